This design comes from an exercise in tuning for small area, a short achievable clock period and few clock cycles per item on the open sky130 flow, not from production work. At most, simulation tests tie the RTL to the original design; equivalence was not proved. Order is by start time. A run may have started before the one above it ended, and the first run may already hold edits. Not every run is shown, and edits may drop behaviour that the tests do not exercise. The RTL of runs 14 to 16, 18, 19, 27 and 28 was laid out without a check of its function. No activity file was given, so power comes from the tool's default toggle rates.

[flow/run.sh]
#!/bin/bash
# synth_recipe.tcl (not shown) runs the flow's synth.tcl, then flattens the netlist and writes it again
# the make line also repeats each setting of config.mk as NAME=value (left out here)
make -C /OpenROAD-flow-scripts/flow DESIGN_CONFIG=/design/flow/config.mk WORK_HOME=/design/flow/orfs CLKGATE_MAP_FILE= SYNTH_SCRIPT=/design/flow/synth_recipe.tcl finish
[flow/config.mk]
export PLATFORM = sky130hd
export DESIGN_NAME = divisor_secuencial
export DESIGN_NICKNAME = divisor_secuencial
export VERILOG_FILES = /design/flow/design.v
export SDC_FILE = /design/flow/constraint.sdc
export NUM_CORES = 4
export LEC_CHECK = 0
export CAP_MARGIN = 20
export CORE_MARGIN = 2
export CORE_UTILIZATION = 40
export PLACE_DENSITY = 0.6
export SLEW_MARGIN = 20
[flow/constraint.sdc]
create_clock -name core_clock -period 10.0 [get_ports {clk}]
set_input_delay 2.0000 -clock core_clock [delete_from_list [all_inputs] [get_ports {clk}]]
set_output_delay 2.0000 -clock core_clock [all_outputs]
set_load 0.01 [all_outputs]
[flow/design.v]
module divisor_secuencial #(
    parameter N = 32
) (
    input  logic             clk,
    input  logic             rst,
    input  logic             valid,
    input  logic [N-1:0]     A,
    input  logic [N-1:0]     B,
    output logic [N-1:0]     Q,
    output logic [N-1:0]     R,
    output logic             done,
    output logic             error
);
    logic [N-1:0]   divisor_reg;
    logic [2*N-1:0] acumulador;   
    logic [N:0]     contador;
    logic           div_by_zero;
    typedef enum logic [1:0] {IDLE, SHIFT, SUB, DONE_STATE} state_t;
    state_t state, next_state;
    assign div_by_zero = (B == '0);
    assign Q     = acumulador[N-1:0];
    assign R     = acumulador[2*N-1:N];
    assign done  = (state == DONE_STATE);
    assign error = div_by_zero && done;
    always_comb begin
        next_state = state;
        case (state)
            IDLE:       if (valid)               next_state = div_by_zero ? DONE_STATE : SHIFT;
            SHIFT:                                 next_state = SUB;
            SUB:        if (contador == N)       next_state = DONE_STATE;
                        else                     next_state = SHIFT;
            DONE_STATE:                            next_state = IDLE;
            default:                               next_state = IDLE;
        endcase
    end
    always_ff @(posedge clk or posedge rst) begin
        if (rst) begin
            state       <= IDLE;
            acumulador  <= '0;
            divisor_reg <= '0;
            contador    <= '0;
        end else begin
            state <= next_state;
            if (state == IDLE && valid && !div_by_zero) begin
                acumulador  <= { {N{1'b0}}, A };    
                divisor_reg <= B;
                contador    <= '0;
            end
            else if (state == SHIFT) begin
                acumulador <= acumulador << 1;
                contador   <= contador + 1;
            end
            else if (state == SUB) begin
                if (acumulador[2*N-1:N] >= divisor_reg) begin
                    acumulador[2*N-1:N] <= acumulador[2*N-1:N] - divisor_reg;
                    acumulador[0]       <= 1'b1;
                end else begin
                    acumulador[0] <= 1'b0;
                end
            end
        end
    end
endmodule
==> impl_metrics.ini, run 1 <==
[route]
firstDrtPassIters = 5
routed_via_density = 5.26
route.detailed.drc = 0
dr.first_iter.drc_count = 511
avgRoutedWirePerCell_um = 15.8
antenna_left = 0
totalWireLength_um = 20600
vias = 6823

[clocking]
cts.sinks = 131
cts-resized-gates = 0
clock_path_buffers = 2
clkLatencyLatePin_ns = 0.43
clkTransAtPathRegs_ns = 0.07
post_cts_buffers = 0
cts_root_buf = clkbuf_16
tritoncts = done
cts_buffers = 17
cts_max_level = 4
postCtsHoldBufs = 0

[setup_path]
required_ns = 8.00
crit_arrival_ns = 4.40
cp_common_cell = clkdlybuf4s50_1
cp_top_family = simple AND/OR/NAND/NOR gates
start_kind = primary input
critPathSlowestCell = clkdlybuf4s50_1
crit_path_max_incr_delay_ns = 0.53
end_kind = output pin
path_cells = clkdlybuf4s50_1 > nor4_1 > nand4_1 > nor2_1 > and2_1 > clkdlybuf4s50_1
crit_fanout = 4
worstSetupPathType = in2out
crit_buf_inv = 2

[global_routing]
grt_busiest_layer = met1
grt_pass1_vias = 6432
grt_overflow = 0
grt_use_met1 = 0.309
use_met3 = 0.0343
grt_start_max_net_pins = 70
grt_util_met2 = 0.301
grt_pass1_wl_um = 33400
gr-usage-all-layers = 0.205
antenna_found_initial = 0

[layout]
largest_reg_flops = 64
n_fill_cell = 1871
final_area_um2 = 9870
nNetsFinal = 1122
regArea_um2 = 3280
final_cells = 1298
syn_to_final_growth_pct = 26.9
antenna_cells = 0
drive_above_1_share = 0.0697
postLayoutCoreUtil = 0.512
multiInputGateArea_um2 = 4110

[placement]
place.gp.congestion = 0.862
port-buffer-count = 132
place_area_um2 = 9260
place_hpwl_um = 14000
dp_cells = 1266

[synth]
syn_nets = 1011
synthCells = 909
yosysTopAreaCellShare = 0.421
synth-seq-cells = 131
synth.area.top_cells = dfrtp_1 (42%), nand2_1 (7.2%), ha_1 (5.5%)
synth_area_um2 = 7780
async_flop_share = 1.00
yosysSeqAreaShare = 0.421
yosysMostFrequentCell = nand2_1
synth_fa_ha_area_frac = 0.0572
yosysTopAreaCell = dfrtp_1
ys_top_cells_by_count = nand2_1 (149), dfrtp_1 (131), nor2_1 (109)
avgSynthCellArea_um2 = 8.56
synth-xor-area-share = 0.0585
ys.flop_type = dfrtp_1
synth_top_family_by_area = simple AND/OR/NAND/NOR gates
yosys.cell_types.count = 76
synth_simple_gate_area_frac = 0.211
synth_edf_count = 0
yosysWarnings = 1
synth_mux_area_frac = 0.00514
synth-compound-area-share = 0.194

[timing]
holdWs_ns = 0.530
fin_crit_sh = 0.640
tightest_slew_ns = 0.850
drv_slew = 0
fmax_mhz = 156
max-slew-margin-rel = 0.432
period_needed_ns = 6.40
skew_ns = 0.00855
setup_tns_ns = 0
final-setup-viol-count = 0
hold_viol = 0
rsz0062_at_grt = no

[job]
maxCapViolCount = 0

[floorplanning]
initial_utilization = 0.404
die_h_um = 143
dieArea_um2 = 20600
core_area_um2 = 19300
ioPinCount = 133
rows = 51
die_x_um = 143

[power_and_ir_drop]
powerDensity_nw_per_um2 = 374
p_leak_nw = 4.28
peakVddDrop_v = 0.000173

[outcome]
status = no timing/DRC/antenna violations

[hold_path]
hold_class = reg2reg
-- cells in the final DEF (no fill, tap or decap), types with 4 or more instances in the layout --
cell type	synthesis	layout
xnor2_1	23	23
a22oi_1	4	4
nor4_1	14	14
dfrtp_1	131	131
buf_4	3	5
a21o_1	8	8
and2_1	4	4
clkinv_4	0	4
o21ai_0	68	68
nand2_1	149	148
clkbuf_16	0	17
clkdlybuf4s50_1	0	132
inv_6	0	4
nor3_1	9	9
a211oi_1	9	9
and3_1	8	8
o211a_1	4	4
or3_1	6	6
a31oi_1	39	39
o211ai_1	5	5
nand3_1	14	14
a211oi_2	5	5
inv_1	47	46
o21bai_1	5	5
nand4_1	18	18
mux2i_1	4	4
ha_1	34	34
nor2_1	109	108
xor2_1	29	29
a21oi_1	54	54
-- path summary, 6_finish.rpt --
path                                      from              to  slack (ns)  cells past startpoint
worst max-delay path                     B[17]           error        3.60                      6
worst min-delay path            acumulador[14]  acumulador[14]        0.53                      2
worst max register to register  acumulador[32]  acumulador[63]        6.16                     13
worst min register to register  acumulador[14]  acumulador[14]        0.53                      2
max in group asynchronous                  rst  acumulador[55]        6.57                      3
min in group asynchronous                  rst   acumulador[9]        2.09                      2
-- metrics by stage --
step           power [mW]  worst slack, ns
4_1_cts              3.71             3.49
6_report             3.69             3.60
5_1_grt              4.01             3.39
3_3_place_gp         3.01             3.50
3_5_place_dp         3.02             3.51
2_1_floorplan        2.40             4.50
-- per-layer routing --
layer,share of wire,vias up,wire [um]
met5,0,-,0
met4,0.014,0,295
met3,0.042,20,857
met2,0.44,152,9030
met1,0.51,3242,10400
li1,-,3409,-
-- area by class of cell --
| type | instances | share of cell area |
|---|---|---|
| repair buffers | 137 | 0.138 |
| well taps | 265 | 0.0336 |
| flip-flops and latches | 131 | 0.332 |
| clock buffers | 17 | 0.0431 |
| inverters | 47 | 0.0181 |
| clock inverters | 15 | 0.0195 |
| multi-input cells | 686 | 0.416 |
-- logic make-up after synthesis --
group | after synthesis
AND/OR/NAND/NOR | 360
XOR/XNOR | 52
multiplexers | 4
adder cells (fa/ha/maj) | 35
flip-flops | 131
AO/OA/AOI/OAI | 235
buffers and inverters | 92
-- worst reg2reg max path, delay by kind of cell (launching register included) --
kind            cells  cell delay [ns]
buf+inv             2             0.14
simple gates        4             1.42
fa+ha+maj           2             0.60
compound gates      5             1.10
flops               1             0.45
-- power breakdown --
part / leakage (nW) / internal, mW / switching, mW
clock network: 0.306 / 0.399 / 0.267
logic: 2.32 / 0.948 / 1.18
registers: 1.65 / 0.736 / 0.165
Testbench counts, summed over its fixed seeds: cycles 237,600, items 3,600.
==> run 2, diff against run 1 <==
==> flow/design.v (replaced) <==
module divisor_secuencial #(
    parameter N = 32
) (
    input  logic             clk,
    input  logic             rst,
    input  logic             valid,
    input  logic [N-1:0]     A,
    input  logic [N-1:0]     B,
    output logic [N-1:0]     Q,
    output logic [N-1:0]     R,
    output logic             done,
    output logic             error
);
    localparam int W = 5;   
    logic [N-1:0] x_reg;     
    logic [N-1:0] d_reg;     
    logic [N-1:0] q_reg;     
    logic [W-1:0] cnt;       
    logic         err_reg;
    logic s_align, s_step, s_done;
    logic idle;
    assign idle = !(s_align || s_step || s_done);
    function automatic logic [W:0] clz(input logic [N-1:0] v);
        clz = N;
        for (int i = 0; i < N; i++)
            if (v[i]) clz = N - 1 - i;
    endfunction
    logic [W:0] clz_x, clz_d;
    logic [W:0] shamt;
    logic       b_zero, no_bits;
    assign clz_x   = clz(x_reg);
    assign clz_d   = clz(d_reg);
    assign b_zero  = clz_d[W];               
    assign no_bits = clz_x > clz_d;          
    assign shamt   = clz_d - clz_x;
    logic [N:0]   diff;
    logic         ge;
    assign diff = {1'b0, x_reg} - {1'b0, d_reg};
    assign ge   = !diff[N];
    assign Q     = q_reg;
    assign R     = x_reg;
    assign done  = s_done;
    assign error = err_reg;
    always_ff @(posedge clk or posedge rst) begin
        if (rst) begin
            s_align <= 1'b0;
            s_step  <= 1'b0;
            s_done  <= 1'b0;
        end else begin
            s_align <= idle && valid;
            s_step  <= (s_align && !b_zero && !no_bits) || (s_step && cnt != '0);
            s_done  <= (s_align && (b_zero || no_bits)) || (s_step && cnt == '0);
        end
    end
    always_ff @(posedge clk) begin
        if (idle)
            x_reg <= A;
        else if (s_step && ge)
            x_reg <= diff[N-1:0];
        if (idle)
            d_reg <= B;
        else if (s_align)
            d_reg <= d_reg << shamt[W-1:0];
        else
            d_reg <= d_reg >> 1;
        if (s_step)
            q_reg <= {q_reg[N-2:0], ge};
        else
            q_reg <= '0;
        if (s_align)
            cnt <= shamt[W-1:0];
        else
            cnt <= cnt - 1'b1;
        if (s_align)
            err_reg <= b_zero;
    end
endmodule
==> run 2 against run 1 <==
Compared with the run above:
- final cell count fell by 1.4%
- non-clock buffer count rose by 5
- largest cell class unchanged
- fmax rose by 27%
- register-to-register slack got worse by 1.2 ns
- synthesized area barely moved
- worst hold slack got worse by 0.071 ns
- design area fell by 1.8%
- wire length rose by 9.9%
- sequential cell count fell by 26
- critical path type is now reg2reg
- utilization fell by 0.92 points
==> impl_metrics.ini, run 2 <==
[outcome]
status = no timing/DRC/antenna violations

[clocking]
cts_root_buf = clkbuf_16
postCtsHoldBufs = 0
clkTransAtPathRegs_ns = 0.08
clkLatencyLatePin_ns = 0.36
post_cts_buffers = 0
cts-resized-gates = 0
tritoncts = done
cts_buffers = 9
cts_max_level = 3
cts.sinks = 105
clock_path_buffers = 2

[floorplanning]
dieArea_um2 = 20600
die_x_um = 143
ioPinCount = 133
initial_utilization = 0.404
die_h_um = 143
rows = 51
core_area_um2 = 19300

[timing]
fin_crit_sh = 0.505
final-setup-viol-count = 0
setup_tns_ns = 0
period_needed_ns = 5.05
tightest_slew_ns = 0.813
fmax_mhz = 198
rsz0062_at_grt = no
drv_slew = 0
hold_viol = 0
skew_ns = 0.00997
max-slew-margin-rel = 0.458

[layout]
n_fill_cell = 1881
syn_to_final_growth_pct = 24.7
drive_above_1_share = 0.0739
layout_commonest_cell = clkdlybuf4s50_1
antenna_cells = 0
nNetsFinal = 1123
regArea_um2 = 2470
mostFrequentLayoutCells = clkdlybuf4s50_1 (132), nor2_1 (85), a21oi_1 (72)
multiInputGateArea_um2 = 4990

[route]
avgRoutedWirePerCell_um = 17.7
antenna_left = 0
vias = 7062
firstDrtPassIters = 6
route.detailed.drc = 0
dr.first_iter.drc_count = 616
totalWireLength_um = 22600
routed_via_density = 5.52

[synth]
yosysWarnings = 1
avgSynthCellArea_um2 = 8.64
synth_edf_count = 35
synth_area_um2 = 7780
synthCells = 900
synth.area.top_cells = dfxtp_1 (17%), edfxtp_1 (14%), ha_1 (7.1%)
yosysTopAreaCellShare = 0.172
syn_nets = 1013
yosys.cell_types.count = 62
ys_top_cells_by_count = nor2_1 (85), a21oi_1 (72), nand2_1 (71), o21ai_0 (71), dfxtp_1 (67)
yosysTopAreaCell = dfxtp_1
synth-seq-cells = 105
yosysMostFrequentCell = nor2_1
yosysSeqAreaShare = 0.317
async_flop_share = 0.0286
ys.flop_type = dfxtp_1

[placement]
place.gp.congestion = 0.867
port-buffer-count = 132
place_hpwl_um = 16700

[global_routing]
grt_start_max_net_pins = 69
grt_pass1_vias = 6777
grt_pass1_wl_um = 36200
antenna_found_initial = 0
gr-usage-all-layers = 0.223
grt_overflow = 0

[setup_path]
setup.worst_path.start = d_reg[1]
start_kind = flop
required_ns = 10.23
end_kind = flop
worstSetupPathType = reg2reg
crit_arrival_ns = 5.29
crit_fanout = 41
r2r_start = d_reg[1]

[hold_path]
min_from = q_reg[28]
hold_class = reg2reg

[job]
maxCapViolCount = 0
run 2: kinds of logic (layout without fill, tap and decap cells):
logic type | count (synthesis) | count (layout) | share of synthesized area
xor+xnor | 36 | 36 | 0.0405
fa+ha+maj | 46 | 46 | 0.0759
compound gates | 269 | 269 | 0.223
flops | 105 | 105 | 0.317
mux | 79 | 79 | 0.132
simple gates | 270 | 270 | 0.165
buf+inv | 95 | 210 | 0.0463
run 2: final cells by class:
type	instances	area share
timing repair buffer	142	0.144
tap	265	0.0342
inverter	52	0.0201
clock inverter	7	0.00916
multi-input combinational	700	0.515
clock buffer	9	0.0232
sequential	105	0.254
run 2: worst paths after layout:
| check | cells after the start | slack (ns) | to |
|---|---|---|---|
| worst min register to register | 1 | 0.46 | q_reg[29] |
| worst min-delay path | 1 | 0.46 | q_reg[29] |
| max in group asynchronous | 2 | 8.09 | s_align |
| worst max-delay path | 18 | 4.95 | d_reg[28] |
| min in group asynchronous | 2 | 1.79 | s_done |
| worst max register to register | 18 | 4.95 | d_reg[28] |
run 2: layer usage:
layer  GRT usage  vias up  part of all wire
met2       0.357      258              0.45
met4      0.0650        0             0.020
met1       0.306     3265              0.47
met3      0.0407       36             0.063
li1            -     3503                 -
met5           0        -                 0
run 2: critical path, stage by stage (launching register included):
cell	delay [ns]
dfxtp_1	0.46
nor2_1	0.08
o311ai_0	0.28
a311oi_1	0.15
o31ai_1	0.21
a211oi_1	0.14
o311ai_0	0.31
a311oi_1	0.14
o311ai_0	0.40
nand2_1	0.17
fa_2	0.54
buf_4	0.47
mux4_2	0.59
mux2_2	0.30
mux2_2	0.26
mux2i_1	0.12
nor2_1	0.05
a21oi_1	0.14
o21ai_0	0.08
run 2: per-stage QoR:
step                      instance area [um^2]  setup WS [ns]   util  instances  hold slack, ns
after global placement                    9380           5.10  0.487       1264           0.441
final                                     9700           4.95  0.503       1280           0.460
after floorplan                           7780           5.40      -        900           0.435
after CTS                                 9700           4.92  0.503       1280           0.464
after detailed placement                  9380           4.95  0.487       1264           0.446
after global routing                      9700           4.45  0.503       1280           0.482
Testbench counts for the RTL of run 2, summed over its fixed seeds: cycles 32,178, items 3,600.
Power of run 2 is left out: the tool's default activity adds up to more than one toggle a clock period on the data nets, which glitch-free logic cannot reach.
==> run 3, diff against run 2 <==
==> flow/design.v (replaced) <==
module divisor_secuencial #(
    parameter N = 32
) (
    input  logic             clk,
    input  logic             rst,
    input  logic             valid,
    input  logic [N-1:0]     A,
    input  logic [N-1:0]     B,
    output logic [N-1:0]     Q,
    output logic [N-1:0]     R,
    output logic             done,
    output logic             error
);
    logic [N-1:0] x_reg;     
    logic [N-1:0] d_reg;     
    logic [N-1:0] q_reg;     
    logic [4:0]   cnt;       
    logic         err_reg;
    logic s_align1, s_align2, s_step, s_done;
    logic idle;
    assign idle = !(s_align1 || s_align2 || s_step || s_done);
    function automatic logic [5:0] lzc32(input logic [31:0] v);
        logic [15:0] z1;  logic [15:0] c1;         
        logic [7:0]  z2;  logic [15:0] c2;         
        logic [3:0]  z3;  logic [11:0] c3;         
        logic [1:0]  z4;  logic [7:0]  c4;         
        for (int i = 0; i < 16; i++) begin
            z1[i] = !(v[2*i+1] || v[2*i]);
            c1[i] = !v[2*i+1];
        end
        for (int i = 0; i < 8; i++) begin
            z2[i] = z1[2*i+1] && z1[2*i];
            c2[2*i+:2] = z1[2*i+1] ? {1'b1, c1[2*i]} : {1'b0, c1[2*i+1]};
        end
        for (int i = 0; i < 4; i++) begin
            z3[i] = z2[2*i+1] && z2[2*i];
            c3[3*i+:3] = z2[2*i+1] ? {1'b1, c2[4*i+:2]} : {1'b0, c2[4*i+2+:2]};
        end
        for (int i = 0; i < 2; i++) begin
            z4[i] = z3[2*i+1] && z3[2*i];
            c4[4*i+:4] = z3[2*i+1] ? {1'b1, c3[6*i+:3]} : {1'b0, c3[6*i+3+:3]};
        end
        lzc32 = {z4[1] && z4[0], z4[1] ? {1'b1, c4[3:0]} : {1'b0, c4[7:4]}};
    endfunction
    logic [5:0] lz_x, lz_d;
    assign lz_x = lzc32(x_reg);
    assign lz_d = lzc32(d_reg);
    logic [N:0]   diff;
    logic         ge;
    assign diff = {1'b0, x_reg} - {1'b0, d_reg};
    assign ge   = !diff[N];
    assign Q     = q_reg;
    assign R     = x_reg;
    assign done  = s_done;
    assign error = err_reg;
    always_ff @(posedge clk or posedge rst) begin
        if (rst) begin
            s_align1 <= 1'b0;
            s_align2 <= 1'b0;
            s_step   <= 1'b0;
            s_done   <= 1'b0;
        end else begin
            s_align1 <= idle && valid;
            s_align2 <= s_align1 && ge && !lz_d[5];
            s_step   <= s_align2 || (s_step && cnt != '0);
            s_done   <= (s_align1 && (!ge || lz_d[5])) || (s_step && cnt == '0);
        end
    end
    always_ff @(posedge clk) begin
        if (idle)
            x_reg <= A;
        else if (s_step && ge)
            x_reg <= diff[N-1:0];
        if (idle)
            d_reg <= B;
        else if (s_align2)
            d_reg <= d_reg << cnt;
        else if (!s_align1)
            d_reg <= d_reg >> 1;
        if (s_step)
            q_reg <= {q_reg[N-2:0], ge};
        else
            q_reg <= '0;
        if (s_align1)
            cnt <= lz_d[4:0] - lz_x[4:0];
        else if (s_step)
            cnt <= cnt - 1'b1;
        if (s_align1)
            err_reg <= lz_d[5];
    end
endmodule
==> run 3 against run 2 <==
Compared with the run above:
- still clean
- fmax up 39%
- final cell count grew 2.4%
- clock skew grew 0.00094 ns
- sequential cell count increased by 1
- non-clock buffer count increased by 2
==> impl_metrics.ini, run 3 <==
[layout]
syn_to_final_growth_pct = 22.4
drive_above_1_share = 0.0615
nNetsFinal = 1142
mostFrequentLayoutCells = clkdlybuf4s50_1 (132), nor2_1 (118), nand2_1 (95)
n_fill_cell = 1985
postLayoutCoreUtil = 0.496
regArea_um2 = 2840
multiInputGateArea_um2 = 4830
antenna_cells = 0
layout_commonest_cell = clkdlybuf4s50_1

[global_routing]
gr-usage-all-layers = 0.226
antenna_found_initial = 0
grt_util_met2 = 0.368
use_met3 = 0.0388
grt_pass1_vias = 7080
grt_busiest_layer = met2
grt_pass1_wl_um = 38700
grt_overflow = 0
grt_use_met1 = 0.312
grt_start_max_net_pins = 68

[synth]
yosysSeqAreaShare = 0.350
yosysTopAreaCell = edfxtp_1
yosys.cell_types.count = 65
yosysTopAreaCellShare = 0.259
syn_nets = 1047
ys.flop_type = edfxtp_1
synthCells = 941
synth_edf_count = 70
synth.area.top_cells = edfxtp_1 (26%), dfxtp_1 (7.9%), mux4_2 (5.8%)
synth_area_um2 = 8120
synth-seq-cells = 106
yosysWarnings = 1
async_flop_share = 0.0377
ys_top_cells_by_count = nor2_1 (118), nand2_1 (95), a21oi_1 (87)
avgSynthCellArea_um2 = 8.62
yosysMostFrequentCell = nor2_1

[clocking]
cts_max_level = 3
postCtsHoldBufs = 0
clkLatencyLatePin_ns = 0.37
cts.sinks = 106
tritoncts = done
cts_buffers = 9
clkTransAtPathRegs_ns = 0.08
cts-resized-gates = 0
cts_root_buf = clkbuf_16
clock_path_buffers = 2
post_cts_buffers = 0

[timing]
fmax_mhz = 275
drv_slew = 0
final-setup-viol-count = 0
skew_ns = 0.0109
setup_tns_ns = 0
max-slew-margin-rel = 0.471
period_needed_ns = 3.63
hold_viol = 0
tightest_slew_ns = 0.793
rsz0062_at_grt = no
fin_crit_sh = 0.363

[floorplanning]
dieArea_um2 = 21400
core_area_um2 = 20000
die_x_um = 146
ioPinCount = 133
die_h_um = 146
initial_utilization = 0.405
rows = 52

[setup_path]
required_ns = 10.10
r2r_start = x_reg[10]
crit_arrival_ns = 3.73
ff2ff_path_depth = 13
path_cells = or4_1 > nor3_1 > o21ai_0 > a311o_1 > a211oi_1 > ha_1 > inv_1 > fa_1 > a21o_1 > a21oi_1 > xor2_1 > xnor2_1 > a21oi_1
cp_common_cell = a21oi_1
end_kind = flop
crit_path_max_incr_delay_ns = 0.63
critPathSlowestCell = or4_1
start_kind = flop
crit_fanout = 5
r2r_end = cnt[4]
worstSetupPathType = reg2reg
reg2reg_slack_ns = 6.37

[placement]
place.gp.congestion = 0.906
place_hpwl_um = 18100
port-buffer-count = 132

[route]
antenna_left = 0
avgRoutedWirePerCell_um = 18.5
route.detailed.drc = 0
vias = 7397
dr.first_iter.drc_count = 714
totalWireLength_um = 24300
routed_via_density = 5.64
firstDrtPassIters = 5

[hold_path]
hold_class = reg2reg
min_from = q_reg[8]
holdPathStages = 1
min_to = q_reg[9]

[outcome]
status = no timing/DRC/antenna violations

[job]
maxCapViolCount = 0
-- run 3: layout make-up --
class	instances	share of cell area
Clock inverter	7	0.00920
Clock buffer	9	0.0227
Timing Repair Buffer	144	0.142
Tap cell	270	0.0340
Sequential cell	106	0.286
Inverter	50	0.0189
Multi-Input combinational cell	725	0.487
-- run 3: worst max-delay path, delay by kind of cell, from the launching register on --
| kind | cells | cell delay [ns] |
|---|---|---|
| buffers and inverters | 1 | 0.06 |
| AOI/OAI and AO/OA | 6 | 1.15 |
| xor gates and xnor gates | 2 | 0.32 |
| and+or+nand+nor | 2 | 0.80 |
| adders and majority gates | 2 | 0.57 |
| DFF | 1 | 0.45 |
-- run 3: routing by layer --
metal  vias to the layer above  part of all wire
met5                         -                 0
met4                         0             0.018
met3                        39             0.064
met2                       295              0.47
met1                      3455              0.45
li1                       3608                 -
-- run 3: worst max-delay path by stage --
stage	startpoint	end	cells past startpoint
after global routing	x_reg[11]	cnt[4]	13
after floorplan	x_reg[0]	x_reg[0]	12
final	x_reg[10]	cnt[4]	13
after CTS	x_reg[11]	cnt[4]	13
after global placement	x_reg[10]	cnt[4]	13
after detailed placement	x_reg[11]	cnt[4]	13
-- run 3: kinds of logic after synthesis --
family / count (synthesis) / synth area share
xor gates and xnor gates: 34 / 0.0367
and+or+nand+nor: 327 / 0.184
buffers and inverters: 110 / 0.0547
muxes: 55 / 0.101
DFF: 106 / 0.350
AOI/OAI and AO/OA: 270 / 0.211
adders and majority gates: 39 / 0.0620
-- run 3: through the flow --
step / hold WS [ns] / cells / setup WS, ns / cell area (um^2)
CTS: 0.465 / 1311 / 6.35 / 9930
global route: 0.484 / 1311 / 6.10 / 9930
global placement: 0.445 / 1295 / 6.46 / 9610
floorplan: 0.504 / 941 / 6.58 / 8120
detailed placement: 0.444 / 1295 / 6.37 / 9610
finish: 0.460 / 1311 / 6.37 / 9930
Testbench counts for the RTL of run 3, summed over its fixed seeds: cycles 33,940, items 3,600.
Power of run 3 is not shown: the default activity estimate is doubtful for this run.
==> run 4, diff against run 3 <==
--- a/flow/design.v
+++ b/flow/design.v
@@ -16,9 +16,9 @@
     logic [N-1:0] q_reg;     
     logic [4:0]   cnt;       
     logic         err_reg;
-    logic s_align1, s_align2, s_step, s_done;
+    logic s_align, s_step, s_done;
     logic idle;
-    assign idle = !(s_align1 || s_align2 || s_step || s_done);
+    assign idle = !(s_align || s_step || s_done);
     function automatic logic [5:0] lzc32(input logic [31:0] v);
         logic [15:0] z1;  logic [15:0] c1;         
         logic [7:0]  z2;  logic [15:0] c2;         
@@ -42,9 +42,13 @@
         end
         lzc32 = {z4[1] && z4[0], z4[1] ? {1'b1, c4[3:0]} : {1'b0, c4[7:4]}};
     endfunction
-    logic [5:0] lz_x, lz_d;
-    assign lz_x = lzc32(x_reg);
-    assign lz_d = lzc32(d_reg);
+    logic [5:0] lz_a, lz_b;
+    logic [4:0] shamt;
+    always_ff @(posedge clk) begin
+        lz_a <= lzc32(A);
+        lz_b <= lzc32(B);
+    end
+    assign shamt = lz_b[4:0] - lz_a[4:0];
     logic [N:0]   diff;
     logic         ge;
     assign diff = {1'b0, x_reg} - {1'b0, d_reg};
@@ -55,15 +59,13 @@
     assign error = err_reg;
     always_ff @(posedge clk or posedge rst) begin
         if (rst) begin
-            s_align1 <= 1'b0;
-            s_align2 <= 1'b0;
-            s_step   <= 1'b0;
-            s_done   <= 1'b0;
+            s_align <= 1'b0;
+            s_step  <= 1'b0;
+            s_done  <= 1'b0;
         end else begin
-            s_align1 <= idle && valid;
-            s_align2 <= s_align1 && ge && !lz_d[5];
-            s_step   <= s_align2 || (s_step && cnt != '0);
-            s_done   <= (s_align1 && (!ge || lz_d[5])) || (s_step && cnt == '0);
+            s_align <= idle && valid;
+            s_step  <= (s_align && ge && !lz_b[5]) || (s_step && cnt != '0);
+            s_done  <= (s_align && (!ge || lz_b[5])) || (s_step && cnt == '0);
         end
     end
     always_ff @(posedge clk) begin
@@ -73,19 +75,19 @@
             x_reg <= diff[N-1:0];
         if (idle)
             d_reg <= B;
-        else if (s_align2)
-            d_reg <= d_reg << cnt;
-        else if (!s_align1)
+        else if (s_align)
+            d_reg <= d_reg << shamt;
+        else
             d_reg <= d_reg >> 1;
         if (s_step)
             q_reg <= {q_reg[N-2:0], ge};
         else
             q_reg <= '0;
-        if (s_align1)
-            cnt <= lz_d[4:0] - lz_x[4:0];
-        else if (s_step)
+        if (s_align)
+            cnt <= shamt;
+        else
             cnt <= cnt - 1'b1;
-        if (s_align1)
-            err_reg <= lz_d[5];
+        if (s_align)
+            err_reg <= lz_b[5];
     end
 endmodule
==> run 4 against run 3 <==
Compared with the run above:
- still clean
- global-route usage increased by 2.1 points
- sequential cell count increased by 10
- design area increased by 4.3%
==> impl_metrics.ini, run 4 <==
[floorplanning]
die_x_um = 147
dieArea_um2 = 21700
die_h_um = 147
ioPinCount = 133
initial_utilization = 0.407
rows = 52
core_area_um2 = 20200

[synth]
synth_edf_count = 35
yosys.cell_types.count = 79
synthCells = 968
yosysTopAreaCell = dfxtp_1
async_flop_share = 0.0259
synth.area.top_cells = dfxtp_1 (19%), edfxtp_1 (13%), mux2i_1 (6.2%)
syn_nets = 1075
avgSynthCellArea_um2 = 8.51
ys_top_cells_by_count = nand2_1 (87), nor2_1 (86), a21oi_1 (82)
yosysSeqAreaShare = 0.326
synth_area_um2 = 8230
yosysMostFrequentCell = nand2_1
yosysWarnings = 1
synth-seq-cells = 116
yosysTopAreaCellShare = 0.190
ys.flop_type = dfxtp_1

[layout]
mostFrequentLayoutCells = clkdlybuf4s50_1 (132), nand2_1 (87), nor2_1 (85)
nNetsFinal = 1191
syn_to_final_growth_pct = 25.7
layout_commonest_cell = clkdlybuf4s50_1
drive_above_1_share = 0.0811
regArea_um2 = 2690
antenna_cells = 0
n_fill_cell = 1929
multiInputGateArea_um2 = 5100

[setup_path]
path_cells = clkdlybuf4s50_1 > nor4_1 > nand3_1 > nor2_1 > nand3_1 > o21ai_0
crit_arrival_ns = 4.21
cp_common_cell = nand3_1
critPathSlowestCell = nor4_1
crit_buf_inv = 1
end_kind = flop
start_kind = primary input
crit_fanout = 6
worstSetupPathType = in2reg
required_ns = 10.34
crit_path_max_incr_delay_ns = 0.58
cp_top_family = simple AND/OR/NAND/NOR gates

[route]
vias = 7728
route.detailed.drc = 0
routed_via_density = 5.65
dr.first_iter.drc_count = 775
avgRoutedWirePerCell_um = 19.5
firstDrtPassIters = 5
totalWireLength_um = 26600
antenna_left = 0

[clocking]
cts_max_level = 4
clock_path_buffers = 2
post_cts_buffers = 0
postCtsHoldBufs = 0
cts_buffers = 17
cts-resized-gates = 0
cts_root_buf = clkbuf_16
cts.sinks = 116
clkTransAtPathRegs_ns = 0.06
clkLatencyLatePin_ns = 0.42
tritoncts = done

[global_routing]
grt_pass1_wl_um = 41600
gr-usage-all-layers = 0.247
grt_overflow = 0
grt_pass1_vias = 7453
antenna_found_initial = 0
grt_start_max_net_pins = 45

[timing]
drv_slew = 0
period_needed_ns = 3.87
fin_crit_sh = 0.387
hold_viol = 0
rsz0062_at_grt = no
holdWs_ns = 0.456
max-slew-margin-rel = 0.298
setup_tns_ns = 0
final-setup-viol-count = 0
tightest_slew_ns = 1.05
skew_ns = 0.0110
fmax_mhz = 259

[outcome]
status = no timing/DRC/antenna violations

[placement]
port-buffer-count = 132
place.gp.congestion = 0.934
place_hpwl_um = 20100

[job]
maxCapViolCount = 0

[hold_path]
hold_class = reg2reg
-- run 4: cell count changes after synthesis, moves of 9 or more --
cell | before | now
a221oi_1 | 15 | 2
o21ai_1 | 32 | 2
nand3_1 | 7 | 24
a211oi_1 | 9 | 18
mux2i_1 | 28 | 51
edfxtp_1 | 70 | 35
dfxtp_1 | 32 | 78
o21ai_0 | 37 | 80
nor2_1 | 118 | 86
-- run 4: worst paths after layout --
path / start / to / slack (ns) / cells after the start
setup reg to reg: x_reg[0] / x_reg[2] / 6.34 / 12
max in group asynchronous: rst / s_step / 8.13 / 2
hold / removal: q_reg[22] / q_reg[23] / 0.46 / 1
hold reg to reg: q_reg[22] / q_reg[23] / 0.46 / 1
setup / recovery: A[23] / lz_a[2] / 6.13 / 6
min in group asynchronous: rst / s_align / 1.74 / 2
-- run 4: logic make-up (layout without fill, tap and decap cells) --
logic type	after synthesis	in the layout	share of synthesized area
multiplexers	69	69	0.104
AND/OR/NAND/NOR	320	320	0.189
flip-flops	116	116	0.326
buffers and inverters	104	233	0.0576
XOR/XNOR	34	34	0.0362
adder cells (fa/ha/maj)	40	40	0.0626
AO/OA/AOI/OAI	285	285	0.223
-- run 4: final cells by class --
cell class,instances,area share
clock buffers,18,0.0435
repair buffers,145,0.137
inverters,56,0.0203
well taps,270,0.0326
clock inverters,14,0.0146
flip-flops and latches,116,0.260
multi-input cells,748,0.492
-- run 4: stage by stage --
stage,cells,cell area [um^2],setup WS [ns],util
CTS,1367,10400,6.22,0.512
finish,1367,10400,6.13,0.512
global placement,1335,9750,5.78,0.482
detailed placement,1335,9750,5.79,0.482
global route,1367,10400,6.04,0.512
floorplan,968,8230,6.40,-
-- run 4: metal layers --
layer,part of all wire,global-route usage,vias up
li1,-,-,3749
met1,0.45,0.343,3648
met2,0.47,0.396,282
met3,0.059,0.0386,49
met4,0.022,0.0774,0
met5,0,0,-
Testbench counts for the RTL of run 4, summed over its fixed seeds: cycles 32,125, items 3,600.
Power of run 4 is not shown: the default activity estimate is doubtful for this run.
==> run 5, diff against run 4 <==
==> flow/flow/run.sh (new file) <==
#!/bin/bash
# The standard layout (standard.sh), with two changes to how it is made:
#  - the ports are buffered with sky130_fd_sc_hd__buf_1 instead of the resizer's default pick;
#  - repair_timing aims for 6.8 ns of setup slack at the design's 10 ns clock.
# The SDC, the clock period and everything else are the standard flow's own.
bash standard.sh "BUFFER_PORTS_ARGS=-buffer_cell sky130_fd_sc_hd__buf_1" SETUP_SLACK_MARGIN=6.8 finish > standard.log 2>&1
==> flow/standard.sh (new file) <==
#!/bin/bash
# synth_recipe.tcl (not shown) runs the flow's synth.tcl, then flattens the netlist and writes it again
# the make line also repeats each setting of config.mk as NAME=value (left out here)
make -C /OpenROAD-flow-scripts/flow DESIGN_CONFIG=/design/flow/config.mk WORK_HOME=/design/flow/orfs CLKGATE_MAP_FILE= SYNTH_SCRIPT=/design/flow/synth_recipe.tcl "${@:-finish}"
removed: flow/run.sh
==> run 5 against run 4 <==
Compared with the run above:
- critical path depth up 6
- utilization down 2.3 points
- via count up 1.3%
- sequential share of layout area up 1.3 points
- final cell count up 1.5%
- synthesized area unchanged
- count of clock-buffer cells in the layout unchanged
- fmax up 20%
- global-route usage down 0.45 points
- sequential cell count unchanged
- register-to-register slack better by 0.43 ns
- largest cell class unchanged
- die area unchanged
==> impl_metrics.ini, run 5 <==
[route]
routed_via_density = 5.64
route.detailed.drc = 0
totalWireLength_um = 26800
firstDrtPassIters = 6
avgRoutedWirePerCell_um = 19.3
antenna_left = 0
dr.first_iter.drc_count = 728
vias = 7828

[layout]
final_area_um2 = 9890
nNetsFinal = 1211
antenna_cells = 0
drive_above_1_share = 0.122
mostFrequentLayoutCells = buf_1 (132), nand2_1 (87), nor2_1 (83)
final_cells = 1387
syn_to_final_growth_pct = 20.1
layout_commonest_cell = buf_1

[timing]
final-setup-viol-count = 0
drv_slew = 0
rsz0062_at_grt = yes
skew_ns = 0.0106
hold_viol = 0
period_needed_ns = 3.23
setup_tns_ns = 0
tightest_slew_ns = 0.870
max-slew-margin-rel = 0.420
holdWs_ns = 0.454
fin_crit_sh = 0.323
fmax_mhz = 310

[setup_path]
crit_fanout = 8
end_kind = flop
crit_arrival_ns = 3.42
crit_path_max_incr_delay_ns = 0.46
worstSetupPathType = reg2reg
start_kind = flop
critPathSlowestCell = dfxtp_1
cp.depth = 12
cp_top_family = compound AO/OA/AOI/OAI gates
ff2ff_path_depth = 12
path_cells = inv_1 > ha_2 > a2111oi_1 > o21ai_1 > o211ai_1 > o31ai_4 > nor4b_2 > nor3_2 > buf_4 > buf_6 > or2_4 > clkbuf_16
required_ns = 10.19
crit_buf_inv = 4

[synth]
synth-seq-cells = 116
synthCells = 968
avgSynthCellArea_um2 = 8.51
yosysMostFrequentCell = nand2_1
synth_edf_count = 35
yosysTopAreaCell = dfxtp_1
yosysWarnings = 1
yosys.cell_types.count = 79
syn_nets = 1075
ys_top_cells_by_count = nand2_1 (87), nor2_1 (86), a21oi_1 (82)
yosysTopAreaCellShare = 0.190
yosysSeqAreaShare = 0.326
ys.flop_type = dfxtp_1
async_flop_share = 0.0259
synth_area_um2 = 8230
synth.area.top_cells = dfxtp_1 (19%), edfxtp_1 (13%), mux2i_1 (6.2%)

[hold_path]
holdPathStages = 1
hold_class = reg2reg

[placement]
dp_cells = 1334
port-buffer-count = 132
place.gp.congestion = 0.956
place_area_um2 = 8930
place_hpwl_um = 19400

[floorplanning]
rows = 52
core_area_um2 = 20200
initial_utilization = 0.407
die_x_um = 147
die_h_um = 147
ioPinCount = 133
dieArea_um2 = 21700

[clocking]
cts_buffers = 17
clock_path_buffers = 2
cts_max_level = 4
cts_root_buf = clkbuf_16
clkTransAtPathRegs_ns = 0.06
postCtsHoldBufs = 0
cts.sinks = 116
tritoncts = done
clkLatencyLatePin_ns = 0.42

[global_routing]
grt_pass1_vias = 7406
antenna_found_initial = 0
grt_overflow = 0
grt_pass1_wl_um = 40900
gr-usage-all-layers = 0.242
grt_start_max_net_pins = 45

[job]
maxCapViolCount = 0

[outcome]
status = no timing/DRC/antenna violations
run 5: cell counts after synthesis:
No cell type changed its count.
run 5: cell type report:
class	count	area [um^2]
Clock buffer	18	450
Clock inverter	14	113
Fill cell	1964	10300
Inverter	56	210
Multi-Input combinational cell	749	5220
Sequential cell	116	2700
Tap cell	270	338
Timing Repair Buffer	164	861
run 5: metal layers:
| metal | GRT usage | wire, um | share of wire | vias to the layer above |
|---|---|---|---|---|
| met5 | 0 | 0 | 0 | - |
| met4 | 0.0779 | 626 | 0.023 | 0 |
| met3 | 0.0432 | 1620 | 0.060 | 48 |
| met2 | 0.397 | 12800 | 0.48 | 301 |
| met1 | 0.325 | 11800 | 0.44 | 3703 |
| li1 | - | - | - | 3776 |
run 5: cells by family after synthesis:
group	synth area share
AOI/OAI and AO/OA	0.223
xor gates and xnor gates	0.0362
DFF	0.326
adders and majority gates	0.0626
buffers and inverters	0.0576
and+or+nand+nor	0.189
muxes	0.104
run 5: timing repair:
action / in CTS / in global routing
buffers inserted: 11 / 6
gates cloned: 2 / 2
pin swaps: 4 / 5
gates resized for setup: 19 / 21
endpoints found under the setup margin: 40 / 38
run 5: through the flow:
step | utilization | setup slack, ns
floorplan | - | 6.82
global placement | 0.441 | 6.28
finish | 0.489 | 6.77
detailed placement | 0.441 | 6.30
CTS | 0.481 | 6.75
global route | 0.489 | 6.71
run 5: worst paths after layout:
check	from	endpoint	slack, ns
worst max-delay path	d_reg[21]	x_reg[31]	6.77
worst min-delay path	q_reg[26]	q_reg[27]	0.45
worst max register to register	d_reg[21]	x_reg[31]	6.77
worst min register to register	q_reg[26]	q_reg[27]	0.45
max in group asynchronous	rst	s_done	8.45
min in group asynchronous	rst	s_align	1.42
run 5: worst reg2reg max path: stages, from the launching register on:
cell	delay, ns
dfxtp_1	0.46
inv_1	0.18
ha_2	0.36
a2111oi_1	0.36
o21ai_1	0.17
o211ai_1	0.18
o31ai_4	0.14
nor4b_2	0.37
nor3_2	0.08
buf_4	0.15
buf_6	0.12
or2_4	0.27
clkbuf_16	0.17
Power of run 5 is not shown: the default activity estimate is doubtful for this run.
==> run 6, diff against run 5 <==
==> flow/flow/run.sh (replaced) <==
#!/bin/bash
# The standard layout (standard.sh), with two changes to how it is made:
#  - the ports are buffered with sky130_fd_sc_hd__buf_2 instead of the resizer's default pick;
#  - repair_timing aims for 6.8 ns of setup slack at the design's 10 ns clock.
# The SDC, the clock period and everything else are the standard flow's own.
bash standard.sh "BUFFER_PORTS_ARGS=-buffer_cell sky130_fd_sc_hd__buf_2" SETUP_SLACK_MARGIN=6.8 finish > standard.log 2>&1
==> run 6 against run 5 <==
Compared with the run above:
- still clean on timing, DRC and antenna
- first-iteration DRC count increased by 24%
- worst setup slack improved by 0.035 ns
- sequential share of layout area decreased by 0.25 points
- global-route usage increased by 0.32 points
- critical endpoint is now x_reg[8]
==> impl_metrics.ini, run 6 <==
[route]
wl_met1_um = 11800
firstDrtPassIters = 7
wl_met3_um = 1660
route.detailed.drc = 0
avgRoutedWirePerCell_um = 19.4
dr.first_iter.drc_count = 901
antenna_left = 0
routed_via_density = 5.69
vias = 7855
routed-wl-met2_um = 12800
highest_layer = met4
totalWireLength_um = 26900

[global_routing]
grt_pass1_vias = 7568
antenna_found_initial = 0
grt_start_max_net_pins = 45
grt_overflow = 0
gr-usage-all-layers = 0.245
grt_pass1_wl_um = 41500

[layout]
nNetsFinal = 1205
layout_commonest_cell = buf_2
antenna_cells = 0
postLayoutCoreUtil = 0.492
mostFrequentLayoutCells = buf_2 (132), nand2_1 (87), nor2_1 (83)
drive_above_1_share = 0.225
syn_to_final_growth_pct = 20.8

[clocking]
postCtsHoldBufs = 0
cts.sinks = 116
clock_path_buffers = 2
cts_root_buf = clkbuf_16
cts_max_level = 4
cts_buffers = 17
clkLatencyLatePin_ns = 0.43
clkTransAtPathRegs_ns = 0.06
tritoncts = done

[synth]
async_flop_share = 0.0259
ys.flop_type = dfxtp_1
synth-seq-cells = 116
ys_top_cells_by_count = nand2_1 (87), nor2_1 (86), a21oi_1 (82)
synth_edf_count = 35
yosysSeqAreaShare = 0.326
yosysTopAreaCellShare = 0.190
avgSynthCellArea_um2 = 8.51
synthCells = 968
synth.area.top_cells = dfxtp_1 (19%), edfxtp_1 (13%), mux2i_1 (6.2%)
yosysMostFrequentCell = nand2_1
synth_area_um2 = 8230
syn_nets = 1075
yosysWarnings = 1
yosys.cell_types.count = 79
yosysTopAreaCell = dfxtp_1

[job]
maxCapViolCount = 0

[timing]
tightest_slew_ns = 0.852
rsz0062_at_grt = yes
fmax_mhz = 313
skew_ns = 0.00843
period_needed_ns = 3.20
hold_viol = 0
max-slew-margin-rel = 0.429
final-setup-viol-count = 0
fin_crit_sh = 0.320
setup_tns_ns = 0
drv_slew = 0

[outcome]
status = no timing/DRC/antenna violations

[floorplanning]
die_h_um = 147
ioPinCount = 133
die_x_um = 147
dieArea_um2 = 21700
core_area_um2 = 20200
rows = 52
initial_utilization = 0.407

[setup_path]
worstSetupPathType = reg2reg
required_ns = 10.14
crit_arrival_ns = 3.34
end_kind = flop
crit_fanout = 12
start_kind = flop

[placement]
port-buffer-count = 132
place.gp.congestion = 0.935
place_hpwl_um = 19700

[hold_path]
hold_class = reg2reg
[run 6: cell type report]
cell class              count  area (um^2)
fillers                  1949        10300
multi-input cells         750         5190
clock buffers              19          464
clock inverters            13          136
inverters                  56          210
repair buffers            157          920
flip-flops and latches    116         2690
well taps                 270          338
[run 6: stage by stage]
stage | instance area [um^2] | setup slack, ns | hold slack [ns] | std cells
final | 9950 | 6.80 | 0.452 | 1381
after global routing | 9950 | 6.73 | 0.475 | 1381
after CTS | 9860 | 6.80 | 0.454 | 1376
after detailed placement | 9100 | 6.23 | 0.440 | 1334
after global placement | 9100 | 6.19 | 0.435 | 1334
after floorplan | 8250 | 6.82 | 0.402 | 968
[run 6: kinds of logic (layout without fill, tap and decap cells)]
group	count (synthesis)	after routing	share of synthesized area
AOI/OAI and AO/OA	285	285	0.223
DFF	116	116	0.326
xor gates and xnor gates	34	34	0.0362
adders and majority gates	40	40	0.0626
buffers and inverters	104	245	0.0576
and+or+nand+nor	320	322	0.189
muxes	69	69	0.104
[run 6: worst max-delay path: stages, from the launching register on]
cell and delay [ns]:
edfxtp_1 0.35, inv_1 0.05, ha_2 0.19, fa_2 0.34
and2b_4 0.27, o2111ai_4 0.13, a211oi_4 0.33, o2111ai_4 0.16
o31ai_4 0.31, nor4b_4 0.09, nor3_2 0.22, buf_4 0.18
or2_4 0.14, buf_12 0.14
[run 6: final timing paths]
check | start | end | slack, ns | cells past startpoint
hold reg to reg | q_reg[26] | q_reg[27] | 0.45 | 1
setup / recovery | x_reg[0] | x_reg[8] | 6.80 | 13
setup reg to reg | x_reg[0] | x_reg[8] | 6.80 | 13
hold / removal | q_reg[26] | q_reg[27] | 0.45 | 1
max in group asynchronous | rst | s_step | 8.44 | 2
min in group asynchronous | rst | s_align | 1.43 | 2
[run 6: metal layers]
metal | global-route usage | vias to the layer above
met1 | 0.333 | 3731
met5 | 0 | -
li1 | - | 3778
met2 | 0.406 | 295
met4 | 0.0697 | 0
met3 | 0.0395 | 51
[run 6: timing repair]
item	in CTS	in global routing
buffers inserted	7	4
endpoints found under the setup margin	40	39
resized for setup	13	10
pin swaps	4	2
gates cloned	3	1
Power of run 6 is not shown: the default activity estimate is doubtful for this run.
==> run 7, diff against run 6 <==
==> flow/flow/run.sh (replaced) <==
#!/bin/bash
# The standard layout (standard.sh), with changes to how it is made only:
#  - the ports are buffered with sky130_fd_sc_hd__buf_2 instead of the resizer's default pick;
#  - repair_timing aims for extra setup slack at the design's 10 ns clock;
#  - denser placement.
# The SDC, the clock period and everything else are the standard flow's own.
bash standard.sh "BUFFER_PORTS_ARGS=-buffer_cell sky130_fd_sc_hd__buf_2" SETUP_SLACK_MARGIN=7.5 CORE_UTILIZATION=55 PLACE_DENSITY=0.75 finish > standard.log 2>&1
==> run 7 against run 6 <==
Compared with the run above:
- global-route usage rose by 11 points
- largest cell class unchanged
- design area up 21%
- synthesized cell count did not move
- non-clock buffer count rose by 85
- die area decreased by 27%
- wire length grew 25%
- via count rose by 17%
- register-to-register slack worse by 0.03 ns
- critical path depth unchanged
- utilization grew 33 points
- critical path type unchanged
- clock skew is 0.0035 ns higher
- sequential cell count did not move
==> impl_metrics.ini, run 7 <==
[clocking]
cts_root_buf = clkbuf_16
cts.sinks = 116
clkLatencyLatePin_ns = 0.44
clock_path_buffers = 2
cts_max_level = 4
clkTransAtPathRegs_ns = 0.06
cts_buffers = 17
tritoncts = done

[floorplanning]
core_area_um2 = 14600
initial_utilization = 0.564
rows = 44
die_x_um = 126
dieArea_um2 = 16000
ioPinCount = 133
die_h_um = 126

[setup_path]
crit_arrival_ns = 3.37
end_kind = flop
crit_buf_inv = 3
worstSetupPathType = reg2reg
path_cells = inv_1 > ha_2 > fa_2 > and2b_4 > o2111ai_4 > a211oi_4 > o2111ai_4 > o31ai_4 > nor4b_4 > nor3_2 > buf_4 > or2_4 > buf_4
cp_top_family = compound AO/OA/AOI/OAI gates
required_ns = 10.14
crit_path_max_incr_delay_ns = 0.37
start_kind = flop
crit_fanout = 4
critPathSlowestCell = fa_2

[layout]
mostFrequentLayoutCells = buf_2 (93), nor2_1 (76), buf_4 (76)
n_fill_cell = 821
drive_above_1_share = 0.444
layout_commonest_cell = buf_2
syn_to_final_growth_pct = 46.2
nNetsFinal = 1290

[timing]
setup_tns_ns = 0
max-slew-margin-rel = 0.477
rsz0062_at_grt = yes
skew_ns = 0.0119
hold_viol = 0
period_needed_ns = 3.23
tightest_slew_ns = 0.764
fin_crit_sh = 0.323
fmax_mhz = 310
drv_slew = 0
final-setup-viol-count = 0

[synth]
synth-compound-area-share = 0.223
ys.flop_type = dfxtp_1
synth.area.top_cells = dfxtp_1 (19%), edfxtp_1 (13%), mux2i_1 (6.2%)
yosysTopAreaCellShare = 0.190
synth_fa_ha_area_frac = 0.0626
yosysTopAreaCell = dfxtp_1
syn_nets = 1075
synth_top_family_by_area = compound AO/OA/AOI/OAI gates
yosys.cell_types.count = 79
synth_simple_gate_area_frac = 0.189
async_flop_share = 0.0259
yosysSeqAreaShare = 0.326
synth-xor-area-share = 0.0362
synthCells = 968
yosysMostFrequentCell = nand2_1
avgSynthCellArea_um2 = 8.51
ys_top_cells_by_count = nand2_1 (87), nor2_1 (86), a21oi_1 (82)
synth_area_um2 = 8230
synth_mux_area_frac = 0.104
synth-seq-cells = 116
synth_edf_count = 35
yosysWarnings = 1

[placement]
port-buffer-count = 132
place.gp.congestion = 1.01
place_hpwl_um = 18800

[route]
avgRoutedWirePerCell_um = 24.3
vias = 9204
routed_via_density = 6.66
dr.first_iter.drc_count = 1491
firstDrtPassIters = 8
totalWireLength_um = 33600
route.detailed.drc = 0
antenna_left = 0

[hold_path]
hold_class = reg2reg

[job]
maxCapViolCount = 0

[global_routing]
grt_pass1_wl_um = 44900
grt_pass1_vias = 8439
gr-usage-all-layers = 0.360
antenna_found_initial = 2
grt_overflow = 0
grt_start_max_net_pins = 45

[outcome]
status = no timing/DRC/antenna violations
[run 7: through the flow]
step	setup slack (ns)	utilization	std cells	area (um^2)	hold WS (ns)
CTS	6.89	0.755	1348	11000	0.456
global route	6.69	0.825	1382	12000	0.475
global placement	6.34	0.621	1247	9050	0.431
finish	6.77	0.825	1382	12000	0.473
detailed placement	6.37	0.621	1247	9050	0.442
floorplan	6.92	-	968	8360	0.402
[run 7: repair_timing]
| item | CTS | global route |
|---|---|---|
| cloned | 6 | 1 |
| resized for setup | 191 | 170 |
| pin swaps | 45 | 62 |
| buffers inserted | 63 | 31 |
| hold buffers | 0 | 0 |
| hold endpoints to repair | 0 | 0 |
| setup endpoints to repair | 170 | 166 |
[run 7: worst paths after layout]
check / from / endpoint / cells past startpoint / slack, ns
worst max-delay path: x_reg[0] / x_reg[30] / 13 / 6.77
worst min-delay path: q_reg[24] / q_reg[25] / 1 / 0.47
worst max register to register: x_reg[0] / x_reg[30] / 13 / 6.77
worst min register to register: q_reg[24] / q_reg[25] / 1 / 0.47
max in group asynchronous: rst / s_step / 2 / 8.42
min in group asynchronous: rst / s_align / 2 / 1.43
[run 7: logic make-up after synthesis]
group           Yosys count
fa+ha+maj                40
xor+xnor                 34
buf+inv                 104
flops                   116
simple gates            320
compound gates          285
mux                      69
[run 7: layout make-up]
| cell class | instances | area (um^2) | area share |
|---|---|---|---|
| tap | 184 | 230 | 0.0191 |
| multi-input combinational | 750 | 6220 | 0.516 |
| clock buffer | 17 | 425 | 0.0353 |
| clock inverter | 15 | 185 | 0.0154 |
| antenna | 2 | 5.00 | 0.000416 |
| sequential | 116 | 2770 | 0.230 |
| inverter | 56 | 221 | 0.0184 |
| timing repair buffer | 242 | 1990 | 0.165 |
[run 7: layer usage]
| layer | vias to the layer above | GRT usage | part of all wire |
|---|---|---|---|
| met5 | - | 0 | 0 |
| met4 | 0 | 0.168 | 0.074 |
| met3 | 224 | 0.0755 | 0.11 |
| met2 | 732 | 0.578 | 0.46 |
| met1 | 4297 | 0.465 | 0.36 |
| li1 | 3951 | - | - |
Power of run 7 is not shown: the default activity estimate is doubtful for this run.
==> run 8, diff against run 7 <==
==> flow/flow/run.sh (replaced) <==
#!/bin/bash
# The standard layout (standard.sh), with changes to how it is made only:
#  - the ports are buffered with sky130_fd_sc_hd__buf_2 instead of the resizer's default pick;
#  - repair_timing aims for extra setup slack at the design's 10 ns clock.
# The SDC, the clock period and everything else are the standard flow's own.
bash standard.sh "BUFFER_PORTS_ARGS=-buffer_cell sky130_fd_sc_hd__buf_2" SETUP_SLACK_MARGIN=7.0 finish > standard.log 2>&1
==> run 8 against run 7 <==
Compared with the run above:
- still clean on timing, DRC and antenna
- non-clock buffer count down 32
- synthesized cell count unchanged
- sequential cell count unchanged
- die area up 36%
- global-route usage down 9.8 points
- critical path depth down 1
- fmax down 0.56%
- sequential share of layout area up 2.0 points
- synthesized area unchanged
- final cell count up 3.8%
- worst setup slack worse by 0.018 ns
- utilization down 29 points
- largest cell class unchanged
- highest routed layer unchanged
==> impl_metrics.ini, run 8 <==
[global_routing]
antenna_found_initial = 0
grt_pass1_vias = 7986
grt_overflow = 0
grt_start_max_net_pins = 45
gr-usage-all-layers = 0.261
grt_pass1_wl_um = 43900

[synth]
yosys.cell_types.count = 79
yosysSeqAreaShare = 0.326
synth-compound-area-share = 0.223
syn_nets = 1075
synth_simple_gate_area_frac = 0.189
synth_edf_count = 35
synth-seq-cells = 116
ys.flop_type = dfxtp_1
synth_top_family_by_area = compound AO/OA/AOI/OAI gates
yosysTopAreaCellShare = 0.190
yosysWarnings = 1
synth.area.top_cells = dfxtp_1 (19%), edfxtp_1 (13%), mux2i_1 (6.2%)
synth_area_um2 = 8230
avgSynthCellArea_um2 = 8.51
synthCells = 968
synth_mux_area_frac = 0.104
ys_top_cells_by_count = nand2_1 (87), nor2_1 (86), a21oi_1 (82)
yosysTopAreaCell = dfxtp_1
yosysMostFrequentCell = nand2_1
synth_fa_ha_area_frac = 0.0626
async_flop_share = 0.0259
synth-xor-area-share = 0.0362

[timing]
max-slew-margin-rel = 0.436
period_needed_ns = 3.24
fin_crit_sh = 0.324
fmax_mhz = 308
skew_ns = 0.0139
setup_tns_ns = 0
drv_slew = 0
tightest_slew_ns = 0.846
rsz0062_at_grt = yes
final-setup-viol-count = 0
hold_viol = 0

[route]
antenna_left = 0
vias = 8331
route.detailed.drc = 0
firstDrtPassIters = 7
dr.first_iter.drc_count = 876
routed_via_density = 5.81
totalWireLength_um = 29100
avgRoutedWirePerCell_um = 20.3

[setup_path]
crit_fanout = 9
reg2reg_slack_ns = 6.76
crit_arrival_ns = 3.40
r2r_start = x_reg[0]
worstSetupPathType = reg2reg
required_ns = 10.15
start_kind = flop
ff2ff_path_depth = 12
end_kind = flop
r2r_end = x_reg[30]

[layout]
final_cells = 1434
syn_to_final_growth_pct = 31.0
nNetsFinal = 1258
layout_commonest_cell = buf_2
antenna_cells = 0
mostFrequentLayoutCells = buf_2 (129), nand2_1 (82), nor2_1 (79)
drive_above_1_share = 0.314

[hold_path]
hold_class = reg2reg
min_from = lz_b[5]
holdPathStages = 0
min_to = err_reg

[clocking]
cts_buffers = 17
clkLatencyLatePin_ns = 0.44
cts.sinks = 116
clkTransAtPathRegs_ns = 0.06
tritoncts = done
clock_path_buffers = 2
cts_max_level = 4
cts_root_buf = clkbuf_16

[floorplanning]
rows = 52
ioPinCount = 133
die_x_um = 147
initial_utilization = 0.407
dieArea_um2 = 21700
die_h_um = 147
core_area_um2 = 20200

[job]
maxCapViolCount = 0

[placement]
place.gp.congestion = 0.992
port-buffer-count = 132
dp_cells = 1333
place_hpwl_um = 19800

[outcome]
status = no timing/DRC/antenna violations
run 8: cell counts after synthesis:
Identical to the previous run, type by type.
run 8: cell type report:
cell class | instances | area (um^2)
repair buffers | 210 | 1440
well taps | 270 | 338
flip-flops and latches | 116 | 2700
clock inverters | 15 | 159
fillers | 1842 | 9450
clock buffers | 17 | 425
inverters | 56 | 210
multi-input cells | 750 | 5520
run 8: kinds of logic (layout without fill, tap and decap cells):
logic type,Yosys count,count (layout)
adders and majority gates,40,40
muxes,69,69
and+or+nand+nor,320,322
AOI/OAI and AO/OA,285,285
xor gates and xnor gates,34,34
buffers and inverters,104,298
DFF,116,116
run 8: metrics by stage:
stage	util	hold WS, ns	area [um^2]	setup slack, ns
final	0.533	0.451	10800	6.76
after CTS	0.508	0.449	10300	6.75
after floorplan	-	0.402	8290	6.92
after detailed placement	0.451	0.440	9130	6.27
after global placement	0.451	0.433	9130	6.27
after global routing	0.533	0.459	10800	6.63
run 8: layer usage:
layer	global-route usage	vias up	share of wire
li1	-	3877	-
met1	0.340	3947	0.41
met2	0.436	417	0.48
met3	0.0463	90	0.076
met4	0.0986	0	0.035
met5	0	-	0
run 8: worst max-delay path, cell delays in order (launching register included):
cell       delay [ns]
edfxtp_1         0.35
inv_1            0.05
ha_2             0.19
fa_2             0.34
and2b_4          0.27
o2111ai_4        0.13
a211oi_4         0.32
o2111ai_4        0.19
o31ai_4          0.32
nor4b_4          0.09
nor3_4           0.34
or2_4            0.23
buf_12           0.13
run 8: repair_timing:
action / in CTS / in global routing
setup endpoints to repair: 99 / 104
pin swaps: 12 / 24
gates cloned: 4 / 0
hold buffers: 0 / 0
buffers inserted: 39 / 26
endpoints found under the hold margin: 0 / 0
resized for setup: 40 / 79
run 8: worst max-delay path by stage:
stage	startpoint	to	slack, ns	depth (start not counted)
4_1_cts	x_reg[0]	x_reg[30]	6.75	12
3_5_place_dp	B[23]	lz_b[5]	6.27	6
5_1_grt	x_reg[0]	x_reg[29]	6.63	12
2_1_floorplan	B[27]	lz_b[2]	6.92	4
3_3_place_gp	B[23]	lz_b[5]	6.27	6
6_report	x_reg[0]	x_reg[30]	6.76	12
Power of run 8 is not shown: the default activity estimate is doubtful for this run.
==> run 9, diff against run 8 <==
==> flow/flow/run.sh (replaced) <==
#!/bin/bash
# The standard layout (standard.sh), with changes to how it is made only:
#  - the ports are buffered with sky130_fd_sc_hd__buf_2 instead of the resizer's default pick;
#  - repair_timing aims for extra setup slack at the design's 10 ns clock.
# The SDC, the clock period and everything else are the standard flow's own.
bash standard.sh "BUFFER_PORTS_ARGS=-buffer_cell sky130_fd_sc_hd__buf_2" SETUP_SLACK_MARGIN=6.5 finish > standard.log 2>&1
==> run 9 against run 8 <==
Compared with the run above:
- critical path depth decreased by 6
- still clean on timing, DRC and antenna
- register-to-register slack got worse by 0.07 ns
- synthesized cell count unchanged
- final cell count decreased by 4.5%
==> impl_metrics.ini, run 9 <==
[setup_path]
worstSetupPathType = in2reg
required_ns = 10.33
crit_buf_inv = 1
critPathSlowestCell = nor4_1
end_kind = flop
crit_fanout = 4
crit_arrival_ns = 3.71
cp_top_family = simple AND/OR/NAND/NOR gates
path_cells = buf_2 > nor4_1 > nand3_1 > nor3_1 > o21ai_0 > o31ai_1
crit_path_max_incr_delay_ns = 0.72
start_kind = primary input

[clocking]
clkLatencyLatePin_ns = 0.43
tritoncts = done
clkTransAtPathRegs_ns = 0.06
postCtsHoldBufs = 0
clock_path_buffers = 2
cts_buffers = 17
cts.sinks = 116
cts_root_buf = clkbuf_16
cts_max_level = 4

[floorplanning]
dieArea_um2 = 21700
initial_utilization = 0.407
core_area_um2 = 20200
ioPinCount = 133
die_h_um = 147
rows = 52
die_x_um = 147

[synth]
yosysTopAreaCell = dfxtp_1
yosysWarnings = 1
yosysMostFrequentCell = nand2_1
avgSynthCellArea_um2 = 8.51
yosysSeqAreaShare = 0.326
ys_top_cells_by_count = nand2_1 (87), nor2_1 (86), a21oi_1 (82)
synth_edf_count = 35
syn_nets = 1075
yosys.cell_types.count = 79
synth_area_um2 = 8230
synthCells = 968
yosysTopAreaCellShare = 0.190
synth-seq-cells = 116
ys.flop_type = dfxtp_1
synth.area.top_cells = dfxtp_1 (19%), edfxtp_1 (13%), mux2i_1 (6.2%)
async_flop_share = 0.0259

[timing]
final-setup-viol-count = 0
fmax_mhz = 295
hold_viol = 0
period_needed_ns = 3.38
setup_tns_ns = 0
max-slew-margin-rel = 0.324
fin_ws_ns = 6.62
tightest_slew_ns = 0.989
rsz0062_at_grt = no
drv_slew = 0
fin_crit_sh = 0.338
skew_ns = 0.00835

[global_routing]
grt_start_max_net_pins = 45
antenna_found_initial = 1
grt_pass1_wl_um = 40800
gr-usage-all-layers = 0.242
grt_overflow = 0
grt_pass1_vias = 7327

[route]
antenna_left = 0
dr.first_iter.drc_count = 807
firstDrtPassIters = 6
vias = 7773
avgRoutedWirePerCell_um = 19.3
totalWireLength_um = 26400
routed_via_density = 5.67
route.detailed.drc = 0

[layout]
mostFrequentLayoutCells = buf_2 (132), nand2_1 (87), nor2_1 (84)
postLayoutCoreUtil = 0.481
drive_above_1_share = 0.207
syn_to_final_growth_pct = 18.2
layout_commonest_cell = buf_2
nNetsFinal = 1194
final_cells = 1370
antenna_cells = 0
n_fill_cell = 2002

[placement]
place_hpwl_um = 19800
place.gp.congestion = 0.922
dp_cells = 1334
dp_slack_ns = 6.06
port-buffer-count = 132

[outcome]
status = no timing/DRC/antenna violations

[job]
maxCapViolCount = 0

[hold_path]
hold_class = reg2reg
==> run 9: cell count changes in the layout (fill, tap and decap cells not counted), sizes merged <==
cell,before,now
buf,209,145
bufbuf,1,0
clkinvlp,1,2
inv,66,65
or2,4,5
==> run 9: worst paths after layout <==
check                               start         to  slack, ns  depth (start not counted)
worst max-delay path                B[23]    lz_b[0]       6.62                          6
worst min-delay path            q_reg[23]  q_reg[24]       0.45                          1
worst max register to register   x_reg[0]  x_reg[31]       6.69                         11
worst min register to register  q_reg[23]  q_reg[24]       0.45                          1
max in group asynchronous             rst    s_align       8.43                          2
min in group asynchronous             rst     s_step       1.44                          2
==> run 9: final cells by class <==
| class | count | area, um^2 | area share |
|---|---|---|---|
| Sequential cell | 116 | 2690 | 0.276 |
| Clock buffer | 17 | 425 | 0.0437 |
| Inverter | 56 | 210 | 0.0216 |
| Timing Repair Buffer | 145 | 766 | 0.0787 |
| Tap cell | 270 | 338 | 0.0347 |
| Clock inverter | 15 | 160 | 0.0165 |
| Multi-Input combinational cell | 751 | 5140 | 0.529 |
==> run 9: per-layer routing <==
layer | vias to the layer above | global-route usage | part of all wire
met4 | 0 | 0.0837 | 0.029
met5 | - | 0 | 0
met2 | 300 | 0.387 | 0.47
li1 | 3765 | - | -
met1 | 3653 | 0.333 | 0.44
met3 | 55 | 0.0398 | 0.061
==> run 9: kinds of logic after synthesis <==
kind of cell	after synthesis	synth area share
AND/OR/NAND/NOR	320	0.189
AO/OA/AOI/OAI	285	0.223
flip-flops	116	0.326
buffers and inverters	104	0.0576
multiplexers	69	0.104
adder cells (fa/ha/maj)	40	0.0626
XOR/XNOR	34	0.0362
==> run 9: metrics by stage <==
step                      hold WS, ns  area (um^2)
after detailed placement        0.438         9080
after global routing            0.473         9730
after floorplan                 0.402         8230
after CTS                       0.450         9690
after global placement          0.434         9080
final                           0.452         9730
==> run 9: what timing repair did <==
action / CTS / global route
setup endpoints to repair: 34 / 33
buffers inserted: 0 / 1
resized for setup: 5 / 7
cloned: 1 / 2
pin swaps: 0 / 5
Power of run 9 is not shown: the default activity estimate is doubtful for this run.
==> run 10, diff against run 9 <==
==> flow/flow/run.sh (replaced) <==
#!/bin/bash
set -e
here=$PWD
cat > my_synth.tcl <<EOT
proc abc {args} {
  set i [lsearch -exact \$args -script]
  if {\$i >= 0} { lset args [expr {\$i + 1}] $here/flow/area.abc }
  set j [lsearch -exact \$args -D]
  if {\$j >= 0} { lset args [expr {\$j + 1}] 2800 }
  yosys abc {*}\$args
}
source $here/synth_recipe.tcl
EOT
bash standard.sh SYNTH_SCRIPT=$here/my_synth.tcl "BUFFER_PORTS_ARGS=-buffer_cell sky130_fd_sc_hd__buf_2" SETUP_SLACK_MARGIN=6.8 finish > standard.log 2>&1
==> flow/flow/area.abc (new file) <==
&get -n
&st
&syn2
&dch
&nf -R 1000
&put
topo
dnsize -c
==> run 10 against run 9 <==
Compared with the run above:
- still clean on timing, DRC and antenna
- clock skew rose by 0.0021 ns
- synthesized area shrank 9.7%
- first-iteration DRC count shrank 22%
- sequential share of layout area is 0.26 points lower
- critical path type is now reg2reg
- largest cell class unchanged
- highest routed layer unchanged
==> impl_metrics.ini, run 10 <==
[outcome]
status = no timing/DRC/antenna violations

[route]
routed_via_density = 5.65
highest_layer = met4
totalWireLength_um = 26000
avgRoutedWirePerCell_um = 18.9
wl_met3_um = 1470
vias = 7790
antenna_left = 0
route.detailed.drc = 0
wl_met1_um = 11800
dr.first_iter.drc_count = 629
firstDrtPassIters = 6
routed-wl-met2_um = 11900

[synth]
yosysSeqAreaShare = 0.362
yosysTopAreaCellShare = 0.210
yosysTopAreaCell = dfxtp_1
synthCells = 941
yosys.cell_types.count = 48
async_flop_share = 0.0259
synth_simple_gate_area_frac = 0.222
synth_mux_area_frac = 0.0465
synth-compound-area-share = 0.230
yosysWarnings = 1
synth_area_um2 = 7430
synth-xor-area-share = 0.0460
yosysMostFrequentCell = nor2_1
synth.area.top_cells = dfxtp_1 (21%), edfxtp_1 (14%), nor2_1 (8.3%)
synth-seq-cells = 116
avgSynthCellArea_um2 = 7.90
synth_edf_count = 35
synth_top_family_by_area = compound AO/OA/AOI/OAI gates
synth_fa_ha_area_frac = 0.0693
syn_nets = 1048
ys.flop_type = dfxtp_1
ys_top_cells_by_count = nor2_1 (164), a21oi_1 (111), nand2_1 (110)

[layout]
nNetsFinal = 1243
mostFrequentLayoutCells = nor2_1 (163), buf_2 (130), nand2_1 (108)
layout_commonest_cell = nor2_1
n_fill_cell = 1770
antenna_cells = 0
multiInputGateArea_um2 = 4840
regArea_um2 = 2690
drive_above_1_share = 0.217
syn_to_final_growth_pct = 32.1

[timing]
hold_viol = 0
period_needed_ns = 3.41
drv_slew = 0
max-slew-margin-rel = 0.376
tightest_slew_ns = 0.937
skew_ns = 0.0104
fmax_mhz = 293
final-setup-viol-count = 0
fin_crit_sh = 0.341
setup_tns_ns = 0
rsz0062_at_grt = yes

[clocking]
postCtsHoldBufs = 0
tritoncts = done
cts_buffers = 17
clkTransAtPathRegs_ns = 0.06
cts_max_level = 4
cts.sinks = 116
clkLatencyLatePin_ns = 0.43
cts_root_buf = clkbuf_16
clock_path_buffers = 2

[setup_path]
reg2reg_slack_ns = 6.59
cp_common_cell = buf_12
crit_fanout = 5
path_cells = clkinv_2 > ha_4 > fa_2 > nand3b_1 > nand2_2 > a41oi_2 > or3_1 > o211ai_1 > nor3b_4 > or2_1 > and3_4 > a31oi_4 > o21ai_4 > buf_12 > buf_12 > buf_16
required_ns = 10.15
crit_path_max_incr_delay_ns = 0.36
start_kind = flop
worstSetupPathType = reg2reg
end_kind = flop
crit_arrival_ns = 3.57
critPathSlowestCell = edfxtp_1

[floorplanning]
rows = 49
ioPinCount = 133
dieArea_um2 = 19700
initial_utilization = 0.411
die_x_um = 140
core_area_um2 = 18100
die_h_um = 140

[placement]
place.gp.congestion = 0.993
port-buffer-count = 132
place_hpwl_um = 19200

[global_routing]
antenna_found_initial = 0
grt_pass1_wl_um = 40600
grt_overflow = 0
grt_pass1_vias = 7499
gr-usage-all-layers = 0.264
grt_start_max_net_pins = 92

[hold_path]
hold_class = reg2reg

[job]
maxCapViolCount = 0
-- run 10: per-layer routing --
layer | track usage | vias to the layer above
li1 | - | 3823
met1 | 0.352 | 3640
met2 | 0.422 | 271
met3 | 0.0410 | 56
met4 | 0.123 | 0
met5 | 0 | -
-- run 10: cells by family (layout without fill, tap and decap cells) --
| family | Yosys count | in the layout |
|---|---|---|
| muxes | 33 | 33 |
| and+or+nand+nor | 377 | 377 |
| DFF | 116 | 116 |
| AOI/OAI and AO/OA | 287 | 287 |
| xor gates and xnor gates | 39 | 39 |
| adders and majority gates | 40 | 40 |
| buffers and inverters | 49 | 257 |
-- run 10: worst paths after layout --
check,start,to,cells past startpoint
min in group asynchronous,rst,s_align,2
max in group asynchronous,rst,s_step,2
hold reg to reg,q_reg[20],q_reg[21],1
setup reg to reg,x_reg[0],x_reg[6],16
hold / removal,q_reg[20],q_reg[21],1
setup / recovery,x_reg[0],x_reg[6],16
-- run 10: repair_timing --
item,4_1_cts,5_1_grt
buffers inserted,17,11
cloned,3,2
pin swaps,6,14
resized for setup,19,34
setup endpoints to repair,51,58
-- run 10: layout make-up --
cell class	count	area share
repair buffers	176	0.121
multi-input cells	776	0.492
clock buffers	21	0.0512
flip-flops and latches	116	0.274
inverters	49	0.0189
clock inverters	11	0.0138
well taps	229	0.0292
-- run 10: through the flow --
stage               hold WS [ns]  area (um^2)   util  setup slack, ns  std cells
finish                     0.452         9820  0.543             6.59       1378
floorplan                  0.409         7500      -             4.78        941
global route               0.473         9820  0.543             6.48       1378
global placement           0.439         8550  0.473             5.87       1312
CTS                        0.457         9580  0.530             6.61       1365
detailed placement         0.444         8580  0.475             5.87       1313
-- run 10: critical path: cells and delay by family, from the launching register on --
family,cells,cell delay (ns)
buffers and inverters,4,0.45
adder cells (fa/ha/maj),2,0.49
AO/OA/AOI/OAI,4,0.59
flip-flops,1,0.36
AND/OR/NAND/NOR,6,1.22
Power of run 10 is not shown: the default activity estimate is doubtful for this run.
==> run 11, diff against run 10 <==
--- a/flow/flow/run.sh
+++ b/flow/flow/run.sh
@@ -11,4 +11,4 @@
 }
 source $here/synth_recipe.tcl
 EOT
-bash standard.sh SYNTH_SCRIPT=$here/my_synth.tcl "BUFFER_PORTS_ARGS=-buffer_cell sky130_fd_sc_hd__buf_2" SETUP_SLACK_MARGIN=6.8 finish > standard.log 2>&1
+bash standard.sh SYNTH_SCRIPT=$here/my_synth.tcl "BUFFER_PORTS_ARGS=-buffer_cell sky130_fd_sc_hd__buf_2" SETUP_SLACK_MARGIN=6.8 CTS_BUF_LIST=sky130_fd_sc_hd__clkbuf_8 finish > standard.log 2>&1
==> run 11 against run 10 <==
Compared with the run above:
- first-iteration DRC count fell by 9.1%
- non-clock buffer count shrank 1
- wire length fell by 0.84%
- utilization decreased by 1.0 points
- design area is 1.9% lower
- synthesized cell count did not move
- clock skew grew 0.0033 ns
- largest cell class unchanged
- still clean
- die area unchanged
==> impl_metrics.ini, run 11 <==
[hold_path]
min_to = q_reg[9]
hold_class = reg2reg
holdPathStages = 1
min_from = q_reg[8]

[route]
route.detailed.drc = 0
totalWireLength_um = 25800
vias = 7744
firstDrtPassIters = 5
avgRoutedWirePerCell_um = 18.7
routed_via_density = 5.62
antenna_left = 0
dr.first_iter.drc_count = 572

[synth]
synth_edf_count = 35
yosys.cell_types.count = 48
ys.flop_type = dfxtp_1
yosysWarnings = 1
syn_nets = 1048
ys_top_cells_by_count = nor2_1 (164), a21oi_1 (111), nand2_1 (110)
synth_fa_ha_area_frac = 0.0693
yosysTopAreaCellShare = 0.210
synth-compound-area-share = 0.230
synth_top_family_by_area = compound AO/OA/AOI/OAI gates
yosysTopAreaCell = dfxtp_1
avgSynthCellArea_um2 = 7.90
synth-xor-area-share = 0.0460
synth-seq-cells = 116
synthCells = 941
yosysSeqAreaShare = 0.362
yosysMostFrequentCell = nor2_1
synth_mux_area_frac = 0.0465
async_flop_share = 0.0259
synth_simple_gate_area_frac = 0.222
synth_area_um2 = 7430
synth.area.top_cells = dfxtp_1 (21%), edfxtp_1 (14%), nor2_1 (8.3%)

[outcome]
status = no timing/DRC/antenna violations

[timing]
fin_crit_sh = 0.340
drv_slew = 0
period_needed_ns = 3.40
max-slew-margin-rel = 0.374
hold_viol = 0
skew_ns = 0.0138
fmax_mhz = 294
tightest_slew_ns = 0.939
fin_ws_ns = 6.60
final-setup-viol-count = 0
setup_tns_ns = 0
rsz0062_at_grt = yes

[layout]
postLayoutCoreUtil = 0.533
layout_commonest_cell = nor2_1
n_fill_cell = 1802
syn_to_final_growth_pct = 29.6
drive_above_1_share = 0.217
antenna_cells = 0
nNetsFinal = 1242
mostFrequentLayoutCells = nor2_1 (163), buf_2 (130), nand2_1 (109)
final_cells = 1377

[floorplanning]
ioPinCount = 133
core_area_um2 = 18100
dieArea_um2 = 19700
initial_utilization = 0.411
rows = 49
die_h_um = 140
die_x_um = 140

[setup_path]
r2r_end = x_reg[4]
worstSetupPathType = reg2reg
crit_arrival_ns = 3.59
end_kind = flop
start_kind = flop
required_ns = 10.19
reg2reg_slack_ns = 6.60
ff2ff_path_depth = 16
crit_fanout = 5
r2r_start = x_reg[0]

[global_routing]
grt_overflow = 0
antenna_found_initial = 0
grt_pass1_vias = 7439
grt_start_max_net_pins = 92
grt_pass1_wl_um = 40300
gr-usage-all-layers = 0.263

[clocking]
cts_max_level = 4
cts_buffers = 17
cts_root_buf = clkbuf_8
clkLatencyLatePin_ns = 0.46
clkTransAtPathRegs_ns = 0.08
cts.sinks = 116
clock_path_buffers = 2
tritoncts = done
postCtsHoldBufs = 0

[placement]
dp_cells = 1313
place_hpwl_um = 19200
port-buffer-count = 132
place.gp.congestion = 0.993
dp_slack_ns = 5.87

[job]
maxCapViolCount = 0
==> run 11: cell counts after synthesis <==
Identical to the previous run, type by type.
==> run 11: cells by family (layout without fill, tap and decap cells) <==
family	Yosys count	after routing
flops	116	116
fa+ha+maj	40	40
mux	33	33
xor+xnor	39	39
buf+inv	49	256
compound gates	287	287
simple gates	377	377
==> run 11: per-layer routing <==
layer  track usage  vias to the layer above  share of wire
li1              -                     3817              -
met2         0.420                      305           0.45
met4         0.116                        0          0.037
met5             0                        -              0
met1         0.353                     3562           0.45
met3        0.0421                       60          0.066
==> run 11: stage by stage <==
step	area (um^2)	hold WS (ns)
6_report	9630	0.457
5_1_grt	9630	0.479
4_1_cts	9400	0.462
3_5_place_dp	8580	0.444
3_3_place_gp	8550	0.439
2_1_floorplan	7500	0.409
==> run 11: final cells by class <==
class | instances | area, um^2 | share of cell area
sequential | 116 | 2690 | 0.279
clock inverter | 13 | 195 | 0.0203
tap | 229 | 287 | 0.0297
multi-input combinational | 776 | 4840 | 0.502
inverter | 49 | 185 | 0.0192
clock buffer | 19 | 262 | 0.0271
timing repair buffer | 175 | 1180 | 0.123
==> run 11: repair_timing <==
action / in CTS / in global routing
setup buffers: 17 / 10
endpoints found under the hold margin: 0 / 0
endpoints found under the setup margin: 52 / 57
gates resized for setup: 19 / 33
gates cloned: 3 / 2
pin swaps: 6 / 14
==> run 11: worst max-delay path by stage <==
stage          slack, ns      from  cells past startpoint         to
2_1_floorplan       4.78  x_reg[0]                     13   x_reg[0]
3_3_place_gp        5.87     A[30]                      7    lz_a[0]
3_5_place_dp        5.87     A[30]                      7    lz_a[0]
4_1_cts             6.61  x_reg[0]                     19  x_reg[28]
5_1_grt             6.47  x_reg[0]                     16  x_reg[17]
6_report            6.60  x_reg[0]                     16   x_reg[4]
==> run 11: critical path, cell delays in order (launching register included) <==
cell and delay [ns]:
edfxtp_1 0.37, clkinv_2 0.08, ha_4 0.17, fa_2 0.33
nand3b_1 0.17, nand2_2 0.10, a41oi_2 0.11, or3_1 0.33
o211ai_1 0.14, nor3b_2 0.26, or2_1 0.16, and3_4 0.20
a31oi_4 0.10, o21ai_4 0.25, buf_12 0.16, buf_12 0.10
buf_16 0.11
Power of run 11 is not shown: the default activity estimate is doubtful for this run.
==> run 12, diff against run 11 <==
==> flow/flow/run.sh (replaced) <==
#!/bin/bash
# The standard layout (standard.sh), with changes to how it is made only:
#  - the ports are buffered with sky130_fd_sc_hd__buf_2 instead of the resizer's default pick;
#  - repair_timing aims for extra setup slack at the design's 10 ns clock.
# The SDC, the clock period and everything else are the standard flow's own.
bash standard.sh "BUFFER_PORTS_ARGS=-buffer_cell sky130_fd_sc_hd__buf_2" SETUP_SLACK_MARGIN=6.8 CTS_BUF_LIST=sky130_fd_sc_hd__clkbuf_8 finish > standard.log 2>&1
removed: flow/flow/area.abc
==> run 12 against run 11 <==
Compared with the run above:
- global-route usage is 2.1 points lower
- critical path depth shrank 3
- clock skew down 0.0044 ns
- utilization down 5.2 points
- fmax increased by 5.5%
- worst hold slack worse by 0.0021 ns
- first-iteration DRC count is 44% higher
- design area up 1.0%
- worst setup slack improved by 0.18 ns
- die area increased by 10%
- sequential share of layout area shrank 0.27 points
- critical path type unchanged
- synthesized cell count rose by 2.9%
==> impl_metrics.ini, run 12 <==
[outcome]
status = no timing/DRC/antenna violations

[route]
avgRoutedWirePerCell_um = 19.4
routed_via_density = 5.68
dr.first_iter.drc_count = 822
route.detailed.drc = 0
totalWireLength_um = 26800
firstDrtPassIters = 5
vias = 7826
antenna_left = 0

[placement]
place.gp.congestion = 0.935
port-buffer-count = 132
place_hpwl_um = 19700
dp_slack_ns = 6.23

[setup_path]
setup.worst_path.start = x_reg[0]
crit_arrival_ns = 3.39
cp_common_cell = o2111ai_4
required_ns = 10.16
crit_buf_inv = 3
start_kind = flop
end_kind = flop
crit_fanout = 12
cp_top_family = compound AO/OA/AOI/OAI gates
r2r_start = x_reg[0]
crit_path_max_incr_delay_ns = 0.36
critPathSlowestCell = edfxtp_1
path_cells = inv_1 > ha_2 > fa_2 > and2b_4 > o2111ai_4 > a211oi_4 > o2111ai_4 > o31ai_4 > nor4b_4 > nor3_2 > buf_4 > or2_4 > buf_12
worstSetupPathType = reg2reg

[synth]
yosysMostFrequentCell = nand2_1
yosysWarnings = 1
synth_edf_count = 35
ys.flop_type = dfxtp_1
avgSynthCellArea_um2 = 8.51
async_flop_share = 0.0259
synth_area_um2 = 8230
synth.area.top_cells = dfxtp_1 (19%), edfxtp_1 (13%), mux2i_1 (6.2%)
syn_nets = 1075
yosysSeqAreaShare = 0.326
yosysTopAreaCell = dfxtp_1
yosysTopAreaCellShare = 0.190
ys_top_cells_by_count = nand2_1 (87), nor2_1 (86), a21oi_1 (82)
yosys.cell_types.count = 79
synthCells = 968
synth-seq-cells = 116

[clocking]
postCtsHoldBufs = 0
cts.sinks = 116
cts_max_level = 4
clkLatencyLatePin_ns = 0.45
clkTransAtPathRegs_ns = 0.08
cts_buffers = 17
cts_root_buf = clkbuf_8
tritoncts = done
clock_path_buffers = 2

[global_routing]
grt_overflow = 0
grt_pass1_wl_um = 41200
antenna_found_initial = 0
grt_start_max_net_pins = 45
grt_pass1_vias = 7511
gr-usage-all-layers = 0.242

[timing]
tightest_slew_ns = 0.833
fin_crit_sh = 0.322
period_needed_ns = 3.22
final-setup-viol-count = 0
hold_viol = 0
skew_ns = 0.00938
drv_slew = 0
rsz0062_at_grt = yes
holdWs_ns = 0.455
max-slew-margin-rel = 0.441
setup_tns_ns = 0
fmax_mhz = 310
fin_ws_ns = 6.78

[layout]
antenna_cells = 0
multiInputGateArea_um2 = 5190
drive_above_1_share = 0.223
mostFrequentLayoutCells = buf_2 (132), nand2_1 (87), nor2_1 (83)
layout_commonest_cell = buf_2
postLayoutCoreUtil = 0.481
regArea_um2 = 2690
nNetsFinal = 1203
syn_to_final_growth_pct = 18.2
n_fill_cell = 1966

[floorplanning]
die_x_um = 147
rows = 52
core_area_um2 = 20200
ioPinCount = 133
dieArea_um2 = 21700
initial_utilization = 0.407
die_h_um = 147

[hold_path]
min_from = q_reg[4]
hold_class = reg2reg

[job]
maxCapViolCount = 0
==> run 12: final timing paths <==
path	end	slack (ns)	cells past startpoint
min in group asynchronous	s_align	1.40	2
min	q_reg[5]	0.46	1
max reg2reg	x_reg[27]	6.78	13
min reg2reg	q_reg[5]	0.46	1
max	x_reg[27]	6.78	13
max in group asynchronous	s_step	8.47	2
==> run 12: cells by family after synthesis <==
group / share of synthesized area
adder cells (fa/ha/maj): 0.0626
buffers and inverters: 0.0576
AO/OA/AOI/OAI: 0.223
AND/OR/NAND/NOR: 0.189
flip-flops: 0.326
XOR/XNOR: 0.0362
multiplexers: 0.104
==> run 12: cell type report <==
type | instances | share of cell area
repair buffers | 155 | 0.0922
multi-input cells | 750 | 0.533
inverters | 56 | 0.0216
clock inverters | 14 | 0.0171
well taps | 270 | 0.0347
clock buffers | 18 | 0.0254
flip-flops and latches | 116 | 0.276
==> run 12: stage by stage <==
step                      area [um^2]  cells
after detailed placement         9100   1334
after global placement           9100   1334
after global routing             9730   1379
after floorplan                  8250    968
after CTS                        9640   1375
final                            9730   1379
==> run 12: per-layer routing <==
metal	wire (um)	global-route usage	part of all wire
met2	12700	0.400	0.47
met4	538	0.0688	0.020
met3	1630	0.0377	0.061
met5	0	0	0
met1	11900	0.331	0.44
==> run 12: repair_timing <==
item	4_1_cts	5_1_grt
gates cloned	2	2
pin swaps	4	2
endpoints found under the setup margin	37	39
gates resized for setup	13	9
setup buffers	7	2
==> run 12: worst register-to-register path, delay by kind of cell (launching register included) <==
family	cells	cell delay, ns
and+or+nand+nor	4	0.72
adders and majority gates	2	0.53
AOI/OAI and AO/OA	4	0.95
DFF	1	0.36
buffers and inverters	3	0.38
Power of run 12 is not shown: the default activity estimate is doubtful for this run.
==> run 13, diff against run 12 <==
==> flow/flow/run.sh (replaced) <==
#!/bin/bash
bash standard.sh "BUFFER_PORTS_ARGS=-buffer_cell sky130_fd_sc_hd__buf_2" SETUP_SLACK_MARGIN=6.8 CTS_BUF_LIST=sky130_fd_sc_hd__clkbuf_8 TNS_END_PERCENT=0 finish > standard.log 2>&1
==> run 13 against run 12 <==
Compared with the run above:
- design area is 0.98% lower
- still clean on timing, DRC and antenna
- critical path type unchanged
- wire length is 2.2% lower
- first-iteration DRC count is 23% lower
==> impl_metrics.ini, run 13 <==
[clocking]
cts_root_buf = clkbuf_8
cts.sinks = 116
cts_max_level = 4
cts_buffers = 17
clock_path_buffers = 2
tritoncts = done
clkLatencyLatePin_ns = 0.46
clkTransAtPathRegs_ns = 0.09

[timing]
tightest_slew_ns = 0.913
holdWs_ns = 0.455
setup_tns_ns = 0
fin_crit_sh = 0.332
hold_viol = 0
final-setup-viol-count = 0
max-slew-margin-rel = 0.375
fmax_mhz = 301
drv_slew = 0
rsz0062_at_grt = yes
period_needed_ns = 3.32
skew_ns = 0.0163

[layout]
final_area_um2 = 9640
final_cells = 1375
layout_commonest_cell = buf_2
nNetsFinal = 1199
syn_to_final_growth_pct = 17.1
mostFrequentLayoutCells = buf_2 (132), nand2_1 (87), nor2_1 (84)
antenna_cells = 0
drive_above_1_share = 0.212

[job]
maxCapViolCount = 0

[route]
totalWireLength_um = 26200
antenna_left = 0
vias = 7794
routed_via_density = 5.67
dr.first_iter.drc_count = 631
firstDrtPassIters = 5
route.detailed.drc = 0
avgRoutedWirePerCell_um = 19.1

[hold_path]
hold_class = reg2reg

[synth]
yosysWarnings = 1
async_flop_share = 0.0259
yosysTopAreaCell = dfxtp_1
synth-seq-cells = 116
avgSynthCellArea_um2 = 8.51
syn_nets = 1075
synthCells = 968
synth_edf_count = 35
yosysMostFrequentCell = nand2_1
synth.area.top_cells = dfxtp_1 (19%), edfxtp_1 (13%), mux2i_1 (6.2%)
ys.flop_type = dfxtp_1
ys_top_cells_by_count = nand2_1 (87), nor2_1 (86), a21oi_1 (82)
synth_area_um2 = 8230
yosysTopAreaCellShare = 0.190
yosys.cell_types.count = 79
yosysSeqAreaShare = 0.326

[floorplanning]
ioPinCount = 133
core_area_um2 = 20200
die_x_um = 147
initial_utilization = 0.407
dieArea_um2 = 21700
die_h_um = 147
rows = 52

[outcome]
status = no timing/DRC/antenna violations

[placement]
place_area_um2 = 9090
dp_cells = 1334
place.gp.congestion = 0.908
place_hpwl_um = 19300
port-buffer-count = 132

[global_routing]
grt_pass1_wl_um = 41000
antenna_found_initial = 0
gr-usage-all-layers = 0.243
grt_start_max_net_pins = 45
grt_overflow = 0
grt_pass1_vias = 7456

[setup_path]
cp_common_cell = o2111ai_4
required_ns = 10.17
crit_fanout = 11
worstSetupPathType = reg2reg
crit_arrival_ns = 3.49
start_kind = flop
crit_path_max_incr_delay_ns = 0.36
end_kind = flop
critPathSlowestCell = edfxtp_1
path_cells = inv_1 > ha_1 > fa_2 > and2b_4 > o2111ai_4 > a211oi_4 > o2111ai_4 > o31ai_4 > nor4b_4 > nor3_4 > buf_6 > or2_4 > buf_12
[run 13: final cells by class]
type / count / area [um^2]
well taps: 270 / 338
repair buffers: 151 / 840
clock buffers: 17 / 234
clock inverters: 15 / 180
inverters: 56 / 210
multi-input cells: 750 / 5150
flip-flops and latches: 116 / 2690
fillers: 2003 / 10600
[run 13: per-stage QoR]
step	utilization	setup slack, ns
floorplan	-	6.71
global placement	0.449	6.22
detailed placement	0.449	6.28
CTS	0.476	6.75
global route	0.476	6.58
finish	0.476	6.68
[run 13: final timing paths]
| kind | from | to | slack, ns | cells after the start |
|---|---|---|---|---|
| setup / recovery | x_reg[0] | x_reg[7] | 6.68 | 13 |
| setup reg to reg | x_reg[0] | x_reg[7] | 6.68 | 13 |
| hold reg to reg | q_reg[24] | q_reg[25] | 0.45 | 1 |
| max in group asynchronous | rst | s_align | 8.48 | 2 |
| min in group asynchronous | rst | s_step | 1.40 | 2 |
| hold / removal | q_reg[24] | q_reg[25] | 0.45 | 1 |
[run 13: kinds of logic (layout without fill, tap and decap cells)]
family,count (synthesis),count (layout),synth area share
muxes,69,69,0.104
xor gates and xnor gates,34,34,0.0362
buffers and inverters,104,239,0.0576
and+or+nand+nor,320,322,0.189
DFF,116,116,0.326
adders and majority gates,40,40,0.0626
AOI/OAI and AO/OA,285,285,0.223
[run 13: critical path, delay by kind of cell, from the launching register on]
family                     cells  cell delay (ns)
AOI/OAI and AO/OA              4             1.01
adders and majority gates      2             0.58
buffers and inverters          3             0.34
DFF                            1             0.36
and+or+nand+nor                4             0.73
[run 13: routing by layer]
metal,vias up,wire (um),GRT usage
li1,3768,-,-
met2,303,12300,0.394
met4,0,689,0.0702
met1,3677,11700,0.334
met5,-,0,0
met3,46,1620,0.0420
[run 13: timing repair]
item                                    in CTS  in global routing
hold buffers                                 0                  0
pin swaps                                    4                  0
gates cloned                                 2                  0
gates resized for setup                     11                  2
endpoints found under the setup margin      43                 46
hold endpoints to repair                     0                  0
setup buffers                                7                  0
Power of run 13 is not shown: the default activity estimate is doubtful for this run.
==> run 14, diff against run 13 <==
--- a/flow/design.v
+++ b/flow/design.v
@@ -49,6 +49,31 @@
         lz_b <= lzc32(B);
     end
     assign shamt = lz_b[4:0] - lz_a[4:0];
+    logic [N-1:0] d_shift;
+    always_comb begin
+        logic [N-1:0] t;
+        logic [4:0]   s;
+        s = s_align ? shamt : 5'd0;
+        if (!s_align)
+            t = d_reg >> 1;
+        else if (s[0])
+            t = d_reg << 1;
+        else
+            t = d_reg;
+        if (s[1]) t = t << 2;
+        if (s[2]) t = t << 4;
+        if (s[3]) t = t << 8;
+        if (s[4]) t = t << 16;
+        d_shift = t;
+    end
+    logic [N-1:0] b_above;       
+    logic         a_short;
+    always_comb begin
+        b_above[N-1] = 1'b0;
+        for (int i = N - 2; i >= 0; i--)
+            b_above[i] = b_above[i+1] || B[i+1];
+    end
+    assign a_short = !(|(A & ~b_above)) && (b_above[0] || B[0]);
     logic [N:0]   diff;
     logic         ge;
     assign diff = {1'b0, x_reg} - {1'b0, d_reg};
@@ -63,9 +88,10 @@
             s_step  <= 1'b0;
             s_done  <= 1'b0;
         end else begin
-            s_align <= idle && valid;
+            s_align <= idle && valid && !a_short;
             s_step  <= (s_align && ge && !lz_b[5]) || (s_step && cnt != '0);
-            s_done  <= (s_align && (!ge || lz_b[5])) || (s_step && cnt == '0);
+            s_done  <= (idle && valid && a_short) || (s_align && (!ge || lz_b[5])) ||
+                       (s_step && cnt == '0);
         end
     end
     always_ff @(posedge clk) begin
@@ -75,10 +101,8 @@
             x_reg <= diff[N-1:0];
         if (idle)
             d_reg <= B;
-        else if (s_align)
-            d_reg <= d_reg << shamt;
         else
-            d_reg <= d_reg >> 1;
+            d_reg <= d_shift;
         if (s_step)
             q_reg <= {q_reg[N-2:0], ge};
         else
@@ -87,7 +111,6 @@
             cnt <= shamt;
         else
             cnt <= cnt - 1'b1;
-        if (s_align)
-            err_reg <= lz_b[5];
+        err_reg <= !idle && lz_b[5];
     end
 endmodule
==> flow/flow/run.sh (replaced) <==
#!/bin/bash
# The standard layout (standard.sh), with changes to how it is made only:
#  - the ports are buffered with sky130_fd_sc_hd__buf_2 instead of the resizer's default pick;
#  - The clock tree is built from sky130_fd_sc_hd__clkbuf_8.
#  - repair_timing aims for extra setup slack at the design's 10 ns clock.
# The SDC, the clock period and everything else are the standard flow's own.
bash standard.sh "BUFFER_PORTS_ARGS=-buffer_cell sky130_fd_sc_hd__buf_2" SETUP_SLACK_MARGIN=6.8 CTS_BUF_LIST=sky130_fd_sc_hd__clkbuf_8 finish > standard.log 2>&1
==> run 14 against run 13 <==
Compared with the run above:
- critical path type is now in2reg
- largest cell class unchanged
- critical path depth fell by 4
- sequential cell count did not move
- worst hold slack improved by 0.0034 ns
- clock skew rose by 0.0051 ns
- via count rose by 6.3%
- die area barely moved
- still clean
==> impl_metrics.ini, run 14 <==
[timing]
drv_slew = 0
max-slew-margin-rel = 0.409
setup_tns_ns = 0
tightest_slew_ns = 0.886
skew_ns = 0.0214
hold_viol = 0
fin_crit_sh = 0.336
rsz0062_at_grt = yes
fmax_mhz = 297
final-setup-viol-count = 0
period_needed_ns = 3.36

[hold_path]
hold_class = reg2reg
holdPathStages = 1
min_from = q_reg[14]

[layout]
drive_above_1_share = 0.236
nNetsFinal = 1253
mostFrequentLayoutCells = buf_2 (131), a21oi_1 (105), nor2_1 (101)
layout_commonest_cell = buf_2
syn_to_final_growth_pct = 20.8

[setup_path]
r2r_end = x_reg[0]
start_kind = primary input
worstSetupPathType = in2reg
crit_arrival_ns = 3.70
setup.worst_path.start = B[29]
crit_end = s_done
crit_fanout = 6
reg2reg_slack_ns = 6.80
r2r_start = x_reg[0]
ff2ff_path_depth = 13
required_ns = 10.34
end_kind = flop

[global_routing]
antenna_found_initial = 0
grt_pass1_wl_um = 45600
grt_pass1_vias = 7631
gr-usage-all-layers = 0.277
grt_overflow = 0
grt_start_max_net_pins = 64

[clocking]
clock_path_buffers = 2
tritoncts = done
clkTransAtPathRegs_ns = 0.08
clkLatencyLatePin_ns = 0.47
cts.sinks = 116
cts_max_level = 4
postCtsHoldBufs = 0
cts_root_buf = clkbuf_8
cts_buffers = 17

[synth]
syn_nets = 1124
avgSynthCellArea_um2 = 8.09
synth-seq-cells = 116
yosys.cell_types.count = 73
yosysTopAreaCellShare = 0.192
synthCells = 1017
yosysSeqAreaShare = 0.325
async_flop_share = 0.0259
synth_edf_count = 34
yosysWarnings = 1
synth.area.top_cells = dfxtp_1 (19%), edfxtp_1 (12%), a21oi_1 (6.7%)
ys_top_cells_by_count = a21oi_1 (110), nor2_1 (102), dfxtp_1 (79)
yosysMostFrequentCell = a21oi_1
synth_area_um2 = 8230
yosysTopAreaCell = dfxtp_1
ys.flop_type = dfxtp_1

[floorplanning]
ioPinCount = 133
initial_utilization = 0.407
dieArea_um2 = 21700
rows = 52
die_x_um = 147
core_area_um2 = 20200
die_h_um = 147

[route]
dr.first_iter.drc_count = 688
antenna_left = 0
routed_via_density = 5.79
totalWireLength_um = 30800
vias = 8284
avgRoutedWirePerCell_um = 21.5
route.detailed.drc = 0
firstDrtPassIters = 6

[placement]
place.gp.congestion = 0.955
place_hpwl_um = 22900
port-buffer-count = 132

[job]
maxCapViolCount = 0

[outcome]
status = no timing/DRC/antenna violations
## run 14: what timing repair did
item / CTS / global route
resized for setup: 32 / 31
cloned: 2 / 1
pin swaps: 6 / 8
endpoints found under the setup margin: 51 / 42
setup buffers: 9 / 6
## run 14: cell families after synthesis
| kind of cell | Yosys count | share of synthesized area |
|---|---|---|
| buffers and inverters | 129 | 0.0667 |
| XOR/XNOR | 25 | 0.0266 |
| flip-flops | 116 | 0.325 |
| multiplexers | 69 | 0.0872 |
| AO/OA/AOI/OAI | 317 | 0.243 |
| adder cells (fa/ha/maj) | 40 | 0.0626 |
| AND/OR/NAND/NOR | 321 | 0.188 |
## run 14: worst min path at each step
stage | to | slack, ns
final | q_reg[15] | 0.46
after global routing | q_reg[10] | 0.48
after CTS | q_reg[15] | 0.46
after detailed placement | q_reg[15] | 0.44
after global placement | q_reg[3] | 0.44
after floorplan | cnt[0] | 0.44
## run 14: routing by layer
| layer | track usage | wire, um | vias to the layer above |
|---|---|---|---|
| li1 | - | - | 3939 |
| met1 | 0.377 | 13600 | 3890 |
| met2 | 0.432 | 13600 | 391 |
| met3 | 0.0525 | 2340 | 64 |
| met4 | 0.121 | 1280 | 0 |
| met5 | 0 | 0 | - |
## run 14: worst max-delay path, cell delays in order
cell,delay [ns]
buf_6,0.11
nor4_4,0.29
and3_4,0.22
and3_4,0.19
o211ai_1,0.10
a21oi_2,0.21
a211oi_4,0.08
a21o_1,0.19
o41a_1,0.30
## run 14: final cells by class
class | count | area (um^2)
Tap cell | 270 | 338
Clock inverter | 15 | 181
Sequential cell | 116 | 2680
Inverter | 78 | 297
Fill cell | 2072 | 10300
Clock buffer | 17 | 234
Multi-Input combinational cell | 772 | 5250
Antenna cell | 2 | 5.00
Timing Repair Buffer | 161 | 956
## run 14: stage by stage
step	worst slack (ns)	instance area [um^2]	util	hold slack [ns]	std cells
5_1_grt	6.60	9940	0.491	0.484	1429
6_report	6.64	9950	0.492	0.458	1431
2_1_floorplan	5.87	8290	-	0.435	1017
3_5_place_dp	5.88	9120	0.451	0.441	1379
3_3_place_gp	5.91	9120	0.451	0.437	1379
4_1_cts	6.66	9760	0.482	0.458	1422
Power of run 14 is not shown: the default activity estimate is doubtful for this run.
==> run 15, diff against run 14 <==
==> flow/flow/run.sh (replaced) <==
#!/bin/bash
# The standard layout (standard.sh), with changes to how it is made only:
#  - the ports are buffered with sky130_fd_sc_hd__buf_2 instead of the resizer's default pick;
#  - The clock tree is built from sky130_fd_sc_hd__clkbuf_8.
#  - repair_timing aims for extra setup slack at the design's 10 ns clock.
#  - denser floorplan and placement.
# The SDC, the clock period and everything else are the standard flow's own.
bash standard.sh "BUFFER_PORTS_ARGS=-buffer_cell sky130_fd_sc_hd__buf_2" SETUP_SLACK_MARGIN=6.8 CTS_BUF_LIST=sky130_fd_sc_hd__clkbuf_8 CORE_UTILIZATION=55 PLACE_DENSITY=0.7 finish > standard.log 2>&1
==> run 15 against run 14 <==
Compared with the run above:
- still clean
- via count increased by 0.82%
- register-to-register slack improved by 0.07 ns
- wire length down 12%
- final cell count is 5.9% lower
- non-clock buffer count is 3 higher
- critical path depth fell by 2
- sequential cell count did not move
- global-route usage is 5.3 points higher
- fmax is 0.67% lower
- design area shrank 0.69%
- count of clock-buffer cells in the layout up 1
- highest routed layer is now met5
==> impl_metrics.ini, run 15 <==
[setup_path]
crit_buf_inv = 1
end_kind = flop
crit_arrival_ns = 3.72
worstSetupPathType = in2reg
critPathSlowestCell = nor4_1
required_ns = 10.34
ff2ff_path_depth = 12
start_kind = primary input
cp_top_family = compound AO/OA/AOI/OAI gates
r2r_start = d_reg[6]
reg2reg_slack_ns = 6.87
crit_fanout = 5
crit_path_max_incr_delay_ns = 0.57
path_cells = buf_2 > nor4_1 > o211ai_1 > a21oi_2 > a211oi_2 > a21o_1 > o41a_1
r2r_end = x_reg[22]

[route]
route.detailed.drc = 0
highest_layer = met5
firstDrtPassIters = 5
dr.first_iter.drc_count = 997
wl_met1_um = 10900
vias = 8352
antenna_left = 0
routed_via_density = 6.20
routed-wl-met2_um = 12500
avgRoutedWirePerCell_um = 20.1
wl_met3_um = 2450
totalWireLength_um = 27100

[synth]
syn_nets = 1124
yosysMostFrequentCell = a21oi_1
yosysTopAreaCellShare = 0.192
synth.area.top_cells = dfxtp_1 (19%), edfxtp_1 (12%), a21oi_1 (6.7%)
synth_edf_count = 34
yosys.cell_types.count = 73
synth_area_um2 = 8230
ys_top_cells_by_count = a21oi_1 (110), nor2_1 (102), dfxtp_1 (79)
synth-seq-cells = 116
yosysSeqAreaShare = 0.325
synthCells = 1017
avgSynthCellArea_um2 = 8.09
async_flop_share = 0.0259
yosysWarnings = 1
ys.flop_type = dfxtp_1
yosysTopAreaCell = dfxtp_1

[hold_path]
holdPathStages = 1
hold_class = reg2reg
min_from = q_reg[17]
min_to = q_reg[18]

[timing]
rsz0062_at_grt = yes
final-setup-viol-count = 0
fin_crit_sh = 0.338
drv_slew = 0
hold_viol = 0
fin_ws_ns = 6.62
period_needed_ns = 3.38
tightest_slew_ns = 0.870
max-slew-margin-rel = 0.420
skew_ns = 0.0157
setup_tns_ns = 0
fmax_mhz = 295

[placement]
place_area_um2 = 9000
place_hpwl_um = 19400
dp_cells = 1291
port-buffer-count = 132
place.gp.congestion = 1.00
dp_slack_ns = 5.78

[floorplanning]
die_h_um = 126
ioPinCount = 133
core_area_um2 = 14600
rows = 44
initial_utilization = 0.564
die_x_um = 126
dieArea_um2 = 16000

[layout]
layout_commonest_cell = buf_2
syn_to_final_growth_pct = 20.0
mostFrequentLayoutCells = buf_2 (131), a21oi_1 (104), nor2_1 (101)
drive_above_1_share = 0.233
nNetsFinal = 1256
final_area_um2 = 9880
final_cells = 1347

[job]
maxCapViolCount = 0

[global_routing]
gr-usage-all-layers = 0.330
grt_pass1_vias = 7593
grt_pass1_wl_um = 41000
grt_start_max_net_pins = 64
antenna_found_initial = 2
grt_overflow = 0

[outcome]
status = no timing/DRC/antenna violations

[clocking]
cts_root_buf = clkbuf_8
clkLatencyLatePin_ns = 0.47
postCtsHoldBufs = 0
cts_buffers = 17
cts.sinks = 116
clkTransAtPathRegs_ns = 0.07
tritoncts = done
clock_path_buffers = 2
cts_max_level = 4
-- run 15: cell counts after synthesis --
No cell type changed its count.
-- run 15: layer usage --
layer / track usage / up-vias
met4: 0.147 / 2
li1: - / 3939
met2: 0.546 / 471
met1: 0.416 / 3853
met5: 0 / -
met3: 0.0700 / 87
-- run 15: worst max-delay path by stage --
stage	to	cells past startpoint	from
final	s_done	7	B[15]
after global routing	s_done	9	B[29]
after CTS	s_done	9	B[31]
after detailed placement	s_done	8	B[23]
after global placement	s_done	8	B[23]
after floorplan	x_reg[0]	11	x_reg[0]
-- run 15: kinds of logic after synthesis --
group                    share of synthesized area
AO/OA/AOI/OAI                                0.243
XOR/XNOR                                    0.0266
adder cells (fa/ha/maj)                     0.0626
buffers and inverters                       0.0667
flip-flops                                   0.325
multiplexers                                0.0872
AND/OR/NAND/NOR                              0.188
-- run 15: area by class of cell --
cell class                      instances  area [um^2]
Antenna cell                            1         2.50
Clock buffer                           18          248
Clock inverter                         14          186
Fill cell                            1286         4710
Inverter                               78          297
Multi-Input combinational cell        772         5250
Sequential cell                       116         2680
Tap cell                              184          230
Timing Repair Buffer                  164          983
-- run 15: through the flow --
step / hold slack [ns] / utilization
after global routing: 0.472 / 0.677
after CTS: 0.459 / 0.660
after floorplan: 0.435 / -
after detailed placement: 0.438 / 0.617
after global placement: 0.439 / 0.617
final: 0.454 / 0.677
-- run 15: repair_timing --
action | in CTS | in global routing
setup endpoints to repair | 47 | 46
cloned | 2 | 1
buffers inserted | 6 | 14
gates resized for setup | 25 | 32
pin swaps | 6 | 12
Power of run 15 is not shown: the default activity estimate is doubtful for this run.
==> run 16, diff against run 15 <==
--- a/flow/design.v
+++ b/flow/design.v
@@ -16,9 +16,9 @@
     logic [N-1:0] q_reg;     
     logic [4:0]   cnt;       
     logic         err_reg;
-    logic s_align, s_step, s_done;
+    logic s_align, s_step, s_done, s_quick;
     logic idle;
-    assign idle = !(s_align || s_step || s_done);
+    assign idle = !(s_align || s_step || s_done || s_quick);
     function automatic logic [5:0] lzc32(input logic [31:0] v);
         logic [15:0] z1;  logic [15:0] c1;         
         logic [7:0]  z2;  logic [15:0] c2;         
@@ -80,18 +80,19 @@
     assign ge   = !diff[N];
     assign Q     = q_reg;
     assign R     = x_reg;
-    assign done  = s_done;
+    assign done  = s_done || s_quick;
     assign error = err_reg;
     always_ff @(posedge clk or posedge rst) begin
         if (rst) begin
             s_align <= 1'b0;
             s_step  <= 1'b0;
             s_done  <= 1'b0;
+            s_quick <= 1'b0;
         end else begin
             s_align <= idle && valid && !a_short;
+            s_quick <= idle && valid && a_short;
             s_step  <= (s_align && ge && !lz_b[5]) || (s_step && cnt != '0);
-            s_done  <= (idle && valid && a_short) || (s_align && (!ge || lz_b[5])) ||
-                       (s_step && cnt == '0);
+            s_done  <= (s_align && (!ge || lz_b[5])) || (s_step && cnt == '0);
         end
     end
     always_ff @(posedge clk) begin
==> flow/flow/run.sh (replaced) <==
#!/bin/bash
# The standard layout (standard.sh), with changes to how it is made only:
#  - the ports are buffered with sky130_fd_sc_hd__buf_2 instead of the resizer's default pick;
#  - The clock tree is built from sky130_fd_sc_hd__clkbuf_8.
#  - repair_timing aims for extra setup slack at the design's 10 ns clock.
# The SDC, the clock period and everything else are the standard flow's own.
bash standard.sh "BUFFER_PORTS_ARGS=-buffer_cell sky130_fd_sc_hd__buf_2" SETUP_SLACK_MARGIN=6.8 CTS_BUF_LIST=sky130_fd_sc_hd__clkbuf_8 finish > standard.log 2>&1
==> run 16 against run 15 <==
Compared with the run above:
- synthesized cell count increased by 1.1%
- register-to-register slack worse by 0.04 ns
- critical endpoint is now s_align
- utilization is 18 points lower
- fmax grew 3.5%
- largest cell class unchanged
- synthesized area down 1.7%
- critical path type unchanged
==> impl_metrics.ini, run 16 <==
[job]
maxCapViolCount = 0

[route]
firstDrtPassIters = 5
dr.first_iter.drc_count = 662
totalWireLength_um = 27600
routed_via_density = 5.63
avgRoutedWirePerCell_um = 19.0
route.detailed.drc = 0
vias = 8182
antenna_left = 0

[setup_path]
critPathSlowestCell = a221o_1
start_kind = primary input
worstSetupPathType = in2reg
r2r_end = x_reg[24]
reg2reg_slack_ns = 6.83
cp_common_cell = a21oi_2
crit_fanout = 2
required_ns = 10.34
path_cells = buf_6 > nand2b_4 > a21oi_2 > o21bai_1 > a21oi_2 > o221ai_2 > a221o_1 > a311oi_2 > o21ai_4 > nor2b_1
r2r_start = x_reg[0]
crit_path_max_incr_delay_ns = 0.36
crit_arrival_ns = 3.61
setup.worst_path.start = A[0]
end_kind = flop
crit_end = s_align
ff2ff_path_depth = 14

[synth]
yosysSeqAreaShare = 0.334
yosysWarnings = 1
ys_top_cells_by_count = a21oi_1 (122), nor2_1 (118), nand2_1 (83)
yosysTopAreaCellShare = 0.195
synth_edf_count = 34
ys.flop_type = dfxtp_1
synth_area_um2 = 8090
yosysTopAreaCell = dfxtp_1
syn_nets = 1135
yosys.cell_types.count = 68
avgSynthCellArea_um2 = 7.87
synth-seq-cells = 117
yosysMostFrequentCell = a21oi_1
synthCells = 1028
async_flop_share = 0.0342
synth.area.top_cells = dfxtp_1 (20%), edfxtp_1 (13%), a21oi_1 (7.5%)

[floorplanning]
rows = 52
initial_utilization = 0.404
die_x_um = 146
die_h_um = 146
ioPinCount = 133
core_area_um2 = 20000
dieArea_um2 = 21400

[clocking]
cts.sinks = 117
cts_buffers = 17
clock_path_buffers = 2
cts_max_level = 4
clkTransAtPathRegs_ns = 0.07
tritoncts = done
cts_root_buf = clkbuf_8
clkLatencyLatePin_ns = 0.46
postCtsHoldBufs = 0

[timing]
tightest_slew_ns = 0.762
fin_ws_ns = 6.73
setup_tns_ns = 0
skew_ns = 0.0164
final-setup-viol-count = 0
fmax_mhz = 306
period_needed_ns = 3.27
hold_viol = 0
drv_slew = 0
max-slew-margin-rel = 0.487
rsz0062_at_grt = yes
fin_crit_sh = 0.327

[layout]
drive_above_1_share = 0.225
postLayoutCoreUtil = 0.498
syn_to_final_growth_pct = 23.3
mostFrequentLayoutCells = buf_2 (130), a21oi_1 (119), nor2_1 (112)
layout_commonest_cell = buf_2
nNetsFinal = 1275
n_fill_cell = 2026

[outcome]
status = no timing/DRC/antenna violations

[global_routing]
antenna_found_initial = 2
grt_overflow = 0
grt_pass1_wl_um = 42900
gr-usage-all-layers = 0.256
grt_start_max_net_pins = 60
grt_pass1_vias = 7630

[hold_path]
holdPathStages = 1
hold_class = reg2reg

[placement]
place.gp.congestion = 0.964
dp_slack_ns = 5.87
port-buffer-count = 132
place_hpwl_um = 20000
## run 16: worst min-delay path by stage
stage | startpoint | endpoint | slack (ns)
global route | q_reg[14] | q_reg[15] | 0.47
finish | q_reg[5] | q_reg[6] | 0.45
detailed placement | q_reg[7] | q_reg[8] | 0.44
floorplan | cnt[0] | cnt[0] | 0.43
global placement | q_reg[7] | q_reg[8] | 0.44
CTS | q_reg[7] | q_reg[8] | 0.46
## run 16: per-layer routing
layer  GRT usage  wire, um  up-vias
li1            -         -     3990
met1       0.348     12200     3793
met2       0.414     12500      355
met3      0.0575      2320       44
met4      0.0665       595        0
met5           0         0        -
## run 16: cell families after synthesis
| family | after synthesis | synth area share |
|---|---|---|
| mux | 49 | 0.0618 |
| flops | 117 | 0.334 |
| buf+inv | 126 | 0.0590 |
| simple gates | 329 | 0.187 |
| xor+xnor | 32 | 0.0346 |
| fa+ha+maj | 40 | 0.0637 |
| compound gates | 335 | 0.260 |
## run 16: area by class of cell
cell class / count / area, um^2 / share of cell area
Multi-Input combinational cell: 788 / 5250 / 0.526
Inverter: 76 / 289 / 0.0290
Tap cell: 270 / 338 / 0.0339
Clock buffer: 19 / 262 / 0.0262
Timing Repair Buffer: 168 / 947 / 0.0949
Clock inverter: 12 / 184 / 0.0184
Sequential cell: 117 / 2710 / 0.271
Antenna cell: 3 / 7.51 / 0.000752
## run 16: critical path: cells and delay by family
kind / cells / cell delay, ns
AND/OR/NAND/NOR: 2 / 0.27
AO/OA/AOI/OAI: 7 / 1.25
buffers and inverters: 1 / 0.09
## run 16: what timing repair did
action / in CTS / in global routing
endpoints found under the setup margin: 62 / 69
gates resized for setup: 37 / 29
cloned: 3 / 0
pin swaps: 13 / 11
setup buffers: 11 / 17
## run 16: stage by stage
step | cell area (um^2) | std cells | hold slack (ns)
floorplan | 8120 | 1028 | 0.435
global placement | 8990 | 1388 | 0.435
detailed placement | 8990 | 1388 | 0.440
CTS | 9720 | 1433 | 0.456
global route | 9970 | 1450 | 0.475
finish | 9980 | 1453 | 0.453
Power of run 16 is not shown: the default activity estimate is doubtful for this run.
==> run 17, diff against run 16 <==
--- a/flow/design.v
+++ b/flow/design.v
@@ -16,9 +16,9 @@
     logic [N-1:0] q_reg;     
     logic [4:0]   cnt;       
     logic         err_reg;
-    logic s_align, s_step, s_done, s_quick;
+    logic s_align, s_step, s_done;
     logic idle;
-    assign idle = !(s_align || s_step || s_done || s_quick);
+    assign idle = !(s_align || s_step || s_done);
     function automatic logic [5:0] lzc32(input logic [31:0] v);
         logic [15:0] z1;  logic [15:0] c1;         
         logic [7:0]  z2;  logic [15:0] c2;         
@@ -66,31 +66,21 @@
         if (s[4]) t = t << 16;
         d_shift = t;
     end
-    logic [N-1:0] b_above;       
-    logic         a_short;
-    always_comb begin
-        b_above[N-1] = 1'b0;
-        for (int i = N - 2; i >= 0; i--)
-            b_above[i] = b_above[i+1] || B[i+1];
-    end
-    assign a_short = !(|(A & ~b_above)) && (b_above[0] || B[0]);
     logic [N:0]   diff;
     logic         ge;
     assign diff = {1'b0, x_reg} - {1'b0, d_reg};
     assign ge   = !diff[N];
     assign Q     = q_reg;
     assign R     = x_reg;
-    assign done  = s_done || s_quick;
+    assign done  = s_done;
     assign error = err_reg;
     always_ff @(posedge clk or posedge rst) begin
         if (rst) begin
             s_align <= 1'b0;
             s_step  <= 1'b0;
             s_done  <= 1'b0;
-            s_quick <= 1'b0;
         end else begin
-            s_align <= idle && valid && !a_short;
-            s_quick <= idle && valid && a_short;
+            s_align <= idle && valid;
             s_step  <= (s_align && ge && !lz_b[5]) || (s_step && cnt != '0);
             s_done  <= (s_align && (!ge || lz_b[5])) || (s_step && cnt == '0);
         end
@@ -112,6 +102,6 @@
             cnt <= shamt;
         else
             cnt <= cnt - 1'b1;
-        err_reg <= !idle && lz_b[5];
+        err_reg <= lz_b[5];
     end
 endmodule
==> run 17 against run 16 <==
Compared with the run above:
- final cell count fell by 4.3%
- sequential share of layout area is 1.5 points higher
- count of clock-buffer cells in the layout down 2
- clock skew fell by 0.0041 ns
- worst hold slack got worse by 0.022 ns
- global-route usage shrank 1.9 points
- wire length decreased by 12%
- design area shrank 6.0%
- synthesized cell count down 3.1%
- critical path type is now reg2reg
==> impl_metrics.ini, run 17 <==
[outcome]
status = no timing/DRC/antenna violations

[layout]
n_fill_cell = 2042
antenna_cells = 0
layout_commonest_cell = buf_2
mostFrequentLayoutCells = buf_2 (129), nand2_1 (114), nor2_1 (106)
nNetsFinal = 1220
final_cells = 1391
syn_to_final_growth_pct = 18.7
drive_above_1_share = 0.203
final_area_um2 = 9380
postLayoutCoreUtil = 0.483

[placement]
place_area_um2 = 8750
port-buffer-count = 132
place_hpwl_um = 18300
place.gp.congestion = 0.887
dp_cells = 1349

[clocking]
cts_root_buf = clkbuf_8
clkTransAtPathRegs_ns = 0.09
clkLatencyLatePin_ns = 0.46
postCtsHoldBufs = 0
clock_path_buffers = 2
cts_max_level = 4
cts.sinks = 116
cts_buffers = 17
tritoncts = done

[synth]
ys.flop_type = dfxtp_1
synth-seq-cells = 116
yosysTopAreaCell = dfxtp_1
synth.area.top_cells = dfxtp_1 (20%), edfxtp_1 (13%), a21oi_1 (6.3%)
yosys.cell_types.count = 72
async_flop_share = 0.0259
yosysWarnings = 1
synthCells = 996
ys_top_cells_by_count = nand2_1 (117), nor2_1 (106), a21oi_1 (100)
avgSynthCellArea_um2 = 7.93
synth_area_um2 = 7900
yosysTopAreaCellShare = 0.200
yosysSeqAreaShare = 0.339
syn_nets = 1103
yosysMostFrequentCell = nand2_1
synth_edf_count = 34

[setup_path]
crit_buf_inv = 1
critPathSlowestCell = or3_4
path_cells = inv_1 > ha_2 > fa_2 > and2b_1 > o2111ai_2 > a211oi_2 > o32ai_2 > or3_4 > a21oi_4 > a41oi_4 > o21ai_4 > a21o_4
r2r_start = x_reg[0]
required_ns = 10.16
crit_fanout = 8
start_kind = flop
end_kind = flop
cp_top_family = compound AO/OA/AOI/OAI gates
setup.worst_path.start = x_reg[0]
crit_path_max_incr_delay_ns = 0.36
worstSetupPathType = reg2reg
crit_arrival_ns = 3.49

[hold_path]
hold_class = reg2reg
min_from = lz_b[5]

[route]
route.detailed.drc = 0
vias = 7672
antenna_left = 0
avgRoutedWirePerCell_um = 17.5
firstDrtPassIters = 6
totalWireLength_um = 24400
dr.first_iter.drc_count = 626
routed_via_density = 5.52

[timing]
rsz0062_at_grt = yes
drv_slew = 0
period_needed_ns = 3.33
fin_crit_sh = 0.333
fmax_mhz = 300
max-slew-margin-rel = 0.443
skew_ns = 0.0123
hold_viol = 0
setup_tns_ns = 0
final-setup-viol-count = 0
tightest_slew_ns = 0.833

[floorplanning]
ioPinCount = 133
dieArea_um2 = 20900
die_x_um = 145
rows = 51
die_h_um = 145
initial_utilization = 0.407
core_area_um2 = 19400

[job]
maxCapViolCount = 0

[global_routing]
grt_pass1_vias = 7199
gr-usage-all-layers = 0.237
grt_overflow = 0
antenna_found_initial = 0
grt_pass1_wl_um = 37800
grt_start_max_net_pins = 61
[run 17: cell types whose count changed in the layout (fill, tap and decap cells not counted), moves of 9 or more]
cell	delta
nand2_1	+35
buf_4	-22
a21oi_1	-20
inv_1	-17
mux2i_1	-10
o21ai_0	+10
a211oi_1	-9
inv_6	+9
[run 17: final timing paths]
kind	to	cells past startpoint	slack [ns]
setup / recovery	x_reg[0]	12	6.67
hold / removal	err_reg	0	0.43
setup reg to reg	x_reg[0]	12	6.67
hold reg to reg	err_reg	0	0.43
max in group asynchronous	s_align	2	8.46
min in group asynchronous	s_step	2	1.39
[run 17: metrics by stage]
| step | hold WS (ns) | worst slack [ns] |
|---|---|---|
| 2_1_floorplan | 0.374 | 6.44 |
| 5_1_grt | 0.447 | 6.54 |
| 3_3_place_gp | 0.436 | 6.25 |
| 6_report | 0.431 | 6.67 |
| 4_1_cts | 0.431 | 6.67 |
| 3_5_place_dp | 0.430 | 6.22 |
[run 17: final cells by class]
| class | instances | area (um^2) | area share |
|---|---|---|---|
| well taps | 265 | 332 | 0.0354 |
| clock inverters | 15 | 180 | 0.0192 |
| clock buffers | 17 | 234 | 0.0250 |
| repair buffers | 146 | 788 | 0.0841 |
| inverters | 62 | 235 | 0.0251 |
| flip-flops and latches | 116 | 2680 | 0.286 |
| multi-input cells | 770 | 4930 | 0.525 |
[run 17: cell families (layout without fill, tap and decap cells)]
kind of cell               Yosys count  in the layout  share of synthesized area
buffers and inverters              113            240                     0.0597
AOI/OAI and AO/OA                  319            322                      0.260
DFF                                116            116                      0.339
and+or+nand+nor                    341            341                      0.196
muxes                               32             32                     0.0407
adders and majority gates           40             40                     0.0653
xor gates and xnor gates            35             35                     0.0388
[run 17: timing repair]
item                                    in CTS  in global routing
pin swaps                                    6                  5
resized for setup                           11                 19
buffers inserted                             6                  1
endpoints found under the hold margin        0                  0
gates cloned                                 3                  0
endpoints found under the setup margin      42                 50
[run 17: metal layers]
| layer | up-vias | GRT usage | part of all wire |
|---|---|---|---|
| met5 | - | 0 | 0 |
| met4 | 0 | 0.0843 | 0.029 |
| met1 | 3567 | 0.300 | 0.44 |
| met2 | 248 | 0.402 | 0.48 |
| met3 | 48 | 0.0467 | 0.056 |
| li1 | 3809 | - | - |
Testbench counts for the RTL of run 17, summed over its fixed seeds: cycles 32,125, items 3,600.
Power of run 17 is not shown: the default activity estimate is doubtful for this run.
==> run 18, diff against run 17 <==
--- a/flow/design.v
+++ b/flow/design.v
@@ -16,9 +16,9 @@
     logic [N-1:0] q_reg;     
     logic [4:0]   cnt;       
     logic         err_reg;
-    logic s_align, s_step, s_done;
+    logic s_align, s_step, s_done, s_quick;
     logic idle;
-    assign idle = !(s_align || s_step || s_done);
+    assign idle = !(s_align || s_step || s_done || s_quick);
     function automatic logic [5:0] lzc32(input logic [31:0] v);
         logic [15:0] z1;  logic [15:0] c1;         
         logic [7:0]  z2;  logic [15:0] c2;         
@@ -66,23 +66,33 @@
         if (s[4]) t = t << 16;
         d_shift = t;
     end
+    logic [N-1:0] b_above;       
+    logic         a_short;
+    always_comb begin
+        b_above[N-1] = 1'b0;
+        for (int i = N - 2; i >= 0; i--)
+            b_above[i] = b_above[i+1] || B[i+1];
+    end
+    assign a_short = !(|(A & ~b_above)) && (b_above[0] || B[0]);
     logic [N:0]   diff;
     logic         ge;
     assign diff = {1'b0, x_reg} - {1'b0, d_reg};
     assign ge   = !diff[N];
     assign Q     = q_reg;
     assign R     = x_reg;
-    assign done  = s_done;
+    assign done  = s_done || s_quick;
     assign error = err_reg;
     always_ff @(posedge clk or posedge rst) begin
         if (rst) begin
             s_align <= 1'b0;
             s_step  <= 1'b0;
             s_done  <= 1'b0;
+            s_quick <= 1'b0;
         end else begin
             s_align <= idle && valid;
-            s_step  <= (s_align && ge && !lz_b[5]) || (s_step && cnt != '0);
-            s_done  <= (s_align && (!ge || lz_b[5])) || (s_step && cnt == '0);
+            s_quick <= idle && valid && a_short;
+            s_step  <= (s_align && !s_quick && ge && !lz_b[5]) || (s_step && cnt != '0);
+            s_done  <= (s_align && !s_quick && (!ge || lz_b[5])) || (s_step && cnt == '0);
         end
     end
     always_ff @(posedge clk) begin
@@ -102,6 +112,6 @@
             cnt <= shamt;
         else
             cnt <= cnt - 1'b1;
-        err_reg <= lz_b[5];
+        err_reg <= !idle && lz_b[5];
     end
 endmodule
==> run 18 against run 17 <==
Compared with the run above:
- die area grew 5.0%
- critical path depth shrank 10
- final cell count grew 3.5%
- worst hold slack gained 0.028 ns
- sequential cell count grew 1
- wire length grew 22%
- clock skew grew 0.0034 ns
- fmax grew 1.8%
- sequential share of layout area shrank 1.4 points
- design area grew 6.0%
- largest cell class unchanged
==> impl_metrics.ini, run 18 <==
[global_routing]
antenna_found_initial = 0
grt_pass1_wl_um = 43900
grt_pass1_vias = 7733
grt_start_max_net_pins = 70
grt_overflow = 0
gr-usage-all-layers = 0.260

[floorplanning]
core_area_um2 = 20300
dieArea_um2 = 21900
die_x_um = 148
die_h_um = 148
ioPinCount = 133
rows = 52
initial_utilization = 0.409

[synth]
synthCells = 1030
yosysWarnings = 1
synth-seq-cells = 117
syn_nets = 1137
yosys.cell_types.count = 83
yosysSeqAreaShare = 0.326
synth.area.top_cells = dfxtp_1 (19%), edfxtp_1 (12%), ha_1 (5.7%)
synth_edf_count = 34
yosysMostFrequentCell = nor2_1
async_flop_share = 0.0342
yosysTopAreaCellShare = 0.191
ys_top_cells_by_count = nor2_1 (106), a21oi_1 (93), nand2_1 (89)
synth_area_um2 = 8300
ys.flop_type = dfxtp_1
avgSynthCellArea_um2 = 8.06
yosysTopAreaCell = dfxtp_1

[clocking]
clkLatencyLatePin_ns = 0.49
cts_max_level = 4
tritoncts = done
cts_buffers = 17
clock_path_buffers = 2
postCtsHoldBufs = 0
cts_root_buf = clkbuf_8
clkTransAtPathRegs_ns = 0.09
cts.sinks = 117

[route]
totalWireLength_um = 29600
avgRoutedWirePerCell_um = 20.6
antenna_left = 0
vias = 8410
route.detailed.drc = 0
firstDrtPassIters = 6
dr.first_iter.drc_count = 689
routed_via_density = 5.84

[setup_path]
start_kind = flop
crit_arrival_ns = 1.28
path_cells = or2_4 > buf_6
critPathSlowestCell = dfrtp_1
worstSetupPathType = reg2out
crit_fanout = 3
end_kind = output pin
required_ns = 8.00
crit_path_max_incr_delay_ns = 0.42

[timing]
period_needed_ns = 3.28
fmax_mhz = 305
final-setup-viol-count = 0
max-slew-margin-rel = 0.466
hold_viol = 0
rsz0062_at_grt = yes
fin_crit_sh = 0.328
setup_tns_ns = 0
tightest_slew_ns = 0.798
skew_ns = 0.0157
drv_slew = 0

[layout]
syn_to_final_growth_pct = 19.8
mostFrequentLayoutCells = buf_2 (131), nor2_1 (102), a21oi_1 (92)
drive_above_1_share = 0.219
layout_commonest_cell = buf_2
nNetsFinal = 1263
antenna_cells = 0
postLayoutCoreUtil = 0.490

[placement]
place.gp.congestion = 0.949
port-buffer-count = 132
place_hpwl_um = 21700

[outcome]
status = no timing/DRC/antenna violations

[job]
maxCapViolCount = 0

[hold_path]
hold_class = reg2reg
-- run 18: changes by cell type in the layout (fill, tap and decap cells not counted), sizes merged, moves of 8 or more --
cell	before	now
a21o	26	14
and3	5	13
buf	146	155
inv	74	83
mux2	1	10
mux2i	31	42
nand2	117	89
nor3	23	34
xnor2	24	12
-- run 18: path summary, 6_finish.rpt --
check | from | end | slack [ns] | depth (start not counted)
min in group asynchronous | rst | s_quick | 1.41 | 2
min reg2reg | q_reg[23] | q_reg[24] | 0.46 | 1
max reg2reg | x_reg[0] | x_reg[14] | 6.79 | 13
max in group asynchronous | rst | s_align | 8.38 | 2
min | q_reg[23] | q_reg[24] | 0.46 | 1
max | s_quick | done | 6.72 | 2
-- run 18: cells by family (layout without fill, tap and decap cells) --
| family | after synthesis | count (layout) | share of synthesized area |
|---|---|---|---|
| AO/OA/AOI/OAI | 326 | 326 | 0.262 |
| XOR/XNOR | 26 | 26 | 0.0274 |
| adder cells (fa/ha/maj) | 40 | 40 | 0.0621 |
| AND/OR/NAND/NOR | 347 | 347 | 0.201 |
| multiplexers | 52 | 52 | 0.0642 |
| flip-flops | 117 | 117 | 0.326 |
| buffers and inverters | 122 | 261 | 0.0577 |
-- run 18: final cells by class --
cell class	count	area, um^2
Fill cell	2055	10400
Inverter	72	274
Tap cell	270	338
Clock inverter	15	154
Multi-Input combinational cell	791	5310
Clock buffer	17	234
Timing Repair Buffer	157	927
Sequential cell	117	2710
-- run 18: critical path, delay by kind of cell, from the launching register on --
kind | cells | cell delay [ns]
simple gates | 1 | 0.26
flops | 1 | 0.42
buf+inv | 1 | 0.12
-- run 18: per-layer routing --
metal / vias to the layer above / global-route usage / part of all wire
li1: 3977 / - / -
met1: 3945 / 0.357 / 0.44
met2: 422 / 0.407 / 0.44
met3: 66 / 0.0463 / 0.083
met4: 0 / 0.101 / 0.033
met5: - / 0 / 0
-- run 18: what timing repair did --
item / 4_1_cts / 5_1_grt
pin swaps: 1 / 10
cloned: 0 / 3
resized for setup: 13 / 22
endpoints found under the setup margin: 58 / 53
setup buffers: 0 / 14
-- run 18: stage by stage --
step / worst slack (ns) / hold WS (ns) / instances / instance area, um^2
2_1_floorplan: 6.81 / 0.435 / 1030 / 8350
3_3_place_gp: 6.20 / 0.433 / 1390 / 9210
3_5_place_dp: 6.18 / 0.441 / 1390 / 9210
4_1_cts: 6.72 / 0.466 / 1422 / 9650
5_1_grt: 6.68 / 0.480 / 1439 / 9940
6_report: 6.72 / 0.458 / 1439 / 9940
Power of run 18 is not shown: the default activity estimate is doubtful for this run.
==> run 19, diff against run 18 <==
==> flow/flow/run.sh (replaced) <==
#!/bin/bash
# The standard layout (standard.sh), with changes to how it is made only:
#  - the ports are buffered with sky130_fd_sc_hd__buf_2 instead of the resizer's default pick;
#  - The clock tree is built from sky130_fd_sc_hd__clkbuf_8.
#  - repair_timing aims for extra setup slack at the design's 10 ns clock.
# The SDC, the clock period and everything else are the standard flow's own.
bash standard.sh "BUFFER_PORTS_ARGS=-buffer_cell sky130_fd_sc_hd__buf_2" SETUP_SLACK_MARGIN=7.0 CTS_BUF_LIST=sky130_fd_sc_hd__clkbuf_8 finish > standard.log 2>&1
==> run 19 against run 18 <==
Compared with the run above:
- still clean on timing, DRC and antenna
- first-iteration DRC count up 0.58%
- worst setup slack better by 0.054 ns
- register-to-register slack improved by 0.05 ns
- fmax grew 1.7%
- final cell count rose by 3.4%
- via count is 2.0% higher
- critical path type unchanged
- critical endpoint is now R[0]
==> impl_metrics.ini, run 19 <==
[outcome]
status = no timing/DRC/antenna violations

[global_routing]
gr-usage-all-layers = 0.263
grt_overflow = 0
grt_pass1_vias = 7923
antenna_found_initial = 0
grt_start_max_net_pins = 70
grt_pass1_wl_um = 44400

[layout]
regArea_um2 = 2720
n_fill_cell = 1970
mostFrequentLayoutCells = buf_2 (121), nor2_1 (99), a21oi_1 (86)
multiInputGateArea_um2 = 5620
drive_above_1_share = 0.292
nNetsFinal = 1312
syn_to_final_growth_pct = 29.9
antenna_cells = 0
layout_commonest_cell = buf_2

[timing]
period_needed_ns = 3.22
fin_crit_sh = 0.322
hold_viol = 0
fin_ws_ns = 6.78
final-setup-viol-count = 0
max-slew-margin-rel = 0.420
fmax_mhz = 310
skew_ns = 0.0136
rsz0062_at_grt = yes
tightest_slew_ns = 0.867
drv_slew = 0
setup_tns_ns = 0

[synth]
synth.area.top_cells = dfxtp_1 (19%), edfxtp_1 (12%), ha_1 (5.7%)
yosysTopAreaCell = dfxtp_1
async_flop_share = 0.0342
avgSynthCellArea_um2 = 8.06
synth_area_um2 = 8300
yosysTopAreaCellShare = 0.191
synthCells = 1030
yosysMostFrequentCell = nor2_1
yosys.cell_types.count = 83
yosysWarnings = 1
syn_nets = 1137
yosysSeqAreaShare = 0.326
synth-seq-cells = 117
synth_edf_count = 34
ys.flop_type = dfxtp_1
ys_top_cells_by_count = nor2_1 (106), a21oi_1 (93), nand2_1 (89)

[clocking]
clock_path_buffers = 2
cts_buffers = 17
clkLatencyLatePin_ns = 0.47
cts_root_buf = clkbuf_8
tritoncts = done
cts.sinks = 117
postCtsHoldBufs = 0
clkTransAtPathRegs_ns = 0.09
cts_max_level = 4

[setup_path]
crit_fanout = 2
setup.worst_path.start = x_reg[0]
required_ns = 8.00
start_kind = flop
crit_buf_inv = 3
r2r_start = x_reg[0]
cp_common_cell = buf_6
path_cells = buf_4 > buf_6 > buf_6
crit_path_max_incr_delay_ns = 0.40
crit_arrival_ns = 1.22
critPathSlowestCell = edfxtp_1
end_kind = output pin
cp_top_family = flip-flops
worstSetupPathType = reg2out

[placement]
dp_slack_ns = 6.30
port-buffer-count = 132
place_hpwl_um = 21700
place.gp.congestion = 0.974

[hold_path]
min_from = q_reg[0]
hold_class = reg2reg

[floorplanning]
dieArea_um2 = 21900
die_h_um = 148
core_area_um2 = 20300
rows = 52
die_x_um = 148
ioPinCount = 133
initial_utilization = 0.409

[route]
dr.first_iter.drc_count = 693
antenna_left = 0
routed_via_density = 5.77
avgRoutedWirePerCell_um = 20.0
vias = 8581
firstDrtPassIters = 7
route.detailed.drc = 0
totalWireLength_um = 29700

[job]
maxCapViolCount = 0
## run 19: cell counts after synthesis
No cell type changed its count.
## run 19: repair_timing
item	in CTS	in global routing
setup buffers	33	29
pin swaps	5	29
gates cloned	2	2
hold endpoints to repair	0	0
resized for setup	42	85
setup endpoints to repair	97	90
## run 19: kinds of logic after synthesis
family,count (synthesis),synth area share
AOI/OAI and AO/OA,326,0.262
adders and majority gates,40,0.0621
xor gates and xnor gates,26,0.0274
and+or+nand+nor,347,0.201
DFF,117,0.326
muxes,52,0.0642
buffers and inverters,122,0.0577
## run 19: cell type report
| type | count | area share |
|---|---|---|
| clock buffers | 17 | 0.0217 |
| flip-flops and latches | 117 | 0.252 |
| repair buffers | 205 | 0.134 |
| inverters | 72 | 0.0256 |
| clock inverters | 15 | 0.0142 |
| well taps | 270 | 0.0313 |
| multi-input cells | 792 | 0.521 |
## run 19: stage by stage
stage,hold slack [ns],instances,util,cell area (um^2)
2_1_floorplan,0.435,1030,-,8390
3_3_place_gp,0.439,1389,0.455,9240
3_5_place_dp,0.441,1390,0.457,9270
4_1_cts,0.464,1457,0.500,10200
5_1_grt,0.482,1488,0.531,10800
6_report,0.456,1488,0.531,10800
## run 19: metal layers
layer	vias up	global-route usage	part of all wire
met2	434	0.419	0.45
li1	4098	-	-
met3	43	0.0439	0.080
met4	0	0.0871	0.022
met1	4006	0.363	0.44
met5	-	0	0
## run 19: final timing paths
kind / endpoint / slack, ns / depth (start not counted)
setup / recovery: R[0] / 6.78 / 3
hold / removal: q_reg[1] / 0.46 / 1
setup reg to reg: x_reg[18] / 6.84 / 14
hold reg to reg: q_reg[1] / 0.46 / 1
max in group asynchronous: s_align / 8.40 / 2
min in group asynchronous: s_quick / 1.42 / 2
Power of run 19 is not shown: the default activity estimate is doubtful for this run.
==> run 20, diff against run 19 <==
--- a/flow/design.v
+++ b/flow/design.v
@@ -16,9 +16,10 @@
     logic [N-1:0] q_reg;     
     logic [4:0]   cnt;       
     logic         err_reg;
-    logic s_align, s_step, s_done, s_quick;
-    logic idle;
-    assign idle = !(s_align || s_step || s_done || s_quick);
+    logic s_align, s_step, s_done;
+    logic idle, quick;
+    assign idle  = !(s_align || s_step || s_done);
+    assign quick = s_align && s_done;
     function automatic logic [5:0] lzc32(input logic [31:0] v);
         logic [15:0] z1;  logic [15:0] c1;         
         logic [7:0]  z2;  logic [15:0] c2;         
@@ -80,19 +81,18 @@
     assign ge   = !diff[N];
     assign Q     = q_reg;
     assign R     = x_reg;
-    assign done  = s_done || s_quick;
+    assign done  = s_done;
     assign error = err_reg;
     always_ff @(posedge clk or posedge rst) begin
         if (rst) begin
             s_align <= 1'b0;
             s_step  <= 1'b0;
             s_done  <= 1'b0;
-            s_quick <= 1'b0;
         end else begin
             s_align <= idle && valid;
-            s_quick <= idle && valid && a_short;
-            s_step  <= (s_align && !s_quick && ge && !lz_b[5]) || (s_step && cnt != '0);
-            s_done  <= (s_align && !s_quick && (!ge || lz_b[5])) || (s_step && cnt == '0);
+            s_step  <= (s_align && !quick && ge && !lz_b[5]) || (s_step && cnt != '0);
+            s_done  <= (idle && valid && a_short) ||
+                       (s_align && !quick && (!ge || lz_b[5])) || (s_step && cnt == '0);
         end
     end
     always_ff @(posedge clk) begin
==> flow/flow/run.sh (replaced) <==
#!/bin/bash
# The standard layout (standard.sh), with changes to how it is made only:
#  - the ports are buffered with sky130_fd_sc_hd__buf_1 instead of the resizer's default pick;
#  - The clock tree is built from sky130_fd_sc_hd__clkbuf_8.
#  - repair_timing aims for extra setup slack at the design's 10 ns clock.
# The SDC, the clock period and everything else are the standard flow's own.
bash standard.sh "BUFFER_PORTS_ARGS=-buffer_cell sky130_fd_sc_hd__buf_1" SETUP_SLACK_MARGIN=6.8 CTS_BUF_LIST=sky130_fd_sc_hd__clkbuf_8 finish > standard.log 2>&1
==> run 20 against run 19 <==
Compared with the run above:
- still clean on timing, DRC and antenna
- wire length fell by 8.7%
- utilization shrank 2.8 points
- sequential cell count shrank 1
- synthesized area fell by 3.1%
- global-route usage decreased by 1.4 points
- worst setup slack got worse by 0.069 ns
- largest cell class unchanged
==> impl_metrics.ini, run 20 <==
[outcome]
status = no timing/DRC/antenna violations

[route]
totalWireLength_um = 27100
avgRoutedWirePerCell_um = 19.1
firstDrtPassIters = 6
route.detailed.drc = 0
antenna_left = 0
vias = 8101
dr.first_iter.drc_count = 865
routed_via_density = 5.69

[timing]
period_needed_ns = 3.29
final-setup-viol-count = 0
fmax_mhz = 304
max-slew-margin-rel = 0.442
fin_crit_sh = 0.329
skew_ns = 0.0102
fin_ws_ns = 6.71
rsz0062_at_grt = yes
tightest_slew_ns = 0.835
drv_slew = 0
setup_tns_ns = 0
hold_viol = 0

[setup_path]
crit_arrival_ns = 3.47
required_ns = 10.18
start_kind = flop
crit_path_max_incr_delay_ns = 0.36
r2r_start = x_reg[0]
critPathSlowestCell = edfxtp_1
cp_top_family = compound AO/OA/AOI/OAI gates
ff2ff_path_depth = 14
crit_fanout = 6
cp_common_cell = a21oi_4
crit_buf_inv = 3
r2r_end = x_reg[28]
path_cells = inv_1 > ha_2 > fa_2 > nand2b_4 > a21oi_4 > o31ai_4 > and4_4 > a211o_4 > a311oi_4 > a41oi_4 > a21oi_4 > buf_6 > or2_4 > buf_12
end_kind = flop
worstSetupPathType = reg2reg
reg2reg_slack_ns = 6.71
setup.worst_path.start = x_reg[0]

[clocking]
tritoncts = done
clkTransAtPathRegs_ns = 0.08
cts_buffers = 17
clock_path_buffers = 2
cts.sinks = 116
postCtsHoldBufs = 0
cts_root_buf = clkbuf_8
clkLatencyLatePin_ns = 0.46
cts_max_level = 4

[layout]
nNetsFinal = 1253
layout_commonest_cell = buf_1
regArea_um2 = 2680
syn_to_final_growth_pct = 22.6
mostFrequentLayoutCells = buf_1 (126), a21oi_1 (104), nor2_1 (100)
antenna_cells = 0
drive_above_1_share = 0.119
n_fill_cell = 1969
multiInputGateArea_um2 = 5180
postLayoutCoreUtil = 0.503

[synth]
synth.area.top_cells = dfxtp_1 (20%), edfxtp_1 (13%), a21oi_1 (6.5%)
synth-seq-cells = 116
yosys.cell_types.count = 77
syn_nets = 1108
yosysWarnings = 1
synth_area_um2 = 8040
synth_edf_count = 34
ys.flop_type = dfxtp_1
yosysTopAreaCell = dfxtp_1
synthCells = 1001
yosysMostFrequentCell = nor2_1
yosysTopAreaCellShare = 0.197
async_flop_share = 0.0259
yosysSeqAreaShare = 0.333
avgSynthCellArea_um2 = 8.03
ys_top_cells_by_count = nor2_1 (107), a21oi_1 (105), nand2_1 (84)

[placement]
dp_slack_ns = 6.00
place.gp.congestion = 0.964
port-buffer-count = 132
place_hpwl_um = 19700

[global_routing]
grt_util_met2 = 0.372
antenna_found_initial = 0
grt_pass1_vias = 7357
grt_overflow = 0
grt_pass1_wl_um = 41300
grt_use_met1 = 0.370
gr-usage-all-layers = 0.249
grt_busiest_layer = met2
use_met3 = 0.0379
grt_start_max_net_pins = 58

[floorplanning]
dieArea_um2 = 21300
rows = 51
initial_utilization = 0.411
ioPinCount = 133
core_area_um2 = 19600
die_x_um = 146
die_h_um = 146

[hold_path]
holdPathStages = 1
min_to = q_reg[27]
hold_class = reg2reg
min_from = q_reg[26]

[job]
maxCapViolCount = 0
==> run 20: cell type report <==
type / count / area share
clock buffer: 17 / 0.0237
tap: 265 / 0.0336
timing repair buffer: 172 / 0.0979
multi-input combinational: 772 / 0.526
clock inverter: 15 / 0.0208
sequential: 116 / 0.272
inverter: 67 / 0.0261
==> run 20: cell families after synthesis <==
family / share of synthesized area
and+or+nand+nor: 0.193
AOI/OAI and AO/OA: 0.250
DFF: 0.333
buffers and inverters: 0.0560
muxes: 0.0722
adders and majority gates: 0.0641
xor gates and xnor gates: 0.0316
==> run 20: how the worst max path moves through the flow <==
stage	endpoint	slack [ns]	cells after the start
global placement	s_done	6.07	9
global route	x_reg[25]	6.61	14
CTS	x_reg[28]	6.73	14
floorplan	lz_b[0]	6.47	9
detailed placement	s_done	6.00	9
finish	x_reg[28]	6.71	14
==> run 20: timing repair <==
action                                  4_1_cts  5_1_grt
endpoints found under the setup margin       64       59
resized for setup                            28       36
hold endpoints to repair                      0        0
setup buffers                                18       13
gates cloned                                  2        1
pin swaps                                    12        8
==> run 20: layer usage <==
metal,vias up,wire (um)
li1,3895,-
met1,3813,12900
met2,353,11700
met3,40,2030
met4,0,489
met5,-,0
==> run 20: stage by stage <==
step | instance area (um^2) | std cells | hold slack, ns
global route | 9860 | 1424 | 0.478
floorplan | 8120 | 1001 | 0.435
finish | 9860 | 1424 | 0.459
global placement | 8800 | 1358 | 0.436
CTS | 9600 | 1410 | 0.464
detailed placement | 8800 | 1358 | 0.443
Testbench counts for the RTL of run 20, summed over its fixed seeds: cycles 30,393, items 3,600.
Power of run 20 is not shown: the default activity estimate is doubtful for this run.
==> run 21, diff against run 20 <==
==> flow/flow/run.sh (replaced) <==
#!/bin/bash
# The standard layout (standard.sh), with changes to how it is made only:
#  - the ports are buffered with sky130_fd_sc_hd__buf_2 instead of the resizer's default pick;
#  - The clock tree is built from sky130_fd_sc_hd__clkbuf_8.
#  - repair_timing aims for extra setup slack at the design's 10 ns clock.
#  - repair_design aims 10% (not 20%) below the max slew and capacitance limits.
# The SDC, the clock period and everything else are the standard flow's own.
bash standard.sh "BUFFER_PORTS_ARGS=-buffer_cell sky130_fd_sc_hd__buf_2" SETUP_SLACK_MARGIN=6.8 CTS_BUF_LIST=sky130_fd_sc_hd__clkbuf_8 SLEW_MARGIN=10 CAP_MARGIN=10 finish > standard.log 2>&1
==> run 21 against run 20 <==
Compared with the run above:
- via count shrank 0.43%
- count of clock-buffer cells in the layout is the same
- critical endpoint unchanged
- clock skew grew 0.0040 ns
- still clean
==> impl_metrics.ini, run 21 <==
[placement]
dp_slack_ns = 6.03
port-buffer-count = 132
place.gp.congestion = 0.972
place_area_um2 = 8970
place_hpwl_um = 19900

[synth]
synth.area.top_cells = dfxtp_1 (20%), edfxtp_1 (13%), a21oi_1 (6.5%)
yosysTopAreaCell = dfxtp_1
synthCells = 1001
avgSynthCellArea_um2 = 8.03
syn_nets = 1108
yosys.cell_types.count = 77
yosysSeqAreaShare = 0.333
async_flop_share = 0.0259
yosysWarnings = 1
synth_edf_count = 34
yosysMostFrequentCell = nor2_1
yosysTopAreaCellShare = 0.197
ys.flop_type = dfxtp_1
synth_area_um2 = 8040
synth-seq-cells = 116
ys_top_cells_by_count = nor2_1 (107), a21oi_1 (105), nand2_1 (84)

[route]
firstDrtPassIters = 7
vias = 8066
routed_via_density = 5.68
avgRoutedWirePerCell_um = 18.9
totalWireLength_um = 26900
dr.first_iter.drc_count = 678
route.detailed.drc = 0
antenna_left = 0

[clocking]
clock_path_buffers = 2
clkLatencyLatePin_ns = 0.47
cts_root_buf = clkbuf_8
postCtsHoldBufs = 0
clkTransAtPathRegs_ns = 0.09
cts.sinks = 116
cts_buffers = 17
tritoncts = done
cts_max_level = 4

[setup_path]
end_kind = flop
worstSetupPathType = reg2reg
critPathSlowestCell = edfxtp_1
path_cells = inv_1 > ha_2 > fa_2 > nand2b_4 > a21oi_4 > o31ai_2 > and4_4 > a211o_1 > a311oi_4 > a41oi_2 > a21oi_4 > or2_4 > buf_12
required_ns = 10.18
cp_top_family = compound AO/OA/AOI/OAI gates
crit_path_max_incr_delay_ns = 0.35
crit_fanout = 12
cp_common_cell = a21oi_4
crit_buf_inv = 2
crit_arrival_ns = 3.48
start_kind = flop

[timing]
tightest_slew_ns = 0.869
period_needed_ns = 3.29
setup_tns_ns = 0
rsz0062_at_grt = yes
hold_viol = 0
fmax_mhz = 304
holdWs_ns = 0.457
skew_ns = 0.0142
drv_slew = 0
final-setup-viol-count = 0
fin_ws_ns = 6.71
max-slew-margin-rel = 0.419
fin_crit_sh = 0.329

[floorplanning]
core_area_um2 = 19600
die_x_um = 146
ioPinCount = 133
die_h_um = 146
initial_utilization = 0.411
dieArea_um2 = 21300
rows = 51

[layout]
antenna_cells = 0
mostFrequentLayoutCells = buf_2 (131), a21oi_1 (103), nor2_1 (101)
syn_to_final_growth_pct = 21.4
drive_above_1_share = 0.223
layout_commonest_cell = buf_2
regArea_um2 = 2680
final_area_um2 = 9760
n_fill_cell = 1997
multiInputGateArea_um2 = 5140
nNetsFinal = 1248

[job]
maxCapViolCount = 0

[global_routing]
grt_pass1_vias = 7497
grt_start_max_net_pins = 58
grt_pass1_wl_um = 41600
gr-usage-all-layers = 0.251
antenna_found_initial = 1
grt_overflow = 0

[outcome]
status = no timing/DRC/antenna violations

[hold_path]
hold_class = reg2reg
==> run 21: cell counts after synthesis <==
Identical to the previous run, type by type.
==> run 21: routing by layer <==
| layer | routed length [um] | global-route usage |
|---|---|---|
| met1 | 12800 | 0.362 |
| met2 | 11300 | 0.373 |
| met3 | 2020 | 0.0464 |
| met4 | 744 | 0.0931 |
| met5 | 0 | 0 |
==> run 21: timing repair <==
item,CTS,global route
endpoints found under the setup margin,62,53
resized for setup,15,22
gates cloned,1,1
pin swaps,9,3
setup buffers,11,15
==> run 21: area by class of cell <==
class / instances / share of cell area
Multi-Input combinational cell: 773 / 0.527
Sequential cell: 116 / 0.274
Timing Repair Buffer: 166 / 0.0983
Tap cell: 265 / 0.0340
Inverter: 67 / 0.0264
Clock buffer: 17 / 0.0240
Clock inverter: 15 / 0.0164
==> run 21: cells by family (layout without fill, tap and decap cells) <==
family,after synthesis,in the layout,synth area share
multiplexers,56,56,0.0722
AND/OR/NAND/NOR,329,331,0.193
AO/OA/AOI/OAI,317,317,0.250
flip-flops,116,116,0.333
adder cells (fa/ha/maj),40,40,0.0641
buffers and inverters,114,265,0.0560
XOR/XNOR,29,29,0.0316
==> run 21: metrics by stage <==
| stage | utilization | std cells |
|---|---|---|
| floorplan | - | 1001 |
| global route | 0.498 | 1419 |
| finish | 0.498 | 1419 |
| detailed placement | 0.458 | 1359 |
| global placement | 0.458 | 1359 |
| CTS | 0.489 | 1403 |
==> run 21: path summary, 6_finish.rpt <==
| path | from | end | slack (ns) | cells after the start |
|---|---|---|---|---|
| max in group asynchronous | rst | s_align | 8.45 | 2 |
| worst min-delay path | q_reg[17] | q_reg[18] | 0.46 | 1 |
| min in group asynchronous | rst | s_done | 1.39 | 2 |
| worst max register to register | x_reg[0] | x_reg[28] | 6.71 | 13 |
| worst max-delay path | x_reg[0] | x_reg[28] | 6.71 | 13 |
| worst min register to register | q_reg[17] | q_reg[18] | 0.46 | 1 |
Power of run 21 is not shown: the default activity estimate is doubtful for this run.
==> run 22, diff against run 21 <==
==> flow/flow/run.sh (replaced) <==
#!/bin/bash
# The standard layout (standard.sh), with changes to how it is made only:
#  - the ports are buffered with sky130_fd_sc_hd__buf_2 instead of the resizer's default pick;
#  - The clock tree is built from sky130_fd_sc_hd__clkbuf_8.
#  - repair_timing aims for extra setup slack at the design's 10 ns clock.
# The SDC, the clock period and everything else are the standard flow's own.
bash standard.sh "BUFFER_PORTS_ARGS=-buffer_cell sky130_fd_sc_hd__buf_2" SETUP_SLACK_MARGIN=6.8 CTS_BUF_LIST=sky130_fd_sc_hd__clkbuf_8 finish > standard.log 2>&1
==> run 22 against run 21 <==
Compared with the run above:
- worst hold slack stayed put
- clock skew is the same
- final cell count stayed put
- fmax did not move
- global-route usage stayed put
- first-iteration DRC count did not move
- worst setup slack did not move
- sequential share of layout area unchanged
- design area unchanged
- largest cell class unchanged
- utilization unchanged
- critical path type unchanged
- non-clock buffer count stayed put
- wire length unchanged
==> impl_metrics.ini, run 22 <==
[route]
firstDrtPassIters = 7
routed_via_density = 5.68
antenna_left = 0
vias = 8066
avgRoutedWirePerCell_um = 18.9
totalWireLength_um = 26900
route.detailed.drc = 0
dr.first_iter.drc_count = 678

[clocking]
clock_path_buffers = 2
cts_buffers = 17
cts_root_buf = clkbuf_8
cts_max_level = 4
clkTransAtPathRegs_ns = 0.09
clkLatencyLatePin_ns = 0.47
cts.sinks = 116
tritoncts = done

[synth]
avgSynthCellArea_um2 = 8.03
ys_top_cells_by_count = nor2_1 (107), a21oi_1 (105), nand2_1 (84)
yosysSeqAreaShare = 0.333
syn_nets = 1108
ys.flop_type = dfxtp_1
synth-seq-cells = 116
synthCells = 1001
yosysTopAreaCellShare = 0.197
yosysWarnings = 1
yosysMostFrequentCell = nor2_1
yosys.cell_types.count = 77
synth.area.top_cells = dfxtp_1 (20%), edfxtp_1 (13%), a21oi_1 (6.5%)
synth_edf_count = 34
synth_area_um2 = 8040
async_flop_share = 0.0259
yosysTopAreaCell = dfxtp_1

[placement]
place_hpwl_um = 19900
place_area_um2 = 8970
dp_cells = 1359
port-buffer-count = 132
place.gp.congestion = 0.972

[setup_path]
crit_fanout = 12
end_kind = flop
ff2ff_path_depth = 13
reg2reg_slack_ns = 6.71
start_kind = flop
required_ns = 10.18
r2r_start = x_reg[0]
r2r_end = x_reg[28]
worstSetupPathType = reg2reg
crit_arrival_ns = 3.48

[floorplanning]
die_h_um = 146
core_area_um2 = 19600
initial_utilization = 0.411
die_x_um = 146
ioPinCount = 133
rows = 51
dieArea_um2 = 21300

[layout]
final_cells = 1419
n_fill_cell = 1997
postLayoutCoreUtil = 0.498
mostFrequentLayoutCells = buf_2 (131), a21oi_1 (103), nor2_1 (101)
drive_above_1_share = 0.223
layout_commonest_cell = buf_2
syn_to_final_growth_pct = 21.4
antenna_cells = 0
nNetsFinal = 1248
final_area_um2 = 9760

[global_routing]
gr-usage-all-layers = 0.251
grt_overflow = 0
grt_busiest_layer = met2
grt_util_met2 = 0.373
use_met3 = 0.0464
grt_pass1_wl_um = 41600
grt_start_max_net_pins = 58
grt_pass1_vias = 7497
grt_use_met1 = 0.362
antenna_found_initial = 1

[timing]
period_needed_ns = 3.29
setup_tns_ns = 0
final-setup-viol-count = 0
skew_ns = 0.0142
drv_slew = 0
fmax_mhz = 304
fin_crit_sh = 0.329
rsz0062_at_grt = yes
tightest_slew_ns = 0.869
max-slew-margin-rel = 0.419
hold_viol = 0

[job]
maxCapViolCount = 0

[hold_path]
holdPathStages = 1
min_from = q_reg[17]
hold_class = reg2reg
min_to = q_reg[18]

[outcome]
status = no timing/DRC/antenna violations
## run 22: cell counts after synthesis
No cell type changed its count.
## run 22: final cells by class
cell class                 instances  area, um^2  area share
tap                              265         332      0.0340
timing repair buffer             166         960      0.0983
clock buffer                      17         234      0.0240
clock inverter                    15         160      0.0164
inverter                          67         258      0.0264
sequential                       116        2680       0.274
multi-input combinational        773        5140       0.527
## run 22: worst max path at each step
stage / start / end / slack (ns)
2_1_floorplan: B[30] / lz_b[0] / 6.47
3_3_place_gp: B[30] / s_done / 6.12
3_5_place_dp: B[30] / s_done / 6.03
4_1_cts: x_reg[0] / x_reg[19] / 6.71
5_1_grt: x_reg[0] / x_reg[28] / 6.64
6_report: x_reg[0] / x_reg[28] / 6.71
## run 22: cell families (layout without fill, tap and decap cells)
kind of cell	count (synthesis)	in the layout	share of synthesized area
compound gates	317	317	0.250
xor+xnor	29	29	0.0316
fa+ha+maj	40	40	0.0641
buf+inv	114	265	0.0560
flops	116	116	0.333
mux	56	56	0.0722
simple gates	329	331	0.193
## run 22: layer usage
metal,vias up,part of all wire
met5,-,0
met4,0,0.028
li1,3895,-
met1,3810,0.47
met3,47,0.075
met2,314,0.42
## run 22: critical path, stage by stage (launching register included)
cell,delay [ns]
edfxtp_1,0.35
inv_1,0.05
ha_2,0.18
fa_2,0.33
nand2b_4,0.17
a21oi_4,0.17
o31ai_2,0.09
and4_4,0.19
a211o_1,0.32
a311oi_4,0.31
a41oi_2,0.24
a21oi_4,0.25
or2_4,0.20
buf_12,0.15
## run 22: through the flow
stage	hold slack [ns]	setup WS, ns
after floorplan	0.435	6.47
after global placement	0.433	6.12
after detailed placement	0.443	6.03
after CTS	0.463	6.71
after global routing	0.482	6.64
final	0.457	6.71
## run 22: repair_timing
item	in CTS	in global routing
cloned	1	1
pin swaps	9	3
setup buffers	11	15
setup endpoints to repair	62	53
hold buffers	0	0
gates resized for setup	15	22
Power of run 22 is not shown: the default activity estimate is doubtful for this run.
==> run 23, diff against run 22 <==
--- a/flow/design.v
+++ b/flow/design.v
@@ -75,10 +75,10 @@
             b_above[i] = b_above[i+1] || B[i+1];
     end
     assign a_short = !(|(A & ~b_above)) && (b_above[0] || B[0]);
-    logic [N:0]   diff;
+    logic [N-1:0] diff;
     logic         ge;
-    assign diff = {1'b0, x_reg} - {1'b0, d_reg};
-    assign ge   = !diff[N];
+    assign diff = x_reg - d_reg;
+    assign ge   = x_reg >= d_reg;        
     assign Q     = q_reg;
     assign R     = x_reg;
     assign done  = s_done;
@@ -99,7 +99,7 @@
         if (idle)
             x_reg <= A;
         else if (s_step && ge)
-            x_reg <= diff[N-1:0];
+            x_reg <= diff;
         if (idle)
             d_reg <= B;
         else
==> run 23 against run 22 <==
Compared with the run above:
- worst setup slack improved by 0.19 ns
- still clean on timing, DRC and antenna
- register-to-register slack better by 0.19 ns
- fmax up 6.1%
- via count is 0.69% higher
- design area fell by 1.4%
- sequential cell count stayed put
- die area increased by 1.6%
==> impl_metrics.ini, run 23 <==
[setup_path]
r2r_end = d_reg[29]
crit_path_max_incr_delay_ns = 0.28
ff2ff_path_depth = 11
r2r_start = lz_b[0]
start_kind = primary input
reg2reg_slack_ns = 6.90
critPathSlowestCell = or2_4
crit_fanout = 7
path_cells = buf_2 > or2_4 > nor3_2 > and2_1 > and4_4 > o21ai_0 > nand4_1 > o221ai_1
crit_arrival_ns = 3.44
end_kind = flop
required_ns = 10.33
worstSetupPathType = in2reg

[route]
dr.first_iter.drc_count = 849
avgRoutedWirePerCell_um = 19.6
routed_via_density = 5.67
totalWireLength_um = 28000
antenna_left = 0
vias = 8122
route.detailed.drc = 0
firstDrtPassIters = 5

[global_routing]
grt_pass1_wl_um = 42700
antenna_found_initial = 1
grt_pass1_vias = 7502
grt_start_max_net_pins = 76
grt_overflow = 0
gr-usage-all-layers = 0.257

[synth]
synth.area.top_cells = dfxtp_1 (19%), edfxtp_1 (12%), a21oi_1 (6.2%)
ys_top_cells_by_count = nor2_1 (113), nand2_1 (105), a21oi_1 (102)
yosysTopAreaCellShare = 0.193
yosysMostFrequentCell = nor2_1
async_flop_share = 0.0259
yosys.cell_types.count = 70
synth-seq-cells = 116
synthCells = 1033
yosysWarnings = 1
syn_nets = 1140
yosysSeqAreaShare = 0.328
synth_area_um2 = 8170
yosysTopAreaCell = dfxtp_1
synth_edf_count = 34
avgSynthCellArea_um2 = 7.91
ys.flop_type = dfxtp_1

[placement]
port-buffer-count = 132
place.gp.congestion = 0.969
place_hpwl_um = 21600

[layout]
syn_to_final_growth_pct = 17.7
layout_commonest_cell = buf_2
mostFrequentLayoutCells = buf_2 (132), nor2_1 (111), nand2_1 (103)
nNetsFinal = 1255
drive_above_1_share = 0.201

[timing]
setup_tns_ns = 0
final-setup-viol-count = 0
drv_slew = 0
skew_ns = 0.0135
rsz0062_at_grt = yes
max-slew-margin-rel = 0.382
tightest_slew_ns = 0.927
hold_viol = 0
fmax_mhz = 322
period_needed_ns = 3.11
fin_crit_sh = 0.311

[floorplanning]
ioPinCount = 133
die_h_um = 147
core_area_um2 = 20200
dieArea_um2 = 21600
die_x_um = 147
initial_utilization = 0.405
rows = 52

[hold_path]
min_from = q_reg[28]
holdPathStages = 1
min_to = q_reg[29]
hold_class = reg2reg

[clocking]
cts_buffers = 17
cts_max_level = 4
cts_root_buf = clkbuf_8
postCtsHoldBufs = 0
clock_path_buffers = 2
tritoncts = done
clkLatencyLatePin_ns = 0.47
clkTransAtPathRegs_ns = 0.09
cts.sinks = 116

[job]
maxCapViolCount = 0

[outcome]
status = no timing/DRC/antenna violations
-- run 23: changes by cell type after synthesis, moves of 9 or more --
cell,change
mux2_1,-12
nand2_1,+21
buf_1,+9
nand2b_1,-10
o21ai_0,+28
mux2_2,+10
o21ai_1,-35
-- run 23: how the worst max path moves through the flow --
stage / startpoint / to / slack [ns] / cells past startpoint
floorplan: B[27] / lz_b[0] / 6.69 / 7
global placement: B[30] / s_done / 6.24 / 7
detailed placement: B[30] / s_done / 6.18 / 7
CTS: x_reg[0] / x_reg[15] / 6.81 / 13
global route: A[23] / lz_a[1] / 6.78 / 6
finish: B[27] / s_done / 6.89 / 8
-- run 23: cells by family after synthesis --
family | after synthesis | synth area share
fa+ha+maj | 40 | 0.0631
simple gates | 352 | 0.199
xor+xnor | 32 | 0.0343
buf+inv | 124 | 0.0603
compound gates | 313 | 0.245
flops | 116 | 0.328
mux | 56 | 0.0707
-- run 23: metrics by stage --
stage	setup slack, ns	cells	instance area, um^2	utilization	hold WS (ns)
after floorplan	6.69	1033	8200	-	0.430
after global placement	6.24	1389	9030	0.448	0.436
after detailed placement	6.18	1389	9030	0.448	0.440
after CTS	6.81	1421	9480	0.470	0.457
after global routing	6.78	1431	9620	0.477	0.476
final	6.89	1432	9620	0.477	0.453
-- run 23: critical path: cells and delay by family --
kind	cells	cell delay, ns
compound gates	2	0.23
buf+inv	1	0.13
simple gates	5	1.09
-- run 23: final cells by class --
| class | instances | area [um^2] |
|---|---|---|
| Inverter | 70 | 263 |
| Sequential cell | 116 | 2680 |
| Tap cell | 270 | 338 |
| Fill cell | 2071 | 10500 |
| Clock buffer | 17 | 234 |
| Timing Repair Buffer | 150 | 816 |
| Antenna cell | 1 | 2.50 |
| Multi-Input combinational cell | 793 | 5120 |
| Clock inverter | 15 | 176 |
-- run 23: timing repair --
item	CTS	global route
pin swaps	0	2
gates resized for setup	10	19
endpoints found under the setup margin	53	49
buffers inserted	0	10
-- run 23: metal layers --
metal | global-route usage | part of all wire | up-vias | wire [um]
met2 | 0.380 | 0.43 | 383 | 12000
met3 | 0.0643 | 0.099 | 44 | 2780
li1 | - | - | 3932 | -
met4 | 0.0837 | 0.025 | 0 | 701
met5 | 0 | 0 | - | 0
met1 | 0.367 | 0.45 | 3763 | 12500
Testbench counts for the RTL of run 23, summed over its fixed seeds: cycles 30,393, items 3,600.
Power of run 23 is not shown: the default activity estimate is doubtful for this run.
==> run 24, diff against run 23 <==
==> flow/flow/run.sh (replaced) <==
#!/bin/bash
# The standard layout (standard.sh), with changes to how it is made only:
#  - the ports are buffered with sky130_fd_sc_hd__buf_2 instead of the resizer's default pick;
#  - The clock tree is built from sky130_fd_sc_hd__clkbuf_8.
#  - repair_timing aims for extra setup slack at the design's 10 ns clock.
# The SDC, the clock period and everything else are the standard flow's own.
bash standard.sh "BUFFER_PORTS_ARGS=-buffer_cell sky130_fd_sc_hd__buf_2" SETUP_SLACK_MARGIN=7.0 CTS_BUF_LIST=sky130_fd_sc_hd__clkbuf_8 finish > standard.log 2>&1
==> run 24 against run 23 <==
Compared with the run above:
- still clean on timing, DRC and antenna
- global-route usage is 0.53 points higher
- design area is 5.6% higher
- die area stayed put
- critical endpoint is now R[4]
- largest cell class unchanged
==> impl_metrics.ini, run 24 <==
[setup_path]
required_ns = 8.00
start_kind = flop
r2r_start = x_reg[3]
setup.worst_path.start = x_reg[4]
reg2reg_slack_ns = 7.01
crit_path_max_incr_delay_ns = 0.43
worstSetupPathType = reg2out
path_cells = buf_6
critPathSlowestCell = edfxtp_1
cp.depth = 1
crit_buf_inv = 1
r2r_end = x_reg[29]
crit_end = R[4]
end_kind = output pin
crit_arrival_ns = 1.06
cp_top_family = flip-flops
crit_fanout = 2
ff2ff_path_depth = 11

[floorplanning]
core_area_um2 = 20200
ioPinCount = 133
die_x_um = 147
dieArea_um2 = 21600
initial_utilization = 0.405
die_h_um = 147
rows = 52

[clocking]
cts_root_buf = clkbuf_8
tritoncts = done
clock_path_buffers = 2
clkTransAtPathRegs_ns = 0.09
cts.sinks = 116
postCtsHoldBufs = 0
cts_buffers = 17
clkLatencyLatePin_ns = 0.48
cts_max_level = 4

[timing]
period_needed_ns = 3.06
skew_ns = 0.0101
rsz0062_at_grt = yes
hold_viol = 0
tightest_slew_ns = 0.880
fmax_mhz = 327
drv_slew = 0
max-slew-margin-rel = 0.413
fin_crit_sh = 0.306
final-setup-viol-count = 0
setup_tns_ns = 0

[layout]
antenna_cells = 0
drive_above_1_share = 0.250
nNetsFinal = 1300
layout_commonest_cell = buf_2
syn_to_final_growth_pct = 24.4
mostFrequentLayoutCells = buf_2 (127), nor2_1 (112), nand2_1 (102)
regArea_um2 = 2680
multiInputGateArea_um2 = 5270
n_fill_cell = 2028

[global_routing]
grt_pass1_vias = 7890
gr-usage-all-layers = 0.262
grt_use_met1 = 0.355
grt_start_max_net_pins = 77
use_met3 = 0.0739
grt_overflow = 0
grt_pass1_wl_um = 43700
grt_util_met2 = 0.392
grt_busiest_layer = met2
antenna_found_initial = 0

[synth]
avgSynthCellArea_um2 = 7.91
yosysTopAreaCell = dfxtp_1
yosysMostFrequentCell = nor2_1
ys.flop_type = dfxtp_1
synth_edf_count = 34
synthCells = 1033
synth.area.top_cells = dfxtp_1 (19%), edfxtp_1 (12%), a21oi_1 (6.2%)
syn_nets = 1140
synth-seq-cells = 116
yosysTopAreaCellShare = 0.193
yosysSeqAreaShare = 0.328
ys_top_cells_by_count = nor2_1 (113), nand2_1 (105), a21oi_1 (102)
yosys.cell_types.count = 70
synth_area_um2 = 8170
async_flop_share = 0.0259
yosysWarnings = 1

[route]
avgRoutedWirePerCell_um = 20.0
route.detailed.drc = 0
vias = 8473
dr.first_iter.drc_count = 776
totalWireLength_um = 29500
firstDrtPassIters = 6
antenna_left = 0
routed_via_density = 5.74

[placement]
place.gp.congestion = 0.987
place_hpwl_um = 21300
port-buffer-count = 132

[outcome]
status = no timing/DRC/antenna violations

[job]
maxCapViolCount = 0

[hold_path]
hold_class = reg2reg
run 24: cell counts after synthesis:
No cell type changed its count.
run 24: layer usage:
layer	vias to the layer above	share of wire	routed length, um
li1	4034	-	-
met1	3953	0.44	13000
met2	408	0.42	12500
met3	78	0.096	2840
met4	0	0.038	1120
met5	-	0	0
run 24: final cells by class:
cell class,instances,area share
Inverter,70,0.0262
Timing Repair Buffer,192,0.119
Clock buffer,17,0.0230
Timing Repair inverter,1,0.000738
Clock inverter,15,0.0155
Multi-Input combinational cell,795,0.518
Tap cell,270,0.0332
Sequential cell,116,0.264
run 24: repair_timing:
action                                  4_1_cts  5_1_grt
endpoints found under the setup margin      110       98
resized for setup                            34       34
setup buffers                                35       18
gates cloned                                  3        1
pin swaps                                     2       13
endpoints found under the hold margin         0        0
run 24: kinds of logic (layout without fill, tap and decap cells):
logic type	Yosys count	after routing	share of synthesized area
flops	116	116	0.328
xor+xnor	32	32	0.0343
simple gates	352	354	0.199
compound gates	313	313	0.245
mux	56	56	0.0707
buf+inv	124	295	0.0603
fa+ha+maj	40	40	0.0631
run 24: how the worst min path moves through the flow:
stage	startpoint	to	slack (ns)	cells after the start
4_1_cts	q_reg[30]	q_reg[31]	0.47	1
3_5_place_dp	q_reg[8]	q_reg[9]	0.44	1
3_3_place_gp	q_reg[21]	q_reg[22]	0.44	1
2_1_floorplan	lz_b[5]	err_reg	0.43	1
5_1_grt	q_reg[19]	q_reg[20]	0.48	1
6_report	q_reg[17]	q_reg[18]	0.46	1
run 24: metrics by stage:
stage	worst slack [ns]	util	hold WS [ns]	instance area (um^2)	instances
after floorplan	6.69	-	0.430	8200	1033
after global placement	6.26	0.447	0.435	9020	1387
after detailed placement	6.21	0.447	0.443	9020	1387
after CTS	6.92	0.489	0.465	9860	1457
after global routing	6.90	0.504	0.483	10200	1476
final	6.94	0.504	0.460	10200	1476
Power of run 24 is not shown: the default activity estimate is doubtful for this run.
==> run 25, diff against run 24 <==
==> flow/flow/run.sh (replaced) <==
#!/bin/bash
# The standard layout (standard.sh), with changes to how it is made only:
#  - the ports are buffered with sky130_fd_sc_hd__buf_2 instead of the resizer's default pick;
#  - The clock tree is built from sky130_fd_sc_hd__clkbuf_8.
#  - repair_timing aims for extra setup slack at the design's 10 ns clock.
# The SDC, the clock period and everything else are the standard flow's own.
bash standard.sh "BUFFER_PORTS_ARGS=-buffer_cell sky130_fd_sc_hd__buf_2" SETUP_SLACK_MARGIN=6.9 CTS_BUF_LIST=sky130_fd_sc_hd__clkbuf_8 finish > standard.log 2>&1
==> run 25 against run 24 <==
Compared with the run above:
- critical path depth unchanged
- die area unchanged
- non-clock buffer count down 42
- via count down 2.2%
- utilization down 2.2 points
- sequential cell count unchanged
- still clean
- global-route usage down 0.43 points
- fmax down 0.33%
- worst setup slack worse by 0.010 ns
- sequential share of layout area up 1.2 points
- wire length down 2.5%
- count of clock-buffer cells in the layout unchanged
==> impl_metrics.ini, run 25 <==
[clocking]
clock_path_buffers = 2
cts_max_level = 4
cts_buffers = 17
cts.sinks = 116
clkTransAtPathRegs_ns = 0.09
clkLatencyLatePin_ns = 0.48
cts_root_buf = clkbuf_8
tritoncts = done
postCtsHoldBufs = 0

[setup_path]
cp_top_family = flip-flops
start_kind = flop
required_ns = 8.00
worstSetupPathType = reg2out
crit_fanout = 2
critPathSlowestCell = edfxtp_1
crit_buf_inv = 1
crit_path_max_incr_delay_ns = 0.43
end_kind = output pin
reg2reg_slack_ns = 6.95
crit_arrival_ns = 1.07
path_cells = buf_2

[layout]
n_fill_cell = 2045
layout_commonest_cell = buf_2
multiInputGateArea_um2 = 5170
nNetsFinal = 1258
mostFrequentLayoutCells = buf_2 (131), nor2_1 (112), nand2_1 (103)
drive_above_1_share = 0.206
regArea_um2 = 2680
syn_to_final_growth_pct = 18.9
antenna_cells = 0

[placement]
place_hpwl_um = 21300
place.gp.congestion = 0.987
port-buffer-count = 132

[timing]
tightest_slew_ns = 0.878
period_needed_ns = 3.07
skew_ns = 0.0107
final-setup-viol-count = 0
max-slew-margin-rel = 0.415
rsz0062_at_grt = yes
drv_slew = 0
fmax_mhz = 325
hold_viol = 0
fin_crit_sh = 0.307
setup_tns_ns = 0

[synth]
synth-seq-cells = 116
synth.area.top_cells = dfxtp_1 (19%), edfxtp_1 (12%), a21oi_1 (6.2%)
yosysTopAreaCell = dfxtp_1
syn_nets = 1140
yosysSeqAreaShare = 0.328
yosysMostFrequentCell = nor2_1
yosysTopAreaCellShare = 0.193
synth_area_um2 = 8170
yosys.cell_types.count = 70
synthCells = 1033
yosysWarnings = 1
ys_top_cells_by_count = nor2_1 (113), nand2_1 (105), a21oi_1 (102)
synth_edf_count = 34
ys.flop_type = dfxtp_1
async_flop_share = 0.0259
avgSynthCellArea_um2 = 7.91

[global_routing]
antenna_found_initial = 0
grt_overflow = 0
grt_start_max_net_pins = 77
grt_pass1_wl_um = 42900
gr-usage-all-layers = 0.258
grt_pass1_vias = 7614

[hold_path]
hold_class = reg2reg

[job]
maxCapViolCount = 0

[floorplanning]
die_x_um = 147
initial_utilization = 0.405
dieArea_um2 = 21600
ioPinCount = 133
rows = 52
core_area_um2 = 20200
die_h_um = 147

[route]
antenna_left = 0
routed_via_density = 5.78
totalWireLength_um = 28700
firstDrtPassIters = 6
avgRoutedWirePerCell_um = 20.0
dr.first_iter.drc_count = 847
vias = 8286
route.detailed.drc = 0

[outcome]
status = no timing/DRC/antenna violations
run 25: cell counts after synthesis:
Identical to the previous run, type by type.
run 25: what timing repair did:
item                                    4_1_cts  5_1_grt
pin swaps                                     0        7
endpoints found under the setup margin       64       65
resized for setup                            19       20
buffers inserted                              0       12
endpoints found under the hold margin         0        0
cloned                                        2        1
run 25: metal layers:
layer	part of all wire	routed length (um)	GRT usage	up-vias
li1	-	-	-	3934
met1	0.45	12900	0.361	3875
met2	0.43	12200	0.384	413
met3	0.094	2700	0.0646	64
met4	0.032	907	0.0966	0
met5	0	0	0	-
run 25: cell families (layout without fill, tap and decap cells):
kind of cell,after synthesis,after routing,share of synthesized area
flip-flops,116,116,0.328
multiplexers,56,56,0.0707
adder cells (fa/ha/maj),40,40,0.0631
buffers and inverters,124,253,0.0603
XOR/XNOR,32,32,0.0343
AND/OR/NAND/NOR,352,354,0.199
AO/OA/AOI/OAI,313,313,0.245
run 25: final timing paths:
kind,start,to,cells after the start
worst max-delay path,x_reg[26],R[26],1
worst min-delay path,q_reg[30],q_reg[31],1
worst max register to register,x_reg[9],x_reg[1],11
worst min register to register,q_reg[30],q_reg[31],1
max in group asynchronous,rst,s_align,2
min in group asynchronous,rst,s_align,2
run 25: per-stage QoR:
step                hold slack (ns)  instance area (um^2)  std cells  setup WS (ns)   util
finish                        0.460                  9720       1434           6.93  0.482
global route                  0.483                  9720       1434           6.84  0.482
CTS                           0.465                  9490       1421           6.90  0.471
detailed placement            0.443                  9020       1387           6.21  0.447
global placement              0.435                  9020       1387           6.26  0.447
floorplan                     0.430                  8200       1033           6.69      -
run 25: area by class of cell:
type                       count  share of cell area
inverter                      70              0.0274
timing repair inverter         1            0.000773
tap                          270              0.0348
sequential                   116               0.276
multi-input combinational    795               0.532
clock inverter                15              0.0162
timing repair buffer         150              0.0892
clock buffer                  17              0.0241
Power of run 25 is not shown: the default activity estimate is doubtful for this run.
==> run 26, diff against run 25 <==
==> flow/flow/run.sh (replaced) <==
#!/bin/bash
# The standard layout (standard.sh), with changes to how it is made only:
#  - the ports are buffered with sky130_fd_sc_hd__buf_2 instead of the resizer's default pick;
#  - The clock tree is built from sky130_fd_sc_hd__clkbuf_4 and _8.
#  - repair_timing aims for extra setup slack at the design's 10 ns clock.
# The SDC, the clock period and everything else are the standard flow's own.
bash standard.sh "BUFFER_PORTS_ARGS=-buffer_cell sky130_fd_sc_hd__buf_2" SETUP_SLACK_MARGIN=6.9 "CTS_BUF_LIST=sky130_fd_sc_hd__clkbuf_4 sky130_fd_sc_hd__clkbuf_8" finish > standard.log 2>&1
==> run 26 against run 25 <==
Compared with the run above:
- register-to-register slack hardly changed
- sequential share of layout area stayed put
- count of clock-buffer cells in the layout stayed put
- worst setup slack stayed put
- clock skew stayed put
- via count stayed put
- critical path type unchanged
- critical endpoint unchanged
- highest routed layer unchanged
==> impl_metrics.ini, run 26 <==
[global_routing]
grt_pass1_wl_um = 42900
grt_start_max_net_pins = 77
grt_overflow = 0
antenna_found_initial = 0
gr-usage-all-layers = 0.258
grt_pass1_vias = 7614

[placement]
port-buffer-count = 132
place.gp.congestion = 0.987
place_hpwl_um = 21300
place_area_um2 = 9020

[clocking]
tritoncts = done
clkLatencyLatePin_ns = 0.48
cts_buffers = 17
cts_max_level = 4
clock_path_buffers = 2
cts_root_buf = clkbuf_8
cts.sinks = 116
clkTransAtPathRegs_ns = 0.09
postCtsHoldBufs = 0

[synth]
ys_top_cells_by_count = nor2_1 (113), nand2_1 (105), a21oi_1 (102)
yosysMostFrequentCell = nor2_1
synth_area_um2 = 8170
synthCells = 1033
synth_edf_count = 34
yosysTopAreaCell = dfxtp_1
yosys.cell_types.count = 70
synth-seq-cells = 116
yosysWarnings = 1
avgSynthCellArea_um2 = 7.91
ys.flop_type = dfxtp_1
yosysSeqAreaShare = 0.328
yosysTopAreaCellShare = 0.193
synth.area.top_cells = dfxtp_1 (19%), edfxtp_1 (12%), a21oi_1 (6.2%)
syn_nets = 1140
async_flop_share = 0.0259

[setup_path]
cp_top_family = flip-flops
start_kind = flop
crit_fanout = 2
end_kind = output pin
required_ns = 8.00
crit_buf_inv = 1
worstSetupPathType = reg2out
crit_path_max_incr_delay_ns = 0.43
critPathSlowestCell = edfxtp_1
path_cells = buf_2
crit_arrival_ns = 1.07

[layout]
n_fill_cell = 2045
mostFrequentLayoutCells = buf_2 (131), nor2_1 (112), nand2_1 (103)
final_area_um2 = 9720
antenna_cells = 0
multiInputGateArea_um2 = 5170
regArea_um2 = 2680
layout_commonest_cell = buf_2
nNetsFinal = 1258
syn_to_final_growth_pct = 18.9
drive_above_1_share = 0.206

[route]
routed_via_density = 5.78
totalWireLength_um = 28700
antenna_left = 0
vias = 8286
dr.first_iter.drc_count = 847
avgRoutedWirePerCell_um = 20.0
route.detailed.drc = 0
firstDrtPassIters = 6

[floorplanning]
rows = 52
core_area_um2 = 20200
dieArea_um2 = 21600
ioPinCount = 133
initial_utilization = 0.405
die_x_um = 147
die_h_um = 147

[outcome]
status = no timing/DRC/antenna violations

[timing]
hold_viol = 0
tightest_slew_ns = 0.878
fmax_mhz = 325
rsz0062_at_grt = yes
final-setup-viol-count = 0
fin_crit_sh = 0.307
period_needed_ns = 3.07
drv_slew = 0
skew_ns = 0.0107
setup_tns_ns = 0
max-slew-margin-rel = 0.415

[job]
maxCapViolCount = 0

[hold_path]
hold_class = reg2reg
==> run 26: per-layer routing <==
layer / up-vias / track usage / wire, um
met3: 64 / 0.0646 / 2700
met2: 413 / 0.384 / 12200
met5: - / 0 / 0
met1: 3875 / 0.361 / 12900
met4: 0 / 0.0966 / 907
li1: 3934 / - / -
==> run 26: per-stage QoR <==
stage	cells	util	worst slack [ns]	hold slack, ns
finish	1434	0.482	6.93	0.460
global route	1434	0.482	6.84	0.483
CTS	1421	0.471	6.90	0.465
detailed placement	1387	0.447	6.21	0.443
global placement	1387	0.447	6.26	0.435
floorplan	1033	-	6.69	0.430
==> run 26: kinds of logic (layout without fill, tap and decap cells) <==
| logic type | Yosys count | count (layout) | synth area share |
|---|---|---|---|
| AO/OA/AOI/OAI | 313 | 313 | 0.245 |
| AND/OR/NAND/NOR | 352 | 354 | 0.199 |
| XOR/XNOR | 32 | 32 | 0.0343 |
| multiplexers | 56 | 56 | 0.0707 |
| flip-flops | 116 | 116 | 0.328 |
| adder cells (fa/ha/maj) | 40 | 40 | 0.0631 |
| buffers and inverters | 124 | 253 | 0.0603 |
==> run 26: worst paths after layout <==
kind                       slack [ns]      start  depth (start not counted)   endpoint
max in group asynchronous        8.47        rst                          2    s_align
hold reg to reg                  0.46  q_reg[30]                          1  q_reg[31]
min in group asynchronous        1.37        rst                          2    s_align
setup / recovery                 6.93  x_reg[26]                          1      R[26]
hold / removal                   0.46  q_reg[30]                          1  q_reg[31]
setup reg to reg                 6.95   x_reg[9]                         11   x_reg[1]
==> run 26: area by class of cell <==
type / count / share of cell area
multi-input cells: 795 / 0.532
repair buffers: 150 / 0.0892
inverters: 70 / 0.0274
clock inverters: 15 / 0.0162
well taps: 270 / 0.0348
repair inverters: 1 / 0.000773
flip-flops and latches: 116 / 0.276
clock buffers: 17 / 0.0241
==> run 26: repair_timing <==
| item | 4_1_cts | 5_1_grt |
|---|---|---|
| setup buffers | 0 | 12 |
| setup endpoints to repair | 64 | 65 |
| pin swaps | 0 | 7 |
| resized for setup | 19 | 20 |
| cloned | 2 | 1 |
Power of run 26 is not shown: the default activity estimate is doubtful for this run.
==> run 27, diff against run 26 <==
--- a/flow/design.v
+++ b/flow/design.v
@@ -67,14 +67,17 @@
         if (s[4]) t = t << 16;
         d_shift = t;
     end
-    logic [N-1:0] b_above;       
+    logic [N-1:0] a_from, b_from;    
     logic         a_short;
     always_comb begin
-        b_above[N-1] = 1'b0;
-        for (int i = N - 2; i >= 0; i--)
-            b_above[i] = b_above[i+1] || B[i+1];
+        a_from[N-1] = A[N-1];
+        b_from[N-1] = B[N-1];
+        for (int i = N - 2; i >= 0; i--) begin
+            a_from[i] = a_from[i+1] || A[i];
+            b_from[i] = b_from[i+1] || B[i];
+        end
     end
-    assign a_short = !(|(A & ~b_above)) && (b_above[0] || B[0]);
+    assign a_short = |(b_from & ~a_from);
     logic [N-1:0] diff;
     logic         ge;
     assign diff = x_reg - d_reg;
==> flow/flow/run.sh (replaced) <==
#!/bin/bash
# The standard layout (standard.sh), with changes to how it is made only:
#  - the ports are buffered with sky130_fd_sc_hd__buf_2 instead of the resizer's default pick;
#  - The clock tree is built from sky130_fd_sc_hd__clkbuf_8.
#  - repair_timing aims for extra setup slack at the design's 10 ns clock.
# The SDC, the clock period and everything else are the standard flow's own.
bash standard.sh "BUFFER_PORTS_ARGS=-buffer_cell sky130_fd_sc_hd__buf_2" SETUP_SLACK_MARGIN=6.9 CTS_BUF_LIST=sky130_fd_sc_hd__clkbuf_8 finish > standard.log 2>&1
==> run 27 against run 26 <==
Compared with the run above:
- worst setup slack worse by 0.62 ns
- clock skew up 0.0017 ns
- wire length down 4.1%
- fmax down 17%
- non-clock buffer count up 27
- design area up 3.7%
- sequential share of layout area down 0.98 points
- synthesized cell count down 4.4%
- utilization up 3.3 points
- critical path depth up 9
- sequential cell count unchanged
==> impl_metrics.ini, run 27 <==
[route]
route.detailed.drc = 0
vias = 7903
firstDrtPassIters = 5
dr.first_iter.drc_count = 704
antenna_left = 0
avgRoutedWirePerCell_um = 19.5
routed_via_density = 5.58
totalWireLength_um = 27600

[layout]
multiInputGateArea_um2 = 5200
nNetsFinal = 1244
layout_commonest_cell = buf_2
final_cells = 1416
drive_above_1_share = 0.256
regArea_um2 = 2680
n_fill_cell = 1914
syn_to_final_growth_pct = 25.3
postLayoutCoreUtil = 0.514
mostFrequentLayoutCells = buf_2 (128), a21oi_1 (97), nor2_1 (96)

[timing]
skew_ns = 0.0124
setup_tns_ns = 0
max-slew-margin-rel = 0.471
fin_crit_sh = 0.369
final-setup-viol-count = 0
drv_slew = 0
rsz0062_at_grt = yes
tightest_slew_ns = 0.793
fmax_mhz = 271
period_needed_ns = 3.69
hold_viol = 0
fin_ws_ns = 6.31

[global_routing]
grt_start_max_net_pins = 69
grt_overflow = 0
gr-usage-all-layers = 0.253
grt_pass1_wl_um = 41800
antenna_found_initial = 1
grt_pass1_vias = 7437

[synth]
synth-seq-cells = 116
yosysMostFrequentCell = a21oi_1
yosysSeqAreaShare = 0.333
synth.area.top_cells = dfxtp_1 (20%), edfxtp_1 (13%), a21oi_1 (6.2%)
synthCells = 988
yosysWarnings = 1
async_flop_share = 0.0259
yosysTopAreaCell = dfxtp_1
yosysTopAreaCellShare = 0.197
ys.flop_type = dfxtp_1
synth_edf_count = 34
avgSynthCellArea_um2 = 8.14
ys_top_cells_by_count = a21oi_1 (100), nor2_1 (98), nand2_1 (95)
syn_nets = 1095
yosys.cell_types.count = 76
synth_area_um2 = 8040

[setup_path]
crit_arrival_ns = 4.08
cp_common_cell = or3_4
crit_path_max_incr_delay_ns = 0.56
critPathSlowestCell = or4_4
crit_buf_inv = 1
worstSetupPathType = in2reg
cp_top_family = simple AND/OR/NAND/NOR gates
crit_fanout = 4
start_kind = primary input
required_ns = 10.39
end_kind = flop
path_cells = buf_8 > or4_4 > nand2b_4 > or3_4 > or3_4 > nor3_1 > a21oi_1 > o2111ai_2 > a2bb2oi_1 > o31ai_1

[clocking]
tritoncts = done
cts_buffers = 17
cts.sinks = 116
postCtsHoldBufs = 0
cts_root_buf = clkbuf_8
cts_max_level = 4
clock_path_buffers = 2
clkLatencyLatePin_ns = 0.47
clkTransAtPathRegs_ns = 0.09

[floorplanning]
initial_utilization = 0.410
die_h_um = 146
ioPinCount = 133
dieArea_um2 = 21300
rows = 51
core_area_um2 = 19600
die_x_um = 146

[placement]
place.gp.congestion = 0.914
dp_cells = 1345
place_hpwl_um = 20100
dp_slack_ns = 5.53
port-buffer-count = 132

[job]
maxCapViolCount = 0

[hold_path]
hold_class = reg2reg

[outcome]
status = no timing/DRC/antenna violations
[run 27: cell count changes in the layout (fill, tap and decap cells not counted), sizes merged, moves of 6 or more]
cell,change
buf,+26
nor2,-15
nand2,-9
a211oi,-8
a21oi,-6
nand3,-6
o211ai,+6
[run 27: metrics by stage]
step                      area, um^2  hold slack (ns)
after CTS                       9820            0.457
after global routing           10100            0.477
after global placement          8920            0.433
final                          10100            0.454
after detailed placement        8920            0.440
after floorplan                 8040            0.435
[run 27: cells by family after synthesis]
family,Yosys count,share of synthesized area
mux,58,0.0764
compound gates,302,0.239
xor+xnor,32,0.0349
buf+inv,116,0.0548
fa+ha+maj,40,0.0641
simple gates,324,0.197
flops,116,0.333
[run 27: timing repair]
| item | in CTS | in global routing |
|---|---|---|
| endpoints found under the hold margin | 0 | 0 |
| buffers inserted | 25 | 9 |
| setup endpoints to repair | 79 | 69 |
| resized for setup | 52 | 33 |
| pin swaps | 21 | 20 |
| gates cloned | 3 | 1 |
[run 27: path summary, 6_finish.rpt]
path / startpoint / end / slack [ns] / cells past startpoint
max: A[30] / s_done / 6.31 / 10
min: q_reg[18] / q_reg[19] / 0.45 / 1
max reg2reg: d_reg[8] / x_reg[0] / 6.62 / 14
min reg2reg: q_reg[18] / q_reg[19] / 0.45 / 1
max in group asynchronous: rst / s_align / 8.48 / 2
min in group asynchronous: rst / s_done / 1.37 / 2
[run 27: layout make-up]
cell class	count	share of cell area
Multi-Input combinational cell	757	0.516
Sequential cell	116	0.266
Timing Repair Buffer	177	0.121
Tap cell	265	0.0329
Inverter	68	0.0256
Clock buffer	17	0.0232
Clock inverter	15	0.0155
Antenna cell	1	0.000248
[run 27: per-layer routing]
layer / vias up / share of wire / track usage
met1: 3725 / 0.45 / 0.338
met5: - / 0 / 0
met2: 290 / 0.46 / 0.409
met3: 39 / 0.065 / 0.0458
li1: 3849 / - / -
met4: 0 / 0.028 / 0.0922
Power of run 27 is not shown: the default activity estimate is doubtful for this run.
==> run 28, diff against run 27 <==
==> flow/flow/run.sh (replaced) <==
#!/bin/bash
# The standard layout (standard.sh), with changes to how it is made only:
#  - the ports are buffered with sky130_fd_sc_hd__buf_2 instead of the resizer's default pick;
#  - The clock tree is built from sky130_fd_sc_hd__clkbuf_8.
#  - repair_timing aims for extra setup slack at the design's 10 ns clock.
#  - denser placement (PLACE_DENSITY 0.7).
# The SDC, the clock period and everything else are the standard flow's own.
bash standard.sh "BUFFER_PORTS_ARGS=-buffer_cell sky130_fd_sc_hd__buf_2" SETUP_SLACK_MARGIN=6.9 CTS_BUF_LIST=sky130_fd_sc_hd__clkbuf_8 PLACE_DENSITY=0.7 finish > standard.log 2>&1
==> run 28 against run 27 <==
Compared with the run above:
- worst hold slack improved by 0.0010 ns
- die area is the same
- fmax grew 0.25%
- final cell count up 0.42%
- synthesized area did not move
- non-clock buffer count is 6 higher
- global-route usage rose by 0.27 points
- highest routed layer is now met5
==> impl_metrics.ini, run 28 <==
[clocking]
clkLatencyLatePin_ns = 0.48
cts_buffers = 17
cts_max_level = 4
cts_root_buf = clkbuf_8
cts.sinks = 116
postCtsHoldBufs = 0
tritoncts = done
clock_path_buffers = 2
clkTransAtPathRegs_ns = 0.09

[floorplanning]
rows = 51
core_area_um2 = 19600
die_x_um = 146
ioPinCount = 133
die_h_um = 146
initial_utilization = 0.410
dieArea_um2 = 21300

[route]
avgRoutedWirePerCell_um = 19.9
dr.first_iter.drc_count = 719
firstDrtPassIters = 5
routed_via_density = 5.71
totalWireLength_um = 28300
vias = 8117
antenna_left = 0
route.detailed.drc = 0

[synth]
yosysTopAreaCellShare = 0.197
synth-xor-area-share = 0.0349
synth_simple_gate_area_frac = 0.197
synth_edf_count = 34
synth-seq-cells = 116
synth_fa_ha_area_frac = 0.0641
yosysMostFrequentCell = a21oi_1
synth-compound-area-share = 0.239
ys_top_cells_by_count = a21oi_1 (100), nor2_1 (98), nand2_1 (95)
async_flop_share = 0.0259
yosysWarnings = 1
syn_nets = 1095
synth.area.top_cells = dfxtp_1 (20%), edfxtp_1 (13%), a21oi_1 (6.2%)
synth_top_family_by_area = compound AO/OA/AOI/OAI gates
yosysSeqAreaShare = 0.333
synth_area_um2 = 8040
synthCells = 988
yosysTopAreaCell = dfxtp_1
synth_mux_area_frac = 0.0764
avgSynthCellArea_um2 = 8.14
ys.flop_type = dfxtp_1
yosys.cell_types.count = 76

[hold_path]
min_to = q_reg[31]
min_from = q_reg[30]
hold_class = reg2reg
holdPathStages = 1

[setup_path]
path_cells = buf_8 > or4_4 > nand2b_4 > or3_1 > or3_4 > nor2_8 > o211ai_2 > o2111ai_1 > a2bb2oi_1 > o31ai_1
required_ns = 10.39
crit_buf_inv = 1
r2r_end = x_reg[6]
crit_fanout = 5
reg2reg_slack_ns = 6.71
critPathSlowestCell = or4_4
r2r_start = x_reg[0]
worstSetupPathType = in2reg
start_kind = primary input
ff2ff_path_depth = 14
end_kind = flop
crit_path_max_incr_delay_ns = 0.54
crit_arrival_ns = 4.07
setup.worst_path.start = A[30]
cp_top_family = simple AND/OR/NAND/NOR gates

[timing]
hold_viol = 0
holdWs_ns = 0.455
skew_ns = 0.0162
tightest_slew_ns = 0.868
rsz0062_at_grt = yes
fin_crit_sh = 0.368
setup_tns_ns = 0
period_needed_ns = 3.68
drv_slew = 0
final-setup-viol-count = 0
max-slew-margin-rel = 0.416
fmax_mhz = 271

[placement]
port-buffer-count = 132
place.gp.congestion = 0.932
place_hpwl_um = 20300

[layout]
syn_to_final_growth_pct = 26.4
drive_above_1_share = 0.267
nNetsFinal = 1251
antenna_cells = 0
layout_commonest_cell = buf_2
mostFrequentLayoutCells = buf_2 (126), nor2_1 (96), a21oi_1 (95)

[global_routing]
grt_start_max_net_pins = 71
grt_busiest_layer = met2
gr-usage-all-layers = 0.256
antenna_found_initial = 2
grt_use_met1 = 0.343
grt_pass1_vias = 7534
grt_overflow = 0
use_met3 = 0.0436
grt_pass1_wl_um = 42400
grt_util_met2 = 0.410

[outcome]
status = no timing/DRC/antenna violations

[job]
maxCapViolCount = 0
run 28: cell counts after synthesis:
Identical to the previous run, type by type.
run 28: routing by layer:
layer,routed length (um),vias to the layer above
li1,-,3857
met1,12500,3853
met2,13100,339
met3,1800,64
met4,904,4
met5,24,-
run 28: how the worst max path moves through the flow:
| stage | endpoint | cells past startpoint |
|---|---|---|
| 2_1_floorplan | s_done | 9 |
| 3_3_place_gp | s_done | 10 |
| 3_5_place_dp | s_done | 10 |
| 4_1_cts | s_done | 10 |
| 5_1_grt | s_done | 10 |
| 6_report | s_done | 10 |
run 28: what timing repair did:
item | in CTS | in global routing
gates cloned | 3 | 1
endpoints found under the setup margin | 80 | 76
gates resized for setup | 53 | 50
pin swaps | 17 | 20
hold endpoints to repair | 0 | 0
buffers inserted | 25 | 17
run 28: cell families (layout without fill, tap and decap cells):
group / count (synthesis) / in the layout
DFF: 116 / 116
and+or+nand+nor: 324 / 326
adders and majority gates: 40 / 40
AOI/OAI and AO/OA: 302 / 302
muxes: 58 / 58
buffers and inverters: 116 / 283
xor gates and xnor gates: 32 / 32
run 28: stage by stage:
step / cells / setup WS [ns] / instance area [um^2] / util
global route: 1422 / 6.30 / 10200 / 0.519
floorplan: 988 / 6.08 / 8040 / -
global placement: 1344 / 5.69 / 8910 / 0.455
CTS: 1404 / 6.37 / 9770 / 0.499
detailed placement: 1344 / 5.65 / 8910 / 0.455
finish: 1422 / 6.32 / 10200 / 0.519
run 28: area by class of cell:
class                      count  area, um^2
fill                        1892        9420
multi-input combinational    758        5270
sequential                   116        2680
timing repair buffer         183        1190
tap                          265         332
inverter                      68         260
clock buffer                  17         234
clock inverter                15         203
Power of run 28 is not shown: the default activity estimate is doubtful for this run.
==> run 29, diff against run 28 <==
--- a/flow/design.v
+++ b/flow/design.v
@@ -67,17 +67,14 @@
         if (s[4]) t = t << 16;
         d_shift = t;
     end
-    logic [N-1:0] a_from, b_from;    
+    logic [N-1:0] b_above;       
     logic         a_short;
     always_comb begin
-        a_from[N-1] = A[N-1];
-        b_from[N-1] = B[N-1];
-        for (int i = N - 2; i >= 0; i--) begin
-            a_from[i] = a_from[i+1] || A[i];
-            b_from[i] = b_from[i+1] || B[i];
-        end
+        b_above[N-1] = 1'b0;
+        for (int i = N - 2; i >= 0; i--)
+            b_above[i] = b_above[i+1] || B[i+1];
     end
-    assign a_short = |(b_from & ~a_from);
+    assign a_short = !(|(A & ~b_above)) && (b_above[0] || B[0]);
     logic [N-1:0] diff;
     logic         ge;
     assign diff = x_reg - d_reg;
==> run 29 against run 28 <==
Compared with the run above:
- utilization decreased by 4.2 points
- first-iteration DRC count is 43% higher
- via count is 0.87% higher
==> impl_metrics.ini, run 29 <==
[route]
routed_via_density = 5.74
dr.first_iter.drc_count = 1027
firstDrtPassIters = 6
route.detailed.drc = 0
antenna_left = 0
avgRoutedWirePerCell_um = 18.7
totalWireLength_um = 26700
vias = 8188

[setup_path]
cp_top_family = flip-flops
path_cells = buf_2
reg2reg_slack_ns = 7.03
ff2ff_path_depth = 12
crit_fanout = 4
r2r_start = lz_b[0]
crit_arrival_ns = 1.09
end_kind = output pin
start_kind = flop
critPathSlowestCell = dfrtp_2
crit_path_max_incr_delay_ns = 0.46
required_ns = 8.00
worstSetupPathType = reg2out
r2r_end = d_reg[30]
crit_buf_inv = 1

[timing]
max-slew-margin-rel = 0.430
tightest_slew_ns = 0.855
setup_tns_ns = 0
drv_slew = 0
fmax_mhz = 324
final-setup-viol-count = 0
skew_ns = 0.0119
period_needed_ns = 3.09
holdWs_ns = 0.457
rsz0062_at_grt = yes
fin_crit_sh = 0.309
hold_viol = 0

[synth]
synth_top_family_by_area = compound AO/OA/AOI/OAI gates
synthCells = 1033
synth_mux_area_frac = 0.0707
ys_top_cells_by_count = nor2_1 (113), nand2_1 (105), a21oi_1 (102)
synth-seq-cells = 116
synth_simple_gate_area_frac = 0.199
yosysMostFrequentCell = nor2_1
ys.flop_type = dfxtp_1
yosysWarnings = 1
synth-compound-area-share = 0.245
synth_edf_count = 34
yosys.cell_types.count = 70
synth-xor-area-share = 0.0343
yosysTopAreaCellShare = 0.193
synth_fa_ha_area_frac = 0.0631
avgSynthCellArea_um2 = 7.91
yosysTopAreaCell = dfxtp_1
synth_area_um2 = 8170
syn_nets = 1140
yosysSeqAreaShare = 0.328
async_flop_share = 0.0259
synth.area.top_cells = dfxtp_1 (19%), edfxtp_1 (12%), a21oi_1 (6.2%)

[clocking]
clkTransAtPathRegs_ns = 0.08
clkLatencyLatePin_ns = 0.47
cts_max_level = 4
cts_buffers = 17
clock_path_buffers = 2
cts_root_buf = clkbuf_8
tritoncts = done
postCtsHoldBufs = 0
cts.sinks = 116

[global_routing]
grt_start_max_net_pins = 77
grt_overflow = 0
grt_pass1_vias = 7681
gr-usage-all-layers = 0.247
antenna_found_initial = 0
grt_pass1_wl_um = 41700

[layout]
final_area_um2 = 9620
final_cells = 1427
n_fill_cell = 2025
antenna_cells = 0
drive_above_1_share = 0.202
syn_to_final_growth_pct = 17.6
mostFrequentLayoutCells = buf_2 (132), nor2_1 (111), nand2_1 (102)
nNetsFinal = 1251
layout_commonest_cell = buf_2

[outcome]
status = no timing/DRC/antenna violations

[hold_path]
min_to = q_reg[10]
holdPathStages = 1
hold_class = reg2reg
min_from = q_reg[9]

[placement]
dp_cells = 1386
place_hpwl_um = 20300
place.gp.congestion = 0.971
port-buffer-count = 132
place_area_um2 = 9010

[floorplanning]
core_area_um2 = 20200
ioPinCount = 133
die_h_um = 147
initial_utilization = 0.405
dieArea_um2 = 21600
die_x_um = 147
rows = 52

[job]
maxCapViolCount = 0
-- run 29: changes by cell type after synthesis, moves of 4 or more --
cell / before / now
a211oi_1: 11 / 18
a21o_1: 16 / 21
a21oi_2: 0 / 4
a221oi_1: 8 / 4
and3_1: 2 / 7
and4_1: 0 / 4
buf_2: 4 / 15
clkbuf_1: 33 / 25
nand2_1: 95 / 105
nand3_1: 14 / 21
nor2_1: 98 / 113
o211ai_1: 17 / 12
o21a_1: 8 / 4
o21ai_1: 0 / 4
-- run 29: worst max-delay path by stage --
stage	startpoint	endpoint	slack, ns	cells past startpoint
2_1_floorplan	B[27]	lz_b[0]	6.69	7
3_3_place_gp	A[27]	lz_a[1]	6.36	5
3_5_place_dp	B[30]	s_done	6.31	7
4_1_cts	lz_b[0]	d_reg[31]	6.85	11
5_1_grt	x_reg[0]	x_reg[12]	6.87	12
6_report	s_done	done	6.91	1
-- run 29: area by class of cell --
type,instances,area (um^2),area share
sequential,116,2680,0.279
multi-input combinational,794,5150,0.536
clock inverter,14,160,0.0167
inverter,70,267,0.0277
clock buffer,18,248,0.0258
timing repair buffer,144,766,0.0796
timing repair inverter,1,5.00,0.000520
tap,270,338,0.0351
-- run 29: logic make-up after synthesis --
kind of cell | count (synthesis)
AO/OA/AOI/OAI | 313
XOR/XNOR | 32
multiplexers | 56
AND/OR/NAND/NOR | 352
flip-flops | 116
adder cells (fa/ha/maj) | 40
buffers and inverters | 124
-- run 29: per-layer routing --
metal	GRT usage	routed length (um)
met1	0.338	11600
met2	0.378	11700
met3	0.0584	2430
met4	0.0942	995
met5	0	0
-- run 29: repair_timing --
item | in CTS | in global routing
pin swaps | 0 | 3
resized for setup | 15 | 23
cloned | 2 | 0
setup buffers | 0 | 7
setup endpoints to repair | 59 | 64
-- run 29: metrics by stage --
step | utilization | setup slack [ns]
6_report | 0.477 | 6.91
5_1_grt | 0.477 | 6.87
4_1_cts | 0.470 | 6.85
3_5_place_dp | 0.447 | 6.31
3_3_place_gp | 0.447 | 6.36
2_1_floorplan | - | 6.69
Testbench counts for the RTL of run 29, summed over its fixed seeds: cycles 30,393, items 3,600.
Power of run 29 is not shown: the default activity estimate is doubtful for this run.
==> run 30, diff against run 29 <==
==> flow/flow/run.sh (replaced) <==
#!/bin/bash
# The standard layout (standard.sh), with changes to how it is made only:
#  - the ports are buffered with sky130_fd_sc_hd__buf_2 instead of the resizer's default pick;
#  - The clock tree is built from sky130_fd_sc_hd__clkbuf_8.
#  - repair_timing aims for extra setup slack at the design's 10 ns clock.
#  - denser placement (PLACE_DENSITY 0.8).
# The SDC, the clock period and everything else are the standard flow's own.
bash standard.sh "BUFFER_PORTS_ARGS=-buffer_cell sky130_fd_sc_hd__buf_2" SETUP_SLACK_MARGIN=6.9 CTS_BUF_LIST=sky130_fd_sc_hd__clkbuf_8 PLACE_DENSITY=0.8 finish > standard.log 2>&1
==> run 30 against run 29 <==
Compared with the run above:
- synthesized cell count unchanged
- sequential cell count unchanged
- non-clock buffer count down 3
- critical endpoint unchanged
- largest cell class unchanged
- highest routed layer unchanged
==> impl_metrics.ini, run 30 <==
[synth]
yosysMostFrequentCell = nor2_1
yosysTopAreaCell = dfxtp_1
avgSynthCellArea_um2 = 7.91
synth-seq-cells = 116
ys_top_cells_by_count = nor2_1 (113), nand2_1 (105), a21oi_1 (102)
synth_area_um2 = 8170
async_flop_share = 0.0259
syn_nets = 1140
yosysTopAreaCellShare = 0.193
synth_edf_count = 34
synth.area.top_cells = dfxtp_1 (19%), edfxtp_1 (12%), a21oi_1 (6.2%)
yosysWarnings = 1
ys.flop_type = dfxtp_1
synthCells = 1033
yosys.cell_types.count = 70
yosysSeqAreaShare = 0.328

[layout]
mostFrequentLayoutCells = buf_2 (132), nor2_1 (110), nand2_1 (102)
nNetsFinal = 1250
drive_above_1_share = 0.207
n_fill_cell = 1972
syn_to_final_growth_pct = 17.8
layout_commonest_cell = buf_2

[setup_path]
critPathSlowestCell = dfrtp_2
worstSetupPathType = reg2out
start_kind = flop
ff2ff_path_depth = 12
cp_top_family = flip-flops
path_cells = buf_2
crit_buf_inv = 1
end_kind = output pin
crit_fanout = 4
crit_path_max_incr_delay_ns = 0.47
required_ns = 8.00
crit_arrival_ns = 1.09
cp.depth = 1

[timing]
max-slew-margin-rel = 0.448
tightest_slew_ns = 0.829
drv_slew = 0
skew_ns = 0.0120
final-setup-viol-count = 0
rsz0062_at_grt = no
fmax_mhz = 323
setup_tns_ns = 0
period_needed_ns = 3.09
hold_viol = 0
fin_crit_sh = 0.309

[floorplanning]
dieArea_um2 = 21600
initial_utilization = 0.405
core_area_um2 = 20200
rows = 52
ioPinCount = 133
die_x_um = 147
die_h_um = 147

[route]
firstDrtPassIters = 6
vias = 8271
route.detailed.drc = 0
dr.first_iter.drc_count = 1110
avgRoutedWirePerCell_um = 19.3
antenna_left = 0
totalWireLength_um = 27500
routed_via_density = 5.80

[clocking]
clock_path_buffers = 2
cts.sinks = 116
postCtsHoldBufs = 0
clkLatencyLatePin_ns = 0.46
cts_max_level = 4
tritoncts = done
cts_root_buf = clkbuf_8
cts_buffers = 17
clkTransAtPathRegs_ns = 0.08

[global_routing]
grt_pass1_vias = 7687
grt_overflow = 0
antenna_found_initial = 1
grt_pass1_wl_um = 41800
gr-usage-all-layers = 0.248
grt_start_max_net_pins = 67

[job]
maxCapViolCount = 0

[placement]
port-buffer-count = 132
place.gp.congestion = 1.02
place_hpwl_um = 20600

[hold_path]
hold_class = reg2reg
holdPathStages = 1

[outcome]
status = no timing/DRC/antenna violations
run 30: cell counts after synthesis:
Identical to the previous run, type by type.
run 30: stage by stage:
stage                     worst slack [ns]  utilization  area [um^2]  std cells  hold WS, ns
after CTS                             6.86        0.470         9480       1420        0.462
after floorplan                       6.69            -         8200       1033        0.430
after global placement                6.30        0.447         9010       1386        0.432
after global routing                  6.90        0.477         9630       1427        0.483
after detailed placement              6.25        0.447         9010       1386        0.441
final                                 6.91        0.477         9630       1427        0.459
run 30: cell families after synthesis:
family          after synthesis  share of synthesized area
fa+ha+maj                    40                     0.0631
simple gates                352                      0.199
buf+inv                     124                     0.0603
xor+xnor                     32                     0.0343
mux                          56                     0.0707
compound gates              313                      0.245
flops                       116                      0.328
run 30: path summary, 6_finish.rpt:
path,start,end,slack (ns)
worst max-delay path,s_done,done,6.91
worst min-delay path,q_reg[13],q_reg[14],0.46
worst max register to register,lz_b[0],d_reg[30],7.05
worst min register to register,q_reg[13],q_reg[14],0.46
max in group asynchronous,rst,s_done,8.40
min in group asynchronous,rst,s_align,1.42
run 30: timing repair:
item	4_1_cts	5_1_grt
setup buffers	0	4
resized for setup	18	29
cloned	2	2
setup endpoints to repair	70	61
pin swaps	0	3
run 30: per-layer routing:
layer / global-route usage / wire length, um
met2: 0.405 / 12700
met5: 0 / 0
met4: 0.0913 / 913
met1: 0.321 / 11000
met3: 0.0599 / 2850
run 30: area by class of cell:
| type | instances | area, um^2 | area share |
|---|---|---|---|
| clock inverters | 14 | 143 | 0.0148 |
| inverters | 70 | 267 | 0.0277 |
| repair buffers | 141 | 752 | 0.0781 |
| repair inverters | 1 | 5.00 | 0.000520 |
| clock buffers | 18 | 248 | 0.0257 |
| flip-flops and latches | 116 | 2680 | 0.278 |
| multi-input cells | 796 | 5190 | 0.539 |
| well taps | 270 | 338 | 0.0351 |
| diodes | 1 | 2.50 | 0.000260 |
Power of run 30 is not shown: the default activity estimate is doubtful for this run.
==> run 31, diff against run 30 <==
==> flow/flow/run.sh (replaced) <==
#!/bin/bash
# The standard layout (standard.sh), with changes to how it is made only:
#  - the ports are buffered with sky130_fd_sc_hd__buf_2 instead of the resizer's default pick;
#  - The clock tree is built from sky130_fd_sc_hd__clkbuf_8.
#  - repair_timing aims for extra setup slack at the design's 10 ns clock.
#  - denser placement (PLACE_DENSITY 0.7).
# The SDC, the clock period and everything else are the standard flow's own.
bash standard.sh "BUFFER_PORTS_ARGS=-buffer_cell sky130_fd_sc_hd__buf_2" SETUP_SLACK_MARGIN=7.0 CTS_BUF_LIST=sky130_fd_sc_hd__clkbuf_8 PLACE_DENSITY=0.7 finish > standard.log 2>&1
==> run 31 against run 30 <==
Compared with the run above:
- still clean
- synthesized area unchanged
- final cell count increased by 2.9%
- fmax increased by 1.5%
- largest cell class unchanged
==> impl_metrics.ini, run 31 <==
[timing]
final-setup-viol-count = 0
skew_ns = 0.0104
fmax_mhz = 328
fin_crit_sh = 0.305
tightest_slew_ns = 0.934
drv_slew = 0
max-slew-margin-rel = 0.378
hold_viol = 0
setup_tns_ns = 0
rsz0062_at_grt = yes
period_needed_ns = 3.05

[clocking]
cts_max_level = 4
cts_root_buf = clkbuf_8
clkTransAtPathRegs_ns = 0.08
tritoncts = done
clock_path_buffers = 2
cts_buffers = 17
cts.sinks = 116
clkLatencyLatePin_ns = 0.47

[layout]
drive_above_1_share = 0.251
antenna_cells = 0
layout_commonest_cell = buf_2
nNetsFinal = 1293
postLayoutCoreUtil = 0.504
final_area_um2 = 10200
syn_to_final_growth_pct = 24.3
mostFrequentLayoutCells = buf_2 (124), nor2_1 (110), nand2_1 (102)

[synth]
ys.flop_type = dfxtp_1
synth_area_um2 = 8170
synth.area.top_cells = dfxtp_1 (19%), edfxtp_1 (12%), a21oi_1 (6.2%)
synth-compound-area-share = 0.245
synth_edf_count = 34
syn_nets = 1140
yosysMostFrequentCell = nor2_1
yosysSeqAreaShare = 0.328
synthCells = 1033
yosysWarnings = 1
synth-xor-area-share = 0.0343
async_flop_share = 0.0259
avgSynthCellArea_um2 = 7.91
yosysTopAreaCellShare = 0.193
yosys.cell_types.count = 70
synth_fa_ha_area_frac = 0.0631
synth_top_family_by_area = compound AO/OA/AOI/OAI gates
synth_simple_gate_area_frac = 0.199
synth-seq-cells = 116
ys_top_cells_by_count = nor2_1 (113), nand2_1 (105), a21oi_1 (102)
synth_mux_area_frac = 0.0707
yosysTopAreaCell = dfxtp_1

[placement]
place.gp.congestion = 0.971
place_hpwl_um = 20300
place_area_um2 = 9010
port-buffer-count = 132

[hold_path]
hold_class = reg2reg
min_from = q_reg[9]

[route]
totalWireLength_um = 27500
vias = 8400
avgRoutedWirePerCell_um = 18.7
routed_via_density = 5.72
antenna_left = 0
firstDrtPassIters = 6
dr.first_iter.drc_count = 946
route.detailed.drc = 0

[job]
maxCapViolCount = 0

[setup_path]
required_ns = 8.00
start_kind = flop
cp_top_family = flip-flops
crit_fanout = 2
r2r_start = lz_b[0]
end_kind = output pin
crit_arrival_ns = 1.05
crit_path_max_incr_delay_ns = 0.43
setup.worst_path.start = x_reg[14]
crit_buf_inv = 1
worstSetupPathType = reg2out
path_cells = buf_6
critPathSlowestCell = edfxtp_1

[floorplanning]
core_area_um2 = 20200
ioPinCount = 133
initial_utilization = 0.405
rows = 52
dieArea_um2 = 21600
die_h_um = 147
die_x_um = 147

[global_routing]
grt_overflow = 0
grt_start_max_net_pins = 77
grt_pass1_wl_um = 42200
antenna_found_initial = 0
grt_pass1_vias = 7822
gr-usage-all-layers = 0.250

[outcome]
status = no timing/DRC/antenna violations
run 31: changes by cell type in the layout (fill, tap and decap cells not counted), sizes merged:
cell / change
buf: +42
bufinv: +1
clkbuf: +1
clkinv: -4
diode: -1
inv: +3
run 31: timing repair:
| item | 4_1_cts | 5_1_grt |
|---|---|---|
| setup buffers | 28 | 18 |
| cloned | 4 | 1 |
| pin swaps | 0 | 18 |
| setup endpoints to repair | 106 | 99 |
| hold endpoints to repair | 0 | 0 |
| hold buffers | 0 | 0 |
| gates resized for setup | 29 | 64 |
run 31: worst paths after layout:
kind,endpoint,slack [ns],cells past startpoint
max in group asynchronous,s_align,8.41,2
min reg2reg,q_reg[10],0.46,1
min,q_reg[10],0.46,1
max,R[14],6.95,1
max reg2reg,d_reg[30],7.05,12
min in group asynchronous,s_step,1.41,2
run 31: cell families after synthesis:
family                     after synthesis
xor gates and xnor gates                32
adders and majority gates               40
DFF                                    116
and+or+nand+nor                        352
buffers and inverters                  124
muxes                                   56
AOI/OAI and AO/OA                      313
run 31: area by class of cell:
| class | instances | area, um^2 |
|---|---|---|
| tap | 270 | 338 |
| timing repair inverter | 1 | 5.00 |
| multi-input combinational | 796 | 5310 |
| inverter | 70 | 267 |
| timing repair buffer | 184 | 1150 |
| fill | 1960 | 10000 |
| sequential | 116 | 2680 |
| clock buffer | 18 | 248 |
| clock inverter | 14 | 160 |
run 31: stage by stage:
step	instances	hold slack [ns]	setup WS [ns]
after floorplan	1033	0.430	6.69
after global placement	1386	0.436	6.36
after detailed placement	1386	0.437	6.31
after CTS	1450	0.460	6.94
after global routing	1469	0.472	6.93
final	1469	0.458	6.95
run 31: layer usage:
layer / wire length [um] / part of all wire / GRT usage / vias up
met2: 12200 / 0.44 / 0.388 / 408
met1: 11800 / 0.43 / 0.341 / 3921
met4: 1090 / 0.040 / 0.101 / 0
met5: 0 / 0 / 0 / -
li1: - / - / - / 4004
met3: 2480 / 0.090 / 0.0519 / 67
Power of run 31 is not shown: the default activity estimate is doubtful for this run.
==> run 32, diff against run 31 <==
==> flow/flow/run.sh (replaced) <==
#!/bin/bash
# The standard layout (standard.sh), with changes to how it is made only:
#  - the ports are buffered with sky130_fd_sc_hd__buf_2 instead of the resizer's default pick;
#  - The clock tree is built from sky130_fd_sc_hd__clkbuf_8.
#  - repair_timing aims for extra setup slack at the design's 10 ns clock.
#  - denser placement (PLACE_DENSITY 0.7).
# The SDC, the clock period and everything else are the standard flow's own.
bash standard.sh "BUFFER_PORTS_ARGS=-buffer_cell sky130_fd_sc_hd__buf_2" SETUP_SLACK_MARGIN=6.8 CTS_BUF_LIST=sky130_fd_sc_hd__clkbuf_8 PLACE_DENSITY=0.7 finish > standard.log 2>&1
==> run 32 against run 31 <==
Compared with the run above:
- still clean
- design area decreased by 6.1%
- wire length decreased by 4.3%
- synthesized area unchanged
- first-iteration DRC count decreased by 8.9%
- final cell count decreased by 3.1%
- utilization decreased by 3.1 points
- critical path depth unchanged
- die area unchanged
- fmax decreased by 2.6%
==> impl_metrics.ini, run 32 <==
[setup_path]
critPathSlowestCell = dfrtp_1
end_kind = output pin
crit_fanout = 4
cp_top_family = flip-flops
worstSetupPathType = reg2out
r2r_start = s_align
path_cells = buf_2
crit_path_max_incr_delay_ns = 0.47
crit_buf_inv = 1
required_ns = 8.00
start_kind = flop
setup.worst_path.start = s_done
crit_arrival_ns = 1.13

[timing]
holdWs_ns = 0.460
hold_viol = 0
drv_slew = 0
setup_tns_ns = 0
tightest_slew_ns = 0.820
period_needed_ns = 3.13
final-setup-viol-count = 0
fmax_mhz = 320
skew_ns = 0.00870
rsz0062_at_grt = no
max-slew-margin-rel = 0.453
fin_crit_sh = 0.313

[synth]
synth_edf_count = 34
synth_simple_gate_area_frac = 0.199
synthCells = 1033
syn_nets = 1140
yosysTopAreaCell = dfxtp_1
yosysMostFrequentCell = nor2_1
synth_fa_ha_area_frac = 0.0631
synth-compound-area-share = 0.245
yosys.cell_types.count = 70
synth_mux_area_frac = 0.0707
ys.flop_type = dfxtp_1
synth_top_family_by_area = compound AO/OA/AOI/OAI gates
ys_top_cells_by_count = nor2_1 (113), nand2_1 (105), a21oi_1 (102)
avgSynthCellArea_um2 = 7.91
async_flop_share = 0.0259
synth_area_um2 = 8170
synth-xor-area-share = 0.0343
synth.area.top_cells = dfxtp_1 (19%), edfxtp_1 (12%), a21oi_1 (6.2%)
yosysTopAreaCellShare = 0.193
synth-seq-cells = 116
yosysWarnings = 1
yosysSeqAreaShare = 0.328

[layout]
syn_to_final_growth_pct = 16.7
nNetsFinal = 1247
regArea_um2 = 2680
antenna_cells = 0
layout_commonest_cell = buf_2
n_fill_cell = 2010
final_area_um2 = 9540
drive_above_1_share = 0.194
mostFrequentLayoutCells = buf_2 (132), nor2_1 (112), nand2_1 (102)
multiInputGateArea_um2 = 5120

[clocking]
cts.sinks = 116
tritoncts = done
postCtsHoldBufs = 0
clkLatencyLatePin_ns = 0.47
clkTransAtPathRegs_ns = 0.09
clock_path_buffers = 2
cts_max_level = 4
cts_root_buf = clkbuf_8
cts_buffers = 17

[placement]
place_hpwl_um = 20200
place.gp.congestion = 0.999
place_area_um2 = 9010
port-buffer-count = 132

[outcome]
status = no timing/DRC/antenna violations

[route]
antenna_left = 0
vias = 8197
avgRoutedWirePerCell_um = 18.5
dr.first_iter.drc_count = 862
route.detailed.drc = 0
firstDrtPassIters = 5
routed_via_density = 5.76
totalWireLength_um = 26300

[floorplanning]
die_x_um = 147
ioPinCount = 133
rows = 52
die_h_um = 147
initial_utilization = 0.405
core_area_um2 = 20200
dieArea_um2 = 21600

[global_routing]
grt_start_max_net_pins = 58
grt_pass1_wl_um = 40600
antenna_found_initial = 0
gr-usage-all-layers = 0.240
grt_pass1_vias = 7549
grt_overflow = 0

[hold_path]
hold_class = reg2reg
min_from = q_reg[14]

[job]
maxCapViolCount = 0
-- run 32: worst paths after layout --
path	cells after the start	endpoint	slack, ns
min reg2reg	1	q_reg[15]	0.46
max in group asynchronous	2	s_align	8.41
max reg2reg	8	d_reg[28]	6.94
min	1	q_reg[15]	0.46
min in group asynchronous	2	s_step	1.41
max	1	done	6.87
-- run 32: repair_timing --
action                                  4_1_cts  5_1_grt
endpoints found under the setup margin       38       49
resized for setup                            11       16
buffers inserted                              0        4
hold endpoints to repair                      0        0
pin swaps                                     0        2
-- run 32: final cells by class --
| class | count | share of cell area |
|---|---|---|
| sequential | 116 | 0.281 |
| timing repair buffer | 142 | 0.0788 |
| tap | 270 | 0.0354 |
| clock buffer | 17 | 0.0245 |
| clock inverter | 15 | 0.0169 |
| multi-input combinational | 793 | 0.536 |
| inverter | 70 | 0.0275 |
-- run 32: cells by family after synthesis --
kind of cell / count (synthesis)
xor gates and xnor gates: 32
adders and majority gates: 40
and+or+nand+nor: 352
DFF: 116
AOI/OAI and AO/OA: 313
muxes: 56
buffers and inverters: 124
-- run 32: per-layer routing --
metal / up-vias / GRT usage / wire length [um]
met5: - / 0 / 0
met4: 0 / 0.100 / 949
met3: 64 / 0.0547 / 2290
met2: 393 / 0.366 / 11600
met1: 3839 / 0.328 / 11500
li1: 3901 / - / -
-- run 32: stage by stage --
stage,setup slack [ns],utilization,instances
after floorplan,6.69,-,1033
after global placement,6.30,0.447,1387
after detailed placement,6.26,0.447,1387
after CTS,6.83,0.468,1419
after global routing,6.81,0.473,1423
final,6.87,0.473,1423
Power of run 32 is not shown: the default activity estimate is doubtful for this run.

-- static timing again, ports no longer ideal --
The results above use ideal ports. As a check the final layouts listed here were re-extracted and re-timed, cells and wires unchanged. Step 1: set_driving_cell puts a clkbuf_16 on clk and a buf_2 on each other input, an assumption about the parent block. Step 2 adds t to the input delays and takes it off the output delays; t is the mean of the earliest and latest rising clock arrival at the registers after step 1. Input paths then give back, and output paths get back, about the clock's delay inside the block. a / b / c = ideal ports / drivers / drivers and shift; a / b = the first two.
run | t, ns | setup WS [ns] | clock arrival spread, ns | worst data-port slew with drivers (ns)
run 1 | 0.469 | 3.602 / 3.582 / 3.582 | 0.011 / 0.010 | 0.05
run 2 | 0.408 | 4.946 / 4.946 / 4.946 | 0.010 / 0.010 | 0.05
run 3 | 0.404 | 6.366 / 6.366 / 6.366 | 0.012 / 0.012 | 0.04
run 4 | 0.460 | 6.134 / 6.155 / 5.695 | 0.012 / 0.012 | 0.06
run 5 | 0.458 | 6.769 / 6.767 / 6.360 | 0.011 / 0.012 | 0.05
run 6 | 0.465 | 6.804 / 6.804 / 6.414 | 0.008 / 0.008 | 0.05
run 7 | 0.475 | 6.774 / 6.774 / 6.477 | 0.012 / 0.012 | 0.08
run 8 | 0.474 | 6.756 / 6.756 / 6.481 | 0.014 / 0.014 | 0.06
run 9 | 0.466 | 6.616 / 6.638 / 6.172 | 0.008 / 0.008 | 0.05
run 10 | 0.472 | 6.585 / 6.585 / 6.393 | 0.011 / 0.011 | 0.06
run 11 | 0.496 | 6.600 / 6.600 / 6.380 | 0.013 / 0.014 | 0.06
run 12 | 0.479 | 6.778 / 6.778 / 6.427 | 0.009 / 0.009 | 0.05
run 13 | 0.494 | 6.680 / 6.680 / 6.223 | 0.016 / 0.016 | 0.07
run 14 | 0.497 | 6.638 / 6.648 / 6.151 | 0.021 / 0.022 | 0.07
run 15 | 0.494 | 6.616 / 6.617 / 6.123 | 0.017 / 0.016 | 0.07
run 16 | 0.494 | 6.729 / 6.741 / 6.247 | 0.017 / 0.016 | 0.08
run 17 | 0.498 | 6.666 / 6.666 / 6.362 | 0.012 / 0.012 | 0.05
run 18 | 0.525 | 6.724 / 6.677 / 6.348 | 0.016 / 0.016 | 0.05
run 19 | 0.504 | 6.778 / 6.736 / 6.476 | 0.014 / 0.013 | 0.06
run 20 | 0.495 | 6.709 / 6.709 / 6.276 | 0.010 / 0.010 | 0.05
run 21 | 0.509 | 6.706 / 6.706 / 6.317 | 0.014 / 0.014 | 0.04
run 22 | 0.509 | 6.706 / 6.706 / 6.317 | 0.014 / 0.014 | 0.04
run 23 | 0.500 | 6.894 / 6.879 / 6.413 | 0.014 / 0.014 | 0.04
run 24 | 0.517 | 6.937 / 6.899 / 6.549 | 0.010 / 0.010 | 0.04
run 25 | 0.516 | 6.927 / 6.889 / 6.443 | 0.011 / 0.011 | 0.04
run 26 | 0.516 | 6.927 / 6.889 / 6.443 | 0.011 / 0.011 | 0.04
run 27 | 0.504 | 6.306 / 6.302 / 5.798 | 0.012 / 0.012 | 0.06
run 28 | 0.506 | 6.315 / 6.312 / 5.805 | 0.017 / 0.017 | 0.06
run 29 | 0.499 | 6.912 / 6.874 / 6.508 | 0.012 / 0.012 | 0.05
run 30 | 0.494 | 6.907 / 6.870 / 6.435 | 0.013 / 0.013 | 0.06
run 31 | 0.502 | 6.953 / 6.913 / 6.505 | 0.010 / 0.011 | 0.06
run 32 | 0.502 | 6.871 / 6.831 / 6.404 | 0.010 / 0.011 | 0.05
After both steps every run listed still meets setup and hold. The setup slack of run 28, which loses most, moves by -0.003 ns with the drivers and by -0.510 ns with both steps.
